This design comes from an exercise in tuning for small area and a short achievable clock period on the open sky130 flow, not from production work. At most, simulation tests tie the RTL to the original design; equivalence was not proved. The runs stand in the order in which they began. Some may have run side by side, so a run need not build on the results above it, and the first need not be the original design. The series may have gaps, and a smaller design here may also do less where the tests do not look. The RTL of runs 3 to 8 and 21 was laid out without a check of its function.

==> flow/design.v <==
module gcd_input
#(
    parameter DATA_WIDTH = 32
)(
    input wire                         Clk,
    input wire                         Reset,
    input wire                         Start,
    input wire signed [DATA_WIDTH-1:0] Ain,
    input wire signed [DATA_WIDTH-1:0] Bin,
    output reg signed [DATA_WIDTH-1:0] Aout,
    output reg signed [DATA_WIDTH-1:0] Bout,
    output reg        [DATA_WIDTH-1:0] Cout
);
always @(posedge Clk or negedge Reset)
begin
    if(!Reset)
    begin
        Aout <= 0;
        Bout <= 0;
        Cout <= 0;
    end
    else if(!Start)
    begin
        Aout <= Aout;
        Bout <= Bout;
        Cout <= Cout;
    end
    else
    begin
        Aout <= Ain;
        Bout <= Bin;
        Cout <= 0;
    end
end
endmodule
module gcd_plc
#(
    parameter DATA_WIDTH = 32
)(
    input wire                         Clk,
    input wire                         Reset,
    input wire                         Start,
    input wire signed [DATA_WIDTH-1:0] Ain,
    input wire signed [DATA_WIDTH-1:0] Bin,
    input wire        [DATA_WIDTH-1:0] Cin,
    output reg signed [DATA_WIDTH-1:0] Aout,
    output reg signed [DATA_WIDTH-1:0] Bout,
    output reg        [DATA_WIDTH-1:0] Cout
);
wire signed [DATA_WIDTH-1:0] ab_sub;
wire signed [DATA_WIDTH-1:0] ba_sub;
wire signed [DATA_WIDTH-1:0] ab_sub_sr1;
wire signed [DATA_WIDTH-1:0] ba_sub_sr1;
wire signed [DATA_WIDTH-1:0] ain_sr1;
wire signed [DATA_WIDTH-1:0] bin_sr1;
assign ab_sub = Ain - Bin;
assign ba_sub = Bin - Ain;
assign ab_sub_sr1 = ab_sub >>> 1;
assign ba_sub_sr1 = ba_sub >>> 1;
assign ain_sr1 = Ain >>> 1;
assign bin_sr1 = Bin >>> 1;
always @(posedge Clk or negedge Reset)
begin
    if(!Reset)
    begin
        Aout <= 0;
        Bout <= 0;
        Cout <= 0;
    end
    else if(!Start)
    begin
        Aout <= Aout;
        Bout <= Bout;
        Cout <= Cout;
    end
    else if(ab_sub == 0 || Ain == 0 || Bin == 0)
    begin
        Aout <= Ain;
        Bout <= Bin;
        Cout <= Cin;
    end
    else if(ab_sub[DATA_WIDTH-1] == 0)
    begin
        if(Ain[0] == 0 && Bin[0] == 0)
        begin
            Aout <= ab_sub_sr1;
            Bout <= bin_sr1;
            Cout <= Cin + 1;
        end
        else if(Ain[0] == 1 && Bin[0] == 0)
        begin
            Aout <= ab_sub;
            Bout <= bin_sr1;
            Cout <= Cin;
        end
        else if(Ain[0] == 0 && Bin[0] == 1)
        begin
            Aout <= ain_sr1;  
            Bout <= Bin;
            Cout <= Cin;
        end
        else
        begin
            Aout <= ab_sub_sr1;
            Bout <= Bin;
            Cout <= Cin;
        end
    end
    else
    begin
        if(Bin[0] == 0 && Ain[0] == 0)
        begin
            Aout <= ba_sub_sr1;
            Bout <= ain_sr1;
            Cout <= Cin + 1;
        end
        else if(Bin[0] == 1 && Ain[0] == 0)
        begin
            Aout <= ba_sub;
            Bout <= ain_sr1;
            Cout <= Cin;
        end
        else if(Bin[0] == 0 && Ain[0] == 1)
        begin
            Aout <= bin_sr1;  
            Bout <= Ain;
            Cout <= Cin;
        end
        else
        begin
            Aout <= ba_sub_sr1;
            Bout <= Ain;
            Cout <= Cin;
        end
    end
end
endmodule
module gcd_output
#(
    parameter DATA_WIDTH = 32
)(
    input wire                         Clk,
    input wire                         Reset,
    input wire                         Start,
    input wire signed [DATA_WIDTH-1:0] Ain,
    input wire signed [DATA_WIDTH-1:0] Bin,
    input wire        [DATA_WIDTH-1:0] Cin,
    output reg signed [DATA_WIDTH-1:0] Pout,
    output reg                         Done
);
localparam ERROR = 32'hFFFF_FFFF;
always @(posedge Clk or negedge Reset)
begin
    if(!Reset)
    begin
        Pout <= 0;
        Done <= 0;
    end
    else if(!Start || (Ain == 0 && Bin == 0))
    begin
        Pout <= Pout;
        Done <= Done;
    end
    else if(Ain == Bin)
    begin
        Pout <= Ain <<< Cin;
        Done <= 1;
    end
    else if(Ain == 0)
    begin
        Pout <= Bin <<< Cin;
        Done <= 1;
    end
    else if(Bin == 0)
    begin
        Pout <= Ain <<< Cin;
        Done <= 1;
    end
    else
    begin
        Pout <= ERROR;
        Done <= 0;
    end
end
endmodule
module gcd_top
#(
    parameter DATA_WIDTH = 16,
    parameter PIPELINE_DEPTH = 31
)(
    input wire                          Clk,
    input wire                          Reset,
    input wire                          Start,
    input wire  signed [DATA_WIDTH-1:0] A,
    input wire  signed [DATA_WIDTH-1:0] B,
    output wire signed [DATA_WIDTH-1:0] Result,
    output wire                         Done
);
generate
    genvar i;
    for(i = 0; i < (PIPELINE_DEPTH + 1); i = i + 1)
    begin: plc_wire
        wire signed [DATA_WIDTH-1:0] a;
        wire signed [DATA_WIDTH-1:0] b;
        wire        [DATA_WIDTH-1:0] c;
    end
endgenerate
generate
    genvar j;
    for(j = 0; j < PIPELINE_DEPTH; j = j + 1)
    begin: plc
        gcd_plc
        #(
            .DATA_WIDTH(DATA_WIDTH)
        ) inst (
            .Clk   (Clk),
            .Reset (Reset),
            .Start (Start),
            .Ain   (plc_wire[j].a),
            .Bin   (plc_wire[j].b),
            .Cin   (plc_wire[j].c),
            .Aout  (plc_wire[j+1].a),
            .Bout  (plc_wire[j+1].b),
            .Cout  (plc_wire[j+1].c)
        );
    end
endgenerate
gcd_input
#(
    .DATA_WIDTH(DATA_WIDTH)
) input_inst (
    .Clk   (Clk),
    .Reset (Reset),
    .Start (Start),
    .Ain   (A),
    .Bin   (B),
    .Aout  (plc_wire[0].a),
    .Bout  (plc_wire[0].b),
    .Cout  (plc_wire[0].c)
);
gcd_output
#(
    .DATA_WIDTH(DATA_WIDTH)
) output_inst (
    .Clk   (Clk),
    .Reset (Reset),
    .Start (Start),
    .Ain   (plc_wire[PIPELINE_DEPTH].a),
    .Bin   (plc_wire[PIPELINE_DEPTH].b),
    .Cin   (plc_wire[PIPELINE_DEPTH].c),
    .Pout  (Result),
    .Done  (Done)
);
endmodule
==> flow/run.sh <==
#!/bin/bash
# synth_recipe.tcl (not shown) runs the flow's synth.tcl, then flattens the netlist and writes it again
# the make line also repeats each setting of config.mk as NAME=value (left out here)
make -C /OpenROAD-flow-scripts/flow DESIGN_CONFIG=/design/flow/config.mk WORK_HOME=/design/flow/orfs CLKGATE_MAP_FILE= SYNTH_SCRIPT=/design/flow/synth_recipe.tcl finish
==> flow/config.mk <==
export PLATFORM = sky130hd
export DESIGN_NAME = gcd_top
export DESIGN_NICKNAME = gcd_top
export VERILOG_FILES = /design/flow/design.v
export SDC_FILE = /design/flow/constraint.sdc
export NUM_CORES = 4
export LEC_CHECK = 0
export CAP_MARGIN = 20
export CORE_MARGIN = 2
export CORE_UTILIZATION = 30
export PLACE_DENSITY = 0.42
export SLEW_MARGIN = 20
==> flow/constraint.sdc <==
create_clock -name core_clock -period 4.5 [get_ports {Clk}]
set_input_delay 0.9000 -clock core_clock [delete_from_list [all_inputs] [get_ports {Clk}]]
set_output_delay 0.9000 -clock core_clock [all_outputs]
set_load 0.01 [all_outputs]
==> qor.yml, run 1 <==
status: "complete, no violations"
ys_top_cells_by_area: "dfrtp_1 (22%), ha_1 (7.9%), a21oi_1 (5.3%)"
slew_viol_final: 0
rsz0062_at_grt: "false"
clock_path_buffers: 4
ant_nets: 0
cts-root-buf: "clkbuf_16"
hold_slack_ps: 477
clkSlewWorstSetupHoldPaths_ps: 60
drt_iter0_drc: 17700
yosys.cell_types.count: 124
grt_start_max_net_pins: 173
wl_met1_um: 336000
mostFrequentLayoutCell: "nor2_1"
nets: 23100
core.rowCount: 269
placed_area_um2: 178000
ys_seq_area_share_pct: 22.0
synth-edff-count: 0
final_cell_mix: "nor2_1 (1,893), nand2_1 (1,773), a21oi_1 (1,689)"
startpoint_type: "flip-flop"
grt_antenna_before_repair: 11
gp_congestion: 0.949
critPathArrivalTime_ps: 5170
routed-via-count: 174000
synth.largest_area_cell: "dfrtp_1"
first_global_vias: 167000
cts_buffers: 199
dieArea_um2: 543000
io_pins: 52
relSlewSlack_pct: 26.0
avgSynthCellArea_um2: 7.42
num-fill-cells: 57600
port_buffers: 51
netlist_area_um2: 161000
yosysWarningCount: 3
hold_viol_final: 0
wl_per_cell_um: 25.0
gr-total-overflow: 0
finalSetupViolCount: 0
cap_violations: 0
clock_latency_ps: 960
end_kind: "flip-flop"
drive_above_1_share_pct: 11.4
final_cells: 29300
die_x_um: 737
crit_path_max_fanout: 21
totalWireLength_um: 732000
place_hpwl_um: 562000
highest_layer: "met5"
hold_path_class: "flip-flop to flip-flop"
fin_worst_skew_ps: 46.8
clkSinkCount: 1417
synthCells: 21700
synth-seq-cells: 1417
crit_required_ps: 5330
dp_cells: 28900
groute.usage.overall_pct: 25.7
synth-async-reset-ratio_pct: 100
clock.fmax_ghz: 0.230
grt_pass1_wl_um: 1100000
tritoncts: "built"
min_period_over_period_pct: 96.5
initial_core_util_pct: 30.1
met3_length_um: 40200
cts_max_level: 4
synth_ff_type: "dfrtp_1"
synth_top_area_share_pct: 22.0
core-area_um2: 536000
syn_to_final_growth_pct: 15.0
drc: 0
vias_per_cell: 5.95
setup_tns_ps: 0
dr.pass1.iters: 7
fp.dieH_um: 737
syn_nets: 22800
max_slew.worst_pin.slew_ps: 1100
final_area_um2: 185000
timing.final.crit_period_ps: 4340
wl_met2_um: 330000
path_class: "flip-flop to flip-flop"
[per-stage QoR]
step | setup slack, ps | util [%]
6_report | 158 | 34.6
2_1_floorplan | 102 | -
4_1_cts | -50.6 | 34.5
3_5_place_dp | -4.98 | 33.2
5_1_grt | 2.81 | 34.6
3_3_place_gp | -32.8 | 33.2
[flip-flops by register name, indices dropped and copies added (netlist names)]
name and count:
plc.inst.Cout 376, plc.inst.Bout 496, input_inst.Aout 16, input_inst.Bout 16, output_inst.Pout 16, output_inst.Done 1
plc.inst.Aout 496
[critical path: stages, from the launching register on]
cell	delay [ps]
dfrtp_1	340
inv_1	70
ha_1	220
fa_1	440
nand2b_1	210
a21o_1	220
a311o_1	430
a211o_1	310
or3b_2	210
nor4_2	60
buf_12	130
buf_4	150
or2_2	320
buf_12	170
a2111oi_0	620
buf_4	220
o22ai_1	70
[timing repair]
item                                    in CTS  in global routing
pin swaps                                    0                  3
setup buffers                                0                  1
endpoints found under the hold margin       49                  0
hold buffers                                 1                  0
endpoints found under the setup margin       3                280
gates resized for setup                      0                 53
gates cloned                                 0                  0
[cells by family (layout without fill, tap and decap cells)]
kind of cell	Yosys count	after routing	share of synthesized area, %
buffers and inverters	2984	3370	7.11
flip-flops	1417	1417	22.0
adder cells (fa/ha/maj)	1084	1084	8.70
AO/OA/AOI/OAI	7683	7683	32.8
other	0	8	0
multiplexers	423	423	2.74
AND/OR/NAND/NOR	7125	7125	21.2
XOR/XNOR	1000	1000	5.44
[worst paths after layout]
check                                          from                    end  slack (ps)  depth (start not counted)
max in group asynchronous                     Reset    input_inst.Aout[10]        2650                          4
worst min-delay path            output_inst.Pout[0]    output_inst.Pout[0]         480                          2
min in group asynchronous                     Reset  plc[19].inst.Bout[12]         560                          2
worst max-delay path            plc[3].inst.Aout[0]    plc[4].inst.Aout[5]         160                         16
worst min register to register  output_inst.Pout[0]    output_inst.Pout[0]         480                          2
worst max register to register  plc[3].inst.Aout[0]    plc[4].inst.Aout[5]         160                         16
[per-layer routing]
layer  global-route usage (%)  up-vias
li1                         -    81500
met1                     36.2    85300
met4                     7.81        8
met2                     41.5     6298
met3                     2.40     1188
met5                        0        -
[Yosys cell counts, drive strengths merged (198+ instances only)]
cell type  instances
xnor2            649
a221oi           327
clkbuf          1414
mux2i            361
ha              1022
buf              271
xor2             351
o221ai           270
nor4             374
a211oi           258
o22ai            339
and3             250
a21o             313
nand4            221
o211ai           525
nand3            666
o21a             249
inv             1278
nor3             788
o21ai           1183
or3              227
o31ai            306
a22oi            237
a21oi           1697
nand2           1775
nor2            1906
dfrtp           1417
nor2b            198
a31oi            463
[area by class of cell]
type                       count  area, um^2  area share [%]
tap                         7181        8980            4.85
multi-input combinational  17300      115000            62.0
sequential                  1417       35500            19.1
timing repair buffer        1703       14100            7.59
antenna                        8        20.0          0.0108
inverter                    1299        4890            2.64
clock inverter                96        1310           0.708
clock buffer                 272        5680            3.06
Power of run 1 is left out: the tool's default activity adds up to more than one toggle a clock period on the data nets, which glitch-free logic cannot reach.
==> run 2: changes to the inputs <==
==> flow/design.v (replaced) <==
module gcd_input (
    input  wire        Clk,
    input  wire        Reset,
    input  wire        Start,
    input  wire [14:0] Ain,
    input  wire [14:0] Bin,
    output reg  [14:0] Xout,
    output reg  [14:0] Yout,
    output reg  [3:0]  Kout
);
reg  [14:0] a0, b0;
reg         v0;
reg  [14:0] a1, b1;
reg  [3:2]  k1;
reg         v1;
always @(posedge Clk or negedge Reset)
    if (!Reset)      v0 <= 1'b0;
    else if (Start)  v0 <= |(Ain | Bin);
always @(posedge Clk)
    if (Start) begin
        a0 <= Ain;
        b0 <= Bin;
    end
wire [14:0] o0  = a0 | b0;
wire        z8  = ~|o0[7:0];
wire [14:0] o0s = z8 ? {8'b0, o0[14:8]} : o0;
wire        z4  = ~|o0s[3:0];
wire [3:2]  k1n = {z8, z4};
wire [14:0] a0s = (z8 ? {8'b0, a0[14:8]} : a0);
wire [14:0] b0s = (z8 ? {8'b0, b0[14:8]} : b0);
always @(posedge Clk or negedge Reset)
    if (!Reset)      v1 <= 1'b0;
    else if (Start)  v1 <= v0;
always @(posedge Clk)
    if (Start) begin
        a1 <= z4 ? {4'b0, a0s[14:4]} : a0s;
        b1 <= z4 ? {4'b0, b0s[14:4]} : b0s;
        k1 <= k1n;
    end
wire [14:0] o1  = a1 | b1;
wire        z2  = ~|o1[1:0];
wire [14:0] a1s = z2 ? {2'b0, a1[14:2]} : a1;
wire [14:0] b1s = z2 ? {2'b0, b1[14:2]} : b1;
wire        z1  = ~(a1s[0] | b1s[0]);
wire [14:0] a2  = z1 ? {1'b0, a1s[14:1]} : a1s;
wire [14:0] b2  = z1 ? {1'b0, b1s[14:1]} : b1s;
wire        aodd = a2[0];
always @(posedge Clk or negedge Reset)
    if (!Reset)      Xout[0] <= 1'b0;
    else if (Start)  Xout[0] <= v1;
always @(posedge Clk)
    if (Start) begin
        Xout[14:1] <= aodd ? a2[14:1] : b2[14:1];
        Yout       <= aodd ? b2 : a2;
        Kout       <= {k1, z2, z1};
    end
endmodule
module gcd_plc #(
    parameter WYI = 14,
    parameter WYO = 14,
    parameter WXS = 15
)(
    input  wire           Clk,
    input  wire           Reset,
    input  wire           Start,
    input  wire [14:0]    Xin,
    input  wire [WYI-1:0] Yin,
    input  wire [3:0]     Kin,
    output reg  [14:0]    Xout,
    output reg  [WYO-1:0] Yout,
    output reg  [3:0]     Kout
);
localparam WP = WYI - 1;                  
localparam WQ = WXS - 1;                  
localparam W  = (WP > WQ) ? WP : WQ;
wire [W-1:0] p = Yin[WYI-1:1];
wire [W-1:0] q = Xin[WXS-1:1];
wire [W:0]   d  = {1'b0, p} - {1'b0, q};
wire         lt = d[W];                   
wire [W-1:0] dm = q - p;
wire [W-1:0] ad = lt ? dm : d[W-1:0];
wire         yo = Yin[0];
wire [W-1:0]  yn = yo ? ad : p;
wire [14:0]   xs = Yin;
always @(posedge Clk or negedge Reset)
    if (!Reset)      Xout[0] <= 1'b0;
    else if (Start)  Xout[0] <= Xin[0];
always @(posedge Clk)
    if (Start) begin
        Xout[14:1] <= (yo & lt) ? xs[14:1] : Xin[14:1];
        Yout       <= yn[WYO-1:0];
        Kout       <= Kin;
    end
endmodule
module gcd_plc_last (
    input  wire           Clk,
    input  wire           Reset,
    input  wire           Start,
    input  wire [14:0]    Xin,
    input  wire [3:0]     Kin,
    output reg  [14:0]    Xout,
    output reg  [3:0]     Kout
);
always @(posedge Clk or negedge Reset)
    if (!Reset)      Xout[0] <= 1'b0;
    else if (Start)  Xout[0] <= Xin[0];
always @(posedge Clk)
    if (Start) begin
        Xout[14:1] <= Xin[14:1];
        Kout       <= Kin;
    end
endmodule
module gcd_output (
    input  wire        Clk,
    input  wire        Reset,
    input  wire        Start,
    input  wire [14:0] Xin,
    input  wire [3:0]  Kin,
    output reg  [14:0] Pout,
    output reg         Done
);
wire [14:0] r = Xin << Kin;
always @(posedge Clk or negedge Reset)
    if (!Reset) begin
        Pout <= 15'b0;
        Done <= 1'b0;
    end else if (Start && Xin[0]) begin
        Pout <= r;
        Done <= 1'b1;
    end
endmodule
module gcd_top
#(
    parameter DATA_WIDTH = 16,
    parameter PIPELINE_DEPTH = 31
)(
    input wire                          Clk,
    input wire                          Reset,
    input wire                          Start,
    input wire  signed [DATA_WIDTH-1:0] A,
    input wire  signed [DATA_WIDTH-1:0] B,
    output wire signed [DATA_WIDTH-1:0] Result,
    output wire                         Done
);
wire [14:0] x0;
wire [14:0] y0;
wire [3:0] k0;
wire [14:0] x1;
wire [13:0] y1;
wire [3:0] k1;
wire [14:0] x2;
wire [13:0] y2;
wire [3:0] k2;
wire [14:0] x3;
wire [13:0] y3;
wire [3:0] k3;
wire [14:0] x4;
wire [13:0] y4;
wire [3:0] k4;
wire [14:0] x5;
wire [13:0] y5;
wire [3:0] k5;
wire [14:0] x6;
wire [13:0] y6;
wire [3:0] k6;
wire [14:0] x7;
wire [13:0] y7;
wire [3:0] k7;
wire [14:0] x8;
wire [13:0] y8;
wire [3:0] k8;
wire [14:0] x9;
wire [13:0] y9;
wire [3:0] k9;
wire [14:0] x10;
wire [13:0] y10;
wire [3:0] k10;
wire [14:0] x11;
wire [13:0] y11;
wire [3:0] k11;
wire [14:0] x12;
wire [13:0] y12;
wire [3:0] k12;
wire [14:0] x13;
wire [13:0] y13;
wire [3:0] k13;
wire [14:0] x14;
wire [13:0] y14;
wire [3:0] k14;
wire [14:0] x15;
wire [13:0] y15;
wire [3:0] k15;
wire [14:0] x16;
wire [12:0] y16;
wire [3:0] k16;
wire [14:0] x17;
wire [11:0] y17;
wire [3:0] k17;
wire [14:0] x18;
wire [10:0] y18;
wire [3:0] k18;
wire [14:0] x19;
wire [9:0] y19;
wire [3:0] k19;
wire [14:0] x20;
wire [8:0] y20;
wire [3:0] k20;
wire [14:0] x21;
wire [7:0] y21;
wire [3:0] k21;
wire [14:0] x22;
wire [6:0] y22;
wire [3:0] k22;
wire [14:0] x23;
wire [5:0] y23;
wire [3:0] k23;
wire [14:0] x24;
wire [4:0] y24;
wire [3:0] k24;
wire [14:0] x25;
wire [3:0] y25;
wire [3:0] k25;
wire [14:0] x26;
wire [2:0] y26;
wire [3:0] k26;
wire [14:0] x27;
wire [1:0] y27;
wire [3:0] k27;
wire [14:0] x28;
wire [0:0] y28;
wire [3:0] k28;
wire [14:0] x29;
wire [3:0] k29;
gcd_input input_inst (
    .Clk(Clk), .Reset(Reset), .Start(Start),
    .Ain(A[14:0]), .Bin(B[14:0]),
    .Xout(x0), .Yout(y0), .Kout(k0)
);
gcd_plc #(.WYI(15), .WYO(14), .WXS(15)) step1 (
    .Clk(Clk), .Reset(Reset), .Start(Start),
    .Xin(x0), .Yin(y0), .Kin(k0),
    .Xout(x1), .Yout(y1), .Kout(k1)
);
gcd_plc #(.WYI(14), .WYO(14), .WXS(15)) step2 (
    .Clk(Clk), .Reset(Reset), .Start(Start),
    .Xin(x1), .Yin(y1), .Kin(k1),
    .Xout(x2), .Yout(y2), .Kout(k2)
);
gcd_plc #(.WYI(14), .WYO(14), .WXS(15)) step3 (
    .Clk(Clk), .Reset(Reset), .Start(Start),
    .Xin(x2), .Yin(y2), .Kin(k2),
    .Xout(x3), .Yout(y3), .Kout(k3)
);
gcd_plc #(.WYI(14), .WYO(14), .WXS(15)) step4 (
    .Clk(Clk), .Reset(Reset), .Start(Start),
    .Xin(x3), .Yin(y3), .Kin(k3),
    .Xout(x4), .Yout(y4), .Kout(k4)
);
gcd_plc #(.WYI(14), .WYO(14), .WXS(15)) step5 (
    .Clk(Clk), .Reset(Reset), .Start(Start),
    .Xin(x4), .Yin(y4), .Kin(k4),
    .Xout(x5), .Yout(y5), .Kout(k5)
);
gcd_plc #(.WYI(14), .WYO(14), .WXS(15)) step6 (
    .Clk(Clk), .Reset(Reset), .Start(Start),
    .Xin(x5), .Yin(y5), .Kin(k5),
    .Xout(x6), .Yout(y6), .Kout(k6)
);
gcd_plc #(.WYI(14), .WYO(14), .WXS(15)) step7 (
    .Clk(Clk), .Reset(Reset), .Start(Start),
    .Xin(x6), .Yin(y6), .Kin(k6),
    .Xout(x7), .Yout(y7), .Kout(k7)
);
gcd_plc #(.WYI(14), .WYO(14), .WXS(15)) step8 (
    .Clk(Clk), .Reset(Reset), .Start(Start),
    .Xin(x7), .Yin(y7), .Kin(k7),
    .Xout(x8), .Yout(y8), .Kout(k8)
);
gcd_plc #(.WYI(14), .WYO(14), .WXS(15)) step9 (
    .Clk(Clk), .Reset(Reset), .Start(Start),
    .Xin(x8), .Yin(y8), .Kin(k8),
    .Xout(x9), .Yout(y9), .Kout(k9)
);
gcd_plc #(.WYI(14), .WYO(14), .WXS(15)) step10 (
    .Clk(Clk), .Reset(Reset), .Start(Start),
    .Xin(x9), .Yin(y9), .Kin(k9),
    .Xout(x10), .Yout(y10), .Kout(k10)
);
gcd_plc #(.WYI(14), .WYO(14), .WXS(15)) step11 (
    .Clk(Clk), .Reset(Reset), .Start(Start),
    .Xin(x10), .Yin(y10), .Kin(k10),
    .Xout(x11), .Yout(y11), .Kout(k11)
);
gcd_plc #(.WYI(14), .WYO(14), .WXS(15)) step12 (
    .Clk(Clk), .Reset(Reset), .Start(Start),
    .Xin(x11), .Yin(y11), .Kin(k11),
    .Xout(x12), .Yout(y12), .Kout(k12)
);
gcd_plc #(.WYI(14), .WYO(14), .WXS(15)) step13 (
    .Clk(Clk), .Reset(Reset), .Start(Start),
    .Xin(x12), .Yin(y12), .Kin(k12),
    .Xout(x13), .Yout(y13), .Kout(k13)
);
gcd_plc #(.WYI(14), .WYO(14), .WXS(15)) step14 (
    .Clk(Clk), .Reset(Reset), .Start(Start),
    .Xin(x13), .Yin(y13), .Kin(k13),
    .Xout(x14), .Yout(y14), .Kout(k14)
);
gcd_plc #(.WYI(14), .WYO(14), .WXS(15)) step15 (
    .Clk(Clk), .Reset(Reset), .Start(Start),
    .Xin(x14), .Yin(y14), .Kin(k14),
    .Xout(x15), .Yout(y15), .Kout(k15)
);
gcd_plc #(.WYI(14), .WYO(13), .WXS(14)) step16 (
    .Clk(Clk), .Reset(Reset), .Start(Start),
    .Xin(x15), .Yin(y15), .Kin(k15),
    .Xout(x16), .Yout(y16), .Kout(k16)
);
gcd_plc #(.WYI(13), .WYO(12), .WXS(13)) step17 (
    .Clk(Clk), .Reset(Reset), .Start(Start),
    .Xin(x16), .Yin(y16), .Kin(k16),
    .Xout(x17), .Yout(y17), .Kout(k17)
);
gcd_plc #(.WYI(12), .WYO(11), .WXS(12)) step18 (
    .Clk(Clk), .Reset(Reset), .Start(Start),
    .Xin(x17), .Yin(y17), .Kin(k17),
    .Xout(x18), .Yout(y18), .Kout(k18)
);
gcd_plc #(.WYI(11), .WYO(10), .WXS(11)) step19 (
    .Clk(Clk), .Reset(Reset), .Start(Start),
    .Xin(x18), .Yin(y18), .Kin(k18),
    .Xout(x19), .Yout(y19), .Kout(k19)
);
gcd_plc #(.WYI(10), .WYO(9), .WXS(10)) step20 (
    .Clk(Clk), .Reset(Reset), .Start(Start),
    .Xin(x19), .Yin(y19), .Kin(k19),
    .Xout(x20), .Yout(y20), .Kout(k20)
);
gcd_plc #(.WYI(9), .WYO(8), .WXS(9)) step21 (
    .Clk(Clk), .Reset(Reset), .Start(Start),
    .Xin(x20), .Yin(y20), .Kin(k20),
    .Xout(x21), .Yout(y21), .Kout(k21)
);
gcd_plc #(.WYI(8), .WYO(7), .WXS(8)) step22 (
    .Clk(Clk), .Reset(Reset), .Start(Start),
    .Xin(x21), .Yin(y21), .Kin(k21),
    .Xout(x22), .Yout(y22), .Kout(k22)
);
gcd_plc #(.WYI(7), .WYO(6), .WXS(7)) step23 (
    .Clk(Clk), .Reset(Reset), .Start(Start),
    .Xin(x22), .Yin(y22), .Kin(k22),
    .Xout(x23), .Yout(y23), .Kout(k23)
);
gcd_plc #(.WYI(6), .WYO(5), .WXS(6)) step24 (
    .Clk(Clk), .Reset(Reset), .Start(Start),
    .Xin(x23), .Yin(y23), .Kin(k23),
    .Xout(x24), .Yout(y24), .Kout(k24)
);
gcd_plc #(.WYI(5), .WYO(4), .WXS(5)) step25 (
    .Clk(Clk), .Reset(Reset), .Start(Start),
    .Xin(x24), .Yin(y24), .Kin(k24),
    .Xout(x25), .Yout(y25), .Kout(k25)
);
gcd_plc #(.WYI(4), .WYO(3), .WXS(4)) step26 (
    .Clk(Clk), .Reset(Reset), .Start(Start),
    .Xin(x25), .Yin(y25), .Kin(k25),
    .Xout(x26), .Yout(y26), .Kout(k26)
);
gcd_plc #(.WYI(3), .WYO(2), .WXS(3)) step27 (
    .Clk(Clk), .Reset(Reset), .Start(Start),
    .Xin(x26), .Yin(y26), .Kin(k26),
    .Xout(x27), .Yout(y27), .Kout(k27)
);
gcd_plc #(.WYI(2), .WYO(1), .WXS(2)) step28 (
    .Clk(Clk), .Reset(Reset), .Start(Start),
    .Xin(x27), .Yin(y27), .Kin(k27),
    .Xout(x28), .Yout(y28), .Kout(k28)
);
gcd_plc_last step29 (
    .Clk(Clk), .Reset(Reset), .Start(Start),
    .Xin(x28), .Kin(k28),
    .Xout(x29), .Kout(k29)
);
gcd_output output_inst (
    .Clk(Clk), .Reset(Reset), .Start(Start),
    .Xin(x29), .Kin(k29),
    .Pout(Result[14:0]), .Done(Done)
);
assign Result[15] = 1'b0;
endmodule
==> run 2 against run 1 <==
  * Utilization down 0.93 points
  * Clock skew up 9.0 ps
  * Die area decreased by 60%
  * Clock-buffer cell count fell by 129
  * Critical path depth decreased by 5
  * Maximum frequency increased by 16%
  * Via count is 74% lower
  * Final cell count is 68% lower
  * Critical path type unchanged
  * Non-clock buffer count down 1586
==> qor.yml, run 2 <==
grt_start_max_net_pins: 170  # -1.7%
avgSynthCellArea_um2: 9.96  # +34%
yosysWarningCount: 18  # +15
dieArea_um2: 220000  # -60%
hold_viol_final: 0  # unchanged
nets: 7105  # -69%
dr.pass1.iters: 6  # -1
clkSlewWorstSetupHoldPaths_ps: 60  # about the same
min_period_over_period_pct: 83.0  # -14 points
gr-total-overflow: 0  # unchanged
routed-via-count: 45700  # -74%
grt_pass1_wl_um: 248000  # -78%
io_pins: 52  # unchanged
wl_per_cell_um: 16.4  # -34%
critPathArrivalTime_ps: 4250  # -920 ps
crit_path_max_fanout: 13  # -38%
drt_iter0_drc: 2787  # -84%
cts_buffers: 118  # -41%
crit_top_cell: "mux2i_1"
clkSinkCount: 965  # -32%
first_global_vias: 44900  # -73%
place_hpwl_um: 114000  # -80%
core.rowCount: 170  # -37%
setup_tns_ps: 0  # unchanged
critPathSlowestCell: "o41ai_4"
syn_to_final_growth_pct: 11.5
clock_latency_ps: 770  # -190 ps
die_x_um: 469  # -36%
ys_top_cells_by_area: "edfxtp_1 (43%), ha_1 (11%), o21ai_0 (4.3%)"
rsz0062_at_grt: "false"
path_cells: "inv_1 -> ha_1 -> fa_1 -> o21ai_1 -> a221oi_1 -> o41ai_4 -> buf_4 -> mux2i_1 -> a221oi_2 -> o21ai_0 -> mux2i_1"
synth_most_common_cell: "edfxtp_1"
finalSetupViolCount: 0  # unchanged
cts-root-buf: "clkbuf_16"
synth_ff_type: "edfxtp_1"
clock_path_buffers: 3  # -1
status: "complete, no violations"
core-area_um2: 215000  # -60%
relSlewSlack_pct: 28.5  # +2.5 points
max_slew.worst_pin.slew_ps: 1070  # -25.4 ps
synth-async-reset-ratio_pct: 4.97  # -95 points
cts_max_level: 3  # -1
cap_violations: 0  # unchanged
clock.fmax_ghz: 0.268  # +16%
drc: 0  # unchanged
crit_buf_inv: 2  # -3
initial_core_util_pct: 30.2  # +0.092 points
netlist_area_um2: 64800  # -60%
groute.usage.overall_pct: 13.8  # -12 points
synth.largest_area_cell: "edfxtp_1"
fin_worst_skew_ps: 55.9  # +9.05 ps
slew_viol_final: 0  # unchanged
path_class: "flip-flop to flip-flop"
drive_above_1_share_pct: 6.57  # -4.8 points
yosys.cell_types.count: 105  # -15%
hold_buffers: 0  # -1
synthTopCellsByCount: "edfxtp_1 (917), inv_1 (731), ha_1 (559)"
crit_family: "compound AO/OA/AOI/OAI gates"
max_stage_delay_ps: 750  # +130 ps
fp.dieH_um: 469  # -36%
vias_per_cell: 4.85  # -18%
post_cts_resized: 0  # unchanged
syn_nets: 7149  # -69%
final_cell_mix: "edfxtp_1 (917), inv_1 (731), ha_1 (559)"
hold_path_class: "input pin to async pin"
startpoint_type: "flip-flop"
synthCells: 6502  # -70%
timing.final.crit_period_ps: 3730  # -609 ps
gp_congestion: 0.829  # -13%
end_kind: "flip-flop"
ant_nets: 0  # unchanged
crit_required_ps: 5010  # -320 ps
mostFrequentLayoutCell: "edfxtp_1"
ys_seq_area_share_pct: 44.4  # +22 points
totalWireLength_um: 154000  # -79%
grt_antenna_before_repair: 1  # -10
port_buffers: 48  # -5.9%
tritoncts: "built"
synth-edff-count: 917  # +917
cts_setup_buffers: 0  # unchanged
synth_top_area_share_pct: 42.5  # +21 points
synth-seq-cells: 965  # -32%
## run 2: changes by cell type after synthesis, sizes merged, moves of 515 or more
cell and change:
edfxtp +917, o21ai -623, dfrtp -1369, xnor2 -515
nor2 -1527, inv -547, nand3 -584, nand2 -1233
clkbuf -1211, nor3 -709, a21oi -1178
## run 2: final cells by class
type | count | area, um^2
timing repair buffer | 117 | 1140
multi-input combinational | 4524 | 32100
inverter | 732 | 2750
fill | 21800 | 142000
antenna | 4 | 10.0
sequential | 965 | 28700
clock buffer | 143 | 3130
clock inverter | 81 | 805
tap | 2838 | 3550
## run 2: cells by family (layout without fill, tap and decap cells)
family	count (synthesis)	count (layout)	synth area share, %
simple gates	1614	1614	12.0
flops	965	965	44.4
buf+inv	1013	1073	6.06
mux	378	378	6.08
xor+xnor	200	200	2.70
compound gates	1719	1719	16.3
fa+ha+maj	612	612	12.4
other cells	1	5	0.00579
## run 2: layer usage
metal / up-vias / GRT usage (%) / routed length, um
li1: 23100 / - / -
met2: 544 / 23.0 / 72400
met5: - / 0 / 0
met4: 0 / 3.07 / 3050
met3: 191 / 1.79 / 3850
met1: 21900 / 19.1 / 75100
## run 2: path summary, 6_finish.rpt
kind	end	from	slack [ps]	cells after the start
setup / recovery	step12.Yout[13]	step11.Yout[1]	770	11
hold / removal	step13.Xout[0]	Reset	160	1
setup reg to reg	step12.Yout[13]	step11.Yout[1]	770	11
hold reg to reg	step17.Kout[3]	step16.Kout[3]	410	0
max in group asynchronous	step29.Xout[0]	Reset	3920	1
min in group core_clock	step17.Kout[3]	step16.Kout[3]	410	0
## run 2: stage by stage
step | util (%) | std cells | cell area, um^2 | worst slack, ps | hold WS (ps)
2_1_floorplan | - | 6502 | 64800 | 1450 | 400
3_3_place_gp | 31.8 | 9176 | 68300 | 827 | 401
3_5_place_dp | 31.8 | 9176 | 68300 | 824 | 405
4_1_cts | 33.7 | 9400 | 72200 | 784 | 308
5_1_grt | 33.7 | 9404 | 72200 | 462 | 156
6_report | 33.7 | 9404 | 72200 | 767 | 159
Power of run 2 is not shown: the default activity estimate is doubtful for this run.
==> run 3: changes to the inputs <==
--- a/flow/design.v
+++ b/flow/design.v
@@ -76,8 +76,22 @@
 wire [W-1:0] p = Yin[WYI-1:1];
 wire [W-1:0] q = Xin[WXS-1:1];
-wire [W:0]   d  = {1'b0, p} - {1'b0, q};
-wire         lt = d[W];                   
-wire [W-1:0] dm = q - p;
-wire [W-1:0] ad = lt ? dm : d[W-1:0];
+wire [W-1:0] h = ~(p ^ q);
+wire [W-1:0] g = p & ~q;
+reg [W-1:0] gg, hh;
+integer lv, i;
+always @* begin
+    gg = g;
+    hh = h;
+    for (lv = 1; lv < W; lv = lv * 2)
+        for (i = 0; i < W; i = i + 1)
+            if ((i / lv) % 2 == 1) begin
+                gg[i] = gg[i] | (hh[i] & gg[(i / lv) * lv - 1]);
+                hh[i] = hh[i] & hh[(i / lv) * lv - 1];
+            end
+end
+wire [W:0]   c0 = {gg, 1'b0};             
+wire [W:0]   c1 = {gg | hh, 1'b1};        
+wire         ge = c1[W];                  
+wire [W-1:0] ad = h ^ (ge ? c1[W-1:0] : ~c0[W-1:0]);
 wire         yo = Yin[0];
 wire [W-1:0]  yn = yo ? ad : p;
@@ -88,5 +102,5 @@
 always @(posedge Clk)
     if (Start) begin
-        Xout[14:1] <= (yo & lt) ? xs[14:1] : Xin[14:1];
+        Xout[14:1] <= (yo & ~ge) ? xs[14:1] : Xin[14:1];
         Yout       <= yn[WYO-1:0];
         Kout       <= Kin;
--- a/flow/config.mk
+++ b/flow/config.mk
@@ -6,7 +6,9 @@
 export NUM_CORES = 4
 export LEC_CHECK = 0
+export ABC_AREA = 1
 export CAP_MARGIN = 20
 export CORE_MARGIN = 2
-export CORE_UTILIZATION = 30
-export PLACE_DENSITY = 0.42
+export CORE_UTILIZATION = 60
+export PLACE_DENSITY = 0.7
+export SETUP_SLACK_MARGIN = 2.3
 export SLEW_MARGIN = 20
==> run 3 against run 2 <==
  * First-iteration DRC count is 140% higher
  * Sequential share of layout area shrank 4.8 points
  * Still clean
  * Die area down 53%
  * Synthesized cell count rose by 11%
  * Clock-buffer cell count shrank 22
  * Critical endpoint is now step12.Yout[9]
  * Highest routed layer unchanged
  * Utilization is 49 points higher
==> qor.yml, run 3 <==
synth_mux_area_share_pct: 0.0501  # -6.0 points
clock_latency_ps: 720  # -50 ps
slew_viol_final: 0  # unchanged
hold_buffers: 0  # unchanged
die_x_um: 320  # -32%
crit_required_ps: 4950  # -60 ps
wl_per_cell_um: 20.3  # +24%
synth-async-reset-ratio_pct: 4.97  # unchanged
gr-total-overflow: 0  # unchanged
final_cell_mix: "nand2_1 (1,784), edfxtp_1 (917), inv_1 (889)"
critPathArrivalTime_ps: 2940  # -1310 ps
avgSynthCellArea_um2: 8.27  # -17%
first_global_vias: 49400  # +10%
r2r-end: "step12.Yout[9]"
synth_top_family_by_area: "simple AND/OR/NAND/NOR gates"
yosys.area_share.simple_pct: 28.0  # +16 points
cts_max_level: 3  # unchanged
grt_start_max_net_pins: 177  # +4.1%
groute.usage.overall_pct: 28.7  # +15 points
synth_ff_type: "edfxtp_1"
end_kind: "flip-flop"
synthTopCellsByCount: "nand2_1 (2,357), inv_1 (1,068), edfxtp_1 (917)"
netlist_area_um2: 59900  # -7.5%
nets: 8392  # +18%
fp.dieH_um: 320  # -32%
hold_path_class: "input pin to async pin"
clock.fmax_ghz: 0.402  # +50%
core-area_um2: 98700  # -54%
initial_core_util_pct: 60.7  # +30 points
synth.largest_area_cell: "edfxtp_1"
place_ws_ps: 1570  # +745 ps
grt_pass1_wl_um: 242000  # -2.2%
cap_violations: 0  # unchanged
place_hpwl_um: 90400  # -21%
regToRegSetupSlack_ps: 2010  # +1240 ps
status: "complete, no violations"
synth_compound_area_share_pct: 8.51  # -7.8 points
gp_congestion: 0.881  # +6.3%
max_slew.worst_pin.slew_ps: 1090  # +16.5 ps
endpoint: "step12.Yout[9]"
yosysWarningCount: 18  # unchanged
num-fill-cells: 5121  # -76%
yosys.cell_types.count: 57  # -46%
tritoncts: "built"
synth-seq-cells: 965  # unchanged
ys_top_cells_by_area: "edfxtp_1 (46%), nand2_1 (15%), inv_1 (6.7%)"
synth_top_area_share_pct: 46.0  # +3.5 points
clkSinkCount: 965  # unchanged
drive_above_1_share_pct: 35.3  # +29 points
routed-via-count: 57400  # +26%
drt_iter0_drc: 6806  # +140%
synth_most_common_cell: "nand2_1"
synth_xor_area_share_pct: 0  # -2.7 points
synthCells: 7242  # +11%
ant_nets: 0  # unchanged
fin_worst_skew_ps: 34.2  # -21.7 ps
synthAdderAreaFrac_pct: 6.54  # -5.9 points
drc: 0  # unchanged
startpoint: "step11.Xout[8]"
cts-root-buf: "clkbuf_16"
relSlewSlack_pct: 27.4  # -1.1 points
dr.pass1.iters: 7  # +1
rsz0062_at_grt: "true"
io_pins: 52  # unchanged
mostFrequentLayoutCell: "nand2_1"
setup_slack_ps: 2010  # +1240 ps
syn_to_final_growth_pct: 37.0
core.rowCount: 115  # -32%
r2r_cells: 12  # +1
setup_tns_ps: 0  # unchanged
worstReg2RegStart: "step11.Xout[8]"
antenna-diode-count: 0  # -4
startpoint_type: "flip-flop"
port_buffers: 48  # unchanged
vias_per_cell: 6.10  # +26%
cts_buffers: 104  # -12%
hold_viol_final: 0  # unchanged
clkSlewWorstSetupHoldPaths_ps: 70  # about the same
finalSetupViolCount: 0  # unchanged
crit_path_max_fanout: 4  # -9
min_period_over_period_pct: 55.3  # -28 points
clock_path_buffers: 3  # unchanged
dieArea_um2: 102000  # -53%
ys_seq_area_share_pct: 48.0  # +3.6 points
grt_antenna_before_repair: 0  # -1
syn_nets: 7590  # +6.2%
synth-edff-count: 917  # unchanged
totalWireLength_um: 191000  # +24%
path_class: "flip-flop to flip-flop"
timing.final.crit_period_ps: 2490  # -1240 ps
==> run 3: cell types whose count changed in the layout (fill, tap and decap cells not counted), moves of 158 or more <==
cell and change:
mux2i_1 -263, ha_4 +236, nand3_2 +187, nand2_4 +235
o21ai_0 -346, inv_2 +175, buf_4 +531, inv_1 +158
nand2_1 +1242, nand3_1 +378, ha_1 -494, a21oi_1 -280
nand2_2 +445
==> run 3: layout make-up <==
cell class	count	area [um^2]	area share [%]
multi-input combinational	5063	36400	44.3
sequential	965	28700	35.0
timing repair buffer	794	7110	8.66
inverter	1091	4240	5.17
clock buffer	121	2750	3.35
tap	1287	1610	1.96
clock inverter	76	918	1.12
timing repair inverter	25	319	0.389
==> run 3: how the worst min path moves through the flow <==
stage	slack, ps	startpoint	end
floorplan	400	input_inst.k1[2]	input_inst.Kout[2]
global placement	400	step18.Kout[0]	step19.Kout[0]
detailed placement	400	step14.Kout[0]	step15.Kout[0]
CTS	290	Reset	input_inst.v0
global route	330	Reset	input_inst.v0
finish	290	Reset	input_inst.v0
==> run 3: logic make-up after synthesis <==
family,count (synthesis)
muxes,3
and+or+nand+nor,3780
buffers and inverters,1272
other,1
adders and majority gates,313
DFF,965
AOI/OAI and AO/OA,908
==> run 3: timing repair <==
item                       4_1_cts  5_1_grt
setup buffers                  328      388
hold endpoints to repair         0        0
pin swaps                      238      830
gates resized for setup        678     1803
gates cloned                    68       25
setup endpoints to repair      705      669
==> run 3: routing by layer <==
layer	GRT usage (%)	share of wire (%)	up-vias
met5	0	0	-
met4	11.7	5.9	0
met3	3.72	8.5	1202
met2	48.7	49	3606
met1	37.2	37	27000
li1	-	-	25600
==> run 3: worst max-delay path, stage by stage (launching register included) <==
cell and delay, ps:
edfxtp_1 470, inv_2 160, ha_4 240, nand2_4 80, inv_1 70, a21oi_4 220, nand3_4 190, a21oi_4 310
nand2_1 150, nand2_1 80, nand2_1 70, nand3_1 80, nand2_1 110
==> run 3: per-stage QoR <==
step	instances	utilization [%]	area, um^2	hold slack, ps
after floorplan	7242	-	59900	400
after global placement	8416	61.8	61000	401
after detailed placement	8416	61.8	61000	405
after CTS	9009	72.8	71900	293
after global routing	9422	83.1	82100	329
final	9422	83.1	82100	287
Power of run 3 is not shown: the default activity estimate is doubtful for this run.
==> run 4: changes to the inputs <==
--- a/flow/config.mk
+++ b/flow/config.mk
@@ -11,4 +11,3 @@
 export CORE_UTILIZATION = 60
 export PLACE_DENSITY = 0.7
-export SETUP_SLACK_MARGIN = 2.3
 export SLEW_MARGIN = 20
==> run 4 against run 3 <==
  * Still clean on timing, DRC and antenna
  * Sequential share of layout area grew 9.4 points
  * Synthesized area is the same
  * Clock skew rose by 2.6 ps
  * Sequential cell count unchanged
  * Critical endpoint is now step7.Xout[9]
  * Largest cell class is now registers
==> qor.yml, run 4 <==
cts_buffers: 104  # unchanged
synth-edff-count: 917  # unchanged
synthCells: 7242  # unchanged
clkSinkCount: 965  # unchanged
groute.usage.overall_pct: 24.8  # -3.8 points
fin_worst_skew_ps: 36.8  # +2.64 ps
slew_viol_final: 0  # unchanged
vias_per_cell: 5.45  # -11%
syn_to_final_growth_pct: 7.94
fp.dieH_um: 320  # unchanged
place_ws_ps: 1570  # unchanged
ys_seq_area_share_pct: 48.0  # unchanged
synth_ff_type: "edfxtp_1"
tritoncts: "built"
core.rowCount: 115  # unchanged
grt_start_max_net_pins: 177  # unchanged
max_slew.worst_pin.slew_ps: 1040  # -54.5 ps
port_buffers: 48  # unchanged
totalWireLength_um: 128000  # -33%
rsz0062_at_grt: "false"
hold_buffers: 0  # unchanged
synth-async-reset-ratio_pct: 4.97  # unchanged
first_global_vias: 44000  # -11%
crit_path_max_fanout: 27  # +23
setup_slack_ps: 1540  # -469 ps
post_cts_resized: 0  # -100%
dr.pass1.iters: 6  # -1
hold_slack_ps: 310  # +23.0 ps
clock.fmax_ghz: 0.338  # -16%
num-fill-cells: 8243  # +61%
dp_cells: 8416  # unchanged
drt_iter0_drc: 3589  # -47%
grt_antenna_before_repair: 0  # unchanged
cts-root-buf: "clkbuf_16"
relSlewSlack_pct: 31.0  # +3.6 points
hold_viol_final: 0  # unchanged
netlist_area_um2: 59900  # unchanged
startpoint_type: "flip-flop"
synthTopCellsByCount: "nand2_1 (2,357), inv_1 (1,068), edfxtp_1 (917)"
path_class: "flip-flop to flip-flop"
clock_latency_ps: 710  # about the same
cts_setup_buffers: 0  # -100%
dieArea_um2: 102000  # unchanged
timing.final.crit_period_ps: 2960  # +469 ps
ant_nets: 0  # unchanged
io_pins: 52  # unchanged
yosysWarningCount: 18  # unchanged
cts_max_level: 3  # unchanged
final_cell_mix: "nand2_1 (2,357), inv_1 (1,068), edfxtp_1 (917)"
cap_violations: 0  # unchanged
clock_path_buffers: 3  # unchanged
critPathSlowestCell: "a21oi_2"
synth-seq-cells: 965  # unchanged
yosys.cell_types.count: 57  # unchanged
min_period_over_period_pct: 65.7  # +10 points
clkSlewWorstSetupHoldPaths_ps: 60  # about the same
grt_pass1_wl_um: 212000  # -13%
syn_nets: 7590  # unchanged
synth_most_common_cell: "nand2_1"
max_stage_delay_ps: 660  # +190 ps
finalSetupViolCount: 0  # unchanged
end_kind: "flip-flop"
hold_path_class: "input pin to async pin"
nets: 7583  # -9.6%
crit_required_ps: 4910  # -40 ps
path_cells: "ha_1 -> a21oi_2 -> o21ai_1 -> a21oi_2 -> nand2_4 -> nor2_8 -> o21ai_1"
mostFrequentLayoutCell: "nand2_1"
ys_top_cells_by_area: "edfxtp_1 (46%), nand2_1 (15%), inv_1 (6.7%)"
antenna-diode-count: 0  # unchanged
initial_core_util_pct: 60.7  # unchanged
wl_per_cell_um: 14.8  # -27%
die_x_um: 320  # unchanged
routed-via-count: 47000  # -18%
gr-total-overflow: 0  # unchanged
critPathArrivalTime_ps: 3360  # +420 ps
drc: 0  # unchanged
drive_above_1_share_pct: 7.28  # -28 points
avgSynthCellArea_um2: 8.27  # unchanged
place_hpwl_um: 90400  # unchanged
status: "complete, no violations"
synth.largest_area_cell: "edfxtp_1"
core-area_um2: 98700  # unchanged
synth_top_area_share_pct: 46.0  # unchanged
final_cells: 8613  # -8.6%
setup_tns_ps: 0  # unchanged
gp_congestion: 0.881  # unchanged
run 4: cell counts after synthesis:
No cell type changed its count.
run 4: cell type report:
| type | count | area, um^2 | share of cell area (%) |
|---|---|---|---|
| Inverter | 1091 | 4100 | 6.33 |
| Multi-Input combinational cell | 5005 | 25800 | 40.0 |
| Clock inverter | 76 | 918 | 1.42 |
| Clock buffer | 121 | 2750 | 4.25 |
| Tap cell | 1287 | 1610 | 2.49 |
| Timing Repair Buffer | 68 | 706 | 1.09 |
| Sequential cell | 965 | 28700 | 44.5 |
run 4: worst paths after layout:
path,startpoint,endpoint,slack [ps],cells past startpoint
max in group asynchronous,Reset,output_inst.Pout[6],3740,2
setup / recovery,step6.Yout[10],step7.Xout[9],1540,7
setup reg to reg,step6.Yout[10],step7.Xout[9],1540,7
min in group core_clock,step14.Kout[1],step15.Kout[1],410,0
hold / removal,Reset,step6.Xout[0],310,2
hold reg to reg,step14.Kout[1],step15.Kout[1],410,0
run 4: layer usage:
metal  up-vias  track usage (%)  part of all wire [%]
li1      23800                -                     -
met2      1150             42.4                    48
met4         0             8.43                   2.7
met1     21800             33.0                    44
met3       231             2.95                   4.9
met5         -                0                     0
run 4: through the flow:
step,utilization (%),instance area [um^2]
CTS,65.5,64600
global route,65.5,64600
detailed placement,61.8,61000
floorplan,-,59900
finish,65.5,64600
global placement,61.8,61000
run 4: cell families after synthesis:
group           after synthesis  synth area share, %
flops                       965                 48.0
fa+ha+maj                   313                 6.54
other cells                   1              0.00626
compound gates              908                 8.51
buf+inv                    1272                 8.89
mux                           3               0.0501
simple gates               3780                 28.0
run 4: worst max-delay path: cells and delay by family, from the launching register on:
kind	cells	cell delay, ps
flip-flops	1	410
AO/OA/AOI/OAI	4	1200
adder cells (fa/ha/maj)	1	370
AND/OR/NAND/NOR	2	690
Power of run 4 is not shown: the default activity estimate is doubtful for this run.
==> run 5: changes to the inputs <==
--- a/flow/config.mk
+++ b/flow/config.mk
@@ -11,3 +11,4 @@
 export CORE_UTILIZATION = 60
 export PLACE_DENSITY = 0.7
+export SETUP_SLACK_MARGIN = 1.2
 export SLEW_MARGIN = 20
==> run 5 against run 4 <==
  * Still clean on timing, DRC and antenna
  * Clock skew is the same
  * Sequential cell count is the same
  * Register-to-register slack is essentially flat
  * Critical path depth is the same
  * Routed wire length is the same
  * Non-clock buffer count is the same
  * Maximum frequency is the same
  * Critical endpoint unchanged
  * Highest routed layer unchanged
==> qor.yml, run 5 <==
yosys.cell_types.count: 57  # unchanged
dieArea_um2: 102000  # unchanged
wl_per_cell_um: 14.8  # unchanged
first_global_vias: 44000  # unchanged
netlist_area_um2: 59900  # unchanged
drive_above_1_share_pct: 7.28  # unchanged
totalWireLength_um: 128000  # unchanged
critPathArrivalTime_ps: 3360  # about the same
groute.usage.overall_pct: 24.8  # unchanged
syn_nets: 7590  # unchanged
max_slew.worst_pin.slew_ps: 1040  # unchanged
hold_buffers: 0  # unchanged
clock_latency_ps: 710  # about the same
synth_top_area_share_pct: 46.0  # unchanged
die_x_um: 320  # unchanged
status: "complete, no violations"
synthTopCellsByCount: "nand2_1 (2,357), inv_1 (1,068), edfxtp_1 (917)"
clkSinkCount: 965  # unchanged
critPathSlowestCell: "a21oi_2"
fin_worst_skew_ps: 36.8  # unchanged
relSlewSlack_pct: 31.0  # unchanged
hold_viol_final: 0  # unchanged
nets: 7583  # unchanged
finalSetupViolCount: 0  # unchanged
synth-seq-cells: 965  # unchanged
core-area_um2: 98700  # unchanged
clock_path_buffers: 3  # unchanged
clkSlewWorstSetupHoldPaths_ps: 60  # about the same
synth-async-reset-ratio_pct: 4.97  # unchanged
synth_most_common_cell: "nand2_1"
end_kind: "flip-flop"
fp.dieH_um: 320  # unchanged
clock.fmax_ghz: 0.338  # unchanged
place_hpwl_um: 90400  # unchanged
dp_cells: 8416  # unchanged
crit_path_max_fanout: 27  # unchanged
initial_core_util_pct: 60.7  # unchanged
ant_nets: 0  # unchanged
synthCells: 7242  # unchanged
placed_area_um2: 61000  # unchanged
crit_required_ps: 4910  # about the same
setup_tns_ps: 0  # unchanged
grt_start_max_net_pins: 177  # unchanged
cts_buffers: 104  # unchanged
dr.pass1.iters: 6  # unchanged
cts_setup_buffers: 0  # unchanged
routed-via-count: 47000  # unchanged
min_period_over_period_pct: 65.7  # unchanged
antenna-diode-count: 0  # unchanged
final_cell_mix: "nand2_1 (2,357), inv_1 (1,068), edfxtp_1 (917)"
core.rowCount: 115  # unchanged
drc: 0  # unchanged
final_area_um2: 64600  # unchanged
slew_viol_final: 0  # unchanged
path_cells: "ha_1 -> a21oi_2 -> o21ai_1 -> a21oi_2 -> nand2_4 -> nor2_8 -> o21ai_1"
io_pins: 52  # unchanged
timing.final.crit_period_ps: 2960  # unchanged
synth.largest_area_cell: "edfxtp_1"
vias_per_cell: 5.45  # unchanged
startpoint_type: "flip-flop"
grt_antenna_before_repair: 0  # unchanged
tritoncts: "built"
cap_violations: 0  # unchanged
max_stage_delay_ps: 660  # about the same
rsz0062_at_grt: "false"
post_cts_resized: 0  # unchanged
final_cells: 8613  # unchanged
synth-edff-count: 917  # unchanged
cts-root-buf: "clkbuf_16"
gr-total-overflow: 0  # unchanged
path_class: "flip-flop to flip-flop"
syn_to_final_growth_pct: 7.94  # unchanged
yosysWarningCount: 18  # unchanged
drt_iter0_drc: 3589  # unchanged
avgSynthCellArea_um2: 8.27  # unchanged
port_buffers: 48  # unchanged
hold_path_class: "input pin to async pin"
postLayoutCoreUtil_pct: 65.5  # unchanged
ys_seq_area_share_pct: 48.0  # unchanged
gp_congestion: 0.881  # unchanged
mostFrequentLayoutCell: "nand2_1"
cts_max_level: 3  # unchanged
ys_top_cells_by_area: "edfxtp_1 (46%), nand2_1 (15%), inv_1 (6.7%)"
synth_ff_type: "edfxtp_1"
grt_pass1_wl_um: 212000  # unchanged
==> run 5: cell counts in the layout (fill, tap and decap cells not counted) <==
Identical to the previous run, type by type.
==> run 5: routing by layer <==
layer	wire length [um]	GRT usage, %	vias to the layer above
li1	-	-	23800
met1	56600	33.0	21800
met2	61400	42.4	1150
met3	6240	2.95	231
met4	3400	8.43	0
met5	0	0	-
==> run 5: cell families after synthesis <==
| kind of cell | after synthesis | share of synthesized area, % |
|---|---|---|
| buffers and inverters | 1272 | 8.89 |
| and+or+nand+nor | 3780 | 28.0 |
| muxes | 3 | 0.0501 |
| AOI/OAI and AO/OA | 908 | 8.51 |
| other | 1 | 0.00626 |
| DFF | 965 | 48.0 |
| adders and majority gates | 313 | 6.54 |
==> run 5: path summary, 6_finish.rpt <==
path	startpoint	to	slack, ps	cells after the start
worst max-delay path	step6.Yout[10]	step7.Xout[9]	1540	7
worst min-delay path	Reset	step6.Xout[0]	310	2
worst max register to register	step6.Yout[10]	step7.Xout[9]	1540	7
worst min register to register	step14.Kout[1]	step15.Kout[1]	410	0
max in group asynchronous	Reset	output_inst.Pout[6]	3740	2
min in group core_clock	step14.Kout[1]	step15.Kout[1]	410	0
==> run 5: final cells by class <==
cell class	count	area [um^2]
multi-input combinational	5005	25800
inverter	1091	4100
fill	8243	34100
clock buffer	121	2750
timing repair buffer	68	706
tap	1287	1610
clock inverter	76	918
sequential	965	28700
==> run 5: critical path: cells and delay by family (launching register included) <==
kind,cells,cell delay [ps]
compound gates,4,1200
simple gates,2,690
fa+ha+maj,1,370
flops,1,410
==> run 5: through the flow <==
step | hold WS, ps | setup WS (ps)
after floorplan | 400 | 2430
after global placement | 401 | 1580
after detailed placement | 405 | 1570
after CTS | 293 | 1570
after global routing | 341 | 1330
final | 310 | 1540
Power of run 5 is not shown: the default activity estimate is doubtful for this run.
==> run 6: changes to the inputs <==
--- a/flow/config.mk
+++ b/flow/config.mk
@@ -11,4 +11,4 @@
 export CORE_UTILIZATION = 60
 export PLACE_DENSITY = 0.7
-export SETUP_SLACK_MARGIN = 1.2
+export SETUP_SLACK_MARGIN = 1.7
 export SLEW_MARGIN = 20
==> run 6 against run 5 <==
  * Synthesized cell count did not move
  * Non-clock buffer count up 15
  * Sequential cell count unchanged
  * Via count increased by 0.54%
  * Still clean on timing, DRC and antenna
  * Largest cell class unchanged
  * Register-to-register slack improved by 290 ps
  * Global-route usage is essentially flat
  * Critical path depth up 4
  * Clock-buffer cell count stayed put
  * Critical path type unchanged
  * First-iteration DRC count is 6.0% higher
==> qor.yml, run 6 <==
max_slew.worst_pin.slew_ps: 1040  # +2.71 ps
gp_congestion: 0.881  # unchanged
cts_buffers: 104  # unchanged
slew_viol_final: 0  # unchanged
end_kind: "flip-flop"
dieArea_um2: 102000  # unchanged
multi_input_area_um2: 26000  # +0.64%
ys_seq_area_share_pct: 48.0  # unchanged
num-fill-cells: 8221  # -0.27%
cap_violations: 0  # unchanged
syn_nets: 7590  # unchanged
synth_most_common_cell: "nand2_1"
syn_to_final_growth_pct: 8.44
cts_max_level: 3  # unchanged
grt_pass1_wl_um: 212000  # about the same
yosysWarningCount: 18  # unchanged
groute.usage.overall_pct: 24.8  # about the same
hold_viol_final: 0  # unchanged
drt_iter0_drc: 3804  # +6.0%
place_hpwl_um: 90400  # unchanged
core-area_um2: 98700  # unchanged
synthCells: 7242  # unchanged
synth-seq-cells: 965  # unchanged
totalWireLength_um: 129000  # +1.1%
port_buffers: 48  # unchanged
clock_latency_ps: 700  # about the same
clkSinkCount: 965  # unchanged
cts-root-buf: "clkbuf_16"
first_global_vias: 44000  # +0.014%
ant_nets: 0  # unchanged
synth_ff_type: "edfxtp_1"
timing.final.crit_period_ps: 2670  # -290 ps
grt_start_max_net_pins: 177  # unchanged
grt_util_met3_pct: 2.94  # -0.0063 points
gr-total-overflow: 0  # unchanged
avgSynthCellArea_um2: 8.27  # unchanged
grt_antenna_before_repair: 0  # unchanged
finalSetupViolCount: 0  # unchanged
synth.largest_area_cell: "edfxtp_1"
core.rowCount: 115  # unchanged
yosys.cell_types.count: 57  # unchanged
drive_above_1_share_pct: 7.58  # +0.30 points
critPathArrivalTime_ps: 3090  # -270 ps
initial_core_util_pct: 60.7  # unchanged
startpoint_type: "flip-flop"
tritoncts: "built"
synth-async-reset-ratio_pct: 4.97  # unchanged
final_cell_mix: "nand2_1 (2,355), inv_1 (1,068), edfxtp_1 (917)"
synth_top_area_share_pct: 46.0  # unchanged
gr-usage-met2_pct: 42.4  # about the same
dr.pass1.iters: 9  # +3
ys_top_cells_by_area: "edfxtp_1 (46%), nand2_1 (15%), inv_1 (6.7%)"
path_class: "flip-flop to flip-flop"
vias_per_cell: 5.47  # +0.27%
drc: 0  # unchanged
io_pins: 52  # unchanged
hold_slack_ps: 303  # -6.86 ps
clkSlewWorstSetupHoldPaths_ps: 60  # about the same
nets: 7606  # +0.30%
regArea_um2: 28700  # unchanged
wl_per_cell_um: 14.9  # +0.81%
crit_required_ps: 4920  # about the same
fp.dieH_um: 320  # unchanged
clock.fmax_ghz: 0.375  # +11%
placed_area_um2: 61000  # unchanged
routed-via-count: 47200  # +0.54%
status: "complete, no violations"
crit_path_max_fanout: 13  # -52%
top_usage_layer: "met2"
rsz0062_at_grt: "true"
relSlewSlack_pct: 30.8  # -0.18 points
use_met1_pct: 33.0  # about the same
antenna-diode-count: 0  # unchanged
synth-edff-count: 917  # unchanged
min_period_over_period_pct: 59.3  # -6.4 points
clock_path_buffers: 3  # unchanged
final_area_um2: 65000  # +0.47%
hold_path_class: "input pin to async pin"
mostFrequentLayoutCell: "nand2_1"
netlist_area_um2: 59900  # unchanged
setup_tns_ps: 0  # unchanged
synthTopCellsByCount: "nand2_1 (2,357), inv_1 (1,068), edfxtp_1 (917)"
fin_worst_skew_ps: 33.4  # -3.43 ps
die_x_um: 320  # unchanged
## run 6: cell count changes in the layout (fill, tap and decap cells not counted), moves of 2 or more
| cell | change |
|---|---|
| a21oi_4 | +5 |
| nor2_4 | +7 |
| clkinv_2 | +4 |
| inv_2 | -6 |
| nand2_1 | -2 |
| buf_4 | +14 |
| nand2_4 | +6 |
| nand2_2 | -4 |
| a21oi_2 | -5 |
## run 6: layout make-up
type / instances / area share (%)
multi-input combinational: 5013 / 40.0
tap: 1287 / 2.48
sequential: 965 / 44.2
clock buffer: 121 / 4.23
timing repair buffer: 83 / 1.28
clock inverter: 76 / 1.41
inverter: 1091 / 6.32
## run 6: per-stage QoR
stage	setup slack [ps]	cells	utilization, %
floorplan	2430	7242	-
CTS	1740	8613	65.5
global placement	1580	8416	61.8
global route	1690	8636	65.8
finish	1830	8636	65.8
detailed placement	1570	8416	61.8
## run 6: cells by family (layout without fill, tap and decap cells)
group | after synthesis | in the layout | share of synthesized area (%)
flip-flops | 965 | 965 | 48.0
AND/OR/NAND/NOR | 3780 | 3788 | 28.0
other | 1 | 1 | 0.00626
adder cells (fa/ha/maj) | 313 | 313 | 6.54
AO/OA/AOI/OAI | 908 | 908 | 8.51
buffers and inverters | 1272 | 1371 | 8.89
multiplexers | 3 | 3 | 0.0501
## run 6: path summary, 6_finish.rpt
path | depth (start not counted) | start | slack [ps] | endpoint
setup / recovery | 11 | step8.Yout[6] | 1830 | step9.Yout[11]
hold / removal | 2 | Reset | 300 | step6.Xout[0]
setup reg to reg | 11 | step8.Yout[6] | 1830 | step9.Yout[11]
hold reg to reg | 0 | step14.Kout[1] | 410 | step15.Kout[1]
max in group asynchronous | 2 | Reset | 3750 | output_inst.Pout[6]
min in group core_clock | 0 | step14.Kout[1] | 410 | step15.Kout[1]
## run 6: repair_timing
action                                  4_1_cts  5_1_grt
cloned                                        0        8
setup buffers                                 0       15
hold buffers                                  0        0
pin swaps                                     0       14
endpoints found under the setup margin       20      200
gates resized for setup                       2       22
## run 6: per-layer routing
| metal | vias up | routed length (um) |
|---|---|---|
| li1 | 23900 | - |
| met1 | 21900 | 57300 |
| met2 | 1224 | 61800 |
| met3 | 225 | 6570 |
| met4 | 0 | 3340 |
| met5 | - | 0 |
## run 6: worst max-delay path, stage by stage (launching register included)
cell	delay, ps
edfxtp_1	500
ha_1	390
nand2_1	80
nand2_1	100
a21oi_2	250
nand3_4	150
nand2_2	250
nand2_2	250
nand2_1	130
nand3_1	70
nand3_1	100
nand2_1	110
Power of run 6 is not shown: the default activity estimate is doubtful for this run.
==> run 7: changes to the inputs <==
--- a/flow/config.mk
+++ b/flow/config.mk
@@ -11,4 +11,4 @@
 export CORE_UTILIZATION = 60
 export PLACE_DENSITY = 0.7
-export SETUP_SLACK_MARGIN = 1.7
+export SETUP_SLACK_MARGIN = 2.05
 export SLEW_MARGIN = 20
==> run 7 against run 6 <==
  * Non-clock buffer count is 161 higher
  * Hold slack better by 1.2 ps
  * Global-route usage is 0.62 points higher
==> qor.yml, run 7 <==
clock_latency_ps: 710  # about the same
endpoint: "step6.Xout[3]"
netlist_area_um2: 59900  # unchanged
synth.largest_area_cell: "edfxtp_1"
dr.pass1.iters: 6  # -3
postLayoutCoreUtil_pct: 69.8  # +4.0 points
vias_per_cell: 5.55  # +1.6%
totalWireLength_um: 139000  # +8.0%
syn_to_final_growth_pct: 15.0
antenna-diode-count: 0  # unchanged
num-fill-cells: 7669  # -6.7%
fp.dieH_um: 320  # unchanged
io_pins: 52  # unchanged
cp_num_cells: 11  # unchanged
clock.fmax_ghz: 0.412  # +9.8%
nets: 7806  # +2.6%
clkSinkCount: 965  # unchanged
worstReg2RegStart: "step5.Yout[4]"
tritoncts: "built"
gp_congestion: 0.881  # unchanged
syn_nets: 7590  # unchanged
final_cells: 8836  # +2.3%
synthTopCellsByCount: "nand2_1 (2,357), inv_1 (1,068), edfxtp_1 (917)"
highest_layer: "met4"
regToRegSetupSlack_ps: 2070  # +240 ps
critPathSlowestCell: "edfxtp_1"
critPathArrivalTime_ps: 2850  # -240 ps
max_stage_delay_ps: 420  # -80 ps
r2r-end: "step6.Xout[3]"
crit_top_cell: "nand2_2"
timing.final.crit_period_ps: 2430  # -239 ps
r2r_cells: 11  # unchanged
crit_path_max_fanout: 13  # unchanged
grt_pass1_wl_um: 216000  # +2.3%
relSlewSlack_pct: 29.0  # -1.8 points
grt_antenna_before_repair: 0  # unchanged
place_ws_ps: 1570  # unchanged
core-area_um2: 98700  # unchanged
hold_buffers: 0  # unchanged
synth-seq-cells: 965  # unchanged
initial_core_util_pct: 60.7  # unchanged
hold_path_class: "input pin to async pin"
clock_path_buffers: 3  # unchanged
startpoint: "step5.Yout[4]"
synthCells: 7242  # unchanged
finalSetupViolCount: 0  # unchanged
hold_viol_final: 0  # unchanged
synth_most_common_cell: "nand2_1"
path_cells: "ha_1 -> nand2_1 -> inv_1 -> nand2_1 -> nand2_2 -> nand2_2 -> nand3_4 -> a21oi_4 -> nand2_2 -> inv_6 -> o21ai_0"
path_class: "flip-flop to flip-flop"
yosysWarningCount: 18  # unchanged
synth_ff_type: "edfxtp_1"
routed-via-count: 49100  # +3.9%
drive_above_1_share_pct: 11.9  # +4.4 points
dp_cells: 8416  # unchanged
grt_start_max_net_pins: 177  # unchanged
groute.usage.overall_pct: 25.5  # +0.62 points
cap_violations: 0  # unchanged
ys_seq_area_share_pct: 48.0  # unchanged
wl_per_cell_um: 15.8  # +5.5%
end_kind: "flip-flop"
yosys.cell_types.count: 57  # unchanged
place_hpwl_um: 90400  # unchanged
first_global_vias: 44500  # +1.2%
setup_tns_ps: 0  # unchanged
port_buffers: 48  # unchanged
core.rowCount: 115  # unchanged
synth-async-reset-ratio_pct: 4.97  # unchanged
min_period_over_period_pct: 54.0  # -5.3 points
gr-total-overflow: 0  # unchanged
dieArea_um2: 102000  # unchanged
avgSynthCellArea_um2: 8.27  # unchanged
cts_max_level: 3  # unchanged
met3_length_um: 8060  # +23%
cts-root-buf: "clkbuf_16"
startpoint_type: "flip-flop"
drc: 0  # unchanged
crit_family: "simple AND/OR/NAND/NOR gates"
die_x_um: 320  # unchanged
cts_buffers: 104  # unchanged
final_cell_mix: "nand2_1 (2,333), inv_1 (1,067), edfxtp_1 (917)"
ys_top_cells_by_area: "edfxtp_1 (46%), nand2_1 (15%), inv_1 (6.7%)"
slew_viol_final: 0  # unchanged
wl_met2_um: 67200  # +8.7%
ant_nets: 0  # unchanged
crit_required_ps: 4920  # about the same
wl_met1_um: 60300  # +5.1%
crit_buf_inv: 2  # +2
status: "complete, no violations"
fin_worst_skew_ps: 32.6  # -0.848 ps
rsz0062_at_grt: "true"
synth-edff-count: 917  # unchanged
setup_slack_ps: 2070  # +239 ps
synth_top_area_share_pct: 46.0  # unchanged
clkSlewWorstSetupHoldPaths_ps: 60  # about the same
max_slew.worst_pin.slew_ps: 1060  # +26.8 ps
drt_iter0_drc: 4195  # +10%
mostFrequentLayoutCell: "nand2_1"
==> run 7: stage by stage <==
stage | hold slack [ps] | instance area [um^2]
floorplan | 400 | 59900
global placement | 401 | 61000
detailed placement | 405 | 61000
CTS | 293 | 65400
global route | 342 | 68900
finish | 304 | 68900
==> run 7: layout make-up <==
cell class	instances	area [um^2]	share of cell area, %
sequential	965	28700	41.7
multi-input combinational	5039	28300	41.1
inverter	1091	4180	6.07
clock buffer	121	2750	3.99
timing repair buffer	244	2290	3.33
tap	1287	1610	2.34
clock inverter	76	918	1.33
timing repair inverter	13	95.1	0.138
==> run 7: worst min-delay path by stage <==
| stage | end | slack [ps] | start | depth (start not counted) |
|---|---|---|---|---|
| 2_1_floorplan | input_inst.Kout[2] | 400 | input_inst.k1[2] | 0 |
| 3_3_place_gp | step19.Kout[0] | 400 | step18.Kout[0] | 0 |
| 3_5_place_dp | step15.Kout[0] | 400 | step14.Kout[0] | 0 |
| 4_1_cts | input_inst.v0 | 290 | Reset | 2 |
| 5_1_grt | input_inst.v0 | 340 | Reset | 2 |
| 6_report | step6.Xout[0] | 300 | Reset | 2 |
==> run 7: repair_timing <==
action                     4_1_cts  5_1_grt
buffers inserted                36      139
setup endpoints to repair      469      626
cloned                          18       30
gates resized for setup         82      276
pin swaps                       29       72
==> run 7: cells by family (layout without fill, tap and decap cells) <==
kind of cell	Yosys count	in the layout	synth area share, %
AO/OA/AOI/OAI	908	908	8.51
other	1	1	0.00626
AND/OR/NAND/NOR	3780	3814	28.0
adder cells (fa/ha/maj)	313	313	6.54
flip-flops	965	965	48.0
multiplexers	3	3	0.0501
buffers and inverters	1272	1545	8.89
==> run 7: layer usage <==
metal  track usage, %  vias up
met3             2.91      304
met5                0        -
met4             8.20        0
li1                 -    24400
met2             43.3     1507
met1             34.2    22900
Power of run 7 is not shown: the default activity estimate is doubtful for this run.
==> run 8: changes to the inputs <==
--- a/flow/config.mk
+++ b/flow/config.mk
@@ -11,4 +11,4 @@
 export CORE_UTILIZATION = 60
 export PLACE_DENSITY = 0.7
-export SETUP_SLACK_MARGIN = 2.05
+export SETUP_SLACK_MARGIN = 1.9
 export SLEW_MARGIN = 20
==> run 8 against run 7 <==
  * Cell area decreased by 4.4%
  * Non-clock buffer count fell by 128
  * Sequential cell count stayed put
  * Highest routed layer unchanged
  * Clock-buffer cell count did not move
  * Largest cell class unchanged
  * Via count down 3.1%
  * Worst setup slack worse by 61 ps
  * Hold slack gained 5.7 ps
  * Synthesized area is the same
==> qor.yml, run 8 <==
first_global_vias: 44100  # -0.97%
synth_top_area_share_pct: 46.0  # unchanged
synth-edff-count: 917  # unchanged
ant_nets: 0  # unchanged
ys_top_cells_by_area: "edfxtp_1 (46%), nand2_1 (15%), inv_1 (6.7%)"
hold_path_class: "input pin to async pin"
die_x_um: 320  # unchanged
clkSlewWorstSetupHoldPaths_ps: 60  # about the same
mostFrequentLayoutCell: "nand2_1"
synth_most_common_cell: "nand2_1"
place_hpwl_um: 90400  # unchanged
critPathSlowestCell: "clkdlybuf4s50_1"
vias_per_cell: 5.48  # -1.3%
cp_num_cells: 1  # -10
yosysWarningCount: 18  # unchanged
end_kind: "primary output"
dp_cells: 8416  # unchanged
drive_above_1_share_pct: 8.31  # -3.6 points
drc: 0  # unchanged
hold_viol_final: 0  # unchanged
synthTopCellsByCount: "nand2_1 (2,357), inv_1 (1,068), edfxtp_1 (917)"
initial_core_util_pct: 60.7  # unchanged
clock_latency_ps: 700  # about the same
nets: 7650  # -2.0%
status: "complete, no violations"
crit_buf_inv: 1  # -1
rsz0062_at_grt: "true"
max_stage_delay_ps: 540  # +120 ps
hold_buffers: 0  # unchanged
synth_ff_type: "edfxtp_1"
drt_iter0_drc: 3907  # -6.9%
grt_pass1_wl_um: 213000  # -1.6%
startpoint: "output_inst.Pout[10]"
final_cells: 8680  # -1.8%
wl_per_cell_um: 15.2  # -3.8%
synth-seq-cells: 965  # unchanged
setup_tns_ps: 0  # unchanged
startpoint_type: "flip-flop"
final_cell_mix: "nand2_1 (2,349), inv_1 (1,067), edfxtp_1 (917)"
crit_required_ps: 3600  # -1320 ps
grt_antenna_before_repair: 0  # unchanged
cts_max_level: 3  # unchanged
core.rowCount: 115  # unchanged
relSlewSlack_pct: 24.1  # -4.9 points
cap_violations: 0  # unchanged
avgSynthCellArea_um2: 8.27  # unchanged
core-area_um2: 98700  # unchanged
finalSetupViolCount: 0  # unchanged
routed-via-count: 47600  # -3.1%
cts_buffers: 104  # unchanged
crit_path_max_fanout: 2  # -11
grt_start_max_net_pins: 177  # unchanged
max_slew.worst_pin.slew_ps: 1140  # +73.9 ps
critPathArrivalTime_ps: 1590  # -1260 ps
r2r-end: "step11.Xout[7]"
syn_nets: 7590  # unchanged
cts-root-buf: "clkbuf_16"
fp.dieH_um: 320  # unchanged
regToRegSetupSlack_ps: 2020  # -50 ps
crit_family: "buffers and inverters"
tritoncts: "built"
clock_path_buffers: 3  # unchanged
totalWireLength_um: 132000  # -5.5%
endpoint: "Result[10]"
yosys.cell_types.count: 57  # unchanged
netlist_area_um2: 59900  # unchanged
synthCells: 7242  # unchanged
fin_worst_skew_ps: 34.5  # +1.92 ps
dr.pass1.iters: 6  # unchanged
min_period_over_period_pct: 55.3  # +1.4 points
ys_seq_area_share_pct: 48.0  # unchanged
port_buffers: 48  # unchanged
r2r_cells: 9  # -2
synth-async-reset-ratio_pct: 4.97  # unchanged
slew_viol_final: 0  # unchanged
path_cells: "clkdlybuf4s50_1"
groute.usage.overall_pct: 25.0  # -0.42 points
clock.fmax_ghz: 0.402  # -2.5%
gr-total-overflow: 0  # unchanged
timing.final.crit_period_ps: 2490  # +61.3 ps
antenna-diode-count: 0  # unchanged
postLayoutCoreUtil_pct: 66.7  # -3.1 points
synth.largest_area_cell: "edfxtp_1"
path_class: "flip-flop to primary output"
io_pins: 52  # unchanged
dieArea_um2: 102000  # unchanged
syn_to_final_growth_pct: 9.91
gp_congestion: 0.881  # unchanged
worstReg2RegStart: "step10.Yout[4]"
clkSinkCount: 965  # unchanged
## run 8: cell counts after synthesis
Identical to the previous run, type by type.
## run 8: logic make-up (layout without fill, tap and decap cells)
logic type / after synthesis / after routing / synth area share (%)
compound gates: 908 / 908 / 8.51
fa+ha+maj: 313 / 313 / 6.54
buf+inv: 1272 / 1409 / 8.89
flops: 965 / 965 / 48.0
mux: 3 / 3 / 0.0501
other cells: 1 / 1 / 0.00626
simple gates: 3780 / 3794 / 28.0
## run 8: routing by layer
metal,global-route usage (%),part of all wire [%],vias to the layer above
met5,0,0,-
met4,8.33,2.6,0
met3,2.95,5.2,242
met2,42.7,48,1286
met1,33.3,44,22000
li1,-,-,24000
## run 8: area by class of cell
| class | instances | area, um^2 |
|---|---|---|
| tap | 1287 | 1610 |
| clock inverter | 76 | 918 |
| timing repair inverter | 5 | 28.8 |
| fill | 8110 | 32900 |
| inverter | 1091 | 4150 |
| clock buffer | 121 | 2750 |
| timing repair buffer | 116 | 1200 |
| multi-input combinational | 5019 | 26400 |
| sequential | 965 | 28700 |
## run 8: repair_timing
action,CTS,global route
pin swaps,10,30
hold endpoints to repair,0,0
resized for setup,16,93
gates cloned,5,14
buffers inserted,5,43
endpoints found under the setup margin,176,493
## run 8: stage by stage
| stage | worst slack (ps) | area, um^2 | hold WS, ps |
|---|---|---|---|
| 6_report | 2010 | 65800 | 310 |
| 5_1_grt | 1880 | 65800 | 341 |
| 4_1_cts | 1900 | 64800 | 293 |
| 3_5_place_dp | 1570 | 61000 | 405 |
| 3_3_place_gp | 1580 | 61000 | 401 |
| 2_1_floorplan | 2430 | 59900 | 400 |
## run 8: how the worst min path moves through the flow
stage	startpoint	to	slack [ps]	cells past startpoint
detailed placement	step14.Kout[0]	step15.Kout[0]	400	0
global placement	step18.Kout[0]	step19.Kout[0]	400	0
finish	Reset	step11.Xout[0]	310	2
CTS	Reset	input_inst.v0	290	2
global route	Reset	input_inst.v0	340	2
floorplan	input_inst.k1[2]	input_inst.Kout[2]	400	0
Power of run 8 is not shown: the default activity estimate is doubtful for this run.
==> run 9: changes to the inputs <==
--- a/flow/design.v
+++ b/flow/design.v
@@ -76,6 +76,8 @@
 wire [W-1:0] p = Yin[WYI-1:1];
 wire [W-1:0] q = Xin[WXS-1:1];
-wire [W-1:0] h = ~(p ^ q);
-wire [W-1:0] g = p & ~q;
+wire         yo = Yin[0];
+wire [W-1:0] qm = q & {W{yo}};
+wire [W-1:0] h = ~(p ^ qm);
+wire [W-1:0] g = p & ~qm;
 reg [W-1:0] gg, hh;
 integer lv, i;
@@ -93,8 +95,6 @@
 wire [W:0]   c1 = {gg | hh, 1'b1};        
 wire         ge = c1[W];                  
-wire [W-1:0] ad = h ^ (ge ? c1[W-1:0] : ~c0[W-1:0]);
-wire         yo = Yin[0];
-wire [W-1:0]  yn = yo ? ad : p;
-wire [14:0]   xs = Yin;
+wire [W-1:0] yn = h ^ (ge ? c1[W-1:0] : ~c0[W-1:0]);
+wire [14:0]  xs = Yin;
 always @(posedge Clk or negedge Reset)
     if (!Reset)      Xout[0] <= 1'b0;
@@ -102,5 +102,5 @@
 always @(posedge Clk)
     if (Start) begin
-        Xout[14:1] <= (yo & ~ge) ? xs[14:1] : Xin[14:1];
+        Xout[14:1] <= ge ? Xin[14:1] : xs[14:1];
         Yout       <= yn[WYO-1:0];
         Kout       <= Kin;
==> run 9 against run 8 <==
  * Still clean on timing, DRC and antenna
  * Routed wire length is 5.9% lower
  * Maximum frequency down 2.2%
  * Sequential share of layout area is 0.17 points higher
  * Via count shrank 4.6%
  * Critical path depth grew 13
  * Clock-buffer cell count increased by 4
  * Clock skew shrank 6.2 ps
  * Utilization is 3.3 points higher
  * Die area is 4.9% lower
  * Critical endpoint is now step6.Yout[4]
  * Largest cell class unchanged
==> qor.yml, run 9 <==
gr-total-overflow: 0  # unchanged
dieArea_um2: 97400  # -4.9%
io_pins: 52  # unchanged
ys_top_cells_by_area: "edfxtp_1 (48%), nand2_1 (20%), ha_1 (6.9%)"
path_class: "flip-flop to flip-flop"
synth.largest_area_cell: "edfxtp_1"
first_global_vias: 41100  # -6.7%
hold_buffers: 0  # unchanged
grt_start_max_net_pins: 186  # +5.1%
setup_tns_ps: 0  # unchanged
path_cells: "buf_4 -> nand2_1 -> ha_1 -> nand2_1 -> inv_1 -> nand2_1 -> nand2_2 -> nand2_2 -> nand3_4 -> a21oi_4 -> buf_4 -> nand2_1 -> nand3_1 -> nand2_1"
clock_path_buffers: 3  # unchanged
min_period_over_period_pct: 56.6  # +1.2 points
fin_worst_skew_ps: 28.2  # -6.24 ps
core.rowCount: 112  # -2.6%
grt_antenna_before_repair: 0  # unchanged
nets: 7507  # -1.9%
crit_required_ps: 4950  # +1350 ps
startpoint_type: "flip-flop"
highest_layer: "met4"
final_cell_mix: "nand2_1 (2,995), edfxtp_1 (917), inv_1 (818)"
finalSetupViolCount: 0  # unchanged
wl_met1_um: 56300  # -3.5%
synth_top_area_share_pct: 48.4  # +2.4 points
totalWireLength_um: 124000  # -5.9%
vias_per_cell: 5.34  # -2.6%
avgSynthCellArea_um2: 8.26  # about the same
gp_congestion: 0.895  # +1.5%
netlist_area_um2: 56900  # -4.9%
relSlewSlack_pct: 29.6  # +5.5 points
ant_nets: 0  # unchanged
clkSlewWorstSetupHoldPaths_ps: 60  # about the same
syn_to_final_growth_pct: 15.2
max_slew.worst_pin.slew_ps: 1060  # -83.1 ps
antenna-diode-count: 0  # unchanged
tritoncts: "built"
rsz0062_at_grt: "true"
crit_top_cell: "nand2_1"
routed-via-count: 45400  # -4.6%
wl_met2_um: 57700  # -8.5%
crit_buf_inv: 3  # +2
synth_ff_type: "edfxtp_1"
hold_path_class: "input pin to async pin"
syn_nets: 7237  # -4.7%
fp.dieH_um: 312  # -2.5%
yosys.cell_types.count: 53  # -7.0%
wl_per_cell_um: 14.6  # -3.9%
num-fill-cells: 7101  # -12%
place_ws_ps: 1090  # -477 ps
clkSinkCount: 965  # unchanged
cts-root-buf: "clkbuf_16"
status: "complete, no violations"
critPathSlowestCell: "edfxtp_1"
synthTopCellsByCount: "nand2_1 (3,037), edfxtp_1 (917), inv_1 (826)"
synth-seq-cells: 965  # unchanged
clock_latency_ps: 700  # about the same
setup_slack_ps: 1960  # -55.6 ps
crit_path_max_fanout: 10  # +8
port_buffers: 48  # unchanged
regArea_um2: 28700  # unchanged
synth-async-reset-ratio_pct: 4.97  # unchanged
met3_length_um: 6520  # -5.1%
initial_core_util_pct: 60.7  # about the same
cap_violations: 0  # unchanged
max_stage_delay_ps: 410  # -130 ps
cts_buffers: 105  # +0.96%
ys_seq_area_share_pct: 50.5  # +2.5 points
drive_above_1_share_pct: 11.2  # +2.9 points
drc: 0  # unchanged
hold_viol_final: 0  # unchanged
timing.final.crit_period_ps: 2550  # +55.6 ps
mostFrequentLayoutCell: "nand2_1"
multi_input_area_um2: 25700  # -2.9%
cts_max_level: 3  # unchanged
yosysWarningCount: 18  # unchanged
clock.fmax_ghz: 0.393  # -2.2%
synth_most_common_cell: "nand2_1"
place_hpwl_um: 83700  # -7.5%
drt_iter0_drc: 3633  # -7.0%
grt_pass1_wl_um: 197000  # -7.3%
crit_family: "simple AND/OR/NAND/NOR gates"
dr.pass1.iters: 6  # unchanged
synth-edff-count: 917  # unchanged
synthCells: 6889  # -4.9%
core-area_um2: 93700  # -5.0%
slew_viol_final: 0  # unchanged
die_x_um: 312  # -2.5%
groute.usage.overall_pct: 24.3  # -0.77 points
critPathArrivalTime_ps: 3000  # +1410 ps
end_kind: "flip-flop"
run 9: cells by family after synthesis:
logic type / Yosys count / synth area share [%]
compound gates: 610 / 6.16
xor+xnor: 1 / 0.0154
fa+ha+maj: 313 / 6.88
buf+inv: 991 / 7.08
flops: 965 / 50.5
mux: 2 / 0.0396
other cells: 1 / 0.00659
simple gates: 4006 / 29.3
run 9: path summary, 6_finish.rpt:
check / start / to / slack (ps) / depth (start not counted)
worst max-delay path: step5.Yout[0] / step6.Yout[4] / 1960 / 14
worst min-delay path: Reset / input_inst.v0 / 290 / 2
worst max register to register: step5.Yout[0] / step6.Yout[4] / 1960 / 14
worst min register to register: step28.Xout[4] / step29.Xout[4] / 400 / 0
max in group asynchronous: Reset / output_inst.Pout[9] / 3710 / 2
min in group core_clock: step28.Xout[4] / step29.Xout[4] / 400 / 0
run 9: area by class of cell:
type / instances / area share [%]
repair inverters: 3 / 0.0267
flip-flops and latches: 965 / 43.8
well taps: 1254 / 2.39
clock inverters: 72 / 1.44
clock buffers: 125 / 4.18
repair buffers: 276 / 4.00
multi-input cells: 4954 / 39.1
inverters: 854 / 4.99
run 9: routing by layer:
| metal | up-vias | global-route usage, % |
|---|---|---|
| met3 | 203 | 2.83 |
| met4 | 0 | 8.18 |
| met1 | 21100 | 34.1 |
| li1 | 23000 | - |
| met5 | - | 0 |
| met2 | 1104 | 39.5 |
run 9: repair_timing:
action,4_1_cts,5_1_grt
setup endpoints to repair,517,489
gates resized for setup,39,230
pin swaps,14,80
cloned,0,27
buffers inserted,79,116
run 9: through the flow:
step	instances	cell area [um^2]	hold slack [ps]	utilization (%)
after floorplan	6889	56900	400	-
after global placement	8084	58400	400	62.3
after detailed placement	8084	58400	405	62.3
after CTS	8360	63200	286	67.4
after global routing	8503	65600	341	69.9
final	8503	65600	294	69.9
Power of run 9 is not shown: default switching activity piles up to over one toggle a cycle in this logic, so the estimate is an artifact.
==> run 10: changes to the inputs <==
--- a/flow/design.v
+++ b/flow/design.v
@@ -81,14 +81,20 @@
 wire [W-1:0] g = p & ~qm;
 reg [W-1:0] gg, hh;
-integer lv, i;
+localparam DMAX = (W > 8) ? 8 : (W > 4) ? 4 : (W > 2) ? 2 : 1;
+integer d, i;
 always @* begin
     gg = g;
     hh = h;
-    for (lv = 1; lv < W; lv = lv * 2)
-        for (i = 0; i < W; i = i + 1)
-            if ((i / lv) % 2 == 1) begin
-                gg[i] = gg[i] | (hh[i] & gg[(i / lv) * lv - 1]);
-                hh[i] = hh[i] & hh[(i / lv) * lv - 1];
-            end
+    for (d = 1; d < W; d = d * 2) begin
+        for (i = 2 * d - 1; i < W; i = i + 2 * d) begin
+            gg[i] = gg[i] | (hh[i] & gg[i - d]);
+            hh[i] = hh[i] & hh[i - d];
+        end
+    end
+    for (d = DMAX / 2; d >= 1; d = d / 2)
+        for (i = 3 * d - 1; i < W; i = i + 2 * d) begin
+            gg[i] = gg[i] | (hh[i] & gg[i - d]);
+            hh[i] = hh[i] & hh[i - d];
+        end
 end
 wire [W:0]   c0 = {gg, 1'b0};             
--- a/flow/config.mk
+++ b/flow/config.mk
@@ -10,4 +10,6 @@
 export CORE_MARGIN = 2
 export CORE_UTILIZATION = 60
+export CTS_CLUSTER_DIAMETER = 100
+export CTS_CLUSTER_SIZE = 25
 export PLACE_DENSITY = 0.7
 export SETUP_SLACK_MARGIN = 1.9
==> run 10 against run 9 <==
  * Die area down 1.4%
  * Global-route usage down 1.9 points
  * Highest routed layer is now met5
  * Synthesized area down 1.4%
  * Critical path depth up 1
  * Clock skew down 8.6 ps
  * Synthesized cell count down 3.7%
  * Non-clock buffer count down 78
  * Final cell count down 5.4%
  * Sequential cell count unchanged
  * Worst setup slack worse by 23 ps
  * Utilization down 3.0 points
  * Largest cell class unchanged
==> qor.yml, run 10 <==
status: "complete, no violations"
hold_path_class: "input pin to async pin"
crit_path_max_fanout: 8  # -2
clock_path_buffers: 3  # unchanged
cts_max_level: 2  # -1
synth-async-reset-ratio_pct: 4.97  # unchanged
core.rowCount: 112  # unchanged
postLayoutCoreUtil_pct: 66.9  # -3.0 points
dr.pass1.iters: 6  # unchanged
clkSinkCount: 965  # unchanged
critPathSlowestCell: "edfxtp_1"
drive_above_1_share_pct: 10.6  # -0.64 points
rsz0062_at_grt: "true"
critPathArrivalTime_ps: 2970  # -30 ps
end_kind: "flip-flop"
slew_viol_final: 0  # unchanged
gp_congestion: 0.857  # -4.2%
totalWireLength_um: 116000  # -6.3%
timing.final.crit_period_ps: 2570  # +23.4 ps
die_x_um: 310  # -0.72%
synth.largest_area_cell: "edfxtp_1"
cts-root-buf: "clkbuf_16"
final_cell_mix: "nand2_1 (2,783), edfxtp_1 (917), inv_1 (734)"
groute.usage.overall_pct: 22.4  # -1.9 points
crit_required_ps: 4900  # -50 ps
startpoint_type: "flip-flop"
fin_worst_skew_ps: 19.7  # -8.58 ps
synth_xor_area_share_pct: 0.312  # +0.30 points
avgSynthCellArea_um2: 8.46  # +2.3%
syn_to_final_growth_pct: 11.0
yosysWarningCount: 18  # unchanged
crit_top_cell: "nand2_1"
dieArea_um2: 96000  # -1.4%
ys_top_cells_by_area: "edfxtp_1 (49%), nand2_1 (19%), ha_1 (7.0%)"
startpoint: "step5.Yout[0]"
gr-total-overflow: 0  # unchanged
synth_top_area_share_pct: 49.1  # +0.71 points
drc: 0  # unchanged
synth_compound_area_share_pct: 5.36  # -0.80 points
num-fill-cells: 7460  # +5.1%
port_buffers: 48  # unchanged
tritoncts: "built"
synth_mux_area_share_pct: 0.0803  # +0.041 points
initial_core_util_pct: 60.3  # -0.43 points
grt_pass1_wl_um: 179000  # -9.4%
grt_start_max_net_pins: 206  # +11%
ys_seq_area_share_pct: 51.2  # +0.74 points
vias_per_cell: 5.37  # +0.53%
min_period_over_period_pct: 57.1  # +0.52 points
cap_violations: 0  # unchanged
wl_per_cell_um: 14.4  # -0.91%
netlist_area_um2: 56100  # -1.4%
nets: 7111  # -5.3%
relSlewSlack_pct: 25.0  # -4.6 points
synth_ff_type: "edfxtp_1"
synth_top_family_by_area: "simple AND/OR/NAND/NOR gates"
synthAdderAreaFrac_pct: 6.98  # +0.10 points
synth-edff-count: 917  # unchanged
io_pins: 52  # unchanged
cts_buffers: 46  # -56%
clock_latency_ps: 650  # -50 ps
worstReg2RegStart: "step5.Yout[0]"
routed-via-count: 43200  # -4.9%
first_global_vias: 38200  # -7.2%
antenna-diode-count: 0  # unchanged
clkSlewWorstSetupHoldPaths_ps: 100  # +40 ps
yosys.cell_types.count: 52  # -1.9%
path_cells: "buf_6 -> nand2_1 -> ha_1 -> nand2_2 -> inv_1 -> a21oi_1 -> nand2_2 -> nand2_4 -> nand3_4 -> nand2_8 -> nand2_8 -> nand2_2 -> nand2_1 -> nand2_1 -> nand2_1"
max_stage_delay_ps: 440  # +30 ps
hold_viol_final: 0  # unchanged
finalSetupViolCount: 0  # unchanged
place_hpwl_um: 77700  # -7.1%
fp.dieH_um: 310  # -0.72%
clock.fmax_ghz: 0.389  # -0.91%
grt_antenna_before_repair: 1  # +1
drt_iter0_drc: 3229  # -11%
synth_most_common_cell: "nand2_1"
max_slew.worst_pin.slew_ps: 1120  # +68.8 ps
ant_nets: 0  # unchanged
setup_tns_ps: 0  # unchanged
core-area_um2: 93000  # -0.75%
synthCells: 6636  # -3.7%
synthTopCellsByCount: "nand2_1 (2,887), edfxtp_1 (917), inv_1 (741)"
syn_nets: 6984  # -3.5%
yosys.area_share.simple_pct: 29.0  # -0.39 points
mostFrequentLayoutCell: "nand2_1"
synth-seq-cells: 965  # unchanged
path_class: "flip-flop to flip-flop"
==> run 10: cell count changes in the layout (fill, tap and decap cells not counted), moves of 52 or more <==
cell       delta
nand2_2      +52
nand2_1     -212
inv_1        -84
buf_4        -78
nor2_1       -71
clkbuf_16    -58
==> run 10: kinds of logic after synthesis <==
family / count (synthesis)
xor+xnor: 20
simple gates: 3836
other cells: 1
flops: 965
mux: 4
fa+ha+maj: 313
compound gates: 549
buf+inv: 948
==> run 10: critical path, delay by kind of cell, from the launching register on <==
| family | cells | cell delay (ps) |
|---|---|---|
| compound gates | 1 | 170 |
| buf+inv | 2 | 210 |
| flops | 1 | 440 |
| simple gates | 11 | 1150 |
| fa+ha+maj | 1 | 340 |
==> run 10: per-layer routing <==
metal	global-route usage [%]	wire, um	vias up
met1	28.7	50000	20200
met5	0	13	-
met4	6.75	3290	2
met3	2.17	4410	211
li1	-	-	21900
met2	40.2	58400	860
==> run 10: per-stage QoR <==
step           instance area, um^2  hold WS (ps)  setup WS, ps  std cells
3_5_place_dp                 57300           405          1220       7786
5_1_grt                      62300           401          1820       8044
4_1_cts                      59400           332          1900       7927
3_3_place_gp                 57300           400          1240       7786
2_1_floorplan                56100           400          2090       6636
6_report                     62300           331          1930       8044
==> run 10: final timing paths <==
kind | slack (ps) | cells past startpoint | to
setup / recovery | 1930 | 15 | step6.Yout[8]
hold / removal | 330 | 2 | output_inst.Pout[0]
setup reg to reg | 1930 | 15 | step6.Yout[8]
hold reg to reg | 410 | 0 | step28.Kout[1]
max in group asynchronous | 3720 | 2 | step4.Xout[0]
min in group core_clock | 410 | 0 | step28.Kout[1]
==> run 10: cell type report <==
type	count	area (um^2)	area share (%)
clock buffer	65	1250	2.01
clock inverter	10	87.6	0.141
inverter	780	3020	4.84
multi-input combinational	4770	25700	41.2
sequential	965	28700	46.1
tap	1254	1570	2.52
timing repair buffer	198	1950	3.13
timing repair inverter	2	12.5	0.0201
==> run 10: what timing repair did <==
| item | in CTS | in global routing |
|---|---|---|
| hold buffers | 0 | 0 |
| setup buffers | 56 | 75 |
| endpoints found under the hold margin | 0 | 0 |
| setup endpoints to repair | 519 | 604 |
| resized for setup | 36 | 359 |
| pin swaps | 3 | 91 |
| gates cloned | 10 | 42 |
Power of run 10 is left out for the same reason.
==> run 11: changes to the inputs <==
--- a/flow/config.mk
+++ b/flow/config.mk
@@ -13,4 +13,4 @@
 export CTS_CLUSTER_SIZE = 25
 export PLACE_DENSITY = 0.7
-export SETUP_SLACK_MARGIN = 1.9
+export SETUP_SLACK_MARGIN = 2.0
 export SLEW_MARGIN = 20
==> run 11 against run 10 <==
  * Clock skew is 1.9 ps higher
  * Cell area rose by 8.7%
  * Critical path depth rose by 1
  * Clock-buffer cell count did not move
  * Routed wire length is 9.5% higher
  * Critical path type unchanged
  * Highest routed layer unchanged
==> qor.yml, run 11 <==
core.rowCount: 112  # unchanged
nets: 7267  # +2.2%
status: "complete, no violations"
syn_to_final_growth_pct: 20.7
synth_ff_type: "edfxtp_1"
netlist_area_um2: 56100  # unchanged
clkSlewWorstSetupHoldPaths_ps: 100  # about the same
io_pins: 52  # unchanged
hold_slack_ps: 329  # -1.47 ps
synth-seq-cells: 965  # unchanged
postLayoutCoreUtil_pct: 72.8  # +5.8 points
max_slew.worst_pin.slew_ps: 1050  # -76.3 ps
tritoncts: "built"
die_x_um: 310  # unchanged
fin_worst_skew_ps: 21.6  # +1.90 ps
first_global_vias: 38800  # +1.5%
finalSetupViolCount: 0  # unchanged
clock_path_buffers: 3  # unchanged
synth_most_common_cell: "nand2_1"
cts-root-buf: "clkbuf_16"
synthTopCellsByCount: "nand2_1 (2,887), edfxtp_1 (917), inv_1 (741)"
worstReg2RegStart: "step5.Yout[0]"
dieArea_um2: 96000  # unchanged
vias_per_cell: 5.48  # +2.1%
end_kind: "flip-flop"
fp.dieH_um: 310  # unchanged
syn_nets: 6984  # unchanged
groute.usage.overall_pct: 22.9  # +0.49 points
avgSynthCellArea_um2: 8.46  # unchanged
synth_top_area_share_pct: 49.1  # unchanged
drive_above_1_share_pct: 20.9  # +10 points
gp_congestion: 0.857  # unchanged
dr.pass1.iters: 6  # unchanged
clock.fmax_ghz: 0.392  # +0.75%
cts_max_level: 2  # unchanged
clock_latency_ps: 650  # about the same
setup_tns_ps: 0  # unchanged
startpoint_type: "flip-flop"
grt_antenna_before_repair: 1  # unchanged
grt_pass1_wl_um: 182000  # +1.9%
antenna-diode-count: 0  # unchanged
yosys.cell_types.count: 52  # unchanged
final_cell_mix: "nand2_1 (2,456), edfxtp_1 (917), inv_1 (707)"
rsz0062_at_grt: "true"
path_class: "flip-flop to flip-flop"
port_buffers: 48  # unchanged
critPathArrivalTime_ps: 2960  # about the same
hold_path_class: "input pin to async pin"
cts_buffers: 46  # unchanged
hold_viol_final: 0  # unchanged
synth-edff-count: 917  # unchanged
synth.largest_area_cell: "edfxtp_1"
relSlewSlack_pct: 30.1  # +5.1 points
drt_iter0_drc: 3495  # +8.2%
initial_core_util_pct: 60.3  # unchanged
crit_required_ps: 4910  # about the same
hold_buffers: 0  # unchanged
synthCells: 6636  # unchanged
slew_viol_final: 0  # unchanged
mostFrequentLayoutCell: "nand2_1"
drc: 0  # unchanged
routed-via-count: 44900  # +4.1%
cap_violations: 0  # unchanged
timing.final.crit_period_ps: 2550  # -19.2 ps
clkSinkCount: 965  # unchanged
totalWireLength_um: 127000  # +9.5%
core-area_um2: 93000  # unchanged
min_period_over_period_pct: 56.6  # -0.43 points
crit_path_max_fanout: 8  # unchanged
startpoint: "step5.Yout[0]"
ys_seq_area_share_pct: 51.2  # unchanged
ys_top_cells_by_area: "edfxtp_1 (49%), nand2_1 (19%), ha_1 (7.0%)"
ant_nets: 0  # unchanged
yosysWarningCount: 18  # unchanged
gr-total-overflow: 0  # unchanged
place_hpwl_um: 77700  # unchanged
wl_per_cell_um: 15.5  # +7.5%
synth-async-reset-ratio_pct: 4.97  # unchanged
grt_start_max_net_pins: 206  # unchanged
## run 11: path summary, 6_finish.rpt
path,cells after the start,endpoint,slack [ps]
max in group asynchronous,2,step4.Xout[0],3720
min,2,output_inst.Pout[0],330
max reg2reg,16,step6.Xout[9],1950
min in group core_clock,0,step28.Kout[1],410
max,16,step6.Xout[9],1950
min reg2reg,0,step28.Kout[1],410
## run 11: what timing repair did
item / in CTS / in global routing
setup buffers: 80 / 188
cloned: 29 / 42
endpoints found under the setup margin: 610 / 634
resized for setup: 90 / 1169
hold endpoints to repair: 0 / 0
pin swaps: 11 / 365
## run 11: kinds of logic (layout without fill, tap and decap cells)
group                      Yosys count  count (layout)  synth area share [%]
adders and majority gates          313             313                  6.98
buffers and inverters              948            1207                  7.10
xor gates and xnor gates            20              20                 0.312
AOI/OAI and AO/OA                  549             549                  5.36
other                                1               1               0.00668
muxes                                4               4                0.0803
DFF                                965             965                  51.2
and+or+nand+nor                   3836            3887                  29.0
## run 11: worst max-delay path: stages (launching register included)
cell      delay, ps
edfxtp_1        470
buf_6           180
nand2_4          60
inv_4            40
ha_4            260
nand2_2          50
inv_2            70
nand2_4          60
nor3_4          220
nand2_2         110
nand3_4         100
nand2_8          90
buf_12          160
nand2_8         130
clkinv_8        140
nand2_4          90
nand2_2          60
## run 11: metal layers
metal  vias up  part of all wire (%)  GRT usage (%)
met5         -                 0.010              0
met4         2                   2.9           7.02
met3       255                   4.0           2.21
met2      1088                    51           41.1
met1     21300                    42           29.2
li1      22200                     -              -
## run 11: stage by stage
stage | setup slack [ps] | instances | cell area [um^2]
2_1_floorplan | 2090 | 6636 | 56100
3_3_place_gp | 1240 | 7786 | 57300
3_5_place_dp | 1220 | 7786 | 57300
4_1_cts | 1980 | 7970 | 60100
5_1_grt | 1790 | 8200 | 67700
6_report | 1950 | 8200 | 67700
## run 11: final cells by class
type                            instances  area (um^2)
Sequential cell                       965        28700
Inverter                              780         3060
Timing Repair Buffer                  347         3430
Clock inverter                         10         87.6
Tap cell                             1254         1570
Fill cell                            6609        25300
Clock buffer                           65         1250
Timing Repair inverter                  5         40.0
Multi-Input combinational cell       4774        29500
Power of run 11 is left out for the same reason.
==> run 12: changes to the inputs <==
--- a/flow/config.mk
+++ b/flow/config.mk
@@ -13,4 +13,4 @@
 export CTS_CLUSTER_SIZE = 25
 export PLACE_DENSITY = 0.7
-export SETUP_SLACK_MARGIN = 2.0
+export SETUP_SLACK_MARGIN = 1.7
 export SLEW_MARGIN = 20
==> run 12 against run 11 <==
  * Routed wire length shrank 14%
  * Synthesized cell count is the same
  * Clock-buffer cell count is the same
  * Via count shrank 6.5%
  * Still clean
  * Register-to-register slack lost 70 ps
  * Maximum frequency shrank 2.8%
  * Synthesized area is the same
  * Hold slack gained 4.1 ps
  * Die area is the same
  * Critical path type unchanged
  * Clock skew is essentially flat
  * Sequential cell count is the same
==> qor.yml, run 12 <==
clock_latency_ps: 650  # about the same
timing.final.crit_period_ps: 2620  # +74.5 ps
postLayoutCoreUtil_pct: 64.0  # -8.8 points
r2r_cells: 14  # -2
final_area_um2: 59600  # -12%
antenna-diode-count: 0  # unchanged
synth_mux_area_share_pct: 0.0803  # unchanged
syn_to_final_growth_pct: 6.14
cts-root-buf: "clkbuf_16"
routed-via-count: 42000  # -6.5%
dr.pass1.iters: 6  # unchanged
placed_area_um2: 57300  # unchanged
max_slew.worst_pin.slew_ps: 1170  # +123 ps
clkSinkCount: 965  # unchanged
hold_buffers: 0  # unchanged
relSlewSlack_pct: 21.9  # -8.2 points
synth_most_common_cell: "nand2_1"
synth_compound_area_share_pct: 5.36  # unchanged
hold_path_class: "input pin to async pin"
totalWireLength_um: 109000  # -14%
synthAdderAreaFrac_pct: 6.98  # unchanged
ys_top_cells_by_area: "edfxtp_1 (49%), nand2_1 (19%), ha_1 (7.0%)"
fp.dieH_um: 310  # unchanged
clkSlewWorstSetupHoldPaths_ps: 100  # about the same
drt_iter0_drc: 3033  # -13%
synth_top_family_by_area: "simple AND/OR/NAND/NOR gates"
io_pins: 52  # unchanged
hold_viol_final: 0  # unchanged
synth.largest_area_cell: "edfxtp_1"
multi_input_area_um2: 23700  # -20%
grt_pass1_wl_um: 177000  # -2.9%
place_hpwl_um: 77700  # unchanged
gr-total-overflow: 0  # unchanged
crit_top_cell: "nand2_1"
port_buffers: 48  # unchanged
grt_antenna_before_repair: 1  # unchanged
core-area_um2: 93000  # unchanged
grt_start_max_net_pins: 206  # unchanged
slew_viol_final: 0  # unchanged
core.rowCount: 112  # unchanged
ys_seq_area_share_pct: 51.2  # unchanged
regArea_um2: 28700  # unchanged
die_x_um: 310  # unchanged
critPathSlowestCell: "edfxtp_1"
synth_ff_type: "edfxtp_1"
netlist_area_um2: 56100  # unchanged
gp_congestion: 0.857  # unchanged
syn_nets: 6984  # unchanged
setup_tns_ps: 0  # unchanged
path_cells: "buf_4 -> buf_4 -> nand2_1 -> ha_1 -> a21oi_1 -> o22ai_1 -> nor2_1 -> nand3_1 -> nand2_4 -> nand2_8 -> nand2_1 -> nand2_1 -> nand2_1 -> nand2_1"
initial_core_util_pct: 60.3  # unchanged
status: "complete, no violations"
finalSetupViolCount: 0  # unchanged
nets: 7008  # -3.6%
dieArea_um2: 96000  # unchanged
crit_path_max_fanout: 14  # +6
num-fill-cells: 7807  # +18%
synthCells: 6636  # unchanged
cts_max_level: 2  # unchanged
vias_per_cell: 5.29  # -3.5%
mostFrequentLayoutCell: "nand2_1"
first_global_vias: 37800  # -2.4%
cts_buffers: 46  # unchanged
tritoncts: "built"
drive_above_1_share_pct: 5.97  # -15 points
max_stage_delay_ps: 460  # about the same
drc: 0  # unchanged
synth-async-reset-ratio_pct: 4.97  # unchanged
yosysWarningCount: 18  # unchanged
min_period_over_period_pct: 58.3  # +1.7 points
end_kind: "flip-flop"
synth_top_area_share_pct: 49.1  # unchanged
clock_path_buffers: 3  # unchanged
synthTopCellsByCount: "nand2_1 (2,887), edfxtp_1 (917), inv_1 (741)"
yosys.area_share.simple_pct: 29.0  # unchanged
synth-edff-count: 917  # unchanged
cap_violations: 0  # unchanged
wl_per_cell_um: 13.7  # -12%
path_class: "flip-flop to flip-flop"
yosys.cell_types.count: 52  # unchanged
synth_xor_area_share_pct: 0.312  # unchanged
synth-seq-cells: 965  # unchanged
clock.fmax_ghz: 0.381  # -2.8%
fin_worst_skew_ps: 22.0  # +0.479 ps
avgSynthCellArea_um2: 8.46  # unchanged
final_cell_mix: "nand2_1 (2,881), edfxtp_1 (917), inv_1 (736)"
crit_required_ps: 4900  # about the same
rsz0062_at_grt: "false"
critPathArrivalTime_ps: 3030  # +70 ps
ant_nets: 0  # unchanged
startpoint_type: "flip-flop"
groute.usage.overall_pct: 22.1  # -0.73 points
-- run 12: cells by family after synthesis --
group                      after synthesis
and+or+nand+nor                       3836
DFF                                    965
buffers and inverters                  948
AOI/OAI and AO/OA                      549
adders and majority gates              313
xor gates and xnor gates                20
muxes                                    4
other                                    1
-- run 12: metal layers --
metal | global-route usage [%] | wire, um | up-vias | part of all wire [%]
met5 | 0 | 13 | - | 0.012
met4 | 6.55 | 2920 | 2 | 2.7
met3 | 2.12 | 3350 | 168 | 3.1
met2 | 39.8 | 54900 | 696 | 50
met1 | 28.4 | 47800 | 19500 | 44
li1 | - | - | 21600 | -
-- run 12: path summary, 6_finish.rpt --
check                      slack (ps)                  end           start
setup / recovery                 1880       step16.Yout[7]  step15.Yout[0]
hold / removal                    330  output_inst.Pout[0]           Reset
setup reg to reg                 1880       step16.Yout[7]  step15.Yout[0]
hold reg to reg                   410       step28.Kout[1]  step27.Kout[1]
max in group asynchronous        3710        step7.Xout[0]           Reset
min in group core_clock           410       step28.Kout[1]  step27.Kout[1]
-- run 12: worst max-delay path, delay by kind of cell (launching register included) --
kind            cells  cell delay [ps]
flops               1              460
fa+ha+maj           1              260
buf+inv             2              330
compound gates      2              350
simple gates        9              980
-- run 12: final cells by class --
| class | instances | area share [%] |
|---|---|---|
| flip-flops and latches | 965 | 48.3 |
| multi-input cells | 4735 | 39.8 |
| inverters | 780 | 5.00 |
| well taps | 1254 | 2.63 |
| clock buffers | 65 | 2.11 |
| repair buffers | 130 | 2.00 |
| clock inverters | 10 | 0.147 |
| repair inverters | 2 | 0.0252 |
-- run 12: repair_timing --
item | 4_1_cts | 5_1_grt
pin swaps | 1 | 5
buffers inserted | 33 | 33
gates resized for setup | 9 | 54
cloned | 2 | 12
endpoints found under the setup margin | 212 | 466
-- run 12: stage by stage --
stage	instances	setup slack (ps)	hold WS (ps)
2_1_floorplan	6636	2090	400
3_3_place_gp	7786	1240	400
3_5_place_dp	7786	1220	405
4_1_cts	7896	1700	332
5_1_grt	7941	1640	401
6_report	7941	1880	333
Power of run 12 is left out for the same reason.
==> run 13: changes to the inputs <==
--- a/flow/design.v
+++ b/flow/design.v
@@ -9,49 +9,37 @@
     output reg  [3:0]  Kout
 );
+wire [14:0] oi  = Ain | Bin;
+wire        z8  = ~|oi[7:0];
+wire        z4  = z8 ? ~|oi[11:8] : ~|oi[3:0];
+wire [14:0] a8  = z8 ? {8'b0, Ain[14:8]} : Ain;
+wire [14:0] b8  = z8 ? {8'b0, Bin[14:8]} : Bin;
 reg  [14:0] a0, b0;
+reg  [3:2]  k0;
 reg         v0;
-reg  [14:0] a1, b1;
-reg  [3:2]  k1;
-reg         v1;
 always @(posedge Clk or negedge Reset)
     if (!Reset)      v0 <= 1'b0;
-    else if (Start)  v0 <= |(Ain | Bin);
+    else if (Start)  v0 <= |oi;
 always @(posedge Clk)
     if (Start) begin
-        a0 <= Ain;
-        b0 <= Bin;
+        a0 <= z4 ? {4'b0, a8[14:4]} : a8;
+        b0 <= z4 ? {4'b0, b8[14:4]} : b8;
+        k0 <= {z8, z4};
     end
 wire [14:0] o0  = a0 | b0;
-wire        z8  = ~|o0[7:0];
-wire [14:0] o0s = z8 ? {8'b0, o0[14:8]} : o0;
-wire        z4  = ~|o0s[3:0];
-wire [3:2]  k1n = {z8, z4};
-wire [14:0] a0s = (z8 ? {8'b0, a0[14:8]} : a0);
-wire [14:0] b0s = (z8 ? {8'b0, b0[14:8]} : b0);
-always @(posedge Clk or negedge Reset)
-    if (!Reset)      v1 <= 1'b0;
-    else if (Start)  v1 <= v0;
-always @(posedge Clk)
-    if (Start) begin
-        a1 <= z4 ? {4'b0, a0s[14:4]} : a0s;
-        b1 <= z4 ? {4'b0, b0s[14:4]} : b0s;
-        k1 <= k1n;
-    end
-wire [14:0] o1  = a1 | b1;
-wire        z2  = ~|o1[1:0];
-wire [14:0] a1s = z2 ? {2'b0, a1[14:2]} : a1;
-wire [14:0] b1s = z2 ? {2'b0, b1[14:2]} : b1;
-wire        z1  = ~(a1s[0] | b1s[0]);
-wire [14:0] a2  = z1 ? {1'b0, a1s[14:1]} : a1s;
-wire [14:0] b2  = z1 ? {1'b0, b1s[14:1]} : b1s;
-wire        aodd = a2[0];
+wire        z2  = ~|o0[1:0];
+wire        z1  = z2 ? ~o0[2] : ~o0[0];
+wire [14:0] a2  = z2 ? {2'b0, a0[14:2]} : a0;
+wire [14:0] b2  = z2 ? {2'b0, b0[14:2]} : b0;
+wire [14:0] as  = z1 ? {1'b0, a2[14:1]} : a2;
+wire [14:0] bs  = z1 ? {1'b0, b2[14:1]} : b2;
+wire        aodd = as[0];
 always @(posedge Clk or negedge Reset)
     if (!Reset)      Xout[0] <= 1'b0;
-    else if (Start)  Xout[0] <= v1;
+    else if (Start)  Xout[0] <= v0;
 always @(posedge Clk)
     if (Start) begin
-        Xout[14:1] <= aodd ? a2[14:1] : b2[14:1];
-        Yout       <= aodd ? b2 : a2;
-        Kout       <= {k1, z2, z1};
+        Xout[14:1] <= aodd ? as[14:1] : bs[14:1];
+        Yout       <= aodd ? bs : as;
+        Kout       <= {k0, z2, z1};
     end
 endmodule
@@ -140,10 +128,17 @@
     output reg         Done
 );
-wire [14:0] r = Xin << Kin;
+reg  [14:0] r;
+reg         v;
+always @(posedge Clk or negedge Reset)
+    if (!Reset)      v <= 1'b0;
+    else if (Start)  v <= Xin[0];
+always @(posedge Clk)
+    if (Start)
+        r <= Xin << Kin;
 always @(posedge Clk or negedge Reset)
     if (!Reset) begin
         Pout <= 15'b0;
         Done <= 1'b0;
-    end else if (Start && Xin[0]) begin
+    end else if (Start && v) begin
         Pout <= r;
         Done <= 1'b1;
--- a/flow/config.mk
+++ b/flow/config.mk
@@ -13,4 +13,4 @@
 export CTS_CLUSTER_SIZE = 25
 export PLACE_DENSITY = 0.7
-export SETUP_SLACK_MARGIN = 1.7
+export SETUP_SLACK_MARGIN = 1.8
 export SLEW_MARGIN = 20
==> run 13 against run 12 <==
  * Routed wire length grew 5.9%
  * Cell area rose by 1.4%
  * Global-route usage up 0.94 points
  * Synthesized cell count shrank 1.4%
  * Critical path depth is the same
  * First-iteration DRC count rose by 3.2%
  * Clock skew rose by 10 ps
  * Critical endpoint is now step15.Yout[11]
  * Highest routed layer is now met4
==> qor.yml, run 13 <==
cts_max_level: 2  # unchanged
synth_compound_area_share_pct: 5.44  # +0.081 points
place_hpwl_um: 79600  # +2.5%
status: "complete, no violations"
synthAdderAreaFrac_pct: 7.02  # +0.044 points
crit_path_max_fanout: 8  # -6
critPathArrivalTime_ps: 3030  # about the same
gr-total-overflow: 0  # unchanged
hold_viol_final: 0  # unchanged
clkSlewWorstSetupHoldPaths_ps: 100  # about the same
yosysWarningCount: 18  # unchanged
drive_above_1_share_pct: 8.71  # +2.7 points
avgSynthCellArea_um2: 8.52  # +0.79%
fp.dieH_um: 309  # -0.31%
synth.largest_area_cell: "edfxtp_1"
gp_congestion: 0.869  # +1.4%
clock_path_buffers: 3  # unchanged
met3_length_um: 4380  # +31%
vias_per_cell: 5.37  # +1.6%
synth_mux_area_share_pct: 0.552  # +0.47 points
rsz0062_at_grt: "true"
routed-via-count: 42500  # +1.2%
grt_pass1_wl_um: 183000  # +3.2%
ys_top_cells_by_area: "edfxtp_1 (49%), nand2_1 (18%), ha_1 (7.0%)"
yosys.cell_types.count: 54  # +3.8%
grt_start_max_net_pins: 197  # -4.4%
hold_buffers: 0  # unchanged
clock_latency_ps: 640  # about the same
grt_antenna_before_repair: 0  # -1
setup_tns_ps: 0  # unchanged
netlist_area_um2: 55800  # -0.62%
regToRegSetupSlack_ps: 1840  # -30 ps
place_ws_ps: 1120  # -104 ps
mostFrequentLayoutCell: "nand2_1"
timing.final.crit_period_ps: 2660  # +32.9 ps
worstReg2RegStart: "step14.Yout[0]"
wl_met1_um: 50600  # +5.8%
path_class: "flip-flop to flip-flop"
die_x_um: 309  # -0.31%
groute.usage.overall_pct: 23.1  # +0.94 points
drc: 0  # unchanged
synth_top_area_share_pct: 48.6  # -0.50 points
final_cell_mix: "nand2_1 (2,706), edfxtp_1 (902), inv_1 (745)"
end_kind: "flip-flop"
core.rowCount: 111  # -0.89%
cts-root-buf: "clkbuf_16"
cap_violations: 0  # unchanged
initial_core_util_pct: 60.7  # +0.35 points
finalSetupViolCount: 0  # unchanged
synth-async-reset-ratio_pct: 5.05  # +0.079 points
totalWireLength_um: 115000  # +5.9%
port_buffers: 48  # unchanged
setup_slack_ps: 1840  # -32.9 ps
relSlewSlack_pct: 26.9  # +5.0 points
synth-edff-count: 902  # -1.6%
synth_most_common_cell: "nand2_1"
fin_worst_skew_ps: 32.2  # +10.1 ps
postLayoutCoreUtil_pct: 65.7  # +1.7 points
max_slew.worst_pin.slew_ps: 1100  # -75.2 ps
wl_per_cell_um: 14.6  # +6.3%
hold_path_class: "input pin to async pin"
ant_nets: 0  # unchanged
crit_required_ps: 4870  # -30 ps
syn_nets: 6891  # -1.3%
antenna-diode-count: 0  # unchanged
clock.fmax_ghz: 0.376  # -1.2%
synth_ff_type: "edfxtp_1"
core-area_um2: 91900  # -1.2%
synth_xor_area_share_pct: 0.283  # -0.029 points
drt_iter0_drc: 3131  # +3.2%
startpoint: "step14.Yout[0]"
wl_met2_um: 57000  # +3.9%
tritoncts: "built"
yosys.area_share.simple_pct: 28.6  # -0.33 points
synth-seq-cells: 950  # -1.6%
num-fill-cells: 7461  # -4.4%
slew_viol_final: 0  # unchanged
synthTopCellsByCount: "nand2_1 (2,748), edfxtp_1 (902), inv_1 (750)"
syn_to_final_growth_pct: 8.34
cts_buffers: 46  # unchanged
nets: 6987  # -0.30%
highest_layer: "met4"
synthCells: 6543  # -1.4%
io_pins: 52  # unchanged
synth_top_family_by_area: "simple AND/OR/NAND/NOR gates"
dr.pass1.iters: 6  # unchanged
first_global_vias: 38500  # +1.8%
min_period_over_period_pct: 59.0  # +0.73 points
dieArea_um2: 95400  # -0.62%
startpoint_type: "flip-flop"
ys_seq_area_share_pct: 50.7  # -0.49 points
clkSinkCount: 950  # -1.6%
==> run 13: cell count changes after synthesis, moves of 9 or more <==
cell	delta
a21oi_1	+17
buf_12	+10
buf_2	-13
edfxtp_1	-15
inv_1	+9
inv_2	-11
mux2_2	+18
nand2_1	-139
nand2_2	+40
nor2_1	+15
o21ai_0	-14
o21ai_1	-11
o22ai_1	+12
==> run 13: logic make-up after synthesis <==
kind of cell | count (synthesis)
and+or+nand+nor | 3741
DFF | 950
buffers and inverters | 942
AOI/OAI and AO/OA | 550
adders and majority gates | 313
muxes | 28
xor gates and xnor gates | 18
other | 1
==> run 13: path summary, 6_finish.rpt <==
kind	end	cells after the start
min in group core_clock	step29.Kout[0]	0
max in group asynchronous	output_inst.Pout[7]	1
max	step15.Yout[11]	14
min	input_inst.v0	1
min reg2reg	step29.Kout[0]	0
max reg2reg	step15.Yout[11]	14
==> run 13: repair_timing <==
item	CTS	global route
setup endpoints to repair	474	524
pin swaps	3	33
resized for setup	23	156
buffers inserted	59	47
cloned	3	37
==> run 13: area by class of cell <==
class / count / area [um^2] / share of cell area (%)
multi-input combinational: 4688 / 24500 / 40.5
timing repair inverter: 2 / 12.5 / 0.0207
sequential: 950 / 28300 / 46.8
clock buffer: 66 / 1290 / 2.14
tap: 1243 / 1560 / 2.57
inverter: 781 / 3010 / 4.98
timing repair buffer: 170 / 1670 / 2.76
clock inverter: 12 / 128 / 0.211
==> run 13: per-stage QoR <==
stage	instance area (um^2)	hold WS (ps)	std cells
5_1_grt	60400	311	7912
3_3_place_gp	56800	401	7688
3_5_place_dp	56800	405	7688
4_1_cts	58900	424	7828
2_1_floorplan	55800	400	6543
6_report	60400	273	7912
==> run 13: worst max-delay path: stages, from the launching register on <==
cell	delay (ps)
edfxtp_1	410
buf_4	180
buf_4	160
nand2_1	60
ha_1	290
nand2_2	140
o21ai_1	110
nor2_2	180
nand3_4	130
nand2_8	120
buf_2	200
buf_4	130
nand4_1	70
nand3_1	120
nand2_1	100
==> run 13: layer usage <==
metal,track usage (%),up-vias
met5,0,-
met4,6.78,0
met3,2.03,214
met2,41.3,953
met1,29.9,19800
li1,-,21600
Power of run 13 is left out for the same reason.
==> run 14: changes to the inputs <==
--- a/flow/design.v
+++ b/flow/design.v
@@ -34,11 +34,17 @@
 wire [14:0] bs  = z1 ? {1'b0, b2[14:1]} : b2;
 wire        aodd = as[0];
+wire [14:0] ys  = aodd ? bs : as;
 always @(posedge Clk or negedge Reset)
-    if (!Reset)      Xout[0] <= 1'b0;
-    else if (Start)  Xout[0] <= v0;
+    if (!Reset) begin
+        Xout[0] <= 1'b0;
+        Yout[0] <= 1'b0;
+    end else if (Start) begin
+        Xout[0] <= v0;
+        Yout[0] <= ys[0];
+    end
 always @(posedge Clk)
     if (Start) begin
         Xout[14:1] <= aodd ? as[14:1] : bs[14:1];
-        Yout       <= aodd ? bs : as;
+        Yout[14:1] <= ys[14:1];
         Kout       <= {k0, z2, z1};
     end
@@ -92,12 +98,22 @@
 wire [14:0]  xs = Yin;
 always @(posedge Clk or negedge Reset)
-    if (!Reset)      Xout[0] <= 1'b0;
-    else if (Start)  Xout[0] <= Xin[0];
+    if (!Reset) begin
+        Xout[0] <= 1'b0;
+        Yout[0] <= 1'b0;
+    end else if (Start) begin
+        Xout[0] <= Xin[0];
+        Yout[0] <= yn[0];
+    end
 always @(posedge Clk)
     if (Start) begin
         Xout[14:1] <= ge ? Xin[14:1] : xs[14:1];
-        Yout       <= yn[WYO-1:0];
         Kout       <= Kin;
     end
+generate
+    if (WYO > 1) begin : yhi
+        always @(posedge Clk)
+            if (Start) Yout[WYO-1:1] <= yn[WYO-1:1];
+    end
+endgenerate
 endmodule
 module gcd_plc_last (
--- a/flow/config.mk
+++ b/flow/config.mk
@@ -9,8 +9,8 @@
 export CAP_MARGIN = 20
 export CORE_MARGIN = 2
-export CORE_UTILIZATION = 60
+export CORE_UTILIZATION = 70
 export CTS_CLUSTER_DIAMETER = 100
 export CTS_CLUSTER_SIZE = 25
-export PLACE_DENSITY = 0.7
+export PLACE_DENSITY = 0.8
 export SETUP_SLACK_MARGIN = 1.8
 export SLEW_MARGIN = 20
==> run 14 against run 13 <==
  * Clock skew fell by 1.2 ps
  * Synthesized cell count rose by 1.4%
  * Register-to-register slack barely moved
  * Critical path depth rose by 2
  * Critical endpoint is now step3.Yout[4]
  * Synthesized area fell by 0.43%
  * Cell area fell by 0.82%
  * Sequential cell count did not move
  * Non-clock buffer count rose by 2
  * Utilization rose by 10 points
  * Critical path type unchanged
==> qor.yml, run 14 <==
crit_top_cell: "nand2_1"
r2r_cells: 16  # +2
io_pins: 52  # unchanged
critPathSlowestCell: "dfrtp_2"
dr.pass1.iters: 6  # unchanged
synthTopCellsByCount: "nand2_1 (2,877), edfxtp_1 (874), inv_1 (717)"
synth-seq-cells: 950  # unchanged
cap_violations: 0  # unchanged
tritoncts: "built"
core.rowCount: 103  # -7.2%
crit_required_ps: 4910  # +40 ps
core-area_um2: 78700  # -14%
cts-root-buf: "clkbuf_16"
grt_antenna_before_repair: 1  # +1
num-fill-cells: 5491  # -26%
synth-edff-count: 874  # -3.1%
groute.usage.overall_pct: 26.0  # +2.9 points
status: "complete, no violations"
hold_path_class: "input pin to async pin"
netlist_area_um2: 55500  # -0.43%
ys_top_cells_by_area: "edfxtp_1 (47%), nand2_1 (19%), ha_1 (7.1%)"
routed-via-count: 43300  # +1.9%
gr-total-overflow: 0  # unchanged
nets: 7047  # +0.86%
first_global_vias: 39100  # +1.5%
mostFrequentLayoutCell: "nand2_1"
ys_seq_area_share_pct: 50.7  # about the same
fin_worst_skew_ps: 30.9  # -1.25 ps
drive_above_1_share_pct: 7.54  # -1.2 points
yosys.cell_types.count: 50  # -7.4%
startpoint_type: "flip-flop"
synthCells: 6632  # +1.4%
grt_start_max_net_pins: 172  # -13%
clock_path_buffers: 3  # unchanged
syn_nets: 6980  # +1.3%
path_class: "flip-flop to flip-flop"
synth_most_common_cell: "nand2_1"
drt_iter0_drc: 3555  # +14%
drc: 0  # unchanged
die_x_um: 286  # -7.5%
synth_top_area_share_pct: 47.3  # -1.3 points
cts_max_level: 2  # unchanged
clkSinkCount: 950  # unchanged
antenna-diode-count: 0  # unchanged
avgSynthCellArea_um2: 8.37  # -1.8%
finalSetupViolCount: 0  # unchanged
initial_core_util_pct: 70.5  # +9.9 points
crit_buf_inv: 3  # -1
dieArea_um2: 81600  # -14%
r2r-end: "step3.Yout[4]"
relSlewSlack_pct: 35.7  # +8.8 points
synth.largest_area_cell: "edfxtp_1"
place_hpwl_um: 76200  # -4.3%
crit_family: "simple AND/OR/NAND/NOR gates"
max_slew.worst_pin.slew_ps: 965  # -131 ps
path_cells: "buf_4 -> nand2_1 -> ha_1 -> nand2_1 -> inv_1 -> a21oi_1 -> nand2_1 -> nand2_1 -> nand3_2 -> nand2_8 -> nand2_8 -> buf_6 -> nand2_1 -> nand2_1 -> nand2_1 -> nand2_1"
synth_ff_type: "edfxtp_1"
clock_latency_ps: 630  # about the same
fp.dieH_um: 286  # -7.5%
crit_path_max_fanout: 15  # +7
grt_pass1_wl_um: 179000  # -2.2%
cts_buffers: 44  # -4.3%
final_cell_mix: "nand2_1 (2,855), edfxtp_1 (874), inv_1 (709)"
totalWireLength_um: 113000  # -2.2%
regToRegSetupSlack_ps: 1850  # about the same
min_period_over_period_pct: 58.9  # -0.091 points
vias_per_cell: 5.56  # +3.5%
yosysWarningCount: 18  # unchanged
port_buffers: 48  # unchanged
rsz0062_at_grt: "true"
ant_nets: 0  # unchanged
wl_per_cell_um: 14.5  # -0.57%
setup_tns_ps: 0  # unchanged
syn_to_final_growth_pct: 7.92
end_kind: "flip-flop"
clock.fmax_ghz: 0.377  # +0.15%
synth-async-reset-ratio_pct: 8.00  # +2.9 points
max_stage_delay_ps: 370  # -40 ps
worstReg2RegStart: "step2.Yout[0]"
hold_viol_final: 0  # unchanged
timing.final.crit_period_ps: 2650  # -4.08 ps
clkSlewWorstSetupHoldPaths_ps: 110  # about the same
critPathArrivalTime_ps: 3070  # +40 ps
slew_viol_final: 0  # unchanged
gp_congestion: 0.862  # -0.89%
==> run 14: final cells by class <==
class	instances	area [um^2]	area share, %
Sequential cell	950	28200	47.0
Multi-Input combinational cell	4783	24500	40.9
Inverter	746	2860	4.78
Timing Repair Buffer	172	1720	2.86
Tap cell	1050	1310	2.19
Clock buffer	76	1230	2.05
Clock inverter	6	75.1	0.125
Timing Repair inverter	2	15.0	0.0251
==> run 14: worst max path at each step <==
| stage | startpoint | end | cells after the start |
|---|---|---|---|
| global placement | A[6] | input_inst.a0[1] | 9 |
| global route | step2.Yout[0] | step3.Yout[7] | 16 |
| floorplan | step7.Yout[0] | step8.Yout[10] | 17 |
| detailed placement | step16.Yout[0] | step17.Yout[8] | 12 |
| CTS | step22.Yout[0] | step23.Yout[2] | 12 |
| finish | step2.Yout[0] | step3.Yout[4] | 16 |
==> run 14: cell families after synthesis <==
kind of cell / share of synthesized area (%)
AO/OA/AOI/OAI: 5.45
adder cells (fa/ha/maj): 7.05
buffers and inverters: 6.93
XOR/XNOR: 0.252
flip-flops: 50.7
multiplexers: 0.494
other: 0.00675
AND/OR/NAND/NOR: 29.1
==> run 14: repair_timing <==
item | 4_1_cts | 5_1_grt
setup endpoints to repair | 492 | 556
setup buffers | 14 | 92
cloned | 2 | 35
hold buffers | 0 | 0
resized for setup | 48 | 134
pin swaps | 1 | 33
==> run 14: routing by layer <==
| layer | vias to the layer above | wire length [um] | track usage, % |
|---|---|---|---|
| met5 | - | 0 | 0 |
| met4 | 0 | 4130 | 8.68 |
| met3 | 269 | 5820 | 2.63 |
| met2 | 1185 | 55800 | 45.4 |
| met1 | 20100 | 47100 | 34.1 |
| li1 | 21800 | - | - |
==> run 14: stage by stage <==
| stage | setup slack [ps] | hold WS (ps) | utilization, % | cell area, um^2 | cells |
|---|---|---|---|---|---|
| floorplan | 1980 | 400 | - | 55500 | 6632 |
| global placement | 1390 | 400 | 71.7 | 56500 | 7560 |
| detailed placement | 1340 | 405 | 71.7 | 56500 | 7560 |
| CTS | 1800 | 343 | 73.8 | 58100 | 7658 |
| global route | 1720 | 388 | 76.1 | 59900 | 7785 |
| finish | 1850 | 322 | 76.1 | 59900 | 7785 |
Power of run 14 is left out for the same reason.
==> run 15: changes to the inputs <==
--- a/flow/config.mk
+++ b/flow/config.mk
@@ -9,8 +9,8 @@
 export CAP_MARGIN = 20
 export CORE_MARGIN = 2
-export CORE_UTILIZATION = 70
+export CORE_UTILIZATION = 60
 export CTS_CLUSTER_DIAMETER = 100
 export CTS_CLUSTER_SIZE = 25
-export PLACE_DENSITY = 0.8
-export SETUP_SLACK_MARGIN = 1.8
+export PLACE_DENSITY = 0.7
+export SETUP_SLACK_MARGIN = 1.9
 export SLEW_MARGIN = 20
==> run 15 against run 14 <==
  * Clock-buffer cell count shrank 1
  * Routed wire length grew 5.1%
  * Worst setup slack gained 63 ps
  * Global-route usage fell by 3.0 points
  * Highest routed layer unchanged
  * First-iteration DRC count about the same
  * Sequential share of layout area down 2.2 points
  * Final cell count up 3.0%
  * Clock skew decreased by 8.2 ps
  * Non-clock buffer count grew 79
  * Via count increased by 0.78%
==> qor.yml, run 15 <==
status: "complete, no violations"
clock.fmax_ghz: 0.386  # +2.4%
relSlewSlack_pct: 27.8  # -7.8 points
drive_above_1_share_pct: 12.4  # +4.8 points
highest_layer: "met4"
tritoncts: "built"
synth.largest_area_cell: "edfxtp_1"
first_global_vias: 38600  # -1.3%
grt_antenna_before_repair: 0  # -1
wl_met2_um: 57400  # +2.8%
max_stage_delay_ps: 360  # about the same
num-fill-cells: 7163  # +30%
cts-root-buf: "clkbuf_16"
synth_xor_area_share_pct: 0.252  # unchanged
port_buffers: 48  # unchanged
crit_family: "simple AND/OR/NAND/NOR gates"
cts_buffers: 46  # +4.5%
slew_viol_final: 0  # unchanged
hold_buffers: 0  # unchanged
clock_latency_ps: 650  # +20 ps
synth-edff-count: 874  # unchanged
antenna-diode-count: 0  # unchanged
vias_per_cell: 5.44  # -2.1%
cap_violations: 0  # unchanged
avgSynthCellArea_um2: 8.37  # unchanged
core-area_um2: 91700  # +16%
dieArea_um2: 95000  # +16%
synth_top_family_by_area: "simple AND/OR/NAND/NOR gates"
setup_tns_ps: 0  # unchanged
syn_to_final_growth_pct: 13.2
gr-total-overflow: 0  # unchanged
placed_area_um2: 56600  # +0.29%
routed-via-count: 43600  # +0.78%
final_area_um2: 62800  # +4.8%
ant_nets: 0  # unchanged
wl_per_cell_um: 14.8  # +2.1%
netlist_area_um2: 55500  # unchanged
drc: 0  # unchanged
cts_max_level: 2  # unchanged
rsz0062_at_grt: "true"
synthAdderAreaFrac_pct: 7.05  # unchanged
path_cells: "buf_4 -> buf_4 -> nand2_1 -> ha_1 -> a21oi_2 -> o21ai_0 -> nor2_1 -> nand3_4 -> buf_12 -> nand2_4 -> nand3_1 -> nand3_1 -> nand2_1"
mostFrequentLayoutCell: "nand2_1"
synth_mux_area_share_pct: 0.494  # unchanged
synthTopCellsByCount: "nand2_1 (2,877), edfxtp_1 (874), inv_1 (717)"
met3_length_um: 5410  # -7.0%
hold_slack_ps: 312  # -10.6 ps
end_kind: "flip-flop"
ys_seq_area_share_pct: 50.7  # unchanged
dr.pass1.iters: 6  # unchanged
crit_required_ps: 4890  # -20 ps
crit_path_max_fanout: 8  # -7
place_hpwl_um: 76700  # +0.64%
gp_congestion: 0.864  # +0.24%
clkSinkCount: 950  # unchanged
hold_path_class: "input pin to async pin"
startpoint_type: "flip-flop"
hold_viol_final: 0  # unchanged
synth_ff_type: "edfxtp_1"
path_class: "flip-flop to flip-flop"
synth_most_common_cell: "nand2_1"
io_pins: 52  # unchanged
yosys.area_share.simple_pct: 29.1  # unchanged
totalWireLength_um: 119000  # +5.1%
finalSetupViolCount: 0  # unchanged
yosysWarningCount: 18  # unchanged
ys_top_cells_by_area: "edfxtp_1 (47%), nand2_1 (19%), ha_1 (7.1%)"
dp_cells: 7696  # +1.8%
min_period_over_period_pct: 57.5  # -1.4 points
drt_iter0_drc: 3556  # +0.028%
synth_compound_area_share_pct: 5.45  # unchanged
nets: 7140  # +1.3%
synthCells: 6632  # unchanged
timing.final.crit_period_ps: 2590  # -63.1 ps
wl_met1_um: 53200  # +13%
crit_buf_inv: 3  # unchanged
critPathArrivalTime_ps: 2980  # -90 ps
die_x_um: 308  # +7.9%
grt_pass1_wl_um: 183000  # +2.4%
grt_start_max_net_pins: 204  # +19%
final_cell_mix: "nand2_1 (2,741), edfxtp_1 (874), inv_1 (706)"
synth-async-reset-ratio_pct: 8.00  # unchanged
synth_top_area_share_pct: 47.3  # unchanged
core.rowCount: 111  # +7.8%
max_slew.worst_pin.slew_ps: 1080  # +118 ps
yosys.cell_types.count: 50  # unchanged
final_cells: 8016  # +3.0%
syn_nets: 6980  # unchanged
groute.usage.overall_pct: 23.0  # -3.0 points
fp.dieH_um: 308  # +7.9%
fin_worst_skew_ps: 22.8  # -8.15 ps
clkSlewWorstSetupHoldPaths_ps: 100  # about the same
clock_path_buffers: 3  # unchanged
regToRegSetupSlack_ps: 1910  # +60 ps
synth-seq-cells: 950  # unchanged
initial_core_util_pct: 60.6  # -9.9 points
critPathSlowestCell: "dfrtp_2"
==> run 15: cell counts after synthesis <==
No cell type changed its count.
==> run 15: final cells by class <==
class                      instances  area (um^2)  area share [%]
sequential                       950        28200            44.8
multi-input combinational       4795        26200            41.7
inverter                         746         2910            4.63
timing repair buffer             251         2550            4.06
tap                             1186         1480            2.36
clock buffer                      75         1320            2.11
clock inverter                    11          163           0.259
timing repair inverter             2         16.3          0.0259
==> run 15: through the flow <==
step	utilization, %	setup slack, ps
2_1_floorplan	-	1980
3_3_place_gp	61.8	1070
3_5_place_dp	61.8	1070
4_1_cts	64.6	1900
5_1_grt	68.5	1810
6_report	68.5	1910
==> run 15: worst paths after layout <==
path	startpoint	endpoint	cells past startpoint
max	step5.Yout[0]	step6.Yout[8]	13
min	Reset	step7.Yout[0]	1
max reg2reg	step5.Yout[0]	step6.Yout[8]	13
min reg2reg	step10.Kout[3]	step11.Kout[3]	0
max in group asynchronous	Reset	step21.Xout[0]	2
min in group core_clock	step10.Kout[3]	step11.Kout[3]	0
==> run 15: cells by family (layout without fill, tap and decap cells) <==
kind of cell | Yosys count | count (layout)
buffers and inverters | 933 | 1085
adders and majority gates | 313 | 313
AOI/OAI and AO/OA | 555 | 555
DFF | 950 | 950
muxes | 25 | 25
and+or+nand+nor | 3839 | 3885
xor gates and xnor gates | 16 | 16
other | 1 | 1
==> run 15: per-layer routing <==
layer / up-vias / global-route usage [%]
met5: - / 0
met4: 0 / 5.84
met3: 190 / 2.07
met2: 1056 / 39.1
met1: 20400 / 32.0
li1: 22000 / -
==> run 15: timing repair <==
action                     in CTS  in global routing
gates resized for setup        83                416
setup endpoints to repair     550                578
setup buffers                  62                123
pin swaps                       8                108
gates cloned                   15                 34
Power of run 15 is left out for the same reason.
==> run 16: changes to the inputs <==
==> flow/design.v: back to that of run 10 <==
--- a/flow/config.mk
+++ b/flow/config.mk
@@ -13,4 +13,4 @@
 export CTS_CLUSTER_SIZE = 25
 export PLACE_DENSITY = 0.7
-export SETUP_SLACK_MARGIN = 1.9
+export SETUP_SLACK_MARGIN = 1.8
 export SLEW_MARGIN = 20
==> run 16 against run 15 <==
  * Maximum frequency rose by 2.0%
  * Clock skew down 2.6 ps
  * Clock-buffer cell count shrank 10
  * Critical endpoint is now step8.Xout[10]
  * Register-to-register slack gained 50 ps
  * Via count decreased by 2.6%
  * Final cell count fell by 0.47%
  * Critical path depth is 2 higher
  * Synthesized cell count is essentially flat
  * Still clean
  * Non-clock buffer count shrank 105
==> qor.yml, run 16 <==
port_buffers: 48  # unchanged
path_class: "flip-flop to flip-flop"
totalWireLength_um: 112000  # -6.0%
vias_per_cell: 5.33  # -2.2%
grt_pass1_wl_um: 178000  # -2.9%
first_global_vias: 38000  # -1.6%
clkSinkCount: 965  # +1.6%
use_met1_pct: 28.5  # -3.4 points
timing.final.crit_period_ps: 2540  # -51.6 ps
status: "complete, no violations"
finalSetupViolCount: 0  # unchanged
wl_per_cell_um: 14.0  # -5.5%
ys_seq_area_share_pct: 51.2  # +0.52 points
die_x_um: 310  # +0.52%
fp.dieH_um: 310  # +0.52%
antenna-diode-count: 0  # unchanged
ant_nets: 0  # unchanged
io_pins: 52  # unchanged
grt_start_max_net_pins: 206  # +0.98%
initial_core_util_pct: 60.3  # -0.27 points
critPathArrivalTime_ps: 2930  # -50 ps
cts_max_level: 2  # unchanged
crit_required_ps: 4890  # about the same
drive_above_1_share_pct: 7.12  # -5.2 points
setup_tns_ps: 0  # unchanged
relSlewSlack_pct: 28.3  # +0.50 points
fin_worst_skew_ps: 20.2  # -2.59 ps
hold_viol_final: 0  # unchanged
synth-seq-cells: 965  # +1.6%
syn_nets: 6984  # +0.057%
max_slew.worst_pin.slew_ps: 1080  # -7.50 ps
max_stage_delay_ps: 370  # about the same
grt_antenna_before_repair: 1  # +1
final_cells: 7978  # -0.47%
core.rowCount: 112  # +0.90%
hold_buffers: 0  # unchanged
tritoncts: "built"
synthCells: 6636  # +0.060%
postLayoutCoreUtil_pct: 64.9  # -3.6 points
clkSlewWorstSetupHoldPaths_ps: 100  # about the same
gp_congestion: 0.857  # -0.75%
slew_viol_final: 0  # unchanged
synth_top_area_share_pct: 49.1  # +1.8 points
ys_top_cells_by_area: "edfxtp_1 (49%), nand2_1 (19%), ha_1 (7.0%)"
place_hpwl_um: 77700  # +1.3%
cts_buffers: 46  # unchanged
num-fill-cells: 7705  # +7.6%
drt_iter0_drc: 3030  # -15%
path_cells: "buf_4 -> nand2_1 -> inv_1 -> ha_1 -> nand2_1 -> inv_1 -> nand2_2 -> nor3_1 -> nand2_1 -> nand3_2 -> nand2_8 -> nand2_8 -> inv_4 -> nand2_1 -> nand2_1"
top_usage_layer: "met2"
avgSynthCellArea_um2: 8.46  # +1.0%
synth-async-reset-ratio_pct: 4.97  # -3.0 points
end_kind: "flip-flop"
crit_top_cell: "nand2_1"
startpoint_type: "flip-flop"
nets: 7045  # -1.3%
cts-root-buf: "clkbuf_16"
synth.largest_area_cell: "edfxtp_1"
dr.pass1.iters: 9  # +3
min_period_over_period_pct: 56.4  # -1.1 points
yosys.cell_types.count: 52  # +4.0%
critPathSlowestCell: "edfxtp_1"
netlist_area_um2: 56100  # +1.1%
drc: 0  # unchanged
routed-via-count: 42500  # -2.6%
rsz0062_at_grt: "true"
hold_path_class: "input pin to async pin"
synth_most_common_cell: "nand2_1"
groute.usage.overall_pct: 22.2  # -0.78 points
clock.fmax_ghz: 0.394  # +2.0%
synth-edff-count: 917  # +4.9%
core-area_um2: 93000  # +1.5%
crit_path_max_fanout: 15  # +7
final_cell_mix: "nand2_1 (2,861), edfxtp_1 (917), inv_1 (736)"
grt_util_met3_pct: 2.14  # +0.070 points
mostFrequentLayoutCell: "nand2_1"
clock_path_buffers: 3  # unchanged
gr-total-overflow: 0  # unchanged
dp_cells: 7786  # +1.2%
syn_to_final_growth_pct: 7.62
gr-usage-met2_pct: 39.9  # +0.82 points
cap_violations: 0  # unchanged
synthTopCellsByCount: "nand2_1 (2,887), edfxtp_1 (917), inv_1 (741)"
clock_latency_ps: 650  # about the same
yosysWarningCount: 18  # unchanged
synth_ff_type: "edfxtp_1"
dieArea_um2: 96000  # +1.1%
## run 16: layout make-up
type                    instances  area (um^2)  area share [%]
clock buffers                  65         1250            2.08
inverters                     780         3000            4.97
multi-input cells            4756        24300            40.3
well taps                    1254         1570            2.60
flip-flops and latches        965        28700            47.6
clock inverters                10         87.6           0.145
repair inverters                2         15.0          0.0249
repair buffers                146         1390            2.29
## run 16: logic make-up (layout without fill, tap and decap cells)
kind of cell | Yosys count | in the layout | share of synthesized area (%)
buffers and inverters | 948 | 1003 | 7.10
AO/OA/AOI/OAI | 549 | 549 | 5.36
flip-flops | 965 | 965 | 51.2
AND/OR/NAND/NOR | 3836 | 3869 | 29.0
XOR/XNOR | 20 | 20 | 0.312
adder cells (fa/ha/maj) | 313 | 313 | 6.98
multiplexers | 4 | 4 | 0.0803
other | 1 | 1 | 0.00668
## run 16: repair_timing
action,in CTS,in global routing
endpoints found under the setup margin,424,530
pin swaps,3,19
hold endpoints to repair,0,0
setup buffers,47,35
cloned,5,30
resized for setup,19,136
## run 16: metrics by stage
step           cell area, um^2  worst slack [ps]  hold slack [ps]
2_1_floorplan            56100              2090              400
3_3_place_gp             57300              1240              400
3_5_place_dp             57300              1220              405
4_1_cts                  59100              1810              332
5_1_grt                  60400              1750              401
6_report                 60400              1960              336
## run 16: final timing paths
check | startpoint | slack, ps | endpoint | cells after the start
setup reg to reg | step7.Yout[0] | 1960 | step8.Xout[10] | 15
hold reg to reg | step27.Kout[1] | 410 | step28.Kout[1] | 0
min in group core_clock | step27.Kout[1] | 410 | step28.Kout[1] | 0
setup / recovery | step7.Yout[0] | 1960 | step8.Xout[10] | 15
hold / removal | Reset | 340 | output_inst.Pout[0] | 2
max in group asynchronous | Reset | 3710 | step7.Xout[0] | 2
## run 16: critical path, delay by kind of cell (launching register included)
kind | cells | cell delay [ps]
adder cells (fa/ha/maj) | 1 | 290
buffers and inverters | 4 | 420
flip-flops | 1 | 370
AND/OR/NAND/NOR | 10 | 1200
## run 16: layer usage
layer | up-vias | wire (um)
li1 | 21700 | -
met1 | 19800 | 48700
met5 | - | 13
met2 | 780 | 55900
met3 | 198 | 3850
met4 | 2 | 3140
Power of run 16 is left out for the same reason.
==> run 17: changes to the inputs <==
==> flow/design.v: back to that of run 14 <==
==> run 17 against run 16 <==
  * Critical path type unchanged
  * Synthesized cell count hardly changed
  * Hold slack worse by 16 ps
  * Register-to-register slack worse by 130 ps
  * Routed wire length is 1.4% higher
  * Still clean
  * Highest routed layer is now met4
  * Critical endpoint is now step6.Xout[8]
  * Synthesized area is 1.1% lower
==> qor.yml, run 17 <==
io_pins: 52  # unchanged
critPathArrivalTime_ps: 3040  # +110 ps
synth_top_area_share_pct: 47.3  # -1.8 points
drc: 0  # unchanged
synth_ff_type: "edfxtp_1"
max_slew.worst_pin.slew_ps: 1040  # -36.4 ps
fp.dieH_um: 308  # -0.52%
synth.largest_area_cell: "edfxtp_1"
cts_buffers: 46  # unchanged
ys_top_cells_by_area: "edfxtp_1 (47%), nand2_1 (19%), ha_1 (7.1%)"
dr.pass1.iters: 6  # -3
first_global_vias: 38200  # +0.70%
clock_path_buffers: 3  # unchanged
fin_worst_skew_ps: 21.3  # +1.08 ps
cts_max_level: 2  # unchanged
startpoint_type: "flip-flop"
grt_start_max_net_pins: 204  # -0.97%
crit_required_ps: 4870  # -20 ps
synthTopCellsByCount: "nand2_1 (2,877), edfxtp_1 (874), inv_1 (717)"
path_class: "flip-flop to flip-flop"
yosys.cell_types.count: 50  # -3.8%
yosysWarningCount: 18  # unchanged
status: "complete, no violations"
initial_core_util_pct: 60.6  # +0.27 points
synth-async-reset-ratio_pct: 8.00  # +3.0 points
grt_antenna_before_repair: 0  # -1
synth-seq-cells: 950  # -1.6%
synth-edff-count: 874  # -4.7%
syn_to_final_growth_pct: 9.07
final_cell_mix: "nand2_1 (2,837), edfxtp_1 (874), inv_1 (710)"
relSlewSlack_pct: 30.8  # +2.4 points
hold_viol_final: 0  # unchanged
crit_path_max_fanout: 14  # -1
vias_per_cell: 5.38  # +0.94%
place_hpwl_um: 76700  # -1.3%
drive_above_1_share_pct: 8.39  # +1.3 points
routed-via-count: 42700  # +0.50%
gp_congestion: 0.864  # +0.76%
antenna-diode-count: 0  # unchanged
cts-root-buf: "clkbuf_16"
groute.usage.overall_pct: 22.7  # +0.47 points
end_kind: "flip-flop"
netlist_area_um2: 55500  # -1.1%
ant_nets: 0  # unchanged
port_buffers: 48  # unchanged
postLayoutCoreUtil_pct: 66.1  # +1.2 points
clock.fmax_ghz: 0.375  # -4.8%
ys_seq_area_share_pct: 50.7  # -0.52 points
clkSinkCount: 950  # -1.6%
core.rowCount: 111  # -0.89%
finalSetupViolCount: 0  # unchanged
wl_per_cell_um: 14.2  # +1.9%
synthCells: 6632  # -0.060%
totalWireLength_um: 113000  # +1.4%
die_x_um: 308  # -0.52%
avgSynthCellArea_um2: 8.37  # -0.99%
gr-total-overflow: 0  # unchanged
nets: 7067  # +0.31%
hold_slack_ps: 320  # -16.1 ps
clkSlewWorstSetupHoldPaths_ps: 100  # about the same
grt_pass1_wl_um: 181000  # +1.8%
dieArea_um2: 95000  # -1.0%
cap_violations: 0  # unchanged
hold_path_class: "input pin to async pin"
syn_nets: 6980  # -0.057%
timing.final.crit_period_ps: 2660  # +127 ps
min_period_over_period_pct: 59.2  # +2.8 points
tritoncts: "built"
rsz0062_at_grt: "true"
setup_tns_ps: 0  # unchanged
mostFrequentLayoutCell: "nand2_1"
slew_viol_final: 0  # unchanged
synth_most_common_cell: "nand2_1"
core-area_um2: 91700  # -1.5%
drt_iter0_drc: 3252  # +7.3%
clock_latency_ps: 640  # about the same
-- run 17: cell types whose count changed after synthesis, sizes merged, moves of 10 or more --
cell,before,now
nor2,223,238
inv,779,744
edfxtp,917,874
a21oi,252,262
mux2,4,19
or2,32,18
nand3,434,448
clkbuf,60,83
nand2,2986,2970
dfrtp,48,76
-- run 17: routing by layer --
metal	track usage (%)	wire (um)	vias to the layer above
met5	0	0	-
met3	2.05	5170	157
met1	31.7	52100	19800
met4	5.46	2220	0
met2	38.5	53700	916
li1	-	-	21800
-- run 17: final cells by class --
cell class / instances / area, um^2
Timing Repair inverter: 3 / 22.5
Inverter: 746 / 2880
Fill cell: 7460 / 31100
Tap cell: 1186 / 1480
Multi-Input combinational cell: 4784 / 24600
Timing Repair Buffer: 188 / 1860
Sequential cell: 950 / 28200
Clock inverter: 11 / 163
Clock buffer: 75 / 1320
-- run 17: cells by family after synthesis --
family	Yosys count	share of synthesized area, %
AND/OR/NAND/NOR	3839	29.1
AO/OA/AOI/OAI	555	5.45
adder cells (fa/ha/maj)	313	7.05
flip-flops	950	50.7
other	1	0.00675
buffers and inverters	933	6.93
XOR/XNOR	16	0.252
multiplexers	25	0.494
-- run 17: final timing paths --
kind	from	depth (start not counted)	to	slack [ps]
max	step5.Yout[0]	12	step6.Xout[8]	1840
min	Reset	1	step7.Yout[0]	320
max reg2reg	step5.Yout[0]	12	step6.Xout[8]	1840
min reg2reg	step10.Kout[3]	0	step11.Kout[3]	420
max in group asynchronous	Reset	2	step21.Xout[0]	3240
min in group core_clock	step10.Kout[3]	0	step11.Kout[3]	420
-- run 17: through the flow --
stage                     area, um^2  cells  worst slack (ps)
after floorplan                55500   6632              1980
after global placement         56600   7696              1070
after detailed placement       56600   7696              1070
after CTS                      58700   7818              1790
after global routing           60600   7943              1760
final                          60600   7943              1840
-- run 17: critical path: stages, from the launching register on --
cell and delay [ps]:
dfrtp_2 390, clkbuf_4 200, nand2_1 80, ha_1 330, a21oi_2 200, o21ai_0 100, nor2_1 240, nand3_4 190
nand2_8 160, buf_4 160, nand2_8 100, nand2_1 110, nand2_1 120
-- run 17: what timing repair did --
item | CTS | global route
resized for setup | 57 | 167
hold buffers | 0 | 0
buffers inserted | 29 | 94
cloned | 7 | 31
endpoints found under the setup margin | 497 | 559
pin swaps | 5 | 43
Power of run 17 is left out for the same reason.
==> run 18: changes to the inputs <==
==> flow/design.v: back to that of run 10 <==
--- a/flow/config.mk
+++ b/flow/config.mk
@@ -9,8 +9,8 @@
 export CAP_MARGIN = 20
 export CORE_MARGIN = 2
-export CORE_UTILIZATION = 60
+export CORE_UTILIZATION = 70
 export CTS_CLUSTER_DIAMETER = 100
 export CTS_CLUSTER_SIZE = 25
-export PLACE_DENSITY = 0.7
+export PLACE_DENSITY = 0.8
 export SETUP_SLACK_MARGIN = 1.8
 export SLEW_MARGIN = 20
==> run 18 against run 17 <==
  * Utilization up 10 points
  * Global-route usage increased by 4.3 points
  * Via count grew 2.5%
  * Synthesized cell count about the same
  * Synthesized area rose by 1.1%
  * Non-clock buffer count fell by 40
  * First-iteration DRC count up 2.2%
  * Maximum frequency rose by 0.59%
  * Clock-buffer cell count fell by 9
  * Worst setup slack improved by 16 ps
  * Sequential share of layout area grew 1.2 points
  * Largest cell class unchanged
==> qor.yml, run 18 <==
mostFrequentLayoutCell: "nand2_1"
fin_worst_skew_ps: 19.0  # -2.26 ps
crit_required_ps: 4890  # +20 ps
port_buffers: 48  # unchanged
ys_top_cells_by_area: "edfxtp_1 (49%), nand2_1 (19%), ha_1 (7.0%)"
synth_xor_area_share_pct: 0.312  # +0.060 points
yosysWarningCount: 18  # unchanged
io_pins: 52  # unchanged
synth_ff_type: "edfxtp_1"
critPathSlowestCell: "o21ai_0"
core.rowCount: 103  # -7.2%
max_stage_delay_ps: 440  # +50 ps
drt_iter0_drc: 3325  # +2.2%
path_class: "flip-flop to flip-flop"
synthAdderAreaFrac_pct: 6.98  # -0.074 points
relSlewSlack_pct: 24.9  # -5.8 points
postLayoutCoreUtil_pct: 76.1  # +10 points
place_hpwl_um: 79100  # +3.1%
rsz0062_at_grt: "true"
cap_violations: 0  # unchanged
die_x_um: 287  # -6.8%
hold_slack_ps: 367  # +46.5 ps
grt_pass1_wl_um: 186000  # +3.0%
synth-edff-count: 917  # +4.9%
core-area_um2: 79100  # -14%
cts_max_level: 2  # unchanged
slew_viol_final: 0  # unchanged
groute.usage.overall_pct: 27.0  # +4.3 points
path_cells: "buf_6 -> buf_4 -> nand2_1 -> ha_1 -> nand2_1 -> nor2_1 -> nor3_2 -> nand3_4 -> nand2_8 -> nand2_4 -> o21ai_0"
synth-seq-cells: 965  # +1.6%
initial_core_util_pct: 70.9  # +10 points
synth_most_common_cell: "nand2_1"
wl_per_cell_um: 14.9  # +4.9%
final_cell_mix: "nand2_1 (2,858), edfxtp_1 (917), inv_1 (736)"
status: "complete, no violations"
synthCells: 6636  # +0.060%
num-fill-cells: 5539  # -26%
crit_buf_inv: 2  # unchanged
setup_tns_ps: 0  # unchanged
fp.dieH_um: 287  # -6.8%
dieArea_um2: 82400  # -13%
synth_mux_area_share_pct: 0.0803  # -0.41 points
yosys.cell_types.count: 52  # +4.0%
gr-total-overflow: 0  # unchanged
first_global_vias: 40200  # +5.1%
syn_to_final_growth_pct: 7.32
netlist_area_um2: 56100  # +1.1%
grt_start_max_net_pins: 199  # -2.5%
drc: 0  # unchanged
nets: 7052  # -0.21%
place_ws_ps: 1320  # +253 ps
routed-via-count: 43800  # +2.5%
crit_top_cell: "nand2_1"
min_period_over_period_pct: 58.9  # -0.35 points
cts_buffers: 45  # -2.2%
gp_congestion: 0.896  # +3.7%
totalWireLength_um: 116000  # +2.7%
clock.fmax_ghz: 0.378  # +0.59%
hold_buffers: 0  # unchanged
timing.final.crit_period_ps: 2650  # -15.8 ps
dr.pass1.iters: 7  # +1
hold_viol_final: 0  # unchanged
hold_path_class: "input pin to async pin"
synth-async-reset-ratio_pct: 4.97  # -3.0 points
clock_path_buffers: 3  # unchanged
yosys.area_share.simple_pct: 29.0  # -0.16 points
synth_top_family_by_area: "simple AND/OR/NAND/NOR gates"
critPathArrivalTime_ps: 3040  # about the same
synth.largest_area_cell: "edfxtp_1"
avgSynthCellArea_um2: 8.46  # +1.0%
end_kind: "flip-flop"
tritoncts: "built"
finalSetupViolCount: 0  # unchanged
clkSlewWorstSetupHoldPaths_ps: 110  # about the same
grt_antenna_before_repair: 0  # unchanged
cts-root-buf: "clkbuf_16"
synthTopCellsByCount: "nand2_1 (2,887), edfxtp_1 (917), inv_1 (741)"
setup_slack_ps: 1850  # +15.8 ps
max_slew.worst_pin.slew_ps: 1130  # +87.5 ps
startpoint_type: "flip-flop"
syn_nets: 6984  # +0.057%
ant_nets: 0  # unchanged
crit_family: "simple AND/OR/NAND/NOR gates"
clkSinkCount: 965  # +1.6%
ys_seq_area_share_pct: 51.2  # +0.52 points
synth_top_area_share_pct: 49.1  # +1.8 points
vias_per_cell: 5.63  # +4.7%
crit_path_max_fanout: 11  # -3
clock_latency_ps: 640  # about the same
drive_above_1_share_pct: 7.21  # -1.2 points
synth_compound_area_share_pct: 5.36  # -0.098 points
==> run 18: logic make-up after synthesis <==
kind of cell,count (synthesis)
AO/OA/AOI/OAI,549
adder cells (fa/ha/maj),313
buffers and inverters,948
flip-flops,965
AND/OR/NAND/NOR,3836
other,1
multiplexers,4
XOR/XNOR,20
==> run 18: final cells by class <==
cell class,count,area [um^2],share of cell area (%)
Sequential cell,965,28700,47.7
Multi-Input combinational cell,4763,24400,40.6
Inverter,780,3000,4.99
Timing Repair Buffer,148,1400,2.32
Tap cell,1050,1310,2.18
Clock buffer,66,1270,2.10
Clock inverter,5,52.6,0.0873
Timing Repair inverter,1,7.51,0.0125
Antenna cell,1,2.50,0.00416
==> run 18: through the flow <==
step | cells | area, um^2
final | 7779 | 60200
after global routing | 7778 | 60200
after CTS | 7706 | 58900
after detailed placement | 7580 | 57000
after global placement | 7580 | 57000
after floorplan | 6636 | 56100
==> run 18: routing by layer <==
| metal | track usage (%) | vias to the layer above | wire length, um |
|---|---|---|---|
| li1 | - | 21700 | - |
| met1 | 34.1 | 20500 | 48200 |
| met2 | 49.1 | 1280 | 58900 |
| met3 | 2.41 | 275 | 5440 |
| met4 | 8.55 | 0 | 3650 |
| met5 | 0 | - | 0 |
==> run 18: final timing paths <==
check | from | endpoint | slack, ps | cells after the start
worst max-delay path | step14.Yout[0] | step15.Xout[1] | 1850 | 11
worst min-delay path | Reset | output_inst.Pout[1] | 370 | 2
worst max register to register | step14.Yout[0] | step15.Xout[1] | 1850 | 11
worst min register to register | step15.Kout[0] | step16.Kout[0] | 420 | 0
max in group asynchronous | Reset | step1.Xout[0] | 3630 | 2
min in group core_clock | step15.Kout[0] | step16.Kout[0] | 420 | 0
==> run 18: repair_timing <==
action | 4_1_cts | 5_1_grt
buffers inserted | 52 | 34
pin swaps | 3 | 30
endpoints found under the hold margin | 0 | 0
resized for setup | 15 | 139
endpoints found under the setup margin | 466 | 545
gates cloned | 3 | 38
Power of run 18 is left out for the same reason.
==> run 19: changes to the inputs <==
--- a/flow/config.mk
+++ b/flow/config.mk
@@ -9,8 +9,8 @@
 export CAP_MARGIN = 20
 export CORE_MARGIN = 2
-export CORE_UTILIZATION = 70
+export CORE_UTILIZATION = 60
 export CTS_CLUSTER_DIAMETER = 100
 export CTS_CLUSTER_SIZE = 25
-export PLACE_DENSITY = 0.8
-export SETUP_SLACK_MARGIN = 1.8
+export PLACE_DENSITY = 0.7
+export SETUP_SLACK_MARGIN = 1.85
 export SLEW_MARGIN = 20
==> run 19 against run 18 <==
  * Largest cell class unchanged
  * Hold slack lost 31 ps
  * Utilization shrank 10 points
  * Critical endpoint is now step10.Yout[5]
  * Cell area grew 1.7%
  * Synthesized cell count is the same
  * Routed wire length shrank 2.2%
  * Non-clock buffer count grew 21
  * Maximum frequency grew 0.36%
  * Register-to-register slack is essentially flat
==> qor.yml, run 19 <==
routed-via-count: 42800  # -2.3%
place_hpwl_um: 77700  # -1.7%
hold_path_class: "input pin to async pin"
synth-edff-count: 917  # unchanged
ant_nets: 0  # unchanged
clock_latency_ps: 650  # about the same
gp_congestion: 0.857  # -4.3%
synth.largest_area_cell: "edfxtp_1"
synthAdderAreaFrac_pct: 6.98  # unchanged
cap_violations: 0  # unchanged
relSlewSlack_pct: 26.9  # +2.0 points
synth_top_area_share_pct: 49.1  # unchanged
dieArea_um2: 96000  # +16%
min_period_over_period_pct: 58.6  # -0.21 points
gr-total-overflow: 0  # unchanged
final_area_um2: 61200  # +1.7%
port_buffers: 48  # unchanged
setup_slack_ps: 1860  # +9.59 ps
startpoint_type: "flip-flop"
critPathSlowestCell: "edfxtp_1"
grt_start_max_net_pins: 206  # +3.5%
synthCells: 6636  # unchanged
synthTopCellsByCount: "nand2_1 (2,887), edfxtp_1 (917), inv_1 (741)"
fp.dieH_um: 310  # +7.9%
synth_most_common_cell: "nand2_1"
timing.final.crit_period_ps: 2640  # -9.59 ps
slew_viol_final: 0  # unchanged
end_kind: "flip-flop"
fin_worst_skew_ps: 19.9  # +0.869 ps
io_pins: 52  # unchanged
syn_nets: 6984  # unchanged
synth_compound_area_share_pct: 5.36  # unchanged
placed_area_um2: 57300  # +0.50%
clkSinkCount: 965  # unchanged
hold_buffers: 0  # unchanged
max_slew.worst_pin.slew_ps: 1100  # -29.7 ps
synth_top_family_by_area: "simple AND/OR/NAND/NOR gates"
totalWireLength_um: 114000  # -2.2%
ys_seq_area_share_pct: 51.2  # unchanged
drive_above_1_share_pct: 8.50  # +1.3 points
synth_xor_area_share_pct: 0.312  # unchanged
cts_max_level: 2  # unchanged
critPathArrivalTime_ps: 3030  # about the same
hold_viol_final: 0  # unchanged
crit_path_max_fanout: 7  # -4
mostFrequentLayoutCell: "nand2_1"
avgSynthCellArea_um2: 8.46  # unchanged
antenna-diode-count: 0  # -1
crit_top_cell: "nand2_1"
clock.fmax_ghz: 0.379  # +0.36%
yosysWarningCount: 18  # unchanged
initial_core_util_pct: 60.3  # -11 points
finalSetupViolCount: 0  # unchanged
status: "complete, no violations"
path_cells: "buf_6 -> buf_4 -> nand2_1 -> ha_4 -> nand2_1 -> o21ai_0 -> nor2_1 -> nand3_4 -> nand2_8 -> nand2_8 -> nand2_1 -> nand2_1 -> nand2_1 -> nand2_1"
synth_ff_type: "edfxtp_1"
drc: 0  # unchanged
clkSlewWorstSetupHoldPaths_ps: 100  # about the same
clock_path_buffers: 3  # unchanged
dr.pass1.iters: 6  # -1
core-area_um2: 93000  # +18%
crit_required_ps: 4890  # about the same
synth-async-reset-ratio_pct: 4.97  # unchanged
groute.usage.overall_pct: 22.3  # -4.7 points
max_stage_delay_ps: 500  # +60 ps
rsz0062_at_grt: "true"
place_ws_ps: 1220  # -98.2 ps
wl_per_cell_um: 14.2  # -5.0%
first_global_vias: 38000  # -5.4%
syn_to_final_growth_pct: 9.10
core.rowCount: 112  # +8.7%
synth_mux_area_share_pct: 0.0803  # unchanged
yosys.cell_types.count: 52  # unchanged
ys_top_cells_by_area: "edfxtp_1 (49%), nand2_1 (19%), ha_1 (7.0%)"
die_x_um: 310  # +7.9%
grt_pass1_wl_um: 178000  # -4.5%
synth-seq-cells: 965  # unchanged
cts_buffers: 46  # +2.2%
nets: 7075  # +0.33%
yosys.area_share.simple_pct: 29.0  # unchanged
final_cell_mix: "nand2_1 (2,830), edfxtp_1 (917), inv_1 (735)"
netlist_area_um2: 56100  # unchanged
cts-root-buf: "clkbuf_16"
path_class: "flip-flop to flip-flop"
tritoncts: "built"
vias_per_cell: 5.34  # -5.1%
setup_tns_ps: 0  # unchanged
drt_iter0_drc: 3247  # -2.3%
grt_antenna_before_repair: 1  # +1
-- run 19: final cells by class --
type,instances,area (um^2)
Timing Repair inverter,1,7.51
Clock buffer,65,1250
Sequential cell,965,28700
Multi-Input combinational cell,4764,24900
Clock inverter,10,87.6
Inverter,780,3010
Fill cell,7604,31800
Timing Repair Buffer,169,1660
Tap cell,1254,1570
-- run 19: cells by family after synthesis --
group / after synthesis
simple gates: 3836
flops: 965
buf+inv: 948
compound gates: 549
fa+ha+maj: 313
xor+xnor: 20
mux: 4
other cells: 1
-- run 19: worst paths after layout --
check / depth (start not counted) / start / slack (ps) / endpoint
worst min register to register: 0 / step27.Kout[1] / 410 / step28.Kout[1]
max in group asynchronous: 2 / Reset / 3710 / step4.Xout[0]
worst max-delay path: 14 / step9.Yout[0] / 1860 / step10.Yout[5]
min in group core_clock: 0 / step27.Kout[1] / 410 / step28.Kout[1]
worst min-delay path: 2 / Reset / 340 / output_inst.Pout[0]
worst max register to register: 14 / step9.Yout[0] / 1860 / step10.Yout[5]
-- run 19: per-layer routing --
layer | vias to the layer above | wire length, um | GRT usage [%]
met4 | 2 | 3160 | 6.70
met3 | 194 | 4250 | 2.16
met5 | - | 13 | 0
met1 | 19900 | 49000 | 28.5
li1 | 21800 | - | -
met2 | 825 | 57200 | 39.9
-- run 19: timing repair --
item,in CTS,in global routing
resized for setup,25,229
buffers inserted,51,53
endpoints found under the hold margin,0,0
endpoints found under the setup margin,486,575
pin swaps,3,53
cloned,5,38
-- run 19: worst max-delay path, delay by kind of cell (launching register included) --
family          cells  cell delay [ps]
compound gates      1               90
fa+ha+maj           1              230
buf+inv             2              330
flops               1              500
simple gates       10             1250
-- run 19: through the flow --
step	std cells	utilization, %	hold WS (ps)
4_1_cts	7917	63.6	332
6_report	8008	65.8	336
3_3_place_gp	7786	61.6	400
3_5_place_dp	7786	61.6	405
2_1_floorplan	6636	-	400
5_1_grt	8008	65.8	401
Power of run 19 is left out for the same reason.
==> run 20: changes to the inputs <==
--- a/flow/config.mk
+++ b/flow/config.mk
@@ -13,4 +13,4 @@
 export CTS_CLUSTER_SIZE = 25
 export PLACE_DENSITY = 0.7
-export SETUP_SLACK_MARGIN = 1.85
+export SETUP_SLACK_MARGIN = 1.75
 export SLEW_MARGIN = 20
==> run 20 against run 19 <==
  * Still clean on timing, DRC and antenna
  * Register-to-register slack hardly changed
  * Utilization is 1.4 points lower
  * Sequential share of layout area is 1.0 points higher
  * Synthesized cell count stayed put
  * Critical path depth is 1 higher
  * Sequential cell count stayed put
  * Worst setup slack worse by 5.4 ps
  * Routed wire length is 3.0% lower
  * Clock-buffer cell count stayed put
  * Via count is 1.1% lower
  * Die area stayed put
  * Cell area is 2.2% lower
==> qor.yml, run 20 <==
status: "complete, no violations"
cts_max_level: 2  # unchanged
tritoncts: "built"
max_slew.worst_pin.slew_ps: 1090  # -6.20 ps
wl_per_cell_um: 13.9  # -2.4%
clock_path_buffers: 3  # unchanged
r2r_cells: 15  # +1
nets: 7023  # -0.73%
min_period_over_period_pct: 58.8  # +0.12 points
ys_seq_area_share_pct: 51.2  # unchanged
drt_iter0_drc: 2982  # -8.2%
syn_to_final_growth_pct: 6.73
die_x_um: 310  # unchanged
path_cells: "buf_4 -> buf_4 -> buf_4 -> nand2_1 -> ha_1 -> nand2_1 -> o22ai_1 -> nor2_1 -> nand3_2 -> nand2_4 -> nand2_8 -> nand2_1 -> nand2_1 -> nand2_1 -> nand2_1"
mostFrequentLayoutCell: "nand2_1"
setup_tns_ps: 0  # unchanged
core-area_um2: 93000  # unchanged
synthCells: 6636  # unchanged
grt_start_max_net_pins: 206  # unchanged
io_pins: 52  # unchanged
port_buffers: 48  # unchanged
regToRegSetupSlack_ps: 1860  # about the same
avgSynthCellArea_um2: 8.46  # unchanged
syn_nets: 6984  # unchanged
rsz0062_at_grt: "true"
ys_top_cells_by_area: "edfxtp_1 (49%), nand2_1 (19%), ha_1 (7.0%)"
drc: 0  # unchanged
grt_util_met3_pct: 2.13  # -0.027 points
gr-total-overflow: 0  # unchanged
top_usage_layer: "met2"
cap_violations: 0  # unchanged
finalSetupViolCount: 0  # unchanged
synth_most_common_cell: "nand2_1"
clkSinkCount: 965  # unchanged
groute.usage.overall_pct: 22.2  # -0.083 points
netlist_area_um2: 56100  # unchanged
grt_pass1_wl_um: 177000  # -0.32%
hold_viol_final: 0  # unchanged
crit_top_cell: "nand2_1"
antenna-diode-count: 0  # unchanged
place_hpwl_um: 77700  # unchanged
fin_worst_skew_ps: 22.0  # +2.18 ps
use_met1_pct: 28.4  # -0.11 points
crit_buf_inv: 3  # +1
synthTopCellsByCount: "nand2_1 (2,887), edfxtp_1 (917), inv_1 (741)"
dieArea_um2: 96000  # unchanged
relSlewSlack_pct: 27.3  # +0.41 points
fp.dieH_um: 310  # unchanged
critPathSlowestCell: "edfxtp_1"
initial_core_util_pct: 60.3  # unchanged
routed-via-count: 42300  # -1.1%
timing.final.crit_period_ps: 2640  # +5.36 ps
critPathArrivalTime_ps: 3040  # about the same
core.rowCount: 112  # unchanged
hold_path_class: "input pin to async pin"
crit_path_max_fanout: 7  # unchanged
crit_family: "simple AND/OR/NAND/NOR gates"
synth-edff-count: 917  # unchanged
synth-async-reset-ratio_pct: 4.97  # unchanged
final_cell_mix: "nand2_1 (2,871), edfxtp_1 (917), inv_1 (736)"
clkSlewWorstSetupHoldPaths_ps: 100  # about the same
gr-usage-met2_pct: 39.8  # -0.088 points
r2r-end: "step16.Yout[1]"
drive_above_1_share_pct: 6.46  # -2.0 points
synth-seq-cells: 965  # unchanged
first_global_vias: 37900  # -0.29%
hold_buffers: 0  # unchanged
path_class: "flip-flop to flip-flop"
yosysWarningCount: 18  # unchanged
synth_top_area_share_pct: 49.1  # unchanged
end_kind: "flip-flop"
cts_buffers: 46  # unchanged
slew_viol_final: 0  # unchanged
synth.largest_area_cell: "edfxtp_1"
yosys.cell_types.count: 52  # unchanged
dr.pass1.iters: 6  # unchanged
clock_latency_ps: 650  # about the same
cts-root-buf: "clkbuf_16"
gp_congestion: 0.857  # unchanged
max_stage_delay_ps: 480  # -20 ps
final_area_um2: 59900  # -2.2%
worstReg2RegStart: "step15.Yout[0]"
grt_antenna_before_repair: 1  # unchanged
synth_ff_type: "edfxtp_1"
clock.fmax_ghz: 0.378  # -0.20%
placed_area_um2: 57300  # unchanged
vias_per_cell: 5.31  # -0.50%
crit_required_ps: 4900  # about the same
startpoint_type: "flip-flop"
totalWireLength_um: 110000  # -3.0%
ant_nets: 0  # unchanged
run 20: cell counts after synthesis:
No cell type changed its count.
run 20: kinds of logic after synthesis:
group,count (synthesis),synth area share [%]
other,1,0.00668
flip-flops,965,51.2
buffers and inverters,948,7.10
XOR/XNOR,20,0.312
multiplexers,4,0.0803
AND/OR/NAND/NOR,3836,29.0
AO/OA/AOI/OAI,549,5.36
adder cells (fa/ha/maj),313,6.98
run 20: repair_timing:
item | CTS | global route
endpoints found under the setup margin | 326 | 517
cloned | 3 | 22
resized for setup | 13 | 99
pin swaps | 2 | 10
buffers inserted | 40 | 30
run 20: worst max path at each step:
stage                            to           start  depth (start not counted)  slack (ps)
global placement    step18.Xout[13]  step17.Yout[0]                         15        1240
detailed placement  step18.Xout[13]  step17.Yout[0]                         15        1220
finish               step16.Yout[1]  step15.Yout[0]                         15        1860
CTS                   step7.Yout[9]   step6.Yout[0]                         14        1750
floorplan           step11.Yout[10]  step10.Yout[0]                         16        2090
global route         step16.Yout[1]  step15.Yout[0]                         15        1690
run 20: through the flow:
stage / hold slack (ps) / setup WS [ps] / utilization [%] / std cells
after floorplan: 400 / 2090 / - / 6636
after global routing: 401 / 1690 / 64.4 / 7956
after detailed placement: 405 / 1220 / 61.6 / 7786
after CTS: 332 / 1750 / 63.4 / 7904
after global placement: 400 / 1240 / 61.6 / 7786
final: 340 / 1860 / 64.4 / 7956
run 20: layer usage:
layer | vias up | routed length, um
li1 | 21700 | -
met1 | 19700 | 48200
met2 | 758 | 55400
met3 | 176 | 3660
met4 | 2 | 3010
met5 | - | 13
run 20: cell type report:
class,count,area (um^2)
fill,7761,33200
sequential,965,28700
multi-input combinational,4747,24000
inverter,780,3000
tap,1254,1570
clock buffer,65,1250
timing repair buffer,134,1240
clock inverter,10,87.6
timing repair inverter,1,7.51
run 20: worst reg2reg max path, cell delays in order, from the launching register on:
cell	delay [ps]
edfxtp_1	480
buf_4	180
buf_4	140
buf_4	130
nand2_1	50
ha_1	250
nand2_1	110
o22ai_1	80
nor2_1	170
nand3_2	160
nand2_4	230
nand2_8	120
nand2_1	130
nand2_1	50
nand2_1	50
nand2_1	60
Power of run 20 is left out for the same reason.
==> run 21: changes to the inputs <==
--- a/flow/design.v
+++ b/flow/design.v
@@ -104,12 +104,22 @@
 wire [14:0]  xs = Yin;
 always @(posedge Clk or negedge Reset)
-    if (!Reset)      Xout[0] <= 1'b0;
-    else if (Start)  Xout[0] <= Xin[0];
+    if (!Reset) begin
+        Xout[0] <= 1'b0;
+        Yout[0] <= 1'b0;
+    end else if (Start) begin
+        Xout[0] <= Xin[0];
+        Yout[0] <= yn[0];
+    end
 always @(posedge Clk)
     if (Start) begin
         Xout[14:1] <= ge ? Xin[14:1] : xs[14:1];
-        Yout       <= yn[WYO-1:0];
         Kout       <= Kin;
     end
+generate
+    if (WYO > 1) begin : yhi
+        always @(posedge Clk)
+            if (Start) Yout[WYO-1:1] <= yn[WYO-1:1];
+    end
+endgenerate
 endmodule
 module gcd_plc_last (
--- a/flow/config.mk
+++ b/flow/config.mk
@@ -13,4 +13,4 @@
 export CTS_CLUSTER_SIZE = 25
 export PLACE_DENSITY = 0.7
-export SETUP_SLACK_MARGIN = 1.75
+export SETUP_SLACK_MARGIN = 1.8
 export SLEW_MARGIN = 20
==> run 21 against run 20 <==
  * Largest cell class unchanged
  * First-iteration DRC count up 9.7%
  * Synthesized area up 0.13%
  * Global-route usage up 0.49 points
  * Non-clock buffer count up 35
  * Maximum frequency up 0.41%
  * Still clean
  * Critical endpoint is now step9.Xout[1]
==> qor.yml, run 21 <==
dr.pass1.iters: 6  # unchanged
crit_required_ps: 4890  # about the same
synth-async-reset-ratio_pct: 7.77  # +2.8 points
netlist_area_um2: 56200  # +0.13%
tritoncts: "built"
drc: 0  # unchanged
drive_above_1_share_pct: 8.23  # +1.8 points
totalWireLength_um: 116000  # +5.5%
synth.largest_area_cell: "edfxtp_1"
core.rowCount: 112  # unchanged
gr-total-overflow: 0  # unchanged
startpoint_type: "flip-flop"
synth-edff-count: 890  # -2.9%
core-area_um2: 93000  # unchanged
ys_seq_area_share_pct: 50.9  # -0.31 points
finalSetupViolCount: 0  # unchanged
relSlewSlack_pct: 35.8  # +8.5 points
grt_start_max_net_pins: 160  # -22%
place_hpwl_um: 78400  # +0.91%
min_period_over_period_pct: 58.5  # -0.24 points
synth_top_area_share_pct: 47.6  # -1.5 points
startpoint: "step8.Yout[0]"
wl_per_cell_um: 14.4  # +4.2%
status: "complete, no violations"
yosysWarningCount: 18  # unchanged
mostFrequentLayoutCell: "nand2_1"
synth_most_common_cell: "nand2_1"
critPathArrivalTime_ps: 3020  # -20 ps
antenna-diode-count: 0  # unchanged
setup_slack_ps: 1870  # +10.9 ps
dieArea_um2: 96100  # +0.12%
drt_iter0_drc: 3271  # +9.7%
synthCells: 6690  # +0.81%
place_ws_ps: 1350  # +127 ps
clkSinkCount: 965  # unchanged
syn_to_final_growth_pct: 8.58
final_cell_mix: "nand2_1 (2,860), edfxtp_1 (890), inv_1 (722)"
avgSynthCellArea_um2: 8.40  # -0.68%
cts_max_level: 2  # unchanged
nets: 7114  # +1.3%
postLayoutCoreUtil_pct: 65.6  # +1.2 points
syn_nets: 7038  # +0.77%
yosys.cell_types.count: 54  # +3.8%
regArea_um2: 28600  # -0.36%
synth-seq-cells: 965  # unchanged
clock_path_buffers: 3  # unchanged
routed-via-count: 43100  # +1.9%
grt_antenna_before_repair: 0  # -1
clock.fmax_ghz: 0.380  # +0.41%
fin_worst_skew_ps: 19.1  # -2.96 ps
worstReg2RegStart: "step8.Yout[0]"
port_buffers: 48  # unchanged
initial_core_util_pct: 60.4  # +0.077 points
crit_path_max_fanout: 14  # +7
die_x_um: 310  # about the same
clkSlewWorstSetupHoldPaths_ps: 90  # about the same
max_slew.worst_pin.slew_ps: 961  # -130 ps
hold_path_class: "input pin to async pin"
synth_ff_type: "edfxtp_1"
num-fill-cells: 7687  # -0.95%
clock_latency_ps: 660  # about the same
synthTopCellsByCount: "nand2_1 (2,899), edfxtp_1 (890), inv_1 (728)"
hold_viol_final: 0  # unchanged
timing.final.crit_period_ps: 2630  # -10.9 ps
rsz0062_at_grt: "true"
multi_input_area_um2: 24900  # +3.7%
fp.dieH_um: 310  # about the same
cap_violations: 0  # unchanged
vias_per_cell: 5.35  # +0.66%
ys_top_cells_by_area: "edfxtp_1 (48%), nand2_1 (19%), ha_1 (7.0%)"
end_kind: "flip-flop"
groute.usage.overall_pct: 22.7  # +0.49 points
setup_tns_ps: 0  # unchanged
first_global_vias: 38300  # +1.0%
io_pins: 52  # unchanged
gp_congestion: 0.841  # -1.9%
path_class: "flip-flop to flip-flop"
grt_pass1_wl_um: 181000  # +2.1%
cts_buffers: 45  # -2.2%
slew_viol_final: 0  # unchanged
cts-root-buf: "clkbuf_16"
ant_nets: 0  # unchanged
-- run 21: changes by cell type after synthesis, moves of 9 or more --
cell      delta
clkbuf_1    +13
o21ai_0     +39
nand2_1     +12
nand2_2     +14
dfrtp_1     +27
inv_1       -13
edfxtp_1    -27
buf_4       -13
o21ai_1      -9
buf_2       +16
-- run 21: logic make-up (layout without fill, tap and decap cells) --
family	after synthesis	in the layout	share of synthesized area, %
and+or+nand+nor	3865	3909	29.1
DFF	965	965	50.9
buffers and inverters	945	1013	7.01
AOI/OAI and AO/OA	581	581	5.65
adders and majority gates	313	313	6.97
xor gates and xnor gates	16	16	0.249
muxes	4	4	0.0802
other	1	1	0.00667
-- run 21: critical path, cell delays in order, from the launching register on --
cell,delay [ps]
dfrtp_2,430
buf_12,140
buf_4,140
buf_4,150
nand2_1,60
ha_1,270
nand2_1,100
o21ai_0,90
nor2_1,200
nand3_4,170
nand2_8,140
buf_4,130
nand2_4,110
nand2_1,120
o21ai_0,110
-- run 21: layer usage --
metal / up-vias / GRT usage (%) / wire, um
li1: 22000 / - / -
met1: 20000 / 30.7 / 51000
met2: 954 / 38.8 / 56400
met3: 176 / 2.86 / 5920
met4: 0 / 5.57 / 3030
met5: - / 0 / 0
-- run 21: timing repair --
| action | in CTS | in global routing |
|---|---|---|
| resized for setup | 54 | 176 |
| setup buffers | 15 | 86 |
| hold buffers | 0 | 0 |
| endpoints found under the setup margin | 505 | 563 |
| pin swaps | 1 | 38 |
| cloned | 5 | 41 |
-- run 21: metrics by stage --
stage / std cells / cell area, um^2 / hold WS [ps]
finish: 8056 / 61000 / 260
global route: 8056 / 61000 / 285
CTS: 7929 / 59100 / 249
detailed placement: 7826 / 57400 / 405
global placement: 7826 / 57400 / 400
floorplan: 6690 / 56200 / 400
-- run 21: path summary, 6_finish.rpt --
kind	endpoint	slack, ps	depth (start not counted)
setup / recovery	step9.Xout[1]	1870	14
hold / removal	input_inst.v0	260	1
setup reg to reg	step9.Xout[1]	1870	14
hold reg to reg	step4.Kout[0]	420	0
max in group asynchronous	output_inst.Pout[11]	3300	2
min in group core_clock	step4.Kout[0]	420	0
-- run 21: layout make-up --
cell class,count,area share [%]
clock buffer,77,2.13
clock inverter,6,0.0800
inverter,759,4.83
multi-input combinational,4824,40.8
sequential,965,46.9
tap,1254,2.57
timing repair buffer,169,2.62
timing repair inverter,2,0.0246
Power of run 21 is left out for the same reason.

==> afterwards: timing with drivers on the ports <==
No port has a modelled driver above. Below, the same layouts with a new extraction and two added sets of constraints. Step 1: set_driving_cell puts a clkbuf_16 on Clk and a buf_2 on each other input, an assumption about the parent block. Step 2 adds t to the input delays and takes it off the output delays; t is the mean of the earliest and latest rising clock arrival at the registers after step 1. Input paths then give back, and output paths get back, about the clock's delay inside the block. a / b / c = no drivers / after step 1 / after step 2; a / b = the first two.
run | shift t [ns] | setup slack, ns | worst setup path after step 2 | slew at the worst register clock pin (ns) | cell pins on the clock port's net
run 1 | 1.072 | 0.158 / 0.158 / 0.158 | register to register | 0.07 / 0.07 | 1
run 2 | 0.838 | 0.767 / 0.767 / 0.767 | register to register | 0.06 / 0.06 | 1
run 3 | 0.780 | 2.011 / 2.011 / 1.585 | input to register | 0.07 / 0.07 | 1
run 4 | 0.760 | 1.543 / 1.543 / 1.543 | register to register | 0.06 / 0.06 | 1
run 5 | 0.760 | 1.543 / 1.543 / 1.543 | register to register | 0.06 / 0.06 | 1
run 6 | 0.758 | 1.833 / 1.833 / 1.557 | input to register | 0.06 / 0.06 | 1
run 7 | 0.764 | 2.072 / 2.072 / 1.543 | input to register | 0.06 / 0.06 | 1
run 8 | 0.758 | 2.011 / 1.937 / 1.548 | input to register | 0.06 / 0.06 | 1
run 9 | 0.752 | 1.955 / 1.924 / 1.433 | input to register | 0.07 / 0.07 | 1
run 10 | 0.711 | 1.932 / 1.927 / 1.479 | input to register | 0.10 / 0.10 | 1
run 11 | 0.714 | 1.951 / 1.951 / 1.714 | input to register | 0.11 / 0.11 | 1
run 12 | 0.708 | 1.876 / 1.876 / 1.477 | input to register | 0.11 / 0.11 | 1
run 13 | 0.693 | 1.843 / 1.843 / 1.426 | input to register | 0.10 / 0.10 | 1
run 14 | 0.694 | 1.847 / 1.847 / 1.371 | input to register | 0.11 / 0.11 | 1
run 15 | 0.710 | 1.911 / 1.911 / 1.358 | input to register | 0.11 / 0.11 | 1
run 16 | 0.706 | 1.962 / 1.932 / 1.472 | input to register | 0.11 / 0.11 | 1
run 17 | 0.712 | 1.835 / 1.835 / 1.338 | input to register | 0.10 / 0.10 | 1
run 18 | 0.701 | 1.851 / 1.851 / 1.420 | input to register | 0.11 / 0.11 | 1
run 19 | 0.708 | 1.861 / 1.861 / 1.465 | input to register | 0.10 / 0.10 | 1
run 20 | 0.704 | 1.855 / 1.855 / 1.470 | input to register | 0.11 / 0.11 | 1
run 21 | 0.712 | 1.866 / 1.866 / 1.552 | input to register | 0.11 / 0.11 | 1
After both steps setup and hold are still met in every run listed. For run 15, which loses most, drivers alone change the setup slack by 0.000 ns; drivers and shift together by -0.553 ns.
